What follows belongs to an exercise in optimizing a design on an open flow for small area; a production flow would make more cautious choices. Where RTL was checked, it was by simulation tests only, not by an equivalence proof against the original. The runs stand in the order in which they began. Some may have run side by side, so a run need not build on the results above it, and the first need not be the original design. Not every run is shown, and edits may drop behaviour that the tests do not exercise. Function not checked in runs 8 and 9: the RTL went through the layout flow alone.

$ cat flow/run.sh
#!/bin/bash
# synth_recipe.tcl (not shown) runs the flow's synth.tcl, then flattens the netlist and writes it again
# the make line also repeats each setting of config.mk as NAME=value (left out here)
make -C /OpenROAD-flow-scripts/flow DESIGN_CONFIG=/design/flow/config.mk WORK_HOME=/design/flow/orfs CLKGATE_MAP_FILE= SYNTH_SCRIPT=/design/flow/synth_recipe.tcl finish
$ cat flow/constraint.sdc
create_clock -name core_clock -period 15.0 [get_ports {clk}]
set_input_delay 3.0000 -clock core_clock [delete_from_list [all_inputs] [get_ports {clk}]]
set_output_delay 3.0000 -clock core_clock [all_outputs]
set_load 0.01 [all_outputs]
$ cat flow/design.v
module i2c_master  
    (input clk,
    input rst,
    output Sda_Out,
    input Sda_In,
    input Processor_Ready,
    input [6:0] Peripheral_Address,
    input [7:0] Command_Data_Frames,
    input Scl_Out,
    input i2c_writes,  
    input [3:0] SHT_Reads,
    input CRC_Error_Out,
    input [2:0] Scl_State_Out,
    output [3:0] Bytes_Received,
    output [7:0] Data_Received,
    output [3:0] Output_Received_Counter,
    output [2:0] Master_State_Out,
    input Scl_Flag_Out
    );
    parameter Master_Processor = 3'b000;
    parameter Master_Start = 3'b001;
    parameter Master_Transmit_Address = 3'b010;
    parameter Master_Receive = 3'b011;
    parameter Master_Write = 3'b100; 
    parameter Master_Ack = 3'b101;
    parameter Master_End = 3'b110;
    parameter Scl_Start = 3'b000;
    parameter Scl_Transmit = 3'b001;
    parameter Scl_Ack = 3'b010;
    parameter Scl_Stop = 3'b011;
    wire [6:0] Master_Address;
    wire [7:0] Master_Frames; 
    wire Sda_Counter_Ready;
    wire Sda_Falling_Edge;
    wire Sda_Rising_Edge;
    reg [18:0] Processor_Counter;
    reg [8:0] Sda_Counter;
    reg [2:0] Master_Writes;
    reg [3:0] Transmit_Counter;
    reg [2:0] Master_State;
    reg Master_Data;
    reg [3:0] Receive_Counter;
    reg [7:0] Received_Data;
    reg Scl_Edge_Checker;
    reg [3:0] Local_Bytes_Received;
    reg [3:0] Total_Receive_Counter;
    reg Write_Flag;
    reg Ack_Error, Ack_Pass;
    reg r_or_w;
    reg Write_State_Flag;
    assign Master_Address = Peripheral_Address;
    assign Master_Frames = Command_Data_Frames;
    assign Sda_Out = Master_Data;
    assign Bytes_Received = Local_Bytes_Received;
    assign Data_Received = Received_Data;
    assign Output_Received_Counter = Total_Receive_Counter;
    assign Master_State_Out = Master_State;
    wire Scl_Falling_Edge, Scl_Rising_Edge;
    assign Sda_Counter_Ready = (Sda_Counter == 480);
    assign Scl_Falling_Edge = (Scl_Edge_Checker && !Scl_Out);
    assign Scl_Rising_Edge = (!Scl_Edge_Checker && Scl_Out);
    always @(posedge clk) begin
        if (rst) begin
            Master_State <= Master_Processor;
            Sda_Counter <= 5'd0;
            Transmit_Counter <= 4'd0;
            Local_Bytes_Received <= 4'd0;
            Total_Receive_Counter <= 4'd0;
            Write_Flag <= 1'b0;
            Ack_Error <= 1'b0;
            Master_Data <= 1'b1;
            Ack_Pass <= 1'b0;
            r_or_w <= 1'b0;
            Receive_Counter <= 4'd0;
            Write_State_Flag <= 1'b0;
            Master_Writes <= 1;
            Processor_Counter <= 0;
            Received_Data <= 8'd0;
            Scl_Edge_Checker <= 1'b0;
        end
        else begin
        case(Master_State)
            Master_Processor: begin  
                Processor_Counter <= Processor_Counter + 1;
                if (Processor_Ready && Processor_Counter > 480) begin  
                    Ack_Error <= 0;
                    Processor_Counter <= 0;
                    Master_State <= Master_Start;
                end
            end
            Master_Start: begin  
                if (Sda_Counter < 480) begin  
                    Sda_Counter <= Sda_Counter + 1;
                end
                Write_State_Flag <= 0;
                if ((Sda_In || Sda_Counter_Ready) && Scl_State_Out == Scl_Start) begin 
                    if (Scl_Out && Sda_Counter_Ready) begin
                        Master_Data <= 0; 
                    end
                    if (Sda_Counter_Ready && Scl_Flag_Out) begin  
                        Sda_Counter <= 0;
                        Master_State <= Master_Transmit_Address; 
                    end
                end
                if (Scl_State_Out !== Scl_Start && Sda_Counter_Ready) begin
                    Sda_Counter <= 0;
                end
            end
            Master_Transmit_Address: begin  
                if (!Scl_Out && Transmit_Counter < 8 && Scl_State_Out == Scl_Transmit) begin  
                    if (Sda_Counter < 480) begin  
                        Sda_Counter <= Sda_Counter + 1;
                        if (Master_Address[6-Transmit_Counter] && Sda_Counter > 240 && Transmit_Counter !== 7) begin  
                            Transmit_Counter <= Transmit_Counter + 1; 
                            Sda_Counter <= 0;
                            Master_Data <= 1;
                        end
                        if (!Master_Address[6-Transmit_Counter] && Sda_Counter > 240 && Transmit_Counter !== 7) begin
                            Transmit_Counter <= Transmit_Counter + 1; 
                            Sda_Counter <= 0;
                            Master_Data <= 0;
                        end
                        if (Transmit_Counter == 7 && Sda_Counter > 240) begin
                            Transmit_Counter <= Transmit_Counter + 1; 
                            Sda_Counter <= 0;
                        end
                    end        
                end
                if (Scl_Out && Transmit_Counter < 8) begin
                    Sda_Counter <= 0;
                end
                if (Transmit_Counter == 8) begin  
                    if (Sda_Counter < 480) begin  
                        Sda_Counter <= Sda_Counter + 1;
                    end
                    Master_Data <= r_or_w ? 1 : 0;
                    if (Sda_Counter_Ready && !Scl_Out) begin
                        Transmit_Counter <= 0; 
                        Sda_Counter <= 0;
                        Master_State <= Master_Ack; 
                    end 	
                end
            end
            Master_Ack: begin  
                if (!Scl_Out && !Write_Flag) begin 
                    if (Sda_Counter < 480) begin  
                        Sda_Counter <= Sda_Counter + 1;
                    end
                    if (Sda_Counter > 240) begin
                        Master_Data <= 1;  
                        Write_Flag <= 1;  
                        Sda_Counter <= 0;
                    end
                end
                if (Write_Flag) begin 
                    if (Scl_Out && !Sda_In) begin  
                        Ack_Pass <= 1;
                    end
                    if (Scl_Out && Sda_In) begin
                        Write_Flag <= 0; 
                        Ack_Error <= 1;
                        Master_State <= Master_End;
                    end
                    if (Ack_Pass && Scl_State_Out == Scl_Ack) begin
                        if (Master_Writes == 0) begin  
                            if (Sda_Counter < 480) begin  
                                Sda_Counter <= Sda_Counter + 1;
                            end
                            if (!Write_State_Flag) begin  
                                Sda_Counter <= 0;
                                Write_Flag <= 0; 
                                Ack_Pass <= 0;
                                Master_State <= Master_Receive; 
                            end
                            if (Write_State_Flag && Sda_Counter > 240) begin
                                Sda_Counter <= 0;
                                Write_Flag <= 0; 
                                Ack_Pass <= 0;
                                Master_Data <= 0;
                                Master_State <= Master_End;
                            end
                        end
                        else begin  
                            Write_Flag <= 0; 
                            Ack_Pass <= 0;
                            Master_State <= Master_Write; 
                        end
                    end
                end
            end
            Master_Write: begin  
                if (!Scl_Out && Transmit_Counter < 8 && Scl_State_Out == Scl_Transmit) begin  
                    if (Sda_Counter < 480) begin 
                        Sda_Counter <= Sda_Counter + 1;
                    end
                        if (Transmit_Counter < 8) begin
                            if (Master_Frames[7 - Transmit_Counter] && Sda_Counter > 240) begin  
                                Transmit_Counter <= Transmit_Counter + 1; 
                                Sda_Counter <= 0;
                                Master_Data <= 1;
                            end
                            else if (!Master_Frames[7 - Transmit_Counter] && Sda_Counter > 240) begin 
                                Transmit_Counter <= Transmit_Counter + 1; 
                                Sda_Counter <= 0;
                                Master_Data <= 0;
                            end
                        end
                        if (Transmit_Counter == 7 && Sda_Counter > 240) begin
                            Transmit_Counter <= Transmit_Counter + 1; 
                            Sda_Counter <= 0;
                        end
                    end
                if (Scl_Out && Transmit_Counter < 8) begin
                    Sda_Counter <= 0;
                end
                if (Transmit_Counter == 8) begin
                    if (Sda_Counter < 480) begin 
                        Sda_Counter <= Sda_Counter + 1;
                    end
                    if (Master_Writes == 1) begin  
                        r_or_w <= 1;
                        Write_State_Flag <= 1;  
                    end
                    if (Sda_Counter_Ready && !Scl_Out) begin
                        Master_Writes <= Master_Writes - 1;  
                        Transmit_Counter <= 0;
                        Master_State <= Master_Ack;
                    end
                end
            end
            Master_Receive: begin                                 
                if (Scl_Out) begin
                    Sda_Counter <= 0;
                end
                Scl_Edge_Checker <= Scl_Out;
                if (Receive_Counter < 8 && Scl_Rising_Edge) begin  
		            Receive_Counter <= Receive_Counter + 1;  
		            Received_Data[7-Receive_Counter] <= Sda_In;  
	            end
                if (Receive_Counter == 8 && !Scl_Out && !Scl_Falling_Edge) begin 
                    if (Sda_Counter < 480) begin  
                        Sda_Counter <= Sda_Counter + 1;
                    end
                    if (Sda_Counter > 240 && SHT_Reads !== Total_Receive_Counter) begin
                        Master_Data <= 0; 
                        Receive_Counter <= Receive_Counter + 1; 
                        Sda_Counter <= 0;
                    end
                    if (Sda_Counter > 240 && SHT_Reads == Total_Receive_Counter) begin  
                        Receive_Counter <= Receive_Counter + 1; 
                        Sda_Counter <= 0;
                    end
                end
                if (Receive_Counter == 9 && !Scl_Out) begin  
                    if (Sda_Counter < 480) begin  
                        Sda_Counter <= Sda_Counter + 1;
                    end
                    if (Sda_Counter > 240) begin
                        Local_Bytes_Received <= Local_Bytes_Received + 1; 
                        Master_Data <= 1;    
                        Receive_Counter <= 0; 
                        Total_Receive_Counter <= Total_Receive_Counter + 1;  
                        Sda_Counter <= 0;
                        if (SHT_Reads == Total_Receive_Counter) begin  
                            Total_Receive_Counter <= 0;
                            Master_Data <= 0; 
                            r_or_w <= 0;
                            Master_Writes <= i2c_writes; 
                            Master_State <= Master_End;                         
                        end
                    end                    
                end
                if (CRC_Error_Out) begin  
                    Receive_Counter <= 0;  
                    Scl_Edge_Checker <= 0;
                    Total_Receive_Counter <= 0;
                    Master_State <= Master_End;
                end
            end
            Master_End: begin
                if (Sda_Counter < 480) begin  
                        Sda_Counter <= Sda_Counter + 1;
                end
                if (Scl_State_Out == Scl_Stop) begin  
                    if (Scl_Out && Sda_Counter_Ready) begin
                        Sda_Counter <= 0;
                        Master_Data <= 1; 
                    end
                end
                if (Scl_State_Out == Scl_Start && Sda_Counter_Ready) begin  
                    Sda_Counter <= 0;
                    Master_State <= Master_Processor; 
                end
                if (Scl_State_Out == Scl_Transmit) begin  
                    Sda_Counter <= 0;
                end
            end
        endcase
        end
    end
endmodule
module i2c_scl 
    (input clk,
    input rst,
    output Scl_Out,
    input Sda_In,
    input [3:0] SHT_Reads,
    input [3:0] Output_Received_Counter,
    input [2:0] Master_State_Out,
    output [2:0] Scl_State_Out,
    output Scl_Flag_Out
    );
    parameter Scl_Start = 3'b000;
    parameter Scl_Transmit = 3'b001;
    parameter Scl_Ack = 3'b010;
    parameter Scl_Stop = 3'b011;
    parameter Master_Processor = 3'b000;
    parameter Master_Start = 3'b001;
    parameter Master_Transmit_Address = 3'b010;
    parameter Master_Receive = 3'b011;
    parameter Master_Write = 3'b100; 
    parameter Master_Ack = 3'b101;
    parameter Master_End = 3'b110;
    reg [2:0] Scl_State;
    reg [8:0] Scl_Counter;
    reg Scl_Out_Local;
    reg [4:0] Scl_Transmit_Counter;
    reg Scl_Flag; 
    wire Scl_Counter_Ready;
    assign Scl_Out = Scl_Out_Local;
    assign Scl_State_Out = Scl_State;
    assign Scl_Counter_Ready = (Scl_Counter == 480);
    assign Scl_Flag_Out = Scl_Flag;
    always @(posedge clk) begin
        if (rst) begin
            Scl_Counter <= 5'd0;
            Scl_Transmit_Counter <= 5'd0;
            Scl_State <= Scl_Start;
            Scl_Out_Local <= 1;
            Scl_Flag <= 0;
        end
        else begin
        case (Scl_State)
            Scl_Start: begin  
                if (Master_State_Out == Master_Start) begin  
                    if (!Sda_In && !Scl_Flag) begin
                        Scl_Counter <= Scl_Counter + 1;
                        if (Scl_Counter_Ready) begin
                            Scl_Out_Local <= 0;
                            Scl_Counter <= 0;
                            Scl_Flag <= 1;
                        end
                    end
                end
                if (Scl_Flag == 1) begin
                    Scl_Counter <= Scl_Counter + 1;
                    if (Scl_Counter_Ready) begin
                        Scl_Counter <= 0;
                        Scl_Flag <= 0;
                        Scl_State <= Scl_Transmit;
                    end
                end                
            end
            Scl_Transmit: begin  
                if (Scl_Transmit_Counter < 18) begin  
                    if (Scl_Counter_Ready) begin
                        if (Scl_Out) begin
                            Scl_Out_Local <= 0;
                            Scl_Counter <= 0;
                            Scl_Transmit_Counter <= Scl_Transmit_Counter + 1;
                        end
                        else begin
                            Scl_Out_Local <= 1;
                            Scl_Counter <= 0;
                            Scl_Transmit_Counter <= Scl_Transmit_Counter + 1;
                        end
                    end
                    else begin
                        Scl_Counter <= Scl_Counter + 1;
                    end
                end
                else begin
                    Scl_Counter <= 0;
                    Scl_Transmit_Counter <= 0; 
                    Scl_State <= Scl_Ack;
                end
            end
            Scl_Ack: begin  
                if (Master_State_Out == Master_End) begin 
                    Scl_State <= Scl_Stop;
                end
                if (Master_State_Out == Master_Start) begin
                    Scl_Counter <= Scl_Counter + 1;
                    if (Scl_Counter_Ready) begin
                        Scl_Out_Local <= 1;
                        Scl_Counter <= 0;
                        Scl_State <= Scl_Start;
                    end
                end
                else if ((Master_State_Out == Master_Receive && SHT_Reads != Output_Received_Counter) || Master_State_Out == Master_Transmit_Address || Master_State_Out == Master_Write) begin  
                    Scl_State <= Scl_Transmit;
                end
            end
            Scl_Stop: begin  
                if (Master_State_Out == Master_End) begin
                    Scl_Counter <= Scl_Counter + 1;
                    if (Scl_Counter > 240) begin
                        Scl_Counter <= 0;
                        Scl_Out_Local <= 1;
                    end
                end
                if (Sda_In && Scl_Out_Local) begin
                    Scl_State <= Scl_Start;
                end
            end
        endcase
        end
    end
endmodule
module i2c_sht40
    (
        input clk,
        input rst,
        input [3:0] Output_Received_Counter,
        input [7:0] Data_Received, 
        output [3:0] SHT_Reads,
        output [15:0] Temperature_Output,
        output [15:0] Humidity_Output,
        output Temp_Ready_Out, RH_Ready_Out,
        output CRC_Error_Out
    );
    parameter SHT_Initial = 3'b000;
    parameter SHT_1 = 3'b001;
    parameter SHT_2 = 3'b010;
    parameter SHT_3 = 3'b011;
    wire Sht_Writes;
    wire [2:0] Sht_Reads;
    wire [1:0] Sht_Checksum;
    wire [5:0] Poly;
    reg [7:0] Temp_CRC; 
    reg [2:0] SHT_State;
    reg CRC_Error;
    reg SHT1_Counter;
    reg SHT2_Counter;
    reg Temp_Ready, RH_Ready;
    reg [15:0] Temperature, Humidity;
    reg [3:0] CRC_Counter;
    reg SHT1_Flag, SHT2_Flag; 
    assign Sht_Writes = 1'b1;  
    assign Sht_Checksum = 2'd3;  
    assign Poly = 6'b110001;  
    assign SHT_Reads = 4'd5;
    assign Temperature_Output = Temperature;
    assign Humidity_Output = Humidity;
    assign Temp_Ready_Out = Temp_Ready;
    assign RH_Ready_Out = RH_Ready;
    assign CRC_Error_Out = CRC_Error;
    always @(posedge clk) begin
        if (rst) begin
            SHT_State <= SHT_Initial;
            CRC_Error <= 1'b0;
            SHT1_Counter <= 1'b0;
            SHT2_Counter <= 1'b0;
            CRC_Counter <= 4'd0;
            SHT1_Flag <= 0;
            SHT2_Flag <= 0;
            RH_Ready <= 0;
            Temp_Ready <= 0;
            Temp_CRC <= 8'd0;
            Temperature <= 16'd0;
            Humidity <= 16'd0;
        end
        else begin
        case (SHT_State)
            SHT_Initial: begin
                CRC_Error <= 0;
                if (Output_Received_Counter == 1) begin 
                    SHT_State <= SHT_1;
                    RH_Ready <= 0;
                end
                if (Output_Received_Counter == 4) begin 
                    Temp_Ready <= 0;
                    SHT_State <= SHT_1;
                end
            end
            SHT_1: begin
                if (Output_Received_Counter == 1 && ~SHT1_Flag) begin
                    Temperature[15:8] <= Data_Received;
                    SHT1_Flag <= 1;
                end
                if (Output_Received_Counter == 4 && ~SHT1_Flag) begin
                    Humidity[15:8] <= Data_Received;
                    SHT1_Flag <= 1;
                end
                if (~SHT1_Counter) begin  
                    Temp_CRC <= (8'b11111111 ^ Data_Received); 
                    SHT1_Counter <= 1;
                end  
                if (CRC_Counter < 8 && SHT1_Counter) begin
                    CRC_Counter <= CRC_Counter + 1;
                    if (Temp_CRC[7] == 1'b0) begin
                        Temp_CRC <= {Temp_CRC[6:0], 1'b0};
                    end
                    else begin
                        Temp_CRC <= {Temp_CRC[6:0], 1'b0} ^ Poly;	
                    end
                end
                if (Output_Received_Counter == 2 || Output_Received_Counter == 5) begin
                    SHT1_Counter <= 0;
                    CRC_Counter <= 0;
                    SHT1_Flag <= 0;
                    SHT_State <= SHT_2; 
                end
            end
            SHT_2: begin
                if (Output_Received_Counter == 2 && ~SHT2_Flag) begin
                    Temperature[7:0] <= Data_Received;
                    SHT2_Flag <= 1;
                end
                if (Output_Received_Counter == 5 && ~SHT2_Flag) begin
                    Humidity[7:0] <= Data_Received;
                    SHT2_Flag <= 1;
                end
                if (~SHT2_Counter) begin  
                    Temp_CRC <= Temp_CRC ^ Data_Received;
                    SHT2_Counter <= 1;
                end
                if (CRC_Counter < 8 && SHT2_Counter) begin
                    CRC_Counter <= CRC_Counter + 1;
                    if (Temp_CRC[7] == 0) begin
                        Temp_CRC <= {Temp_CRC[6:0], 1'b0};
                    end
                    else begin
                        Temp_CRC <= {Temp_CRC[6:0], 1'b0} ^ Poly;	
                    end
                end
                if (Output_Received_Counter == 3 || Output_Received_Counter == 0) begin
                    SHT2_Counter <= 0;
                    CRC_Counter <= 0;
                    SHT2_Flag <= 0;
                    SHT_State <= SHT_3; 
                end              
            end
            SHT_3: begin  
                if (Temp_CRC == Data_Received) begin
                    if (Output_Received_Counter == 3) begin
                        Temp_Ready <= 1;
                        SHT_State <= SHT_Initial;
                    end
                    if (Output_Received_Counter == 0) begin
                        RH_Ready <= 1;
                        SHT_State <= SHT_Initial;
                    end            
                end
                if (Temp_CRC !== Data_Received) begin  
                    CRC_Error <= 1;
                    SHT_State <= SHT_Initial;
                end
            end
        endcase
        end
    end
endmodule
module segdisplay 
    (
        input clk,
        input rst,
        input [15:0] i_temp, i_rh,
        input i_r_temp, i_r_rh,
        output reg an7, an6, an5, an4, an3, an2, an1, an0,  
        output reg ca, cb, cc, cd, ce, cf, cg, dp  
    );
    parameter zero = 7'b0000001;
    parameter one = 7'b1001111;
    parameter two = 7'b0010010;
    parameter three = 7'b0000110;
    parameter four = 7'b1001100;
    parameter five = 7'b0100100;
    parameter six = 7'b0100000;
    parameter seven = 7'b0001111;
    parameter eight = 7'b0000000;
    parameter nine = 7'b0000100;
    parameter f_letter = 7'b0111000;
    parameter h_letter = 7'b1001000;
    parameter blank = 7'b1111111;
    wire [6:0] digit_lut [15:0];
    assign digit_lut[15] = blank;
    assign digit_lut[14] = blank;
    assign digit_lut[13] = blank;
    assign digit_lut[12] = blank;
    assign digit_lut[11] = blank;
    assign digit_lut[10] = blank;
    assign digit_lut[9] = nine;
    assign digit_lut[8] = eight;
    assign digit_lut[7] = seven;
    assign digit_lut[6] = six;
    assign digit_lut[5] = five;
    assign digit_lut[4] = four;
    assign digit_lut[3] = three;
    assign digit_lut[2] = two;
    assign digit_lut[1] = one;
    assign digit_lut[0] = zero;
    wire [3:0] temp_deci;
    wire [6:0] temp_int;
    wire [31:0] temp_temp;
    wire [31:0] temp_rh;
    wire [3:0] rh_deci;
    wire [6:0] rh_int;
    reg [3:0] out_digit;
    reg [3:0] temp_bcd_shifts;
    reg [14:0] double_dabble_temp;  
    reg [3:0] temp_tens;
    reg [3:0] temp_ones;
    reg [3:0] rh_bcd_shifts;
    reg [14:0] double_dabble_rh;  
    reg [3:0] rh_tens;
    reg [3:0] rh_ones;
    reg [20:0] counter;
    reg dd_temp_flag;
    reg dd_rh_flag;
    reg i_r_temp_flag;
    reg i_r_rh_flag;
    reg digit_out_flag;
    assign temp_rh = (i_rh * 1250) >> 16;  
    assign rh_deci = temp_rh % 10;  
    assign rh_int = ((i_rh * 125) >> 16) - 6;  
    assign temp_temp = (i_temp * 3150) >> 16; 
    assign temp_deci = temp_temp % 10;  
    assign temp_int = ((i_temp * 315) >> 16) - 49;  
    always @(posedge clk) begin
        if (rst) begin
            double_dabble_temp <= 15'd0;
            temp_bcd_shifts <= 0;
            temp_tens <= 4'd0;
            temp_ones <= 4'd0;
            dd_temp_flag <= 0;
            i_r_temp_flag <= 0;
        end
        else begin
        if (i_r_temp && ~i_r_temp_flag) begin  
            if (dd_temp_flag == 0) begin
                double_dabble_temp [6:0] <= temp_int;
                double_dabble_temp [14:7] <= 0;
                dd_temp_flag <= 1;
            end
            if (temp_bcd_shifts < 7 && dd_temp_flag == 1) begin
                temp_bcd_shifts <= temp_bcd_shifts + 1;
                double_dabble_temp <= {double_dabble_temp[13:0], 1'b0};
                if (double_dabble_temp[9:6] > 4 && temp_bcd_shifts !== 6) begin  
                    double_dabble_temp[10:7] <= double_dabble_temp[9:6] + 3;
                end               
            end
            if (temp_bcd_shifts == 7) begin 
                temp_bcd_shifts <= 0;
                dd_temp_flag <= 0;
                temp_tens <= double_dabble_temp [14:11];
                temp_ones <= double_dabble_temp [10:7];
                i_r_temp_flag <= 1;
            end
        end
        if (~i_r_temp)
            i_r_temp_flag <= 0;
        end
    end
    always @(posedge clk) begin
        if (rst) begin
            double_dabble_rh <= 15'd0;
            rh_bcd_shifts <= 0;
            rh_tens <= 4'd0;
            rh_ones <= 4'd0;
            dd_rh_flag <= 0;
            i_r_rh_flag <= 0;
        end
        else begin
        if (i_r_rh && ~i_r_rh_flag) begin  
            if (dd_rh_flag == 0) begin
                double_dabble_rh [6:0] <= rh_int;
                double_dabble_rh [14:7] <= 0;
                dd_rh_flag <= 1;
            end
            if (rh_bcd_shifts < 7 && dd_rh_flag == 1) begin 
                rh_bcd_shifts <= rh_bcd_shifts + 1;
                double_dabble_rh <= {double_dabble_rh[13:0], 1'b0};
                if (double_dabble_rh[9:6] > 4 && rh_bcd_shifts !== 6) begin  
                    double_dabble_rh[10:7] <= double_dabble_rh[9:6] + 3;
                end               
            end
            if (rh_bcd_shifts == 7) begin 
                rh_bcd_shifts <= 0;
                dd_rh_flag <= 0;
                rh_tens <= double_dabble_rh [14:11];
                rh_ones <= double_dabble_rh [10:7];
                i_r_rh_flag <= 1;
            end
        end
        if (~i_r_rh)
            i_r_rh_flag <= 0;
        end
    end
    always @(posedge clk) begin
        if (rst) begin
            {an7, an6, an5, an4, an3, an2, an1, an0} <= 8'hFF;
            {ca, cb, cc, cd, ce, cf, cg, dp} <= 8'hFF;
            out_digit <= 1;
            counter <= 0;
            digit_out_flag <= 0;
        end
        else begin
        case (out_digit)  
            1: begin
                if (~digit_out_flag) begin
                    {an7, an6, an5, an4, an3, an2, an1, an0} <= 8'b01111111;
                    {ca, cb, cc, cd, ce, cf, cg} <= digit_lut[temp_tens];
                    dp <= 1;
                    digit_out_flag <= 1;
                end
                counter <= counter + 1;
                if (counter > 2000) begin
                    digit_out_flag <= 0;
                    counter <= 0;
                    out_digit <= 2;
                end
            end
            2: begin
                if (~digit_out_flag) begin
                    {an7, an6, an5, an4, an3, an2, an1, an0} <= 8'b10111111;
                    {ca, cb, cc, cd, ce, cf, cg} <= digit_lut[temp_ones];
                    dp <= 0;
                    digit_out_flag <= 1;
                end
                counter <= counter + 1;
                if (counter > 2000) begin
                    digit_out_flag <= 0;
                    counter <= 0;
                    out_digit <= 3;
                end
            end
            3: begin
                if (~digit_out_flag) begin
                    {an7, an6, an5, an4, an3, an2, an1, an0} <= 8'b11011111;
                    {ca, cb, cc, cd, ce, cf, cg} <= digit_lut[temp_deci];
                    dp <= 1;
                    digit_out_flag <= 1;      
                end 
                counter <= counter + 1;
                if (counter > 2000) begin
                    digit_out_flag <= 0;
                    counter <= 0;
                    out_digit <= 4;
                end         
            end
            4: begin  
                if (~digit_out_flag) begin              
                    {an7, an6, an5, an4, an3, an2, an1, an0} <= 8'b11101111;
                    {ca, cb, cc, cd, ce, cf, cg} <= f_letter;
                    dp <= 1;
                    digit_out_flag <= 1;
                end
                counter <= counter + 1;
                if (counter > 2000) begin
                    digit_out_flag <= 0;
                    counter <= 0;
                    out_digit <= 5;
                end
            end
            5: begin
                if (~digit_out_flag) begin
                    {an7, an6, an5, an4, an3, an2, an1, an0} <= 8'b11110111;
                    {ca, cb, cc, cd, ce, cf, cg} <= digit_lut[rh_tens];
                    dp <= 1;
                    digit_out_flag <= 1;
                end
                counter <= counter + 1;
                if (counter > 2000) begin
                    digit_out_flag <= 0;
                    counter <= 0;
                    out_digit <= 6;
                end
            end
            6: begin
                if (~digit_out_flag) begin
                    {an7, an6, an5, an4, an3, an2, an1, an0} <= 8'b11111011;
                    {ca, cb, cc, cd, ce, cf, cg} <= digit_lut[rh_ones];
                    dp <= 0;
                    digit_out_flag <= 1;
                end
                counter <= counter + 1;
                if (counter > 2000) begin
                    digit_out_flag <= 0;
                    counter <= 0;
                    out_digit <= 7;
                end
            end
            7: begin
                if (~digit_out_flag) begin
                    {an7, an6, an5, an4, an3, an2, an1, an0} <= 8'b11111101;
                    {ca, cb, cc, cd, ce, cf, cg} <= digit_lut[rh_deci];
                    dp <= 1;
                    digit_out_flag <= 1;
                end
                counter <= counter + 1;
                if (counter > 2000) begin
                    digit_out_flag <= 0;
                    counter <= 0;
                    out_digit <= 8;
                end
            end
            8: begin
                if (~digit_out_flag) begin
                    {an7, an6, an5, an4, an3, an2, an1, an0} <= 8'b11111110;
                    {ca, cb, cc, cd, ce, cf, cg} <= h_letter;
                    dp <= 1;
                    digit_out_flag <= 1;
                end
                counter <= counter + 1;
                if (counter > 2000) begin
                    digit_out_flag <= 0;
                    counter <= 0;
                    out_digit <= 1;
                end
            end
        endcase
        end
    end
endmodule
module I2C_Top
    (
        input clk,
        input rst,  
        input processor,
        input Sda_In,  
        output Sda_Out,  
        output Scl_Out,  
        output an7, an6, an5, an4, an3, an2, an1, an0, ca, cb, cc, cd, ce, cf, cg, dp
    );
    wire [6:0] Address;
    wire [7:0] Data_Frames;
    wire writes;
    wire [3:0] shtreads, bytesreceived, outputreceivedcounter;
    wire [2:0] masterstateout;
    wire [7:0] datareceived;
    wire [15:0] tempoutput, rhoutput;
    wire tempreadyout, rhreadyout;
    wire [2:0] sclstateout;
    wire CRC_Error_Out;
    wire Scl_Flag_Out;
    i2c_master master1 (
        .clk (clk),
        .rst (rst),
        .Sda_Out(Sda_Out),
        .Sda_In(Sda_In),
        .Processor_Ready(processor),
        .Command_Data_Frames(Data_Frames),
        .Peripheral_Address(Address),
        .Scl_Out(Scl_Out),
        .i2c_writes(writes),
        .SHT_Reads(shtreads),
        .Bytes_Received(bytesreceived),
        .Data_Received(datareceived),
        .Output_Received_Counter(outputreceivedcounter),
        .Master_State_Out(masterstateout),
        .Scl_State_Out(sclstateout),
        .CRC_Error_Out(CRC_Error_Out),
        .Scl_Flag_Out(Scl_Flag_Out)
        );
    i2c_sht40 peripheral1 (
        .clk (clk),
        .rst (rst),
        .Output_Received_Counter(outputreceivedcounter),
        .Data_Received(datareceived),
        .SHT_Reads(shtreads),
        .Temperature_Output(tempoutput),
        .Humidity_Output(rhoutput),
        .Temp_Ready_Out(tempreadyout),
        .RH_Ready_Out(rhreadyout),
        .CRC_Error_Out(CRC_Error_Out)
        );
    i2c_scl scl1 (
        .clk(clk),
        .rst (rst),
        .Scl_Out(Scl_Out),
        .Sda_In(Sda_In),
        .SHT_Reads(shtreads),
        .Output_Received_Counter(outputreceivedcounter),
        .Master_State_Out(masterstateout),
        .Scl_State_Out(sclstateout),
        .Scl_Flag_Out(Scl_Flag_Out)
    );
    segdisplay segdisplay1 (
        .clk(clk),
        .rst (rst),
        .i_temp(tempoutput),
        .i_rh(rhoutput),
        .i_r_temp(tempreadyout),
        .i_r_rh(rhreadyout),
        .an7(an7),
        .an6(an6),
        .an5(an5),
        .an4(an4),
        .an3(an3),
        .an2(an2),
        .an1(an1),
        .an0(an0),
        .ca(ca),
        .cb(cb),
        .cc(cc),
        .cd(cd),
        .ce(ce),
        .cf(cf),
        .cg(cg),
        .dp(dp)
    );
    assign Address = 7'b1000100;  
    assign Data_Frames = 8'b11100000;  
    assign writes = 1'b1;
endmodule
$ cat flow/config.mk
export PLATFORM = sky130hd
export DESIGN_NAME = I2C_Top
export DESIGN_NICKNAME = I2C_Top
export VERILOG_FILES = /design/flow/design.v
export SDC_FILE = /design/flow/constraint.sdc
export NUM_CORES = 4
export LEC_CHECK = 0
export CAP_MARGIN = 20
export CORE_MARGIN = 2
export CORE_UTILIZATION = 40
export SLEW_MARGIN = 20
==> flow_metrics.tcl, run 1 <==
set metrics [dict create \
    cap_violations 0 \
    cp-start-kind "register" \
    slew_headroom_pct 37.3 \
    crit_start "peripheral1.Humidity[7]" \
    die-area_sq_um 69100 \
    cp_common_cell "ha_1" \
    tightest_slew_ns 0.941 \
    wl_um 68400 \
    cts_buffers 29 \
    nets 3746 \
    grt_remaining_overflow 0 \
    dp_hpwl_um 52400 \
    path_depth 38 \
    cts_resized 0 \
    cts_hold_buffers 0 \
    core-area_sq_um 66100 \
    grt_pass1_wl_um 116000 \
    critPathCaptureType "register" \
    r2r_start "peripheral1.Humidity[7]" \
    avgRoutedWirePerCell_um 16.4 \
    fp.dieH_um 263 \
    vias 24010 \
    fp-row-count 94 \
    synth_ff_type "dfxtp_1" \
    fillers 6723 \
    netlist_area_sq_um 26800 \
    worst_r2r_path_depth 38 \
    synthToLayoutAreaGrowth_pct 6.91 \
    fmax_ghz 0.0865 \
    first_pass_iters 6 \
    worstSetupPathType "register to register" \
    slowest_stage "dfxtp_1" \
    worst_hold_path.num_cells 2 \
    cp-endpoint "segdisplay1.cc" \
    grt_usage_pct 19.5 \
    vias_per_cell 5.74 \
    synthCells 3381 \
    antenna_found_initial 0 \
    clk_latency_ns 0.57 \
    slowest_delay_ns 0.65 \
    final_cells 4182 \
    initial_utilization_pct 40.6 \
    fin_skew_ns 0.0153 \
    ant_nets 0 \
    ys_seq_elements 232 \
    rsz0062_at_grt "no" \
    fin_crit_sh_pct 77.1 \
    io-pin-count 22 \
    worstPathArrival_ns 11.98 \
    grt_start_max_net_pins 69 \
    setup_tns_ns 0 \
    ys_types 120 \
    slew_violations 0 \
    reg2reg_setup_slack_ns 3.44 \
    diodes 0 \
    crit_family "adder cells" \
    r2r-end "segdisplay1.cc" \
    dieWidth_um 263 \
    cts_setup_buffers 0 \
    clk_pin_slew_ns 0.06 \
    placed_cells 4128 \
    critPathBufInv 5 \
    post-route-min-period_ns 11.56 \
    root_buffer "clkbuf_16" \
    synth_edf_count 0 \
    crit_required_ns 15.42 \
    finalSetupViolCount 0 \
    cts_tree "yes" \
    grt_pass1_vias 22861 \
    crit_fanout 15 \
    status "timing/DRC/antenna clean" \
    gp_congestion 0.923 \
    synth_area_per_cell_sq_um 7.93 \
    synth_fp_nets 3832 \
    h-tree-depth 1 \
    port_buffers 21 \
    seq_area_frac_synth_pct 17.3 \
    final-hold-violation-count 0 \
    yosysWarnings 4 \
    fin_util_pct 43.4 \
    async_flop_share_pct 0 \
    cts_sinks 232 \
    clock_path_buffers 3 \
    drt_iter0_drc 1763 \
    drive_gt1_share_pct 5.00 \
    holdCritPathClass "register to register" \
    drc_errors 0 \
]
==> cell usage in the layout, fill, tap and decap left out, drive strengths merged, types with 53 or more instances in the layout <==
cell type  Yosys  layout
nor2         368     368
fa           167     167
a31oi         53      53
dfxtp        232     232
o21ai        162     162
nand2        251     251
a21oi        242     242
nor3         100     100
inv          321     323
xnor2         89      89
mux2i         63      63
nand3        102     102
xor2          56      56
a211oi        68      68
ha           280     280
==> cells by family after synthesis <==
kind of cell             after synthesis  share of synthesized area, %
multiplexers                          71                          2.71
flip-flops                           232                          17.3
XOR/XNOR                             145                          4.76
AND/OR/NAND/NOR                     1105                          20.0
AO/OA/AOI/OAI                        890                          22.4
buffers and inverters                482                          6.93
adder cells (fa/ha/maj)              456                          25.9
==> sequential cells by signal, summed over array words and instances, names as in the netlist, 5 cells and up <==
name	cells
peripheral1.Temperature	16
scl1.Scl_Transmit_Counter	5
scl1.Scl_Counter	9
segdisplay1.double_dabble_temp	15
peripheral1.Humidity	16
master1.Received_Data	8
segdisplay1.counter	21
master1.Sda_Counter	9
segdisplay1.double_dabble_rh	15
master1.Processor_Counter	19
peripheral1.Temp_CRC	8
==> synth_stat cells (all sizes together) (11+ instances only) <==
cell type / instances / share of area, %
a2111oi: 11 / 0.44
a211oi: 68 / 2.0
a21o: 48 / 1.3
a21oi: 242 / 4.6
a221oi: 15 / 0.54
a22oi: 21 / 0.59
a31oi: 53 / 1.3
a41oi: 11 / 0.39
and2: 23 / 0.54
and3: 41 / 0.97
buf: 31 / 0.62
clkbuf: 128 / 1.8
dfxtp: 232 / 17
fa: 167 / 12
ha: 280 / 13
inv: 321 / 4.5
mux2i: 63 / 2.4
nand2: 251 / 3.5
nand2b: 33 / 0.78
nand3: 102 / 1.9
nand4: 42 / 1.0
nor2: 368 / 5.2
nor2b: 27 / 0.64
nor3: 100 / 2.0
nor4: 29 / 0.81
o2111ai: 12 / 0.44
o211ai: 40 / 1.2
o21a: 18 / 0.50
o21ai: 162 / 3.0
o22ai: 31 / 0.75
o31ai: 20 / 0.65
or2: 16 / 0.37
or3: 23 / 0.56
xnor2: 89 / 2.9
xor2: 56 / 1.8
==> how the worst min path moves through the flow <==
stage	startpoint	endpoint	slack, ns
after floorplan	segdisplay1.counter[10]	segdisplay1.counter[10]	0.43
after global placement	segdisplay1.double_dabble_rh[14]	segdisplay1.rh_tens[3]	0.44
after detailed placement	segdisplay1.double_dabble_rh[5]	segdisplay1.double_dabble_rh[5]	0.45
after CTS	segdisplay1.double_dabble_rh[5]	segdisplay1.double_dabble_rh[5]	0.46
after global routing	segdisplay1.double_dabble_rh[5]	segdisplay1.double_dabble_rh[5]	0.48
final	segdisplay1.double_dabble_rh[5]	segdisplay1.double_dabble_rh[5]	0.45
==> metal layers <==
| layer | part of all wire, % | routed length (um) | global-route usage, % |
|---|---|---|---|
| met4 | 2.0 | 1400 | 4.60 |
| met5 | 0 | 0 | 0 |
| met3 | 4.8 | 3290 | 2.10 |
| met1 | 47 | 32100 | 26.7 |
| met2 | 46 | 31700 | 33.0 |
==> final cells by class <==
cell class              count  area [sq um]  area share, %
inverters                 323          1210           4.23
well taps                 864          1080           3.77
clock buffers              41           821           2.86
repair buffers             42           369           1.29
clock inverters            13           205          0.716
multi-input cells        2667         20300           70.9
flip-flops and latches    232          4640           16.2
==> stage by stage <==
step | setup WS, ns | cell area (sq um) | hold WS (ns)
floorplan | 5.07 | 26800 | 0.430
global placement | 3.86 | 27600 | 0.441
detailed placement | 3.57 | 27600 | 0.449
CTS | 3.52 | 28700 | 0.457
global route | 2.41 | 28700 | 0.481
finish | 3.44 | 28700 | 0.455
==> tightest hold or removal path, delay by kind of cell, from the launching register on <==
| kind | cells | cell delay, ns |
|---|---|---|
| flip-flops | 1 | 0.31 |
| AND/OR/NAND/NOR | 1 | 0.05 |
| AO/OA/AOI/OAI | 1 | 0.05 |
Power of run 1 is not shown: the default activity estimate is doubtful for this run.
==> inputs of run 2 (changes only) <==
--- a/flow/design.v
+++ b/flow/design.v
@@ -569,95 +569,29 @@
         input i_r_temp, i_r_rh,
-        output reg an7, an6, an5, an4, an3, an2, an1, an0,  
-        output reg ca, cb, cc, cd, ce, cf, cg, dp  
+        output an7, an6, an5, an4, an3, an2, an1, an0,  
+        output ca, cb, cc, cd, ce, cf, cg, dp  
     );
-    parameter zero = 7'b0000001;
-    parameter one = 7'b1001111;
-    parameter two = 7'b0010010;
-    parameter three = 7'b0000110;
-    parameter four = 7'b1001100;
-    parameter five = 7'b0100100;
-    parameter six = 7'b0100000;
-    parameter seven = 7'b0001111;
-    parameter eight = 7'b0000000;
-    parameter nine = 7'b0000100;
-    parameter f_letter = 7'b0111000;
-    parameter h_letter = 7'b1001000;
-    parameter blank = 7'b1111111;
-    wire [6:0] digit_lut [15:0];
-    assign digit_lut[15] = blank;
-    assign digit_lut[14] = blank;
-    assign digit_lut[13] = blank;
-    assign digit_lut[12] = blank;
-    assign digit_lut[11] = blank;
-    assign digit_lut[10] = blank;
-    assign digit_lut[9] = nine;
-    assign digit_lut[8] = eight;
-    assign digit_lut[7] = seven;
-    assign digit_lut[6] = six;
-    assign digit_lut[5] = five;
-    assign digit_lut[4] = four;
-    assign digit_lut[3] = three;
-    assign digit_lut[2] = two;
-    assign digit_lut[1] = one;
-    assign digit_lut[0] = zero;
-    wire [3:0] temp_deci;
-    wire [6:0] temp_int;
-    wire [31:0] temp_temp;
-    wire [31:0] temp_rh;
-    wire [3:0] rh_deci;
-    wire [6:0] rh_int;
-    reg [3:0] out_digit;
-    reg [3:0] temp_bcd_shifts;
-    reg [14:0] double_dabble_temp;  
-    reg [3:0] temp_tens;
-    reg [3:0] temp_ones;
-    reg [3:0] rh_bcd_shifts;
-    reg [14:0] double_dabble_rh;  
-    reg [3:0] rh_tens;
-    reg [3:0] rh_ones;
-    reg [20:0] counter;
-    reg dd_temp_flag;
-    reg dd_rh_flag;
-    reg i_r_temp_flag;
-    reg i_r_rh_flag;
-    reg digit_out_flag;
-    assign temp_rh = (i_rh * 1250) >> 16;  
-    assign rh_deci = temp_rh % 10;  
-    assign rh_int = ((i_rh * 125) >> 16) - 6;  
-    assign temp_temp = (i_temp * 3150) >> 16; 
-    assign temp_deci = temp_temp % 10;  
-    assign temp_int = ((i_temp * 315) >> 16) - 49;  
+    wire [18:0] t5 = {3'b000, i_temp} + {1'b0, i_temp, 2'b00};
+    wire [24:0] pt = {t5, 6'b0} - {6'b0, t5};
+    wire [18:0] dt = {3'b0, pt[15:0]} + {1'b0, pt[15:0], 2'b00};
+    wire [3:0] temp_deci = dt[18:15];
+    wire [17:0] h3 = {2'b00, i_rh} + {1'b0, i_rh, 1'b0};
+    wire [22:0] ph = {i_rh, 7'b0} - {5'b0, h3};
+    wire [18:0] dh = {3'b0, ph[15:0]} + {1'b0, ph[15:0], 2'b00};
+    wire [3:0] rh_deci = dh[18:15];
+    reg [6:0] ut, uh;
+    reg [3:0] kt, kh;
+    reg ft, fh;
     always @(posedge clk) begin
         if (rst) begin
-            double_dabble_temp <= 15'd0;
-            temp_bcd_shifts <= 0;
-            temp_tens <= 4'd0;
-            temp_ones <= 4'd0;
-            dd_temp_flag <= 0;
-            i_r_temp_flag <= 0;
-        end
-        else begin
-        if (i_r_temp && ~i_r_temp_flag) begin  
-            if (dd_temp_flag == 0) begin
-                double_dabble_temp [6:0] <= temp_int;
-                double_dabble_temp [14:7] <= 0;
-                dd_temp_flag <= 1;
-            end
-            if (temp_bcd_shifts < 7 && dd_temp_flag == 1) begin
-                temp_bcd_shifts <= temp_bcd_shifts + 1;
-                double_dabble_temp <= {double_dabble_temp[13:0], 1'b0};
-                if (double_dabble_temp[9:6] > 4 && temp_bcd_shifts !== 6) begin  
-                    double_dabble_temp[10:7] <= double_dabble_temp[9:6] + 3;
-                end               
-            end
-            if (temp_bcd_shifts == 7) begin 
-                temp_bcd_shifts <= 0;
-                dd_temp_flag <= 0;
-                temp_tens <= double_dabble_temp [14:11];
-                temp_ones <= double_dabble_temp [10:7];
-                i_r_temp_flag <= 1;
+            ut <= 7'd49; kt <= 0; ft <= 0;
+        end else begin
+            if (i_r_temp && ~ft) begin
+                if (kt == 8) begin
+                    kt <= 0;
+                    ut <= pt[22:16];
+                    ft <= 1;
+                end else
+                    kt <= kt + 1;
             end
-        end
-        if (~i_r_temp)
-            i_r_temp_flag <= 0;
+            if (~i_r_temp) ft <= 0;
         end
@@ -666,160 +600,76 @@
         if (rst) begin
-            double_dabble_rh <= 15'd0;
-            rh_bcd_shifts <= 0;
-            rh_tens <= 4'd0;
-            rh_ones <= 4'd0;
-            dd_rh_flag <= 0;
-            i_r_rh_flag <= 0;
-        end
-        else begin
-        if (i_r_rh && ~i_r_rh_flag) begin  
-            if (dd_rh_flag == 0) begin
-                double_dabble_rh [6:0] <= rh_int;
-                double_dabble_rh [14:7] <= 0;
-                dd_rh_flag <= 1;
+            uh <= 7'd6; kh <= 0; fh <= 0;
+        end else begin
+            if (i_r_rh && ~fh) begin
+                if (kh == 8) begin
+                    kh <= 0;
+                    uh <= ph[22:16];
+                    fh <= 1;
+                end else
+                    kh <= kh + 1;
             end
-            if (rh_bcd_shifts < 7 && dd_rh_flag == 1) begin 
-                rh_bcd_shifts <= rh_bcd_shifts + 1;
-                double_dabble_rh <= {double_dabble_rh[13:0], 1'b0};
-                if (double_dabble_rh[9:6] > 4 && rh_bcd_shifts !== 6) begin  
-                    double_dabble_rh[10:7] <= double_dabble_rh[9:6] + 3;
-                end               
-            end
-            if (rh_bcd_shifts == 7) begin 
-                rh_bcd_shifts <= 0;
-                dd_rh_flag <= 0;
-                rh_tens <= double_dabble_rh [14:11];
-                rh_ones <= double_dabble_rh [10:7];
-                i_r_rh_flag <= 1;
-            end
-        end
-        if (~i_r_rh)
-            i_r_rh_flag <= 0;
+            if (~i_r_rh) fh <= 0;
         end
     end
+    reg [10:0] cnt;
+    reg [2:0] sd;
+    reg blank;
+    reg [3:0] code;
+    wire [2:0] nd = sd + 1;
+    wire [6:0] v = nd[2] ? (uh - 7'd6) : (ut - 7'd49);
+    wire [3:0] tens = (v >= 100) ? 4'd15 : v / 10;
+    wire [3:0] ones = v % 10;
+    reg [3:0] ncode;
+    always @(*) begin
+        case (nd[1:0])
+            2'd0: ncode = tens;
+            2'd1: ncode = ones;
+            2'd2: ncode = nd[2] ? rh_deci : temp_deci;
+            default: ncode = nd[2] ? 4'd11 : 4'd10;
+        endcase
+    end
     always @(posedge clk) begin
         if (rst) begin
-            {an7, an6, an5, an4, an3, an2, an1, an0} <= 8'hFF;
-            {ca, cb, cc, cd, ce, cf, cg, dp} <= 8'hFF;
-            out_digit <= 1;
-            counter <= 0;
-            digit_out_flag <= 0;
+            cnt <= 11'd2001;
+            sd <= 3'd7;
+            blank <= 1;
+            code <= 4'd15;
+        end else begin
+            if (cnt == 11'd2001) begin
+                cnt <= 0;
+                sd <= nd;
+                blank <= 0;
+                code <= ncode;
+            end else
+                cnt <= cnt + 1;
         end
-        else begin
-        case (out_digit)  
-            1: begin
-                if (~digit_out_flag) begin
-                    {an7, an6, an5, an4, an3, an2, an1, an0} <= 8'b01111111;
-                    {ca, cb, cc, cd, ce, cf, cg} <= digit_lut[temp_tens];
-                    dp <= 1;
-                    digit_out_flag <= 1;
-                end
-                counter <= counter + 1;
-                if (counter > 2000) begin
-                    digit_out_flag <= 0;
-                    counter <= 0;
-                    out_digit <= 2;
-                end
-            end
-            2: begin
-                if (~digit_out_flag) begin
-                    {an7, an6, an5, an4, an3, an2, an1, an0} <= 8'b10111111;
-                    {ca, cb, cc, cd, ce, cf, cg} <= digit_lut[temp_ones];
-                    dp <= 0;
-                    digit_out_flag <= 1;
-                end
-                counter <= counter + 1;
-                if (counter > 2000) begin
-                    digit_out_flag <= 0;
-                    counter <= 0;
-                    out_digit <= 3;
-                end
-            end
-            3: begin
-                if (~digit_out_flag) begin
-                    {an7, an6, an5, an4, an3, an2, an1, an0} <= 8'b11011111;
-                    {ca, cb, cc, cd, ce, cf, cg} <= digit_lut[temp_deci];
-                    dp <= 1;
-                    digit_out_flag <= 1;      
-                end 
-                counter <= counter + 1;
-                if (counter > 2000) begin
-                    digit_out_flag <= 0;
-                    counter <= 0;
-                    out_digit <= 4;
-                end         
-            end
-            4: begin  
-                if (~digit_out_flag) begin              
-                    {an7, an6, an5, an4, an3, an2, an1, an0} <= 8'b11101111;
-                    {ca, cb, cc, cd, ce, cf, cg} <= f_letter;
-                    dp <= 1;
-                    digit_out_flag <= 1;
-                end
-                counter <= counter + 1;
-                if (counter > 2000) begin
-                    digit_out_flag <= 0;
-                    counter <= 0;
-                    out_digit <= 5;
-                end
-            end
-            5: begin
-                if (~digit_out_flag) begin
-                    {an7, an6, an5, an4, an3, an2, an1, an0} <= 8'b11110111;
-                    {ca, cb, cc, cd, ce, cf, cg} <= digit_lut[rh_tens];
-                    dp <= 1;
-                    digit_out_flag <= 1;
-                end
-                counter <= counter + 1;
-                if (counter > 2000) begin
-                    digit_out_flag <= 0;
-                    counter <= 0;
-                    out_digit <= 6;
-                end
-            end
-            6: begin
-                if (~digit_out_flag) begin
-                    {an7, an6, an5, an4, an3, an2, an1, an0} <= 8'b11111011;
-                    {ca, cb, cc, cd, ce, cf, cg} <= digit_lut[rh_ones];
-                    dp <= 0;
-                    digit_out_flag <= 1;
-                end
-                counter <= counter + 1;
-                if (counter > 2000) begin
-                    digit_out_flag <= 0;
-                    counter <= 0;
-                    out_digit <= 7;
-                end
-            end
-            7: begin
-                if (~digit_out_flag) begin
-                    {an7, an6, an5, an4, an3, an2, an1, an0} <= 8'b11111101;
-                    {ca, cb, cc, cd, ce, cf, cg} <= digit_lut[rh_deci];
-                    dp <= 1;
-                    digit_out_flag <= 1;
-                end
-                counter <= counter + 1;
-                if (counter > 2000) begin
-                    digit_out_flag <= 0;
-                    counter <= 0;
-                    out_digit <= 8;
-                end
-            end
-            8: begin
-                if (~digit_out_flag) begin
-                    {an7, an6, an5, an4, an3, an2, an1, an0} <= 8'b11111110;
-                    {ca, cb, cc, cd, ce, cf, cg} <= h_letter;
-                    dp <= 1;
-                    digit_out_flag <= 1;
-                end
-                counter <= counter + 1;
-                if (counter > 2000) begin
-                    digit_out_flag <= 0;
-                    counter <= 0;
-                    out_digit <= 1;
-                end
-            end
+    end
+    assign an7 = blank | (sd != 3'd0);
+    assign an6 = blank | (sd != 3'd1);
+    assign an5 = blank | (sd != 3'd2);
+    assign an4 = blank | (sd != 3'd3);
+    assign an3 = blank | (sd != 3'd4);
+    assign an2 = blank | (sd != 3'd5);
+    assign an1 = blank | (sd != 3'd6);
+    assign an0 = blank | (sd != 3'd7);
+    assign dp = an6 & an2;
+    reg [6:0] seg;
+    always @(*) begin
+        case (code)
+            4'd0: seg = 7'b0000001;
+            4'd1: seg = 7'b1001111;
+            4'd2: seg = 7'b0010010;
+            4'd3: seg = 7'b0000110;
+            4'd4: seg = 7'b1001100;
+            4'd5: seg = 7'b0100100;
+            4'd6: seg = 7'b0100000;
+            4'd7: seg = 7'b0001111;
+            4'd8: seg = 7'b0000000;
+            4'd9: seg = 7'b0000100;
+            4'd10: seg = 7'b0111000;
+            4'd11: seg = 7'b1001000;
+            default: seg = 7'b1111111;
         endcase
-        end
     end
+    assign {ca, cb, cc, cd, ce, cf, cg} = seg;
 endmodule
==> run 2 against run 1 <==
Against the previous run:
- non-clock buffer count fell by 11
- global-route usage rose by 0.46 points
- worst setup slack gained 4.5 ns
- clock skew fell by 0.0032 ns
- largest cell class unchanged
- fmax up 63%
- via count shrank 44%
- wire length down 45%
- area after synthesis fell by 46%
- final area decreased by 45%
- clock-buffer cell count down 24
- first-iteration DRC count is 45% lower
- critical path type unchanged
==> flow_metrics.tcl, run 2 <==
set metrics [dict create \
    status "timing/DRC/antenna clean" \
    netlist_top_cells_count "nor2_1 (224), dfxtp_1 (182), nand2_1 (155)" \
    synthSimpleGateAreaFrac_pct 23.1 \
    holdCritPathClass "register to register" \
    ant_nets 0 \
    drive_gt1_share_pct 4.20 \
    gp_congestion 0.918 \
    critPathCaptureType "register" \
    cts_sinks 182 \
    synth.most_common_cell "nor2_1" \
    grt_start_max_net_pins 73 \
    cts_setup_buffers 0 \
    reg_top3 "master1.Processor_Counter (19), peripheral1.Humidity (16), peripheral1.Temperature (16)" \
    die-area_sq_um 38000 \
    finalSetupViolCount 0 \
    fmax_ghz 0.141 \
    vias 13530 \
    root_buffer "clkbuf_16" \
    core-area_sq_um 35700 \
    synthCells 1907 \
    netlist_area_sq_um 14600 \
    clock_path_buffers 2 \
    setup_tns_ns 0 \
    fin_skew_ns 0.0121 \
    async_flop_share_pct 0 \
    synth_area_per_cell_sq_um 7.65 \
    synthToLayoutAreaGrowth_pct 7.51 \
    nets 2013 \
    slew_violations 0 \
    crit_required_ns 15.38 \
    ys_types 91 \
    synth.area.top_cells "dfxtp_1 (25%), ha_1 (11%), nor2_1 (5.8%)" \
    diodes 0 \
    antenna_found_initial 0 \
    cts_tree "yes" \
    yosysWarnings 4 \
    fillers 3645 \
    largest_reg_flops 19 \
    slowest_stage "a31oi_1" \
    grt_pass1_vias 12604 \
    clk_latency_ns 0.46 \
    synth_top_family_by_area "simple AND/OR/NAND/NOR gates" \
    avgRoutedWirePerCell_um 16.0 \
    rsz0062_at_grt "no" \
    slowest_delay_ns 0.50 \
    first_pass_iters 5 \
    worstSetupPathType "register to register" \
    worstPathArrival_ns 7.47 \
    synthAdderAreaFrac_pct 12.9 \
    fp-row-count 69 \
    synthMuxAreaShare_pct 4.70 \
    synth_compound_area_share_pct 22.6 \
    seq_area_frac_synth_pct 25.0 \
    initial_utilization_pct 40.8 \
    final-hold-violation-count 0 \
    vias_per_cell 5.78 \
    synth-xor-area-share_pct 6.85 \
    yosysTopAreaCellShare_pct 25.0 \
    cts_hold_buffers 0 \
    most-common-layout-cells "nor2_1 (224), dfxtp_1 (182), nand2_1 (155), a21oi_1 (146), ha_1 (133)" \
    cts_buffers 17 \
    tightest_slew_ns 1.07 \
    cap_violations 0 \
    wl_um 37500 \
    synth_edf_count 0 \
    synth_area_leader_cell "dfxtp_1" \
    h-tree-depth 4 \
    cts_resized 0 \
    dieWidth_um 195 \
    synth_ff_type "dfxtp_1" \
    crit_fanout 6 \
    clk_pin_slew_ns 0.07 \
    io-pin-count 22 \
    dp_hpwl_um 27100 \
    post-route-min-period_ns 7.09 \
    top_register "master1.Processor_Counter" \
    port_buffers 21 \
    slew_headroom_pct 28.4 \
    layout_commonest_cell "nor2_1" \
    grt_usage_pct 20.0 \
    drc_errors 0 \
    ys_seq_elements 182 \
    cp-start-kind "register" \
    drt_iter0_drc 978 \
    synth_fp_nets 2054 \
    fp.dieH_um 195 \
    fin_crit_sh_pct 47.3 \
    grt_remaining_overflow 0 \
    grt_pass1_wl_um 63600 \
]
## run 2: logic make-up after synthesis
group / after synthesis
and+or+nand+nor: 703
AOI/OAI and AO/OA: 509
buffers and inverters: 188
DFF: 182
adders and majority gates: 144
xor gates and xnor gates: 114
muxes: 67
## run 2: cell type report
cell class	instances	area [sq um]	area share, %
tap	461	577	3.68
timing repair buffer	31	283	1.80
clock buffer	17	425	2.71
inverter	97	367	2.34
clock inverter	15	155	0.990
sequential	182	3640	23.2
multi-input combinational	1537	10200	65.2
## run 2: worst paths after layout
check                           cells after the start  slack [ns]                        from            endpoint
worst max-delay path                               30        7.91  peripheral1.Temperature[0]  segdisplay1.seg[1]
worst min-delay path                                1        0.47            master1.Ack_Pass    master1.Ack_Pass
worst max register to register                     30        7.91  peripheral1.Temperature[0]  segdisplay1.seg[1]
worst min register to register                      1        0.47            master1.Ack_Pass    master1.Ack_Pass
## run 2: per-stage QoR
| stage | cells | utilization [%] | worst slack (ns) | instance area [sq um] | hold WS (ns) |
|---|---|---|---|---|---|
| 2_1_floorplan | 1907 | - | 8.79 | 14600 | 0.438 |
| 3_3_place_gp | 2308 | 42.2 | 8.15 | 15100 | 0.449 |
| 3_5_place_dp | 2308 | 42.2 | 7.98 | 15100 | 0.455 |
| 4_1_cts | 2340 | 43.8 | 7.91 | 15700 | 0.474 |
| 5_1_grt | 2340 | 43.9 | 7.45 | 15700 | 0.496 |
| 6_report | 2340 | 43.9 | 7.91 | 15700 | 0.473 |
## run 2: layer usage
layer / vias up / routed length [um] / share of wire [%] / global-route usage (%)
met1: 6364 / 18300 / 49 / 28.0
met2: 331 / 16700 / 45 / 31.5
li1: 6793 / - / - / -
met5: - / 0 / 0 / 0
met4: 0 / 469 / 1.3 / 5.51
met3: 42 / 2010 / 5.4 / 3.42
## run 2: worst max-delay path, delay by kind of cell (launching register included)
kind | cells | cell delay [ns]
adder cells (fa/ha/maj) | 5 | 1.49
XOR/XNOR | 2 | 0.34
buffers and inverters | 2 | 0.24
flip-flops | 1 | 0.38
AND/OR/NAND/NOR | 7 | 1.29
AO/OA/AOI/OAI | 14 | 3.26
Power of run 2 is not shown: the default activity estimate is doubtful for this run.
==> inputs of run 3 (changes only) <==
==> flow/design.v (replaced) <==
module i2c_master  
    (input clk,
    input rst,
    output Sda_Out,
    input Sda_In,
    input Processor_Ready,
    input [6:0] Peripheral_Address,
    input [7:0] Command_Data_Frames,
    input Scl_Out,
    input i2c_writes,  
    input [3:0] SHT_Reads,
    input CRC_Error_Out,
    input [2:0] Scl_State_Out,
    output [3:0] Bytes_Received,
    output [7:0] Data_Received,
    output [3:0] Output_Received_Counter,
    output [2:0] Master_State_Out,
    input Scl_Flag_Out,
    output Bit_Strobe,      
    output Byte_Done        
    );
    localparam [6:0] Address_Bits = 7'b1000100;  
    localparam [7:0] Command_Bits = 8'b11100000;  
    parameter Master_Processor = 3'b000;
    parameter Master_Start = 3'b001;
    parameter Master_Transmit_Address = 3'b010;
    parameter Master_Receive = 3'b011;
    parameter Master_Write = 3'b100; 
    parameter Master_Ack = 3'b101;
    parameter Master_End = 3'b110;
    parameter Scl_Start = 3'b000;
    parameter Scl_Transmit = 3'b001;
    parameter Scl_Ack = 3'b010;
    parameter Scl_Stop = 3'b011;
    reg [18:0] Counter;
    reg [3:0] Bit_Counter;
    reg [2:0] Master_State;
    reg Master_Data;
    reg [7:0] Received_Data;
    reg Scl_Edge_Checker;
    reg [2:0] Total_Receive_Counter;
    reg Write_Flag;
    reg Ack_Pass;
    reg r_or_w;  
    reg Write_State_Flag;
    wire [8:0] Sda_Counter = Counter[8:0];
    wire [3:0] Transmit_Counter = Bit_Counter;
    wire [3:0] Receive_Counter = Bit_Counter;
    wire Sda_Counter_Ready = (Sda_Counter == 480);
    wire Sda_Inc_Ok = (Sda_Counter < 480);
    wire Sda_Half = (Sda_Counter > 240);
    wire [18:0] Sda_Inc = {10'd0, Sda_Counter + 9'd1};
    wire Last_Read = (Total_Receive_Counter == 3'd5);
    assign Sda_Out = Master_Data;
    assign Bytes_Received = 4'd0;
    assign Data_Received = Received_Data;
    assign Output_Received_Counter = {1'b0, Total_Receive_Counter};
    assign Master_State_Out = Master_State;
    wire Scl_Falling_Edge = (Scl_Edge_Checker && !Scl_Out);
    wire Scl_Rising_Edge = (!Scl_Edge_Checker && Scl_Out);
    wire In_Receive = (Master_State == Master_Receive);
    assign Bit_Strobe = In_Receive && Receive_Counter < 8 && Scl_Rising_Edge;
    assign Byte_Done = In_Receive && Receive_Counter == 9 && !Scl_Out && Sda_Half;
    always @(posedge clk) begin
        if (rst) begin
            Master_State <= Master_Processor;
            Counter <= 19'd0;
            Bit_Counter <= 4'd0;
            Total_Receive_Counter <= 3'd0;
            Write_Flag <= 1'b0;
            Master_Data <= 1'b1;
            Ack_Pass <= 1'b0;
            r_or_w <= 1'b0;
            Write_State_Flag <= 1'b0;
            Received_Data <= 8'd0;
            Scl_Edge_Checker <= 1'b0;
        end
        else begin
        case(Master_State)
            Master_Processor: begin
                Counter <= Counter + 1;
                if (Processor_Ready && Counter > 480) begin
                    Counter <= 0;
                    Master_State <= Master_Start;
                end
            end
            Master_Start: begin
                if (Sda_Inc_Ok) Counter <= Sda_Inc;
                Write_State_Flag <= 0;
                if ((Sda_In || Sda_Counter_Ready) && Scl_State_Out == Scl_Start) begin 
                    if (Scl_Out && Sda_Counter_Ready) Master_Data <= 0; 
                    if (Sda_Counter_Ready && Scl_Flag_Out) begin
                        Counter <= 0;
                        Master_State <= Master_Transmit_Address; 
                    end
                end
                if (Scl_State_Out != Scl_Start && Sda_Counter_Ready) Counter <= 0;
            end
            Master_Transmit_Address: begin
                if (!Scl_Out && Transmit_Counter < 8 && Scl_State_Out == Scl_Transmit) begin
                    if (Sda_Inc_Ok) begin
                        Counter <= Sda_Inc;
                        if (Sda_Half) begin
                            Bit_Counter <= Transmit_Counter + 1; 
                            Counter <= 0;
                            if (Transmit_Counter != 7)
                                Master_Data <= Address_Bits[3'd6 - Transmit_Counter[2:0]];
                        end
                    end        
                end
                if (Scl_Out && Transmit_Counter < 8) Counter <= 0;
                if (Transmit_Counter == 8) begin
                    if (Sda_Inc_Ok) Counter <= Sda_Inc;
                    Master_Data <= r_or_w;
                    if (Sda_Counter_Ready && !Scl_Out) begin
                        Bit_Counter <= 0; 
                        Counter <= 0;
                        Master_State <= Master_Ack; 
                    end 	
                end
            end
            Master_Ack: begin
                if (!Scl_Out && !Write_Flag) begin 
                    if (Sda_Inc_Ok) Counter <= Sda_Inc;
                    if (Sda_Half) begin
                        Master_Data <= 1;
                        Write_Flag <= 1;
                        Counter <= 0;
                    end
                end
                if (Write_Flag) begin 
                    if (Scl_Out && !Sda_In) Ack_Pass <= 1;
                    if (Scl_Out && Sda_In) begin
                        Write_Flag <= 0; 
                        Master_State <= Master_End;
                    end
                    if (Ack_Pass && Scl_State_Out == Scl_Ack) begin
                        if (r_or_w) begin
                            if (Sda_Inc_Ok) Counter <= Sda_Inc;
                            if (!Write_State_Flag) begin
                                Counter <= 0;
                                Write_Flag <= 0; 
                                Ack_Pass <= 0;
                                Master_State <= Master_Receive; 
                            end
                            if (Write_State_Flag && Sda_Half) begin
                                Counter <= 0;
                                Write_Flag <= 0; 
                                Ack_Pass <= 0;
                                Master_Data <= 0;
                                Master_State <= Master_End;
                            end
                        end
                        else begin
                            Write_Flag <= 0; 
                            Ack_Pass <= 0;
                            Master_State <= Master_Write; 
                        end
                    end
                end
            end
            Master_Write: begin
                if (!Scl_Out && Transmit_Counter < 8 && Scl_State_Out == Scl_Transmit) begin
                    if (Sda_Inc_Ok) Counter <= Sda_Inc;
                    if (Sda_Half) begin
                        Bit_Counter <= Transmit_Counter + 1; 
                        Counter <= 0;
                        Master_Data <= Command_Bits[3'd7 - Transmit_Counter[2:0]];
                    end
                end
                if (Scl_Out && Transmit_Counter < 8) Counter <= 0;
                if (Transmit_Counter == 8) begin
                    if (Sda_Inc_Ok) Counter <= Sda_Inc;
                    if (!r_or_w) begin
                        r_or_w <= 1;
                        Write_State_Flag <= 1;
                    end
                    if (Sda_Counter_Ready && !Scl_Out) begin
                        Bit_Counter <= 0;
                        Master_State <= Master_Ack;
                    end
                end
            end
            Master_Receive: begin                                 
                if (Scl_Out) Counter <= 0;
                Scl_Edge_Checker <= Scl_Out;
                if (Receive_Counter < 8 && Scl_Rising_Edge) begin
		            Bit_Counter <= Receive_Counter + 1;
		            Received_Data[3'd7 - Receive_Counter[2:0]] <= Sda_In;
	            end
                if (Receive_Counter == 8 && !Scl_Out && !Scl_Falling_Edge) begin 
                    if (Sda_Inc_Ok) Counter <= Sda_Inc;
                    if (Sda_Half) begin
                        if (!Last_Read) Master_Data <= 0; 
                        Bit_Counter <= Receive_Counter + 1; 
                        Counter <= 0;
                    end
                end
                if (Receive_Counter == 9 && !Scl_Out) begin
                    if (Sda_Inc_Ok) Counter <= Sda_Inc;
                    if (Sda_Half) begin
                        Master_Data <= 1;    
                        Bit_Counter <= 0; 
                        Total_Receive_Counter <= Total_Receive_Counter + 1;
                        Counter <= 0;
                        if (Last_Read) begin
                            Total_Receive_Counter <= 0;
                            Master_Data <= 0; 
                            r_or_w <= 0;
                            Master_State <= Master_End;                         
                        end
                    end                    
                end
                if (CRC_Error_Out) begin
                    Bit_Counter <= 0;
                    Scl_Edge_Checker <= 0;
                    Total_Receive_Counter <= 0;
                    Master_State <= Master_End;
                end
            end
            Master_End: begin
                if (Sda_Inc_Ok) Counter <= Sda_Inc;
                if (Scl_State_Out == Scl_Stop) begin
                    if (Scl_Out && Sda_Counter_Ready) begin
                        Counter <= 0;
                        Master_Data <= 1; 
                    end
                end
                if (Scl_State_Out == Scl_Start && Sda_Counter_Ready) begin
                    Counter <= 0;
                    Master_State <= Master_Processor; 
                end
                if (Scl_State_Out == Scl_Transmit) Counter <= 0;
            end
            default: ;
        endcase
        end
    end
endmodule
module i2c_scl 
    (input clk,
    input rst,
    output Scl_Out,
    input Sda_In,
    input [3:0] SHT_Reads,
    input [3:0] Output_Received_Counter,
    input [2:0] Master_State_Out,
    output [2:0] Scl_State_Out,
    output Scl_Flag_Out
    );
    parameter Scl_Start = 3'b000;
    parameter Scl_Transmit = 3'b001;
    parameter Scl_Ack = 3'b010;
    parameter Scl_Stop = 3'b011;
    parameter Master_Processor = 3'b000;
    parameter Master_Start = 3'b001;
    parameter Master_Transmit_Address = 3'b010;
    parameter Master_Receive = 3'b011;
    parameter Master_Write = 3'b100; 
    parameter Master_Ack = 3'b101;
    parameter Master_End = 3'b110;
    reg [2:0] Scl_State;
    reg [8:0] Scl_Counter;
    reg Scl_Out_Local;
    reg [4:0] Scl_Transmit_Counter;
    reg Scl_Flag; 
    wire Scl_Counter_Ready;
    assign Scl_Out = Scl_Out_Local;
    assign Scl_State_Out = Scl_State;
    assign Scl_Counter_Ready = (Scl_Counter == 480);
    assign Scl_Flag_Out = Scl_Flag;
    always @(posedge clk) begin
        if (rst) begin
            Scl_Counter <= 5'd0;
            Scl_Transmit_Counter <= 5'd0;
            Scl_State <= Scl_Start;
            Scl_Out_Local <= 1;
            Scl_Flag <= 0;
        end
        else begin
        case (Scl_State)
            Scl_Start: begin  
                if (Master_State_Out == Master_Start) begin  
                    if (!Sda_In && !Scl_Flag) begin
                        Scl_Counter <= Scl_Counter + 1;
                        if (Scl_Counter_Ready) begin
                            Scl_Out_Local <= 0;
                            Scl_Counter <= 0;
                            Scl_Flag <= 1;
                        end
                    end
                end
                if (Scl_Flag == 1) begin
                    Scl_Counter <= Scl_Counter + 1;
                    if (Scl_Counter_Ready) begin
                        Scl_Counter <= 0;
                        Scl_Flag <= 0;
                        Scl_State <= Scl_Transmit;
                    end
                end                
            end
            Scl_Transmit: begin  
                if (Scl_Transmit_Counter < 18) begin  
                    if (Scl_Counter_Ready) begin
                        if (Scl_Out) begin
                            Scl_Out_Local <= 0;
                            Scl_Counter <= 0;
                            Scl_Transmit_Counter <= Scl_Transmit_Counter + 1;
                        end
                        else begin
                            Scl_Out_Local <= 1;
                            Scl_Counter <= 0;
                            Scl_Transmit_Counter <= Scl_Transmit_Counter + 1;
                        end
                    end
                    else begin
                        Scl_Counter <= Scl_Counter + 1;
                    end
                end
                else begin
                    Scl_Counter <= 0;
                    Scl_Transmit_Counter <= 0; 
                    Scl_State <= Scl_Ack;
                end
            end
            Scl_Ack: begin  
                if (Master_State_Out == Master_End) begin 
                    Scl_State <= Scl_Stop;
                end
                if (Master_State_Out == Master_Start) begin
                    Scl_Counter <= Scl_Counter + 1;
                    if (Scl_Counter_Ready) begin
                        Scl_Out_Local <= 1;
                        Scl_Counter <= 0;
                        Scl_State <= Scl_Start;
                    end
                end
                else if ((Master_State_Out == Master_Receive && SHT_Reads != Output_Received_Counter) || Master_State_Out == Master_Transmit_Address || Master_State_Out == Master_Write) begin  
                    Scl_State <= Scl_Transmit;
                end
            end
            Scl_Stop: begin  
                if (Master_State_Out == Master_End) begin
                    Scl_Counter <= Scl_Counter + 1;
                    if (Scl_Counter > 240) begin
                        Scl_Counter <= 0;
                        Scl_Out_Local <= 1;
                    end
                end
                if (Sda_In && Scl_Out_Local) begin
                    Scl_State <= Scl_Start;
                end
            end
        endcase
        end
    end
endmodule
module i2c_sht40
    (
        input clk,
        input rst,
        input [3:0] Output_Received_Counter,
        input [7:0] Data_Received, 
        input Bit_Strobe,
        input Bit_In,
        input Byte_Done,
        output [3:0] SHT_Reads,
        output [15:0] Temperature_Output,
        output [15:0] Humidity_Output,
        output Temp_Ready_Out, RH_Ready_Out,
        output CRC_Error_Out
    );
    reg Done1, Done2;
    reg [7:0] CRC;
    reg CRC_Error;
    reg Temp_Ready, RH_Ready;
    reg [15:0] Temperature, Humidity;
    wire [2:0] ORC = Output_Received_Counter[2:0];
    assign SHT_Reads = 4'd5;
    assign Temperature_Output = Temperature;
    assign Humidity_Output = Humidity;
    assign Temp_Ready_Out = Temp_Ready;
    assign RH_Ready_Out = RH_Ready;
    assign CRC_Error_Out = CRC_Error;
    wire Check = Done2 && (ORC == 3'd3 || ORC == 3'd0);
    wire CRC_Ok = (CRC == 8'd0);
    always @(posedge clk) begin
        if (rst) begin
            Done1 <= 1'b0;
            Done2 <= 1'b0;
            CRC <= 8'hFF;
            CRC_Error <= 1'b0;
            RH_Ready <= 0;
            Temp_Ready <= 0;
            Temperature <= 16'd0;
            Humidity <= 16'd0;
        end
        else begin
            Done1 <= Byte_Done;
            Done2 <= Done1;
            CRC_Error <= Check && !CRC_Ok;
            if (Done1 && ORC == 3'd1) RH_Ready <= 0;
            if (Done1 && ORC == 3'd4) Temp_Ready <= 0;
            if (Done2 && ORC == 3'd1) Temperature[15:8] <= Data_Received;
            if (Done2 && ORC == 3'd2) Temperature[7:0] <= Data_Received;
            if (Done2 && ORC == 3'd4) Humidity[15:8] <= Data_Received;
            if (Done2 && ORC == 3'd5) Humidity[7:0] <= Data_Received;
            if (Check && CRC_Ok && ORC == 3'd3) Temp_Ready <= 1;
            if (Check && CRC_Ok && ORC == 3'd0) RH_Ready <= 1;
            if (Bit_Strobe)
                CRC <= {CRC[6:0], 1'b0} ^ ((CRC[7] ^ Bit_In) ? 8'h31 : 8'h00);
            if (Check)
                CRC <= 8'hFF;
        end
    end
endmodule
module seg_rca #(parameter W = 8)
    (input [W-1:0] a, input [W-1:0] b, input ci, output [W-1:0] s);
    wire [W:0] c;
    assign c[0] = ci;
    genvar i;
    generate for (i = 0; i < W; i = i + 1) begin : bit_
        assign s[i] = a[i] ^ b[i] ^ c[i];
        assign c[i+1] = (a[i] & b[i]) | (c[i] & (a[i] ^ b[i]));
    end endgenerate
endmodule
module segdisplay 
    (
        input clk,
        input rst,
        input [15:0] i_temp, i_rh,
        input i_r_temp, i_r_rh,
        output an7, an6, an5, an4, an3, an2, an1, an0,  
        output ca, cb, cc, cd, ce, cf, cg, dp  
    );
    wire [18:0] t5;
    seg_rca #(19) a_t5 (.a({3'b0, i_temp}), .b({1'b0, i_temp, 2'b0}), .ci(1'b0), .s(t5));
    wire [22:0] pt;
    seg_rca #(23) a_pt (.a({t5[16:0], 6'b0}), .b(~{4'b0, t5}), .ci(1'b1), .s(pt));
    wire [18:0] dt;
    seg_rca #(19) a_dt (.a({3'b0, pt[15:0]}), .b({1'b0, pt[15:0], 2'b0}), .ci(1'b0), .s(dt));
    wire [3:0] temp_deci = dt[18:15];
    wire [17:0] h3;
    seg_rca #(18) a_h3 (.a({2'b0, i_rh}), .b({1'b0, i_rh, 1'b0}), .ci(1'b0), .s(h3));
    wire [22:0] ph;
    seg_rca #(23) a_ph (.a({i_rh, 7'b0}), .b(~{5'b0, h3}), .ci(1'b1), .s(ph));
    wire [18:0] dh;
    seg_rca #(19) a_dh (.a({3'b0, ph[15:0]}), .b({1'b0, ph[15:0], 2'b0}), .ci(1'b0), .s(dh));
    wire [3:0] rh_deci = dh[18:15];
    reg [10:0] cnt;
    reg [2:0] sd;
    reg blank;
    reg [3:0] code;
    reg [6:0] ut, uh;
    wire load_ok = (cnt < 11'd1993);
    always @(posedge clk) begin
        if (rst) begin
            ut <= 7'd49;
            uh <= 7'd6;
        end else begin
            if (i_r_temp && load_ok) ut <= pt[22:16];
            if (i_r_rh && load_ok) uh <= ph[22:16];
        end
    end
    wire [2:0] nd = sd + 1;
    wire [6:0] v = nd[2] ? (uh - 7'd6) : (ut - 7'd49);
    wire [3:0] tens = (v >= 100) ? 4'd15 : v / 10;
    wire [3:0] ones = v % 10;
    wire [3:0] ncode = (nd[1:0] == 2'd0) ? tens :
                       (nd[1:0] == 2'd1) ? ones :
                       (nd[1:0] == 2'd2) ? (nd[2] ? rh_deci : temp_deci) :
                       (nd[2] ? 4'd11 : 4'd10);
    always @(posedge clk) begin
        if (rst) begin
            cnt <= 11'd2001;
            sd <= 3'd7;
            blank <= 1;
            code <= 4'd15;
        end else begin
            if (cnt == 11'd2001) begin
                cnt <= 0;
                sd <= nd;
                blank <= 0;
                code <= ncode;
            end else
                cnt <= cnt + 1;
        end
    end
    assign an7 = blank | (sd != 3'd0);
    assign an6 = blank | (sd != 3'd1);
    assign an5 = blank | (sd != 3'd2);
    assign an4 = blank | (sd != 3'd3);
    assign an3 = blank | (sd != 3'd4);
    assign an2 = blank | (sd != 3'd5);
    assign an1 = blank | (sd != 3'd6);
    assign an0 = blank | (sd != 3'd7);
    assign dp = an6 & an2;
    wire [6:0] seg =
        (code == 4'd0) ? 7'b0000001 :
        (code == 4'd1) ? 7'b1001111 :
        (code == 4'd2) ? 7'b0010010 :
        (code == 4'd3) ? 7'b0000110 :
        (code == 4'd4) ? 7'b1001100 :
        (code == 4'd5) ? 7'b0100100 :
        (code == 4'd6) ? 7'b0100000 :
        (code == 4'd7) ? 7'b0001111 :
        (code == 4'd8) ? 7'b0000000 :
        (code == 4'd9) ? 7'b0000100 :
        (code == 4'd10) ? 7'b0111000 :
        (code == 4'd11) ? 7'b1001000 : 7'b1111111;
    assign {ca, cb, cc, cd, ce, cf, cg} = seg;
endmodule
module I2C_Top
    (
        input clk,
        input rst,  
        input processor,
        input Sda_In,  
        output Sda_Out,  
        output Scl_Out,  
        output an7, an6, an5, an4, an3, an2, an1, an0, ca, cb, cc, cd, ce, cf, cg, dp
    );
    wire [6:0] Address;
    wire [7:0] Data_Frames;
    wire writes;
    wire [3:0] shtreads, bytesreceived, outputreceivedcounter;
    wire [2:0] masterstateout;
    wire [7:0] datareceived;
    wire [15:0] tempoutput, rhoutput;
    wire tempreadyout, rhreadyout;
    wire [2:0] sclstateout;
    wire CRC_Error_Out;
    wire Scl_Flag_Out;
    wire bitstrobe, bytedone;
    i2c_master master1 (
        .clk (clk),
        .rst (rst),
        .Sda_Out(Sda_Out),
        .Sda_In(Sda_In),
        .Processor_Ready(processor),
        .Command_Data_Frames(Data_Frames),
        .Peripheral_Address(Address),
        .Scl_Out(Scl_Out),
        .i2c_writes(writes),
        .SHT_Reads(shtreads),
        .Bytes_Received(bytesreceived),
        .Data_Received(datareceived),
        .Output_Received_Counter(outputreceivedcounter),
        .Master_State_Out(masterstateout),
        .Scl_State_Out(sclstateout),
        .CRC_Error_Out(CRC_Error_Out),
        .Scl_Flag_Out(Scl_Flag_Out),
        .Bit_Strobe(bitstrobe),
        .Byte_Done(bytedone)
        );
    i2c_sht40 peripheral1 (
        .clk (clk),
        .rst (rst),
        .Output_Received_Counter(outputreceivedcounter),
        .Data_Received(datareceived),
        .Bit_Strobe(bitstrobe),
        .Bit_In(Sda_In),
        .Byte_Done(bytedone),
        .SHT_Reads(shtreads),
        .Temperature_Output(tempoutput),
        .Humidity_Output(rhoutput),
        .Temp_Ready_Out(tempreadyout),
        .RH_Ready_Out(rhreadyout),
        .CRC_Error_Out(CRC_Error_Out)
        );
    i2c_scl scl1 (
        .clk(clk),
        .rst (rst),
        .Scl_Out(Scl_Out),
        .Sda_In(Sda_In),
        .SHT_Reads(shtreads),
        .Output_Received_Counter(outputreceivedcounter),
        .Master_State_Out(masterstateout),
        .Scl_State_Out(sclstateout),
        .Scl_Flag_Out(Scl_Flag_Out)
    );
    segdisplay segdisplay1 (
        .clk(clk),
        .rst (rst),
        .i_temp(tempoutput),
        .i_rh(rhoutput),
        .i_r_temp(tempreadyout),
        .i_r_rh(rhreadyout),
        .an7(an7),
        .an6(an6),
        .an5(an5),
        .an4(an4),
        .an3(an3),
        .an2(an2),
        .an1(an1),
        .an0(an0),
        .ca(ca),
        .cb(cb),
        .cc(cc),
        .cd(cd),
        .ce(ce),
        .cf(cf),
        .cg(cg),
        .dp(dp)
    );
    assign Address = 7'b1000100;  
    assign Data_Frames = 8'b11100000;  
    assign writes = 1'b1;
endmodule
--- a/flow/config.mk
+++ b/flow/config.mk
@@ -7,5 +7,8 @@
 export LEC_CHECK = 0
+export ABC_AREA = 1
 export CAP_MARGIN = 20
 export CORE_MARGIN = 2
-export CORE_UTILIZATION = 40
+export CORE_UTILIZATION = 85
+export CTS_BUF_LIST = sky130_fd_sc_hd__clkbuf_2 sky130_fd_sc_hd__clkbuf_4
+export PLACE_DENSITY = 0.92
 export SLEW_MARGIN = 20
==> run 3 against run 2 <==
Against the previous run:
- the flow now stops in global placement (3_3_place_gp)
- area after synthesis is 24% lower
- synthesized cell count shrank 17%
==> flow_metrics.tcl, run 3 <==
set metrics [dict create \
    synth_edf_count 0 \
    yosysTopAreaCellShare_pct 25.3 \
    io-pin-count 22 \
    seq_area_frac_synth_pct 25.3 \
    dieWidth_um 118 \
    port_buffers 21 \
    fp.dieH_um 118 \
    status "did not finish" \
    synth.area.top_cells "dfxtp_1 (25%), inv_1 (9.9%), fa_1 (9.6%)" \
    synthCells 1580 \
    initial_utilization_pct 87.5 \
    fp-row-count 41 \
    stop_stage "global placement (3_3_place_gp)" \
    async_flop_share_pct 0 \
    firstError "[ERROR GPL-0301] Utilization 100.846 % exceeds 100%." \
    synth_area_leader_cell "dfxtp_1" \
    ys_types 55 \
    synth_ff_type "dfxtp_1" \
    netlist_area_sq_um 11100 \
    netlist_top_cells_count "inv_1 (291), nand2_1 (231), nor2_1 (151)" \
    ys_seq_elements 140 \
    synth_fp_nets 1712 \
    synth_area_per_cell_sq_um 7.01 \
    synth.most_common_cell "inv_1" \
    yosysWarnings 4 \
]
[run 3: cell count changes after synthesis, sizes merged, moves of 42 or more]
cell	previous run	this run
nand2	156	244
dfxtp	182	140
mux2i	61	0
nor2	225	157
fa	10	53
xnor2	65	2
ha	133	75
clkbuf	80	26
inv	97	300
[run 3: logic make-up after synthesis]
kind of cell    count (synthesis)  synth area share (%)
simple gates                  553                  22.3
fa+ha+maj                     128                  18.0
flops                         140                  25.3
xor+xnor                       19                  1.50
compound gates                403                  21.4
buf+inv                       337                  11.5
==> inputs of run 4 (changes only) <==
--- a/flow/design.v
+++ b/flow/design.v
@@ -34,3 +34,4 @@
     parameter Scl_Stop = 3'b011;
-    reg [18:0] Counter;
+    reg [8:0] Counter;
+    reg [9:0] Proc_High;
     reg [3:0] Bit_Counter;
@@ -45,3 +46,3 @@
     reg Write_State_Flag;
-    wire [8:0] Sda_Counter = Counter[8:0];
+    wire [8:0] Sda_Counter = Counter;
     wire [3:0] Transmit_Counter = Bit_Counter;
@@ -51,3 +52,14 @@
     wire Sda_Half = (Sda_Counter > 240);
-    wire [18:0] Sda_Inc = {10'd0, Sda_Counter + 9'd1};
+    wire [8:0] Sda_Inc = Counter + 9'd1;
+    wire Proc_Done = Processor_Ready && (Proc_High != 10'd0 || Counter > 480);
+    always @(posedge clk) begin
+        if (rst)
+            Proc_High <= 10'd0;
+        else if (Master_State == Master_Processor && !Proc_Done) begin
+            if (Counter == 9'd511)
+                Proc_High <= {Proc_High[8:0], Proc_High[9] ^ Proc_High[6] ^ (Proc_High[8:0] == 9'd0)};
+        end
+        else
+            Proc_High <= 10'd0;
+    end
     wire Last_Read = (Total_Receive_Counter == 3'd5);
@@ -63,2 +75,4 @@
     assign Byte_Done = In_Receive && Receive_Counter == 9 && !Scl_Out && Sda_Half;
+    always @(posedge clk)
+        if (Bit_Strobe) Received_Data <= {Received_Data[6:0], Sda_In};
     always @(posedge clk) begin
@@ -66,3 +80,3 @@
             Master_State <= Master_Processor;
-            Counter <= 19'd0;
+            Counter <= 9'd0;
             Bit_Counter <= 4'd0;
@@ -74,3 +88,2 @@
             Write_State_Flag <= 1'b0;
-            Received_Data <= 8'd0;
             Scl_Edge_Checker <= 1'b0;
@@ -80,4 +93,4 @@
             Master_Processor: begin
-                Counter <= Counter + 1;
-                if (Processor_Ready && Counter > 480) begin
+                Counter <= Sda_Inc;
+                if (Proc_Done) begin
                     Counter <= 0;
@@ -188,3 +201,2 @@
 		            Bit_Counter <= Receive_Counter + 1;
-		            Received_Data[3'd7 - Receive_Counter[2:0]] <= Sda_In;
 	            end
@@ -435,16 +447,2 @@
     );
-    wire [18:0] t5;
-    seg_rca #(19) a_t5 (.a({3'b0, i_temp}), .b({1'b0, i_temp, 2'b0}), .ci(1'b0), .s(t5));
-    wire [22:0] pt;
-    seg_rca #(23) a_pt (.a({t5[16:0], 6'b0}), .b(~{4'b0, t5}), .ci(1'b1), .s(pt));
-    wire [18:0] dt;
-    seg_rca #(19) a_dt (.a({3'b0, pt[15:0]}), .b({1'b0, pt[15:0], 2'b0}), .ci(1'b0), .s(dt));
-    wire [3:0] temp_deci = dt[18:15];
-    wire [17:0] h3;
-    seg_rca #(18) a_h3 (.a({2'b0, i_rh}), .b({1'b0, i_rh, 1'b0}), .ci(1'b0), .s(h3));
-    wire [22:0] ph;
-    seg_rca #(23) a_ph (.a({i_rh, 7'b0}), .b(~{5'b0, h3}), .ci(1'b1), .s(ph));
-    wire [18:0] dh;
-    seg_rca #(19) a_dh (.a({3'b0, ph[15:0]}), .b({1'b0, ph[15:0], 2'b0}), .ci(1'b0), .s(dh));
-    wire [3:0] rh_deci = dh[18:15];
     reg [10:0] cnt;
@@ -455,2 +453,12 @@
     wire load_ok = (cnt < 11'd1993);
+    wire [2:0] nd = sd + 1;
+    wire sel_h = load_ok ? i_r_rh : nd[2];
+    wire [15:0] x = sel_h ? i_rh : i_temp;
+    wire [18:0] xm;
+    seg_rca #(19) a_xm (.a({3'b0, x}), .b(sel_h ? {2'b0, x, 1'b0} : {1'b0, x, 2'b0}), .ci(1'b0), .s(xm));
+    wire [22:0] p;
+    seg_rca #(23) a_p (.a(sel_h ? {x, 7'b0} : {xm[16:0], 6'b0}), .b(~{4'b0, xm}), .ci(1'b1), .s(p));
+    wire [18:0] d;
+    seg_rca #(19) a_d (.a({3'b0, p[15:0]}), .b({1'b0, p[15:0], 2'b0}), .ci(1'b0), .s(d));
+    wire [3:0] deci = d[18:15];
     always @(posedge clk) begin
@@ -460,7 +468,6 @@
         end else begin
-            if (i_r_temp && load_ok) ut <= pt[22:16];
-            if (i_r_rh && load_ok) uh <= ph[22:16];
+            if (i_r_temp && load_ok) ut <= p[22:16];
+            if (i_r_rh && load_ok) uh <= p[22:16];
         end
     end
-    wire [2:0] nd = sd + 1;
     wire [6:0] v = nd[2] ? (uh - 7'd6) : (ut - 7'd49);
@@ -470,3 +477,3 @@
                        (nd[1:0] == 2'd1) ? ones :
-                       (nd[1:0] == 2'd2) ? (nd[2] ? rh_deci : temp_deci) :
+                       (nd[1:0] == 2'd2) ? deci :
                        (nd[2] ? 4'd11 : 4'd10);
--- a/flow/config.mk
+++ b/flow/config.mk
@@ -10,5 +10,4 @@
 export CORE_MARGIN = 2
-export CORE_UTILIZATION = 85
-export CTS_BUF_LIST = sky130_fd_sc_hd__clkbuf_2 sky130_fd_sc_hd__clkbuf_4
-export PLACE_DENSITY = 0.92
+export CORE_UTILIZATION = 60
+export CTS_BUF_LIST = sky130_fd_sc_hd__clkbuf_8
 export SLEW_MARGIN = 20
==> run 4 against run 3 <==
Against the previous run:
- the run now finishes clean
- area after synthesis decreased by 8.4%
- synthesized cell count decreased by 4.3%
==> flow_metrics.tcl, run 4 <==
set metrics [dict create \
    status "timing/DRC/antenna clean" \
    port_buffers 21 \
    fmax_ghz 0.0996 \
    grt_usage_pct 29.1 \
    dp_hpwl_um 18600 \
    seq_area_frac_synth_pct 28.4 \
    initial_utilization_pct 61.2 \
    grt_pass1_vias 9093 \
    clock_path_buffers 2 \
    cts_hold_buffers 0 \
    dieWidth_um 134 \
    cp-start-kind "register" \
    reg_top3 "peripheral1.Humidity (16), peripheral1.Temperature (16), segdisplay1.cnt (11)" \
    yosysTopAreaCellShare_pct 26.0 \
    synth_area_leader_cell "dfxtp_1" \
    io-pin-count 22 \
    fp-row-count 47 \
    synth_ff_type "dfxtp_1" \
    critPathCaptureType "register" \
    die-area_sq_um 18000 \
    slowest_delay_ns 0.49 \
    nets 1599 \
    grt_start_max_net_pins 62 \
    yosysWarnings 4 \
    crit_required_ns 15.39 \
    vias_per_cell 5.61 \
    clk_pin_slew_ns 0.08 \
    grt_pass1_wl_um 42800 \
    synth_edf_count 8 \
    slew_headroom_pct 26.1 \
    wl_um 25100 \
    post-route-min-period_ns 10.04 \
    root_buffer "clkbuf_8" \
    async_flop_share_pct 0 \
    antenna_found_initial 0 \
    ant_nets 0 \
    drive_gt1_share_pct 5.42 \
    setup_tns_ns 0 \
    layout_commonest_cell "inv_1" \
    synthToLayoutAreaGrowth_pct 7.36 \
    avgRoutedWirePerCell_um 14.4 \
    ys_types 63 \
    worstSetupPathType "register to register" \
    synth_fp_nets 1593 \
    core-area_sq_um 16600 \
    tightest_slew_ns 1.10 \
    cts_buffers 17 \
    drc_errors 0 \
    synth.most_common_cell "inv_1" \
    slowest_stage "nand2_1" \
    ys_seq_elements 140 \
    fin_skew_ns 0.0164 \
    cts_resized 0 \
    fin_crit_sh_pct 66.9 \
    cap_violations 0 \
    drt_iter0_drc 886 \
    fp.dieH_um 134 \
    worst_hold_path.num_cells 2 \
    cts_tree "yes" \
    h-tree-depth 4 \
    fin_util_pct 65.7 \
    rsz0062_at_grt "no" \
    first_pass_iters 8 \
    holdCritPathClass "register to register" \
    grt_remaining_overflow 0 \
    synth.area.top_cells "dfxtp_1 (26%), inv_1 (10%), nand2_1 (9.0%)" \
    cts_sinks 140 \
    most-common-layout-cells "inv_1 (284), nand2_1 (243), o21ai_0 (167), nor2_1 (146), dfxtp_1 (132)" \
    slew_violations 0 \
    synthCells 1512 \
    final-hold-violation-count 0 \
    netlist_top_cells_count "inv_1 (283), nand2_1 (243), o21ai_0 (167)" \
    vias 9817 \
    finalSetupViolCount 0 \
    synth_area_per_cell_sq_um 6.72 \
    crit_fanout 43 \
    gp_congestion 0.977 \
    netlist_area_sq_um 10200 \
    clk_latency_ns 0.47 \
    worst_r2r_path_depth 37 \
    worstPathArrival_ns 10.43 \
    diodes 0 \
    cts_setup_buffers 0 \
    cp_common_cell "fa_1" \
]
## run 4: final timing paths
check / startpoint / end / slack [ns]
max reg2reg: segdisplay1.sd[0] / segdisplay1.uh[5] / 4.96
min reg2reg: peripheral1.Humidity[12] / peripheral1.Humidity[12] / 0.45
min: peripheral1.Humidity[12] / peripheral1.Humidity[12] / 0.45
max: segdisplay1.sd[0] / segdisplay1.uh[5] / 4.96
## run 4: cell families (layout without fill, tap and decap cells)
| logic type | Yosys count | count (layout) | synth area share, % |
|---|---|---|---|
| buffers and inverters | 335 | 354 | 12.6 |
| AND/OR/NAND/NOR | 540 | 540 | 23.1 |
| flip-flops | 140 | 140 | 28.4 |
| adder cells (fa/ha/maj) | 77 | 77 | 11.6 |
| XOR/XNOR | 17 | 17 | 1.54 |
| AO/OA/AOI/OAI | 403 | 403 | 22.8 |
## run 4: cell type report
| cell class | count | area [sq um] |
|---|---|---|
| sequential | 140 | 2880 |
| clock inverter | 14 | 133 |
| fill | 1555 | 5680 |
| inverter | 293 | 1100 |
| timing repair buffer | 29 | 270 |
| tap | 220 | 275 |
| clock buffer | 18 | 248 |
| multi-input combinational | 1037 | 5990 |
## run 4: critical path: cells and delay by family, from the launching register on
family	cells	cell delay (ns)
AOI/OAI and AO/OA	3	0.29
adders and majority gates	24	7.87
buffers and inverters	7	0.67
DFF	1	0.35
and+or+nand+nor	3	0.77
## run 4: metal layers
layer | vias to the layer above | share of wire, % | track usage (%)
li1 | 4997 | - | -
met1 | 4403 | 43 | 37.0
met2 | 345 | 47 | 50.1
met3 | 72 | 6.6 | 5.29
met4 | 0 | 2.7 | 9.59
met5 | - | 0 | 0
## run 4: stage by stage
step / hold WS [ns] / cell area [sq um] / setup slack (ns) / instances
after detailed placement: 0.439 / 10500 / 5.01 / 1719
after CTS: 0.453 / 10900 / 4.97 / 1751
final: 0.450 / 10900 / 4.96 / 1751
after floorplan: 0.419 / 10200 / 5.91 / 1512
after global routing: 0.472 / 10900 / 4.36 / 1751
after global placement: 0.435 / 10500 / 5.19 / 1719
Power of run 4 is not shown: the default activity estimate is doubtful for this run.
==> inputs of run 5 (changes only) <==
--- a/flow/config.mk
+++ b/flow/config.mk
@@ -10,4 +10,4 @@
 export CORE_MARGIN = 2
-export CORE_UTILIZATION = 60
-export CTS_BUF_LIST = sky130_fd_sc_hd__clkbuf_8
+export CORE_UTILIZATION = 65
+export CTS_BUF_LIST = sky130_fd_sc_hd__clkbuf_4 sky130_fd_sc_hd__clkbuf_8
 export SLEW_MARGIN = 20
==> run 5 against run 4 <==
Against the previous run:
- critical endpoint is now segdisplay1.uh[6]
- final area is 0.18% lower
- area after synthesis stayed put
- clock-buffer cell count is 1 lower
- synthesized cell count stayed put
- via count is 0.50% higher
- register-to-register slack worse by 0.08 ns
- critical path depth stayed put
- core utilization is 5.6 points higher
- global-route usage is 2.0 points higher
==> flow_metrics.tcl, run 5 <==
set metrics [dict create \
    h-tree-depth 4 \
    reg_top3 "peripheral1.Humidity (16), peripheral1.Temperature (16), segdisplay1.cnt (11)" \
    slowest_delay_ns 0.48 \
    grt_remaining_overflow 0 \
    fp.dieH_um 129 \
    holdCritPathClass "register to register" \
    synth_area_per_cell_sq_um 6.72 \
    synthCells 1512 \
    worstSetupPathType "register to register" \
    final-hold-violation-count 0 \
    async_flop_share_pct 0 \
    cap_violations 0 \
    synth.most_common_cell "inv_1" \
    slowest_stage "nand2_1" \
    drive_gt1_share_pct 5.43 \
    slew_violations 0 \
    first_pass_iters 7 \
    worstPathArrival_ns 10.48 \
    wl_um 25300 \
    ys_types 63 \
    cts_buffers 17 \
    crit_required_ns 15.36 \
    post-route-min-period_ns 10.12 \
    vias_per_cell 5.67 \
    crit_start "segdisplay1.sd[0]" \
    final_cells 1740 \
    fin_skew_ns 0.0189 \
    layout_commonest_cell "inv_1" \
    dieWidth_um 129 \
    cts_tree "yes" \
    r2r_start "segdisplay1.sd[0]" \
    fin_util_pct 71.3 \
    min-delay-start "peripheral1.Humidity[12]" \
    antenna_found_initial 0 \
    grt_pass1_wl_um 41600 \
    fillers 1344 \
    cp_common_cell "fa_1" \
    fmax_ghz 0.0988 \
    cts_hold_buffers 0 \
    fin_crit_sh_pct 67.5 \
    grt_pass1_vias 8892 \
    root_buffer "clkbuf_8" \
    synthToLayoutAreaGrowth_pct 7.16 \
    setup_tns_ns 0 \
    drc_errors 0 \
    cts_resized 0 \
    port_buffers 21 \
    critPathCaptureType "register" \
    diodes 0 \
    seq_area_frac_synth_pct 28.4 \
    io-pin-count 22 \
    netlist_area_sq_um 10200 \
    synth_fp_nets 1593 \
    ant_nets 0 \
    cts_sinks 140 \
    initial_utilization_pct 66.6 \
    dp_hpwl_um 18800 \
    rsz0062_at_grt "no" \
    synth_edf_count 8 \
    vias 9866 \
    clk_latency_ns 0.47 \
    grt_usage_pct 31.1 \
    die-area_sq_um 16600 \
    ys_seq_elements 140 \
    yosysTopAreaCellShare_pct 26.0 \
    gp_congestion 0.930 \
    cts_setup_buffers 0 \
    finalSetupViolCount 0 \
    status "timing/DRC/antenna clean" \
    netlist_top_cells_count "inv_1 (283), nand2_1 (243), o21ai_0 (167)" \
    fp-row-count 45 \
    core-area_sq_um 15300 \
    nets 1597 \
    cp-start-kind "register" \
    synth.area.top_cells "dfxtp_1 (26%), inv_1 (10%), nand2_1 (9.0%)" \
    placed_cells 1708 \
    yosysWarnings 4 \
    clk_pin_slew_ns 0.09 \
    synth_area_leader_cell "dfxtp_1" \
    slew_headroom_pct 43.6 \
    crit_fanout 43 \
    synth_ff_type "dfxtp_1" \
    most-common-layout-cells "inv_1 (283), nand2_1 (243), o21ai_0 (167), nor2_1 (146), dfxtp_1 (132)" \
    avgRoutedWirePerCell_um 14.5 \
    tightest_slew_ns 0.843 \
    grt_start_max_net_pins 44 \
    clock_path_buffers 2 \
    drt_iter0_drc 716 \
]
## run 5: final timing paths
kind / endpoint / depth (start not counted) / slack [ns]
setup / recovery: segdisplay1.uh[6] / 37 / 4.88
hold / removal: peripheral1.Humidity[12] / 2 / 0.45
setup reg to reg: segdisplay1.uh[6] / 37 / 4.88
hold reg to reg: peripheral1.Humidity[12] / 2 / 0.45
## run 5: final cells by class
type	instances	area [sq um]	share of cell area [%]
Inverter	293	1100	10.1
Clock inverter	15	148	1.36
Timing Repair Buffer	27	255	2.35
Clock buffer	17	234	2.15
Sequential cell	140	2880	26.5
Multi-Input combinational cell	1037	6000	55.1
Tap cell	211	264	2.43
## run 5: cells by family (layout without fill, tap and decap cells)
| family | count (synthesis) | count (layout) | synth area share [%] |
|---|---|---|---|
| DFF | 140 | 140 | 28.4 |
| buffers and inverters | 335 | 352 | 12.6 |
| adders and majority gates | 77 | 77 | 11.6 |
| AOI/OAI and AO/OA | 403 | 403 | 22.8 |
| and+or+nand+nor | 540 | 540 | 23.1 |
| xor gates and xnor gates | 17 | 17 | 1.54 |
## run 5: metrics by stage
stage	hold WS [ns]	instance area, sq um	setup WS [ns]
after CTS	0.450	10900	4.93
final	0.450	10900	4.88
after global routing	0.474	10900	4.33
after global placement	0.435	10500	5.23
after detailed placement	0.437	10500	4.95
after floorplan	0.419	10200	5.91
## run 5: metal layers
metal / track usage (%) / vias to the layer above / share of wire [%]
li1: - / 4996 / -
met1: 38.5 / 4459 / 42
met2: 52.7 / 346 / 47
met3: 6.11 / 65 / 7.1
met4: 13.5 / 0 / 3.1
met5: 0 / - / 0
## run 5: critical path, delay by kind of cell, from the launching register on
family	cells	cell delay, ns
xor+xnor	1	0.08
compound gates	2	0.26
fa+ha+maj	24	7.89
buf+inv	7	0.68
simple gates	3	0.75
flops	1	0.35
Power of run 5 is not shown: the default activity estimate is doubtful for this run.
==> inputs of run 6 (changes only) <==
==> flow/flow/run.sh (new file) <==
#!/bin/bash
# Own flow: the standard layout (standard.sh) throughout, except that the
# synthesis step reads a copy of ORFS's scripts in which abc_area.script is
# replaced by flow/abc_area.script (a stronger ABC area script). Synthesis
# still maps the flip-flops before ABC runs, so the registers, their names and
# cell types are those of the standard synthesis.
set -euo pipefail
W=$PWD
rm -rf "$W/scripts_mod"
cp -r "$FLOW_HOME/scripts" "$W/scripts_mod"
cp "$W/flow/abc_area.script" "$W/scripts_mod/abc_area.script"
bash standard.sh SCRIPTS_DIR="$W/scripts_mod" synth > "$W/standard_synth.log" 2>&1
bash standard.sh finish > "$W/standard_finish.log" 2>&1
==> flow/flow/abc_area.script (new file) <==
strash
&get -n
&deepsyn -T 60
&put
dch -f
map -a
topo
dnsize -c
==> flow/standard.sh (new file) <==
#!/bin/bash
# synth_recipe.tcl (not shown) runs the flow's synth.tcl, then flattens the netlist and writes it again
# the make line also repeats each setting of config.mk as NAME=value (left out here)
make -C /OpenROAD-flow-scripts/flow DESIGN_CONFIG=/design/flow/config.mk WORK_HOME=/design/flow/orfs CLKGATE_MAP_FILE= SYNTH_SCRIPT=/design/flow/synth_recipe.tcl "${@:-finish}"
removed: flow/run.sh
==> run 6 against run 5 <==
Against the previous run:
- sequential share of layout area grew 5.6 points
- worst setup slack gained 0.16 ns
- clock-buffer cell count grew 2
- fmax grew 1.6%
- register-to-register slack gained 0.16 ns
- wire length shrank 30%
- via count shrank 26%
- cell count shrank 25%
- non-clock buffer count shrank 2
- highest routed layer unchanged
- first-iteration DRC count shrank 38%
- flip-flop and latch count is the same
==> flow_metrics.tcl, run 6 <==
set metrics [dict create \
    post-route-min-period_ns 9.96 \
    synth_area_leader_cell "dfxtp_1" \
    cts_buffers 17 \
    drc_errors 0 \
    ys_seq_elements 140 \
    first_pass_iters 5 \
    diodes 0 \
    status "timing/DRC/antenna clean" \
    core-area_sq_um 12100 \
    cap_violations 0 \
    gp_congestion 0.946 \
    avgRoutedWirePerCell_um 13.6 \
    root_buffer "clkbuf_8" \
    synth_area_per_cell_sq_um 7.52 \
    cts_hold_buffers 0 \
    cts_resized 0 \
    cp-start-kind "register" \
    cts_setup_buffers 0 \
    slowest_stage "fa_1" \
    grt_pass1_vias 6828 \
    antenna_found_initial 0 \
    io-pin-count 22 \
    die-area_sq_um 13400 \
    ant_nets 0 \
    synth_edf_count 8 \
    clock_path_buffers 2 \
    grt_remaining_overflow 0 \
    wl_um 17700 \
    seq_area_frac_synth_pct 35.6 \
    yosysTopAreaCellShare_pct 32.6 \
    slew_headroom_pct 39.0 \
    cts_sinks 140 \
    synth_compound_area_share_pct 20.8 \
    synth.most_common_cell "clkinv_1" \
    setup_tns_ns 0 \
    initial_utilization_pct 67.1 \
    clk_pin_slew_ns 0.09 \
    slowest_delay_ns 0.45 \
    h-tree-depth 4 \
    most-common-layout-cells "clkinv_1 (235), nor2_1 (139), dfxtp_1 (132), nand2_1 (104), a21oi_1 (84)" \
    layout_commonest_cell "clkinv_1" \
    synthAdderAreaFrac_pct 14.5 \
    slew_violations 0 \
    dieWidth_um 116 \
    grt_usage_pct 28.3 \
    netlist_top_cells_count "clkinv_1 (235), nor2_1 (139), dfxtp_1 (132)" \
    vias 7319 \
    crit_required_ns 15.33 \
    synth.area.top_cells "dfxtp_1 (33%), clkinv_1 (11%), ha_1 (7.6%)" \
    port_buffers 21 \
    synthCells 1076 \
    synth_fp_nets 1157 \
    async_flop_share_pct 0 \
    tightest_slew_ns 0.906 \
    drive_gt1_share_pct 3.35 \
    dp_hpwl_um 13500 \
    rsz0062_at_grt "no" \
    synth_ff_type "dfxtp_1" \
    synthMuxAreaShare_pct 0.124 \
    fp.dieH_um 116 \
    yosysWarnings 4 \
    layout.area.seq_sq_um 2880 \
    critPathCaptureType "register" \
    nets 1201 \
    clk_latency_ns 0.45 \
    fin_crit_sh_pct 66.4 \
    holdCritPathClass "register to register" \
    cts_tree "yes" \
    multi_input_area_sq_um 4330 \
    reg_top3 "peripheral1.Humidity (16), peripheral1.Temperature (16), segdisplay1.cnt (11)" \
    ys_types 41 \
    synth_top_family_by_area "compound AO/OA/AOI/OAI gates" \
    drt_iter0_drc 442 \
    crit_fanout 36 \
    worstPathArrival_ns 10.29 \
    worstSetupPathType "register to register" \
    grt_start_max_net_pins 37 \
    cp_common_cell "fa_1" \
    synthSimpleGateAreaFrac_pct 17.5 \
    fmax_ghz 0.100 \
    netlist_area_sq_um 8100 \
    synth-xor-area-share_pct 0.541 \
    vias_per_cell 5.63 \
    final-hold-violation-count 0 \
    fin_skew_ns 0.0135 \
    synthToLayoutAreaGrowth_pct 10.9 \
    finalSetupViolCount 0 \
    grt_pass1_wl_um 30400 \
    fillers 975 \
    fp-row-count 40 \
]
-- run 6: cell types whose count changed after synthesis, moves of 8 or more --
cell / change
a21oi_1: -46
clkbuf_1: -37
clkinv_1: +234
inv_1: -283
nand2_1: -139
nand2_2: -11
nand3_1: -21
o211ai_1: -13
o21a_1: +8
o21ai_0: -107
o22ai_1: +36
xor2_1: -11
-- run 6: critical path: cells and delay by family (launching register included) --
family	cells	cell delay [ns]
adder cells (fa/ha/maj)	22	7.05
buffers and inverters	10	1.18
AND/OR/NAND/NOR	5	0.80
flip-flops	1	0.32
AO/OA/AOI/OAI	3	0.27
XOR/XNOR	1	0.21
-- run 6: logic make-up after synthesis --
family,Yosys count
mux,1
fa+ha+maj,77
buf+inv,235
compound gates,279
flops,140
xor+xnor,5
simple gates,339
-- run 6: routing by layer --
metal,up-vias,routed length (um),part of all wire [%],GRT usage [%]
met5,-,0,0,0
li1,3762,-,-,-
met3,48,905,5.1,6.49
met1,3313,8120,46,36.7
met2,196,8170,46,45.8
met4,0,516,2.9,12.2
-- run 6: stage by stage --
stage	setup WS [ns]	instances	utilization (%)	hold WS [ns]	cell area, sq um
finish	5.04	1301	74.4	0.442	8980
global route	4.41	1301	74.4	0.472	8980
CTS	5.07	1301	74.4	0.449	8980
detailed placement	5.14	1269	70.9	0.446	8550
global placement	5.37	1269	70.9	0.425	8550
floorplan	4.69	1076	-	0.412	8100
-- run 6: worst paths after layout --
kind,startpoint,endpoint,slack (ns),depth (start not counted)
setup / recovery,segdisplay1.cnt[7],segdisplay1.ut[6],5.04,41
setup reg to reg,segdisplay1.cnt[7],segdisplay1.ut[6],5.04,41
hold / removal,peripheral1.Done1,peripheral1.Done2,0.44,2
hold reg to reg,peripheral1.Done1,peripheral1.Done2,0.44,2
-- run 6: final cells by class --
cell class,count,area share [%]
multi-input cells,701,48.2
flip-flops and latches,140,32.1
inverters,235,9.82
clock buffers,19,2.84
repair buffers,25,2.68
well taps,168,2.34
clock inverters,13,1.98
Power of run 6 is not shown: the default activity estimate is doubtful for this run.
==> inputs of run 7 (changes only) <==
--- a/flow/config.mk
+++ b/flow/config.mk
@@ -12,2 +12,4 @@
 export CTS_BUF_LIST = sky130_fd_sc_hd__clkbuf_4 sky130_fd_sc_hd__clkbuf_8
+export CTS_CLUSTER_DIAMETER = 100
+export CTS_CLUSTER_SIZE = 40
 export SLEW_MARGIN = 20
==> run 7 against run 6 <==
Against the previous run:
- sequential share of layout area unchanged
- global-route usage unchanged
- worst setup slack unchanged
- cell count unchanged
==> flow_metrics.tcl, run 7 <==
set metrics [dict create \
    cp_common_cell "fa_1" \
    drive_gt1_share_pct 3.35 \
    core-area_sq_um 12100 \
    cts_hold_buffers 0 \
    nets 1201 \
    yosysWarnings 4 \
    synth_area_per_cell_sq_um 7.52 \
    synth.most_common_cell "clkinv_1" \
    path_depth 41 \
    cap_violations 0 \
    cts_setup_buffers 0 \
    clock_path_buffers 2 \
    worstPathArrival_ns 10.29 \
    clk_latency_ns 0.45 \
    final-hold-violation-count 0 \
    synth_fp_nets 1157 \
    fin_skew_ns 0.0135 \
    first_pass_iters 5 \
    status "timing/DRC/antenna clean" \
    worst_r2r_path_depth 41 \
    vias_per_cell 5.63 \
    synthToLayoutAreaGrowth_pct 10.9 \
    min-delay-start "peripheral1.Done1" \
    seq_area_frac_synth_pct 35.6 \
    critPathBufInv 10 \
    grt_start_max_net_pins 37 \
    worstSetupPathType "register to register" \
    grt_usage_pct 28.3 \
    critPathCaptureType "register" \
    fp-row-count 40 \
    h-tree-depth 4 \
    cts_sinks 140 \
    synthCells 1076 \
    reg2reg_setup_slack_ns 5.04 \
    fmax_ghz 0.100 \
    netlist_area_sq_um 8100 \
    vias 7319 \
    fp.dieH_um 116 \
    pre_cts_ws_ns 5.14 \
    grt_remaining_overflow 0 \
    r2r_start "segdisplay1.cnt[7]" \
    slowest_stage "fa_1" \
    finalSetupViolCount 0 \
    fin_ws_ns 5.04 \
    synth.area.top_cells "dfxtp_1 (33%), clkinv_1 (11%), ha_1 (7.6%)" \
    gp_congestion 0.946 \
    reg_top3 "peripheral1.Humidity (16), peripheral1.Temperature (16), segdisplay1.cnt (11)" \
    slew_headroom_pct 39.0 \
    slew_violations 0 \
    synth_edf_count 8 \
    rsz0062_at_grt "no" \
    initial_utilization_pct 67.1 \
    ys_types 41 \
    setup_tns_ns 0 \
    cp-start-kind "register" \
    post-route-min-period_ns 9.96 \
    grt_pass1_wl_um 30400 \
    cts_buffers 17 \
    cts_tree "yes" \
    diodes 0 \
    port_buffers 21 \
    layout_commonest_cell "clkinv_1" \
    wl_um 17700 \
    most-common-layout-cells "clkinv_1 (235), nor2_1 (139), dfxtp_1 (132), nand2_1 (104), a21oi_1 (84)" \
    antenna_found_initial 0 \
    hold_ws_ns 0.442 \
    grt_pass1_vias 6828 \
    fin_crit_sh_pct 66.4 \
    drt_iter0_drc 442 \
    clk_pin_slew_ns 0.09 \
    die-area_sq_um 13400 \
    dieWidth_um 116 \
    slowest_delay_ns 0.45 \
    holdCritPathClass "register to register" \
    synth_ff_type "dfxtp_1" \
    crit_required_ns 15.33 \
    r2r-end "segdisplay1.ut[6]" \
    drc_errors 0 \
    ys_seq_elements 140 \
    crit_family "adder cells" \
    synth_area_leader_cell "dfxtp_1" \
    root_buffer "clkbuf_8" \
    crit_start "segdisplay1.cnt[7]" \
    ant_nets 0 \
    netlist_top_cells_count "clkinv_1 (235), nor2_1 (139), dfxtp_1 (132)" \
    crit_fanout 36 \
    async_flop_share_pct 0 \
    cp-endpoint "segdisplay1.ut[6]" \
    cts_resized 0 \
    io-pin-count 22 \
    yosysTopAreaCellShare_pct 32.6 \
    tightest_slew_ns 0.906 \
    dp_hpwl_um 13500 \
    avgRoutedWirePerCell_um 13.6 \
]
## run 7: cell counts in the layout (fill, tap and decap cells not counted)
No cell type changed its count.
## run 7: logic make-up after synthesis
| logic type | count (synthesis) | synth area share, % |
|---|---|---|
| compound gates | 279 | 20.8 |
| xor+xnor | 5 | 0.541 |
| fa+ha+maj | 77 | 14.5 |
| buf+inv | 235 | 10.9 |
| flops | 140 | 35.6 |
| mux | 1 | 0.124 |
| simple gates | 339 | 17.5 |
## run 7: worst min-delay path by stage
stage / to / depth (start not counted) / slack (ns)
after floorplan: peripheral1.Done2 / 2 / 0.41
after global placement: peripheral1.Done2 / 2 / 0.43
after detailed placement: master1.Received_Data[1] / 0 / 0.45
after CTS: peripheral1.Done2 / 2 / 0.45
after global routing: peripheral1.Done2 / 2 / 0.47
final: peripheral1.Done2 / 2 / 0.44
## run 7: layout make-up
| class | count | area [sq um] |
|---|---|---|
| tap | 168 | 210 |
| timing repair buffer | 25 | 240 |
| fill | 975 | 3080 |
| multi-input combinational | 701 | 4330 |
| clock buffer | 19 | 255 |
| sequential | 140 | 2880 |
| clock inverter | 13 | 178 |
| inverter | 235 | 882 |
## run 7: stage by stage
step	std cells	instance area, sq um	utilization [%]
2_1_floorplan	1076	8100	-
3_3_place_gp	1269	8550	70.9
3_5_place_dp	1269	8550	70.9
4_1_cts	1301	8980	74.4
5_1_grt	1301	8980	74.4
6_report	1301	8980	74.4
## run 7: routing by layer
metal  global-route usage [%]  part of all wire (%)
met2                     45.8                    46
met5                        0                     0
met4                     12.2                   2.9
met1                     36.7                    46
met3                     6.49                   5.1
## run 7: worst min-delay path, stage by stage (launching register included)
cell and delay [ns]:
dfxtp_1 0.33, clkinv_1 0.05, nor2_1 0.03
Power of run 7 is not shown: the default activity estimate is doubtful for this run.
==> inputs of run 8 (changes only) <==
--- a/flow/design.v
+++ b/flow/design.v
@@ -449,4 +449,5 @@
     reg [2:0] sd;
-    reg blank;
     reg [3:0] code;
+    wire blank = (cnt == 11'd2047);
+    wire next_digit = (cnt == 11'd2001) || blank;
     reg [6:0] ut, uh;
@@ -481,11 +482,9 @@
         if (rst) begin
-            cnt <= 11'd2001;
+            cnt <= 11'd2047;
             sd <= 3'd7;
-            blank <= 1;
             code <= 4'd15;
         end else begin
-            if (cnt == 11'd2001) begin
+            if (next_digit) begin
                 cnt <= 0;
                 sd <= nd;
-                blank <= 0;
                 code <= ncode;
==> flow/flow/run.sh (replaced) <==
#!/bin/bash
# Own flow: the standard layout (standard.sh) with two changes:
#  - synthesis reads a copy of ORFS's scripts in which abc_area.script is
#    replaced by flow/abc_area.script (a stronger ABC area script); the
#    flip-flops are mapped before ABC runs, so the registers, their names and
#    cell types are those of the standard synthesis;
#  - the port buffers that global placement inserts on every input and output
#    are sky130_fd_sc_hd__buf_1 cells.
set -euo pipefail
W=$PWD
rm -rf "$W/scripts_mod"
cp -r "$FLOW_HOME/scripts" "$W/scripts_mod"
cp "$W/flow/abc_area.script" "$W/scripts_mod/abc_area.script"
bash standard.sh SCRIPTS_DIR="$W/scripts_mod" synth > "$W/standard_synth.log" 2>&1
bash standard.sh BUFFER_PORTS_ARGS="-buffer_cell sky130_fd_sc_hd__buf_1" finish > "$W/standard_finish.log" 2>&1
--- a/flow/config.mk
+++ b/flow/config.mk
@@ -12,4 +12,2 @@
 export CTS_BUF_LIST = sky130_fd_sc_hd__clkbuf_4 sky130_fd_sc_hd__clkbuf_8
-export CTS_CLUSTER_DIAMETER = 100
-export CTS_CLUSTER_SIZE = 40
 export SLEW_MARGIN = 20
==> run 8 against run 7 <==
Against the previous run:
- wire length decreased by 3.8%
- critical endpoint unchanged
- flip-flop and latch count decreased by 1
- worst setup slack got worse by 0.033 ns
- area after synthesis decreased by 0.85%
- clock-buffer cell count increased by 2
- core utilization decreased by 2.1 points
- highest routed layer unchanged
==> flow_metrics.tcl, run 8 <==
set metrics [dict create \
    cts_hold_buffers 0 \
    dp_hpwl_um 13200 \
    worst_r2r_path_depth 37 \
    drive_gt1_share_pct 3.49 \
    crit_fanout 36 \
    vias_per_cell 5.65 \
    cts_resized 0 \
    async_flop_share_pct 0 \
    final-hold-violation-count 0 \
    final_cells 1264 \
    pre_cts_ws_ns 5.03 \
    tightest_slew_ns 0.769 \
    synth_ff_type "dfxtp_1" \
    synth_area_per_cell_sq_um 7.57 \
    fmax_ghz 0.100 \
    synth_area_leader_cell "dfxtp_1" \
    setup_tns_ns 0 \
    rsz0062_at_grt "no" \
    netlist_area_sq_um 8030 \
    grt_start_max_net_pins 37 \
    slew_headroom_pct 48.4 \
    initial_utilization_pct 66.8 \
    clk_latency_ns 0.44 \
    h-tree-depth 4 \
    grtUsageMet1_pct 34.8 \
    avgRoutedWirePerCell_um 13.5 \
    fin_skew_ns 0.00910 \
    busiest_layer "met2" \
    synth.area.top_cells "dfxtp_1 (33%), clkinv_1 (11%), ha_1 (7.6%)" \
    grt_usage_pct 27.3 \
    antenna_found_initial 0 \
    slowest_delay_ns 0.47 \
    drc_errors 0 \
    dieWidth_um 115 \
    fin_ws_ns 5.00 \
    fp.dieH_um 115 \
    layout_commonest_cell "clkinv_1" \
    layout.area.seq_sq_um 2860 \
    critPathCaptureType "register" \
    synth_fp_nets 1141 \
    seq_area_frac_synth_pct 35.7 \
    cts_buffers 17 \
    yosysWarnings 4 \
    use_met3_pct 5.59 \
    reg_top3 "peripheral1.Humidity (16), peripheral1.Temperature (16), segdisplay1.cnt (11)" \
    wl_um 17000 \
    io-pin-count 22 \
    grtUsageMet2_pct 46.3 \
    crit_required_ns 15.32 \
    finalSetupViolCount 0 \
    grt_pass1_vias 6574 \
    cts_setup_buffers 0 \
    slew_violations 0 \
    slowest_stage "ha_1" \
    ant_nets 0 \
    worst_hold_path.num_cells 2 \
    nets 1185 \
    root_buffer "clkbuf_8" \
    multi_input_area_sq_um 4320 \
    worstPathArrival_ns 10.31 \
    post-route-min-period_ns 10.0 \
    core-area_sq_um 12000 \
    cts_tree "yes" \
    holdCritPathClass "register to register" \
    synthToLayoutAreaGrowth_pct 8.31 \
    drt_iter0_drc 446 \
    first_pass_iters 5 \
    port_buffers 21 \
    synth.most_common_cell "clkinv_1" \
    status "timing/DRC/antenna clean" \
    clock_path_buffers 2 \
    die-area_sq_um 13300 \
    ys_types 39 \
    fillers 1004 \
    diodes 0 \
    fin_crit_sh_pct 66.6 \
    synthCells 1060 \
    yosysTopAreaCellShare_pct 32.7 \
    cp-start-kind "register" \
    ys_seq_elements 139 \
    grt_pass1_wl_um 29200 \
    gp_congestion 0.954 \
    synth_edf_count 8 \
    placed_cells 1232 \
    netlist_top_cells_count "clkinv_1 (227), nor2_1 (135), dfxtp_1 (131)" \
    grt_remaining_overflow 0 \
    cp_common_cell "fa_1" \
    cap_violations 0 \
    most-common-layout-cells "clkinv_1 (227), nor2_1 (135), dfxtp_1 (131), nand2_1 (92), a21oi_1 (83)" \
    clk_pin_slew_ns 0.07 \
    fp-row-count 40 \
    worstSetupPathType "register to register" \
    cts_sinks 139 \
    vias 7144 \
]
run 8: cell types whose count changed in the layout (fill, tap and decap cells not counted), sizes merged, moves of 4 or more:
| cell | previous run | this run |
|---|---|---|
| clkinv | 237 | 233 |
| nand3 | 45 | 54 |
| nor3 | 30 | 25 |
| inv | 7 | 2 |
| nand2 | 104 | 92 |
| buf | 4 | 25 |
| clkdlybuf4s50 | 21 | 0 |
| nor2 | 139 | 135 |
| o21ai | 60 | 65 |
| nor3b | 0 | 4 |
run 8: critical path: cells and delay by family (launching register included):
family,cells,cell delay (ns)
and+or+nand+nor,2,0.16
buffers and inverters,9,1.33
DFF,1,0.41
xor gates and xnor gates,1,0.22
AOI/OAI and AO/OA,2,0.17
adders and majority gates,23,7.56
run 8: cell families after synthesis:
family	share of synthesized area [%]
AOI/OAI and AO/OA	21.0
and+or+nand+nor	17.4
buffers and inverters	10.6
xor gates and xnor gates	0.655
adders and majority gates	14.6
DFF	35.7
run 8: layout make-up:
class | instances | area share [%]
multi-input combinational | 694 | 49.6
sequential | 139 | 32.9
inverter | 227 | 9.80
clock buffer | 21 | 3.18
tap | 147 | 2.12
timing repair buffer | 25 | 1.25
clock inverter | 11 | 1.08
run 8: through the flow:
step / utilization, % / cell area [sq um] / hold slack, ns
floorplan: - / 8030 / 0.411
global placement: 69.3 / 8320 / 0.422
detailed placement: 69.3 / 8320 / 0.429
CTS: 72.4 / 8690 / 0.439
global route: 72.4 / 8690 / 0.446
finish: 72.4 / 8690 / 0.436
run 8: final timing paths:
path,startpoint,endpoint,slack [ns]
worst max register to register,segdisplay1.sd[2],segdisplay1.ut[6],5.00
worst min-delay path,peripheral1.Done1,peripheral1.Done2,0.44
worst max-delay path,segdisplay1.sd[2],segdisplay1.ut[6],5.00
worst min register to register,peripheral1.Done1,peripheral1.Done2,0.44
run 8: routing by layer:
| metal | up-vias | part of all wire [%] |
|---|---|---|
| met5 | - | 0 |
| met1 | 3228 | 46 |
| met4 | 0 | 2.2 |
| met2 | 170 | 47 |
| li1 | 3711 | - |
| met3 | 35 | 4.1 |
Power of run 8 is not shown: the default activity estimate is doubtful for this run.
==> inputs of run 9 (changes only) <==
--- a/flow/flow/run.sh
+++ b/flow/flow/run.sh
@@ -14,2 +14,2 @@
 bash standard.sh SCRIPTS_DIR="$W/scripts_mod" synth > "$W/standard_synth.log" 2>&1
-bash standard.sh BUFFER_PORTS_ARGS="-buffer_cell sky130_fd_sc_hd__buf_1" finish > "$W/standard_finish.log" 2>&1
+bash standard.sh BUFFER_PORTS_ARGS="-buffer_cell sky130_fd_sc_hd__buf_1" CTS_ARGS="-sink_clustering_enable -repair_clock_nets -sink_buffer_max_cap_derate 0.3 -buf_list {sky130_fd_sc_hd__clkbuf_4 sky130_fd_sc_hd__clkbuf_8}" finish > "$W/standard_finish.log" 2>&1
==> run 9 against run 8 <==
Against the previous run:
- critical path depth did not move
- non-clock buffer count did not move
- critical endpoint unchanged
- die area did not move
- still clean on timing, DRC and antenna
- critical path type unchanged
- worst setup slack got worse by 0.016 ns
- highest routed layer unchanged
- register-to-register slack got worse by 0.02 ns
==> flow_metrics.tcl, run 9 <==
set metrics [dict create \
    status "timing/DRC/antenna clean" \
    ys_types 39 \
    synthMuxAreaShare_pct 0 \
    synth_fp_nets 1141 \
    async_flop_share_pct 0 \
    layout.area.seq_sq_um 2860 \
    synth_edf_count 8 \
    synthToLayoutAreaGrowth_pct 8.23 \
    routed.top_layer "met4" \
    synth_compound_area_share_pct 21.0 \
    wl_met2_um 8050 \
    worst_hold_path.num_cells 2 \
    multi_input_area_sq_um 4320 \
    ys_seq_elements 139 \
    setup_tns_ns 0 \
    initial_utilization_pct 66.8 \
    fin_util_pct 72.3 \
    cp-start-kind "register" \
    clk_latency_ns 0.58 \
    vias 7140 \
    tightest_slew_ns 0.764 \
    yosysTopAreaCellShare_pct 32.7 \
    die-area_sq_um 13300 \
    drt_iter0_drc 459 \
    cp_common_cell "fa_1" \
    grt_start_max_net_pins 37 \
    synth_top_family_by_area "compound AO/OA/AOI/OAI gates" \
    dp_hpwl_um 13200 \
    final-hold-violation-count 0 \
    fin_skew_ns 0.00716 \
    yosysWarnings 4 \
    cp-endpoint "segdisplay1.ut[6]" \
    slowest_stage "ha_1" \
    rsz0062_at_grt "no" \
    crit_required_ns 15.45 \
    avgRoutedWirePerCell_um 13.5 \
    port_buffers 21 \
    fillers 1005 \
    cts_hold_buffers 0 \
    worstPathArrival_ns 10.47 \
    slowest_delay_ns 0.47 \
    worstSetupPathType "register to register" \
    fin_crit_sh_pct 66.7 \
    finalSetupViolCount 0 \
    slew_violations 0 \
    synth_area_per_cell_sq_um 7.57 \
    crit_start "segdisplay1.sd[2]" \
    worst_r2r_path_depth 37 \
    grt_pass1_wl_um 29200 \
    vias_per_cell 5.65 \
    clock_path_buffers 2 \
    cts_setup_buffers 0 \
    reg_top3 "peripheral1.Humidity (16), peripheral1.Temperature (16), segdisplay1.cnt (11)" \
    ant_nets 0 \
    root_buffer "clkbuf_4" \
    synth_ff_type "dfxtp_1" \
    synth-xor-area-share_pct 0.655 \
    layout_commonest_cell "clkinv_1" \
    r2r-end "segdisplay1.ut[6]" \
    synth.area.top_cells "dfxtp_1 (33%), clkinv_1 (11%), ha_1 (7.6%)" \
    seq_area_frac_synth_pct 35.7 \
    core-area_sq_um 12000 \
    fp.dieH_um 115 \
    grt_remaining_overflow 0 \
    diodes 0 \
    netlist_top_cells_count "clkinv_1 (227), nor2_1 (135), dfxtp_1 (131)" \
    synthCells 1060 \
    antenna_found_initial 0 \
    cts_sinks 139 \
    gp_congestion 0.954 \
    synthSimpleGateAreaFrac_pct 17.4 \
    drc_errors 0 \
    post-route-min-period_ns 10.01 \
    reg2reg_setup_slack_ns 4.99 \
    m1WireLength_um 7860 \
    synthAdderAreaFrac_pct 14.6 \
    critPathCaptureType "register" \
    holdCritPathClass "register to register" \
    fmax_ghz 0.0999 \
    h-tree-depth 4 \
    most-common-layout-cells "clkinv_1 (227), nor2_1 (135), dfxtp_1 (131), nand2_1 (92), a21oi_1 (83)" \
    cts_buffers 17 \
    crit_fanout 36 \
    cts_tree "yes" \
    grt_usage_pct 27.4 \
    dieWidth_um 115 \
    dr_wl_met3_um 749 \
    fp-row-count 40 \
    synth.most_common_cell "clkinv_1" \
    drive_gt1_share_pct 3.49 \
    synth_area_leader_cell "dfxtp_1" \
    clk_pin_slew_ns 0.08 \
    nets 1185 \
    slew_headroom_pct 48.7 \
    io-pin-count 22 \
    wl_um 17000 \
    netlist_area_sq_um 8030 \
    grt_pass1_vias 6573 \
    first_pass_iters 7 \
    cap_violations 0 \
    cts_resized 0 \
    r2r_start "segdisplay1.sd[2]" \
]
## run 9: worst max-delay path, delay by kind of cell (launching register included)
kind / cells / cell delay (ns)
adders and majority gates: 23 / 7.56
AOI/OAI and AO/OA: 2 / 0.17
DFF: 1 / 0.41
and+or+nand+nor: 2 / 0.16
buffers and inverters: 9 / 1.35
xor gates and xnor gates: 1 / 0.22
## run 9: through the flow
| step | worst slack [ns] | instances | hold WS, ns | area, sq um |
|---|---|---|---|---|
| detailed placement | 5.03 | 1232 | 0.429 | 8320 |
| CTS | 5.03 | 1264 | 0.439 | 8690 |
| global route | 4.43 | 1264 | 0.446 | 8690 |
| floorplan | 4.78 | 1060 | 0.411 | 8030 |
| global placement | 5.34 | 1232 | 0.422 | 8320 |
| finish | 4.99 | 1264 | 0.437 | 8690 |
## run 9: kinds of logic (layout without fill, tap and decap cells)
kind of cell / Yosys count / in the layout
adders and majority gates: 77 / 77
buffers and inverters: 227 / 284
and+or+nand+nor: 329 / 329
xor gates and xnor gates: 6 / 6
AOI/OAI and AO/OA: 282 / 282
DFF: 139 / 139
## run 9: worst min-delay path by stage
stage / from / end / slack, ns
4_1_cts: peripheral1.Done1 / peripheral1.Done2 / 0.44
6_report: peripheral1.Done1 / peripheral1.Done2 / 0.44
2_1_floorplan: peripheral1.Done1 / peripheral1.Done2 / 0.41
3_3_place_gp: peripheral1.Done1 / peripheral1.Done2 / 0.42
3_5_place_dp: peripheral1.Done1 / peripheral1.Done2 / 0.43
5_1_grt: peripheral1.Done1 / peripheral1.Done2 / 0.45
## run 9: layout make-up
type                            count  share of cell area [%]
Clock inverter                     11                    1.08
Clock buffer                       21                    3.11
Sequential cell                   139                    33.0
Tap cell                          147                    2.12
Multi-Input combinational cell    694                    49.7
Timing Repair Buffer               25                    1.25
Inverter                          227                    9.81
## run 9: metal layers
metal / vias to the layer above / global-route usage, %
met5: - / 0
met4: 0 / 9.64
met3: 34 / 5.75
met2: 180 / 46.3
met1: 3215 / 34.8
li1: 3711 / -
Power of run 9 is not shown: the default activity estimate is doubtful for this run.
==> inputs of run 10 (changes only) <==
--- a/flow/design.v
+++ b/flow/design.v
@@ -49,4 +49,7 @@
     wire [3:0] Receive_Counter = Bit_Counter;
-    wire Sda_Counter_Ready = (Sda_Counter == 480);
-    wire Sda_Inc_Ok = (Sda_Counter < 480);
+    wire Sda_Counter_Ready = &Sda_Counter[8:5];       
+    wire Sda_Inc_Ok = !Sda_Counter_Ready;             
+    wire K_Lt8 = !Bit_Counter[3];                     
+    wire K_Eq8 = Bit_Counter[3] && !Bit_Counter[0];   
+    wire K_Eq9 = Bit_Counter[3] && Bit_Counter[0];    
     wire Sda_Half = (Sda_Counter > 240);
@@ -64,3 +67,3 @@
     end
-    wire Last_Read = (Total_Receive_Counter == 3'd5);
+    wire Last_Read = Total_Receive_Counter[2] && Total_Receive_Counter[0];  
     assign Sda_Out = Master_Data;
@@ -73,4 +76,4 @@
     wire In_Receive = (Master_State == Master_Receive);
-    assign Bit_Strobe = In_Receive && Receive_Counter < 8 && Scl_Rising_Edge;
-    assign Byte_Done = In_Receive && Receive_Counter == 9 && !Scl_Out && Sda_Half;
+    assign Bit_Strobe = In_Receive && K_Lt8 && Scl_Rising_Edge;
+    assign Byte_Done = In_Receive && K_Eq9 && !Scl_Out && Sda_Half;
     always @(posedge clk)
@@ -112,3 +115,3 @@
             Master_Transmit_Address: begin
-                if (!Scl_Out && Transmit_Counter < 8 && Scl_State_Out == Scl_Transmit) begin
+                if (!Scl_Out && K_Lt8 && Scl_State_Out == Scl_Transmit) begin
                     if (Sda_Inc_Ok) begin
@@ -118,3 +121,3 @@
                             Counter <= 0;
-                            if (Transmit_Counter != 7)
+                            if (Transmit_Counter[2:0] != 3'd7)
                                 Master_Data <= Address_Bits[3'd6 - Transmit_Counter[2:0]];
@@ -123,4 +126,4 @@
                 end
-                if (Scl_Out && Transmit_Counter < 8) Counter <= 0;
-                if (Transmit_Counter == 8) begin
+                if (Scl_Out && K_Lt8) Counter <= 0;
+                if (K_Eq8) begin
                     if (Sda_Inc_Ok) Counter <= Sda_Inc;
@@ -175,3 +178,3 @@
             Master_Write: begin
-                if (!Scl_Out && Transmit_Counter < 8 && Scl_State_Out == Scl_Transmit) begin
+                if (!Scl_Out && K_Lt8 && Scl_State_Out == Scl_Transmit) begin
                     if (Sda_Inc_Ok) Counter <= Sda_Inc;
@@ -183,4 +186,4 @@
                 end
-                if (Scl_Out && Transmit_Counter < 8) Counter <= 0;
-                if (Transmit_Counter == 8) begin
+                if (Scl_Out && K_Lt8) Counter <= 0;
+                if (K_Eq8) begin
                     if (Sda_Inc_Ok) Counter <= Sda_Inc;
@@ -199,6 +202,6 @@
                 Scl_Edge_Checker <= Scl_Out;
-                if (Receive_Counter < 8 && Scl_Rising_Edge) begin
+                if (K_Lt8 && Scl_Rising_Edge) begin
 		            Bit_Counter <= Receive_Counter + 1;
 	            end
-                if (Receive_Counter == 8 && !Scl_Out && !Scl_Falling_Edge) begin 
+                if (K_Eq8 && !Scl_Out && !Scl_Falling_Edge) begin 
                     if (Sda_Inc_Ok) Counter <= Sda_Inc;
@@ -210,3 +213,3 @@
                 end
-                if (Receive_Counter == 9 && !Scl_Out) begin
+                if (K_Eq9 && !Scl_Out) begin
                     if (Sda_Inc_Ok) Counter <= Sda_Inc;
@@ -281,3 +284,3 @@
     assign Scl_State_Out = Scl_State;
-    assign Scl_Counter_Ready = (Scl_Counter == 480);
+    assign Scl_Counter_Ready = &Scl_Counter[8:5];  
     assign Scl_Flag_Out = Scl_Flag;
@@ -314,3 +317,3 @@
             Scl_Transmit: begin  
-                if (Scl_Transmit_Counter < 18) begin  
+                if (!(Scl_Transmit_Counter[4] && Scl_Transmit_Counter[1])) begin  
                     if (Scl_Counter_Ready) begin
@@ -349,3 +352,3 @@
                 end
-                else if ((Master_State_Out == Master_Receive && SHT_Reads != Output_Received_Counter) || Master_State_Out == Master_Transmit_Address || Master_State_Out == Master_Write) begin  
+                else if ((Master_State_Out == Master_Receive && !(Output_Received_Counter[2] && Output_Received_Counter[0])  ) || Master_State_Out == Master_Transmit_Address || Master_State_Out == Master_Write) begin  
                     Scl_State <= Scl_Transmit;
@@ -396,3 +399,9 @@
     assign CRC_Error_Out = CRC_Error;
-    wire Check = Done2 && (ORC == 3'd3 || ORC == 3'd0);
+    wire O0 = !ORC[2] && !ORC[1] && !ORC[0];
+    wire O1 = !ORC[2] && !ORC[1] && ORC[0];
+    wire O2 = ORC[1] && !ORC[0];
+    wire O3 = ORC[1] && ORC[0];
+    wire O4 = ORC[2] && !ORC[0];
+    wire O5 = ORC[2] && ORC[0];
+    wire Check = Done2 && (O3 || O0);
     wire CRC_Ok = (CRC == 8'd0);
@@ -413,10 +422,10 @@
             CRC_Error <= Check && !CRC_Ok;
-            if (Done1 && ORC == 3'd1) RH_Ready <= 0;
-            if (Done1 && ORC == 3'd4) Temp_Ready <= 0;
-            if (Done2 && ORC == 3'd1) Temperature[15:8] <= Data_Received;
-            if (Done2 && ORC == 3'd2) Temperature[7:0] <= Data_Received;
-            if (Done2 && ORC == 3'd4) Humidity[15:8] <= Data_Received;
-            if (Done2 && ORC == 3'd5) Humidity[7:0] <= Data_Received;
-            if (Check && CRC_Ok && ORC == 3'd3) Temp_Ready <= 1;
-            if (Check && CRC_Ok && ORC == 3'd0) RH_Ready <= 1;
+            if (Done1 && O1) RH_Ready <= 0;
+            if (Done1 && O4) Temp_Ready <= 0;
+            if (Done2 && O1) Temperature[15:8] <= Data_Received;
+            if (Done2 && O2) Temperature[7:0] <= Data_Received;
+            if (Done2 && O4) Humidity[15:8] <= Data_Received;
+            if (Done2 && O5) Humidity[7:0] <= Data_Received;
+            if (Check && CRC_Ok && O3) Temp_Ready <= 1;
+            if (Check && CRC_Ok && O0) RH_Ready <= 1;
             if (Bit_Strobe)
@@ -451,5 +460,5 @@
     wire blank = (cnt == 11'd2047);
-    wire next_digit = (cnt == 11'd2001) || blank;
+    wire next_digit = &cnt[10:6] && cnt[4] && cnt[0];  
     reg [6:0] ut, uh;
-    wire load_ok = (cnt < 11'd1993);
+    wire load_ok = !(&cnt[10:6] && (cnt[5] || cnt[4] || (cnt[3] && |cnt[2:0])));  
     wire [2:0] nd = sd + 1;
--- a/flow/flow/run.sh
+++ b/flow/flow/run.sh
@@ -14,2 +14,2 @@
 bash standard.sh SCRIPTS_DIR="$W/scripts_mod" synth > "$W/standard_synth.log" 2>&1
-bash standard.sh BUFFER_PORTS_ARGS="-buffer_cell sky130_fd_sc_hd__buf_1" CTS_ARGS="-sink_clustering_enable -repair_clock_nets -sink_buffer_max_cap_derate 0.3 -buf_list {sky130_fd_sc_hd__clkbuf_4 sky130_fd_sc_hd__clkbuf_8}" finish > "$W/standard_finish.log" 2>&1
+bash standard.sh BUFFER_PORTS_ARGS="-buffer_cell sky130_fd_sc_hd__buf_1" finish > "$W/standard_finish.log" 2>&1
==> run 10 against run 9 <==
Against the previous run:
- still clean
- core utilization increased by 0.53 points
- critical path depth is the same
- cell count is 0.16% higher
- non-clock buffer count shrank 1
- largest cell class unchanged
==> flow_metrics.tcl, run 10 <==
set metrics [dict create \
    reg2reg_setup_slack_ns 5.19 \
    worstPathArrival_ns 10.15 \
    synth_area_per_cell_sq_um 7.53 \
    drive_gt1_share_pct 3.22 \
    fillers 1015 \
    die-area_sq_um 13200 \
    clock_path_buffers 2 \
    grt_remaining_overflow 0 \
    dp_hpwl_um 13400 \
    diodes 0 \
    cp_common_cell "fa_1" \
    fin_util_pct 72.9 \
    async_flop_share_pct 0 \
    holdCritPathClass "register to register" \
    slew_headroom_pct 45.1 \
    grt_pass1_vias 6733 \
    root_buffer "clkbuf_8" \
    cp-start-kind "register" \
    final-hold-violation-count 0 \
    antenna_found_initial 0 \
    worst_r2r_path_depth 37 \
    ys_seq_elements 139 \
    netlist_area_sq_um 8010 \
    cts_hold_buffers 0 \
    yosysTopAreaCellShare_pct 32.8 \
    synth.most_common_cell "clkinv_1" \
    clk_latency_ns 0.46 \
    io-pin-count 22 \
    slowest_stage "ha_1" \
    crit_required_ns 15.34 \
    h-tree-depth 4 \
    slew_violations 0 \
    nets 1187 \
    synthMuxAreaShare_pct 0 \
    synth_edf_count 8 \
    synthCells 1063 \
    seq_area_frac_synth_pct 35.8 \
    tightest_slew_ns 0.819 \
    ys_types 34 \
    min-delay-start "segdisplay1.cnt[0]" \
    synth_ff_type "dfxtp_1" \
    layout_commonest_cell "clkinv_1" \
    worst_hold_path.num_cells 1 \
    cts_tree "yes" \
    first_pass_iters 5 \
    gp_congestion 1.01 \
    cts_sinks 139 \
    reg_top3 "peripheral1.Humidity (16), peripheral1.Temperature (16), segdisplay1.cnt (11)" \
    synthAdderAreaFrac_pct 14.7 \
    status "timing/DRC/antenna clean" \
    wl_um 17300 \
    synth_top_family_by_area "compound AO/OA/AOI/OAI gates" \
    port_buffers 21 \
    synthSimpleGateAreaFrac_pct 17.0 \
    finalSetupViolCount 0 \
    cts_resized 0 \
    fp-row-count 40 \
    rsz0062_at_grt "no" \
    dieWidth_um 115 \
    yosysWarnings 4 \
    crit_family "adder cells" \
    drc_errors 0 \
    holdPathEnd "segdisplay1.cnt[0]" \
    avgRoutedWirePerCell_um 13.7 \
    synthToLayoutAreaGrowth_pct 9.30 \
    synth-xor-area-share_pct 0.875 \
    cts_buffers 17 \
    drt_iter0_drc 399 \
    critPathBufInv 9 \
    crit_fanout 34 \
    layout.area.seq_sq_um 2860 \
    multi_input_area_sq_um 4300 \
    r2r_start "segdisplay1.sd[2]" \
    synth_fp_nets 1144 \
    cap_violations 0 \
    ant_nets 0 \
    setup_tns_ns 0 \
    synth_compound_area_share_pct 21.2 \
    initial_utilization_pct 66.7 \
    fmax_ghz 0.102 \
    vias_per_cell 5.75 \
    r2r-end "segdisplay1.uh[6]" \
    core-area_sq_um 12000 \
    final_cells 1266 \
    post-route-min-period_ns 9.81 \
    cts_setup_buffers 0 \
    critPathCaptureType "register" \
    synth.area.top_cells "dfxtp_1 (33%), clkinv_1 (11%), ha_1 (7.7%)" \
    most-common-layout-cells "clkinv_1 (226), dfxtp_1 (131), nor2_1 (120), nand2_1 (120), o21ai_0 (84)" \
    fin_skew_ns 0.0115 \
    grt_usage_pct 27.8 \
    grt_start_max_net_pins 35 \
    grt_pass1_wl_um 29600 \
    slowest_delay_ns 0.57 \
    worstSetupPathType "register to register" \
    netlist_top_cells_count "clkinv_1 (225), dfxtp_1 (131), nand2_1 (120), nor2_1 (120), o21ai_0 (85)" \
    vias 7279 \
    placed_cells 1234 \
    synth_area_leader_cell "dfxtp_1" \
    fp.dieH_um 115 \
    fin_crit_sh_pct 65.4 \
    clk_pin_slew_ns 0.07 \
]
run 10: worst reg2reg max path: cells and delay by family, from the launching register on:
| family | cells | cell delay [ns] |
|---|---|---|
| buf+inv | 9 | 1.10 |
| fa+ha+maj | 23 | 7.56 |
| flops | 1 | 0.41 |
| xor+xnor | 1 | 0.17 |
| simple gates | 1 | 0.11 |
| compound gates | 3 | 0.33 |
run 10: cell type report:
| class | count | area share [%] |
|---|---|---|
| clock buffer | 18 | 2.76 |
| timing repair buffer | 24 | 1.16 |
| multi-input combinational | 699 | 49.1 |
| sequential | 139 | 32.7 |
| tap | 147 | 2.10 |
| inverter | 225 | 9.65 |
| clock inverter | 14 | 2.49 |
run 10: kinds of logic (layout without fill, tap and decap cells):
kind of cell,after synthesis,after routing
simple gates,326,326
flops,139,139
buf+inv,225,281
xor+xnor,8,8
compound gates,288,288
fa+ha+maj,77,77
run 10: worst max-delay path by stage:
stage	endpoint	depth (start not counted)	slack, ns	from
floorplan	segdisplay1.uh[6]	35	4.74	segdisplay1.sd[0]
global placement	segdisplay1.ut[6]	37	5.41	segdisplay1.sd[0]
detailed placement	segdisplay1.uh[6]	37	5.22	segdisplay1.sd[0]
CTS	segdisplay1.uh[6]	37	5.21	segdisplay1.sd[0]
global route	segdisplay1.uh[6]	37	4.67	segdisplay1.sd[2]
finish	segdisplay1.uh[6]	37	5.19	segdisplay1.sd[2]
run 10: per-stage QoR:
| stage | area, sq um | worst slack, ns | hold WS (ns) |
|---|---|---|---|
| floorplan | 8010 | 4.74 | 0.400 |
| global placement | 8290 | 5.41 | 0.414 |
| detailed placement | 8290 | 5.22 | 0.417 |
| CTS | 8750 | 5.21 | 0.436 |
| global route | 8750 | 4.67 | 0.467 |
| finish | 8750 | 5.19 | 0.434 |
run 10: metal layers:
metal / up-vias / share of wire (%) / GRT usage (%)
met1: 3344 / 44 / 34.6
met3: 38 / 5.3 / 7.01
met2: 180 / 48 / 47.3
met5: - / 0 / 0
li1: 3717 / - / -
met4: 0 / 2.5 / 9.64
Power of run 10 is not shown: the default activity estimate is doubtful for this run.
==> inputs of run 11 (changes only) <==
==> flow/flow/abc_area.script (replaced) <==
strash
&get -n
&deepsyn -T 60
&nf -p -F 8 -A 4 -a -R 1000
&put
topo
dnsize -c
--- a/flow/config.mk
+++ b/flow/config.mk
@@ -10,3 +10,3 @@
 export CORE_MARGIN = 2
-export CORE_UTILIZATION = 65
+export CORE_UTILIZATION = 75
 export CTS_BUF_LIST = sky130_fd_sc_hd__clkbuf_4 sky130_fd_sc_hd__clkbuf_8
==> run 11 against run 10 <==
Against the previous run:
- global-route usage grew 5.4 points
- register-to-register slack lost 0.57 ns
- core utilization grew 11 points
- via count shrank 2.9%
- still clean on timing, DRC and antenna
- non-clock buffer count is the same
- die area shrank 14%
- clock skew shrank 0.0017 ns
- flip-flop and latch count is the same
- final area shrank 1.3%
- clock-buffer cell count grew 2
==> flow_metrics.tcl, run 11 <==
set metrics [dict create \
    status "timing/DRC/antenna clean" \
    cts_hold_buffers 0 \
    core-area_sq_um 10300 \
    grt_pass1_vias 6687 \
    rsz0062_at_grt "no" \
    cts_setup_buffers 0 \
    synthCells 907 \
    drive_gt1_share_pct 3.95 \
    vias_per_cell 6.43 \
    diodes 0 \
    crit_family "adder cells" \
    post_dp_cell_area_sq_um 8170 \
    ant_nets 0 \
    first_pass_iters 8 \
    hold_ws_ns 0.449 \
    post-route-min-period_ns 10.38 \
    worstSetupPathType "register to register" \
    crit_required_ns 15.34 \
    fin_skew_ns 0.00975 \
    grt_start_max_net_pins 61 \
    synth_ff_type "dfxtp_1" \
    grt_pass1_wl_um 30600 \
    synth.area.top_cells "dfxtp_1 (33%), ha_1 (7.8%), fa_1 (7.1%)" \
    critPathCaptureType "register" \
    cts_sinks 139 \
    synth_fp_nets 988 \
    fin_crit_sh_pct 69.2 \
    initial_utilization_pct 76.8 \
    synthToLayoutAreaGrowth_pct 9.51 \
    slowest_delay_ns 0.63 \
    cts_resized 0 \
    use_met3_pct 6.74 \
    avgRoutedWirePerCell_um 16.7 \
    nets 1031 \
    pre_cts_ws_ns 4.81 \
    synth_area_per_cell_sq_um 8.70 \
    synth_area_leader_cell "dfxtp_1" \
    cts_tree "yes" \
    critPathBufInv 6 \
    fp-row-count 37 \
    grtUsageMet2_pct 57.5 \
    crit_fanout 38 \
    cp_common_cell "fa_1" \
    netlist_top_cells_count "dfxtp_1 (131), nand2_1 (120), nor2_1 (86)" \
    dp_hpwl_um 13000 \
    async_flop_share_pct 0 \
    yosysTopAreaCellShare_pct 33.2 \
    reg_top3 "peripheral1.Humidity (16), peripheral1.Temperature (16), segdisplay1.cnt (11)" \
    seq_area_frac_synth_pct 36.3 \
    layout_commonest_cell "dfxtp_1" \
    ys_seq_elements 139 \
    fp.dieH_um 107 \
    h-tree-depth 4 \
    root_buffer "clkbuf_8" \
    stdcell_area_sq_um 8640 \
    vias 7066 \
    synth.most_common_cell "dfxtp_1" \
    tightest_slew_ns 1.08 \
    grt_usage_pct 33.3 \
    netlist_area_sq_um 7890 \
    finalSetupViolCount 0 \
    grt_remaining_overflow 0 \
    cts_buffers 17 \
    slew_headroom_pct 27.4 \
    holdCritPathClass "register to register" \
    port_buffers 21 \
    setup_tns_ns 0 \
    slowest_stage "ha_1" \
    worstPathArrival_ns 10.72 \
    cap_violations 0 \
    clk_pin_slew_ns 0.08 \
    busiest_layer "met2" \
    clock_path_buffers 2 \
    gp_congestion 0.920 \
    clk_latency_ns 0.44 \
    final-hold-violation-count 0 \
    drc_errors 0 \
    grtUsageMet1_pct 41.1 \
    fin_ws_ns 4.62 \
    most-common-layout-cells "dfxtp_1 (131), nand2_1 (120), nor2_1 (85), a21oi_1 (67), clkinv_1 (58)" \
    dieWidth_um 107 \
    cp-start-kind "register" \
    drt_iter0_drc 614 \
    wl_um 18300 \
    yosysWarnings 4 \
    io-pin-count 22 \
    die-area_sq_um 11400 \
    antenna_found_initial 0 \
    synth_edf_count 8 \
    ys_types 56 \
    slew_violations 0 \
    fmax_ghz 0.0963 \
]
run 11: kinds of logic (layout without fill, tap and decap cells):
| logic type | count (synthesis) | in the layout | synth area share (%) |
|---|---|---|---|
| compound gates | 253 | 253 | 22.1 |
| xor+xnor | 12 | 12 | 1.33 |
| fa+ha+maj | 77 | 77 | 14.9 |
| buf+inv | 58 | 114 | 2.76 |
| flops | 139 | 139 | 36.3 |
| mux | 5 | 5 | 0.682 |
| simple gates | 363 | 363 | 21.9 |
run 11: stage by stage:
step | utilization [%] | std cells
after floorplan | - | 907
after global placement | 79.4 | 1067
after detailed placement | 79.4 | 1067
after CTS | 84.0 | 1099
after global routing | 84.1 | 1099
final | 84.1 | 1099
run 11: layout make-up:
type,count,area [sq um]
clock inverter,12,208
inverter,58,218
clock buffer,20,263
fill,639,1640
tap,136,170
multi-input combinational,710,4820
sequential,139,2860
timing repair buffer,24,103
run 11: metal layers:
layer,part of all wire [%],vias up
met4,2.0,0
met1,42,3371
met2,50,265
met5,0,-
li1,-,3380
met3,5.8,50
run 11: path summary, 6_finish.rpt:
check                                         start             endpoint  slack (ns)  depth (start not counted)
worst max-delay path              segdisplay1.sd[0]    segdisplay1.uh[6]        4.62                         36
worst min-delay path            scl1.Scl_Counter[7]  scl1.Scl_Counter[7]        0.45                          1
worst min register to register  scl1.Scl_Counter[7]  scl1.Scl_Counter[7]        0.45                          1
worst max register to register    segdisplay1.sd[0]    segdisplay1.uh[6]        4.62                         36
Power of run 11 is not shown: the default activity estimate is doubtful for this run.
==> inputs of run 12 (changes only) <==
--- a/flow/flow/run.sh
+++ b/flow/flow/run.sh
@@ -6,2 +6,4 @@
 #    cell types are those of the standard synthesis;
+#  - clock tree synthesis builds its tree from clkbuf_8 cells and
+#    clusters the sinks under clkbuf_4 cells;
 #  - the port buffers that global placement inserts on every input and output
@@ -14,2 +16,2 @@
 bash standard.sh SCRIPTS_DIR="$W/scripts_mod" synth > "$W/standard_synth.log" 2>&1
-bash standard.sh BUFFER_PORTS_ARGS="-buffer_cell sky130_fd_sc_hd__buf_1" finish > "$W/standard_finish.log" 2>&1
+bash standard.sh BUFFER_PORTS_ARGS="-buffer_cell sky130_fd_sc_hd__buf_1" CTS_ARGS="-sink_clustering_enable -repair_clock_nets -root_buf sky130_fd_sc_hd__clkbuf_8 -tree_buf sky130_fd_sc_hd__clkbuf_8 -sink_clustering_buffer sky130_fd_sc_hd__clkbuf_4 -buf_list {sky130_fd_sc_hd__clkbuf_4 sky130_fd_sc_hd__clkbuf_8}" finish > "$W/standard_finish.log" 2>&1
--- a/flow/config.mk
+++ b/flow/config.mk
@@ -10,3 +10,3 @@
 export CORE_MARGIN = 2
-export CORE_UTILIZATION = 75
+export CORE_UTILIZATION = 65
 export CTS_BUF_LIST = sky130_fd_sc_hd__clkbuf_4 sky130_fd_sc_hd__clkbuf_8
==> run 12 against run 11 <==
Against the previous run:
- still clean
- first-iteration DRC count fell by 28%
- fmax barely moved
- final area barely moved
- core utilization fell by 11 points
- worst setup slack got worse by 0.0049 ns
==> flow_metrics.tcl, run 12 <==
set metrics [dict create \
    synth.area.top_cells "dfxtp_1 (33%), ha_1 (7.8%), fa_1 (7.1%)" \
    diodes 0 \
    synth_ff_type "dfxtp_1" \
    synthSimpleGateAreaFrac_pct 21.9 \
    ys_types 56 \
    slowest_stage "ha_1" \
    crit_start "segdisplay1.sd[0]" \
    core-area_sq_um 11900 \
    gp_congestion 0.901 \
    worstSetupPathType "register to register" \
    avgRoutedWirePerCell_um 15.7 \
    ant_nets 0 \
    async_flop_share_pct 0 \
    synthCells 907 \
    clk_pin_slew_ns 0.07 \
    drive_gt1_share_pct 4.05 \
    synthAdderAreaFrac_pct 14.9 \
    vias_per_cell 6.14 \
    worstPathArrival_ns 10.71 \
    cp-start-kind "register" \
    port_buffers 21 \
    synth.most_common_cell "dfxtp_1" \
    slew_violations 0 \
    critPathCaptureType "register" \
    synthToLayoutAreaGrowth_pct 9.59 \
    clock_path_buffers 2 \
    drt_iter0_drc 442 \
    r2r_start "segdisplay1.sd[0]" \
    rsz0062_at_grt "no" \
    crit_required_ns 15.33 \
    grt_start_max_net_pins 61 \
    synth_edf_count 8 \
    netlist_top_cells_count "dfxtp_1 (131), nand2_1 (120), nor2_1 (86)" \
    finalSetupViolCount 0 \
    clk_latency_ns 0.44 \
    cts_sinks 139 \
    antenna_found_initial 0 \
    fp-row-count 40 \
    holdCritPathClass "register to register" \
    synth_top_family_by_area "compound AO/OA/AOI/OAI gates" \
    dp_hpwl_um 12800 \
    synth_fp_nets 988 \
    cap_violations 0 \
    cts_resized 0 \
    grt_usage_pct 27.7 \
    cts_tree "yes" \
    synthMuxAreaShare_pct 0.682 \
    slew_headroom_pct 29.6 \
    ys_seq_elements 139 \
    root_buffer "clkbuf_8" \
    most-common-layout-cells "dfxtp_1 (131), nand2_1 (120), nor2_1 (85), a21oi_1 (67), clkinv_1 (58)" \
    die-area_sq_um 13000 \
    synth-xor-area-share_pct 1.33 \
    setup_tns_ns 0 \
    grt_remaining_overflow 0 \
    wl_um 17400 \
    final-hold-violation-count 0 \
    fp.dieH_um 114 \
    vias 6811 \
    fin_skew_ns 0.0104 \
    drc_errors 0 \
    crit_fanout 38 \
    post-route-min-period_ns 10.39 \
    cp_common_cell "fa_1" \
    initial_utilization_pct 66.2 \
    dieWidth_um 114 \
    h-tree-depth 4 \
    synth_area_per_cell_sq_um 8.70 \
    cts_hold_buffers 0 \
    seq_area_frac_synth_pct 36.3 \
    grt_pass1_vias 6540 \
    layout_commonest_cell "dfxtp_1" \
    tightest_slew_ns 1.05 \
    status "timing/DRC/antenna clean" \
    fmax_ghz 0.0963 \
    reg_top3 "peripheral1.Humidity (16), peripheral1.Temperature (16), segdisplay1.cnt (11)" \
    critPathBufInv 6 \
    crit_family "adder cells" \
    netlist_area_sq_um 7890 \
    yosysTopAreaCellShare_pct 33.2 \
    cts_buffers 17 \
    slowest_delay_ns 0.60 \
    first_pass_iters 8 \
    yosysWarnings 4 \
    synth_area_leader_cell "dfxtp_1" \
    nets 1031 \
    fin_crit_sh_pct 69.2 \
    synth_compound_area_share_pct 22.1 \
    grt_pass1_wl_um 29500 \
    cts_setup_buffers 0 \
    io-pin-count 22 \
    min-delay-start "scl1.Scl_Counter[7]" \
]
==> run 12: cell counts after synthesis <==
No cell type changed its count.
==> run 12: final timing paths <==
kind                         endpoint  slack [ns]  depth (start not counted)
hold / removal    scl1.Scl_Counter[7]        0.46                          1
setup / recovery    segdisplay1.ut[6]        4.61                         36
setup reg to reg    segdisplay1.ut[6]        4.61                         36
hold reg to reg   scl1.Scl_Counter[7]        0.46                          1
==> run 12: cell type report <==
type / count / area, sq um
Clock buffer: 20 / 263
Clock inverter: 12 / 195
Fill cell: 926 / 3260
Inverter: 58 / 218
Multi-Input combinational cell: 710 / 4820
Sequential cell: 139 / 2860
Tap cell: 147 / 184
Timing Repair Buffer: 24 / 103
==> run 12: kinds of logic (layout without fill, tap and decap cells) <==
group                      after synthesis  count (layout)
DFF                                    139             139
AOI/OAI and AO/OA                      253             253
buffers and inverters                   58             114
adders and majority gates               77              77
muxes                                    5               5
xor gates and xnor gates                12              12
and+or+nand+nor                        363             363
==> run 12: layer usage <==
metal  routed length (um)  up-vias  track usage (%)
li1                     -     3374                -
met1                 7730     3222             35.2
met2                 8540      176             47.3
met3                  732       39             5.19
met4                  410        0             10.3
met5                    0        -                0
==> run 12: through the flow <==
stage | instances | instance area, sq um | setup WS [ns] | utilization [%] | hold slack, ns
2_1_floorplan | 907 | 7890 | 4.33 | - | 0.419
3_3_place_gp | 1078 | 8180 | 5.06 | 68.7 | 0.434
4_1_cts | 1110 | 8640 | 4.69 | 72.5 | 0.461
3_5_place_dp | 1078 | 8180 | 4.70 | 68.7 | 0.443
5_1_grt | 1110 | 8650 | 4.12 | 72.6 | 0.480
6_report | 1110 | 8650 | 4.61 | 72.6 | 0.460
Power of run 12 is not shown: the default activity estimate is doubtful for this run.
==> inputs of run 13 (changes only) <==
==> flow/flow/run.sh (replaced) <==
#!/bin/bash
# Own flow: the standard layout (standard.sh) with two changes:
#  - synthesis reads a copy of ORFS's scripts in which abc_area.script is
#    replaced by flow/abc_area.script (a stronger ABC area script); the
#    flip-flops are mapped before ABC runs, so the registers, their names and
#    cell types are those of the standard synthesis;
#  - the port buffers that global placement inserts on every input and output
#    are sky130_fd_sc_hd__buf_1 cells.
set -euo pipefail
W=$PWD
rm -rf "$W/scripts_mod"
cp -r "$FLOW_HOME/scripts" "$W/scripts_mod"
cp "$W/flow/abc_area.script" "$W/scripts_mod/abc_area.script"
bash standard.sh SCRIPTS_DIR="$W/scripts_mod" synth > "$W/standard_synth.log" 2>&1
bash standard.sh BUFFER_PORTS_ARGS="-buffer_cell sky130_fd_sc_hd__buf_1" finish > "$W/standard_finish.log" 2>&1
--- a/flow/config.mk
+++ b/flow/config.mk
@@ -8,6 +8,6 @@
 export ABC_AREA = 1
-export CAP_MARGIN = 20
+export CAP_MARGIN = 5
 export CORE_MARGIN = 2
-export CORE_UTILIZATION = 65
+export CORE_UTILIZATION = 75
 export CTS_BUF_LIST = sky130_fd_sc_hd__clkbuf_4 sky130_fd_sc_hd__clkbuf_8
-export SLEW_MARGIN = 20
+export SLEW_MARGIN = 5
==> run 13 against run 12 <==
Against the previous run:
- still clean on timing, DRC and antenna
- register-to-register slack better by 0.02 ns
- fmax up 0.20%
- via count grew 3.2%
- synthesized cell count stayed put
- clock-buffer cell count stayed put
- clock skew down 0.0011 ns
- wire length rose by 5.5%
- critical path depth unchanged
==> flow_metrics.tcl, run 13 <==
set metrics [dict create \
    cts_setup_buffers 0 \
    finalSetupViolCount 0 \
    netlist_top_cells_count "dfxtp_1 (131), nand2_1 (120), nor2_1 (86)" \
    vias 7028 \
    die-area_sq_um 11400 \
    core-area_sq_um 10300 \
    port_buffers 21 \
    crit_required_ns 15.35 \
    synthToLayoutAreaGrowth_pct 9.45 \
    worstPathArrival_ns 10.72 \
    dp_hpwl_um 13000 \
    yosysTopAreaCellShare_pct 33.2 \
    cts_resized 0 \
    fp.dieH_um 107 \
    fmax_ghz 0.0965 \
    setup_tns_ns 0 \
    tightest_slew_ns 1.19 \
    critPathCaptureType "register" \
    ys_seq_elements 139 \
    cp-endpoint "segdisplay1.uh[6]" \
    slew_violations 0 \
    r2r_start "segdisplay1.sd[0]" \
    worstSetupPathType "register to register" \
    cts_buffers 17 \
    min-delay-start "scl1.Scl_Counter[7]" \
    final-hold-violation-count 0 \
    seq_area_frac_synth_pct 36.3 \
    rsz0062_at_grt "no" \
    async_flop_share_pct 0 \
    reg_top3 "peripheral1.Humidity (16), peripheral1.Temperature (16), segdisplay1.cnt (11)" \
    diodes 0 \
    grt_start_max_net_pins 61 \
    status "timing/DRC/antenna clean" \
    cap_violations 0 \
    clock_path_buffers 2 \
    synthCells 907 \
    grt_usage_pct 33.3 \
    h-tree-depth 4 \
    synth-xor-area-share_pct 1.33 \
    crit_start "segdisplay1.sd[0]" \
    grt_remaining_overflow 0 \
    dieWidth_um 107 \
    cts_sinks 139 \
    clk_pin_slew_ns 0.08 \
    synth.area.top_cells "dfxtp_1 (33%), ha_1 (7.8%), fa_1 (7.1%)" \
    reg2reg_setup_slack_ns 4.64 \
    r2r-end "segdisplay1.uh[6]" \
    netlist_area_sq_um 7890 \
    gp_congestion 0.920 \
    ant_nets 0 \
    fin_skew_ns 0.00935 \
    synth_compound_area_share_pct 22.1 \
    yosysWarnings 4 \
    wl_um 18400 \
    crit_fanout 38 \
    drc_errors 0 \
    synth.most_common_cell "dfxtp_1" \
    synthAdderAreaFrac_pct 14.9 \
    layout_commonest_cell "dfxtp_1" \
    slowest_delay_ns 0.62 \
    grt_pass1_vias 6687 \
    slowest_stage "ha_1" \
    ys_types 56 \
    cp_common_cell "fa_1" \
    worst_r2r_path_depth 36 \
    fp-row-count 37 \
    post-route-min-period_ns 10.36 \
    initial_utilization_pct 76.8 \
    fin_crit_sh_pct 69.1 \
    fin_util_pct 84.0 \
    synthSimpleGateAreaFrac_pct 21.9 \
    grt_pass1_wl_um 30600 \
    antenna_found_initial 0 \
    io-pin-count 22 \
    most-common-layout-cells "dfxtp_1 (131), nand2_1 (120), nor2_1 (85), a21oi_1 (67), clkinv_1 (58)" \
    cp-start-kind "register" \
    synth_ff_type "dfxtp_1" \
    drive_gt1_share_pct 3.84 \
    slew_headroom_pct 20.7 \
    avgRoutedWirePerCell_um 16.7 \
    drt_iter0_drc 625 \
    synth_top_family_by_area "compound AO/OA/AOI/OAI gates" \
    synth_fp_nets 988 \
    first_pass_iters 6 \
    synth_edf_count 8 \
    cts_hold_buffers 0 \
    holdCritPathClass "register to register" \
    vias_per_cell 6.39 \
    synthMuxAreaShare_pct 0.682 \
    root_buffer "clkbuf_8" \
    clk_latency_ns 0.45 \
    cts_tree "yes" \
    synth_area_leader_cell "dfxtp_1" \
    synth_area_per_cell_sq_um 8.70 \
    nets 1031 \
]
## run 13: cell counts after synthesis
Identical to the previous run, type by type.
## run 13: worst min-delay path by stage
stage	cells past startpoint	end	slack [ns]
global placement	1	scl1.Scl_Counter[7]	0.43
global route	1	scl1.Scl_Counter[7]	0.48
finish	1	scl1.Scl_Counter[7]	0.45
CTS	1	scl1.Scl_Counter[7]	0.45
detailed placement	1	scl1.Scl_Counter[7]	0.44
floorplan	1	scl1.Scl_Counter[7]	0.42
## run 13: routing by layer
metal	part of all wire (%)	up-vias	wire [um]	global-route usage [%]
li1	-	3373	-	-
met1	41	3337	7620	41.1
met2	50	273	9280	57.5
met3	5.9	45	1090	6.74
met4	2.1	0	388	12.2
met5	0	-	0	0
## run 13: metrics by stage
step	instance area [sq um]	setup slack [ns]	instances	hold slack, ns
6_report	8640	4.64	1099	0.449
4_1_cts	8640	4.75	1099	0.451
3_3_place_gp	8170	5.09	1067	0.432
5_1_grt	8640	4.15	1099	0.480
2_1_floorplan	7890	4.33	907	0.419
3_5_place_dp	8170	4.81	1067	0.440
## run 13: final cells by class
class / count / area [sq um]
clock inverter: 12 / 208
inverter: 58 / 218
tap: 136 / 170
sequential: 139 / 2860
clock buffer: 20 / 263
fill: 642 / 1640
timing repair buffer: 24 / 103
multi-input combinational: 710 / 4810
## run 13: cell families after synthesis
| family | count (synthesis) |
|---|---|
| xor+xnor | 12 |
| mux | 5 |
| flops | 139 |
| compound gates | 253 |
| simple gates | 363 |
| buf+inv | 58 |
| fa+ha+maj | 77 |
## run 13: worst max-delay path: cells and delay by family, from the launching register on
kind,cells,cell delay (ns)
AO/OA/AOI/OAI,1,0.20
XOR/XNOR,1,0.09
adder cells (fa/ha/maj),24,8.04
buffers and inverters,6,1.03
flip-flops,1,0.36
AND/OR/NAND/NOR,4,0.55
Power of run 13 is not shown: the default activity estimate is doubtful for this run.
==> inputs of run 14 (changes only) <==
--- a/flow/flow/run.sh
+++ b/flow/flow/run.sh
@@ -1,3 +1,3 @@
 #!/bin/bash
-# Own flow: the standard layout (standard.sh) with two changes:
+# Own flow: the standard layout (standard.sh) with these changes:
 #  - synthesis reads a copy of ORFS's scripts in which abc_area.script is
@@ -6,2 +6,3 @@
 #    cell types are those of the standard synthesis;
+#  - clock tree synthesis adds no dummy load cells (-dont_use_dummy_load);
 #  - the port buffers that global placement inserts on every input and output
@@ -14,2 +15,2 @@
 bash standard.sh SCRIPTS_DIR="$W/scripts_mod" synth > "$W/standard_synth.log" 2>&1
-bash standard.sh BUFFER_PORTS_ARGS="-buffer_cell sky130_fd_sc_hd__buf_1" finish > "$W/standard_finish.log" 2>&1
+bash standard.sh BUFFER_PORTS_ARGS="-buffer_cell sky130_fd_sc_hd__buf_1" CTS_ARGS="-repair_clock_nets -dont_use_dummy_load -buf_list {sky130_fd_sc_hd__clkbuf_4 sky130_fd_sc_hd__clkbuf_8}" finish > "$W/standard_finish.log" 2>&1
--- a/flow/config.mk
+++ b/flow/config.mk
@@ -8,3 +8,3 @@
 export ABC_AREA = 1
-export CAP_MARGIN = 5
+export CAP_MARGIN = 20
 export CORE_MARGIN = 2
@@ -12,2 +12,2 @@
 export CTS_BUF_LIST = sky130_fd_sc_hd__clkbuf_4 sky130_fd_sc_hd__clkbuf_8
-export SLEW_MARGIN = 5
+export SLEW_MARGIN = 20
==> run 14 against run 13 <==
Against the previous run:
- worst setup slack better by 0.094 ns
- non-clock buffer count stayed put
- first-iteration DRC count is 6.4% lower
- die area stayed put
- global-route usage is 1.4 points lower
- hold slack better by 0.0060 ns
- critical path type unchanged
==> flow_metrics.tcl, run 14 <==
set metrics [dict create \
    status "timing/DRC/antenna clean" \
    slew_violations 0 \
    final-hold-violation-count 0 \
    vias 6873 \
    cp_common_cell "fa_1" \
    synth_edf_count 8 \
    rsz0062_at_grt "no" \
    synthToLayoutAreaGrowth_pct 6.64 \
    synth_fp_nets 988 \
    reg_top3 "peripheral1.Humidity (16), peripheral1.Temperature (16), segdisplay1.cnt (11)" \
    fmax_ghz 0.0974 \
    grt_usage_pct 31.8 \
    synth_ff_type "dfxtp_1" \
    port_buffers 21 \
    synth_area_per_cell_sq_um 8.70 \
    cts_buffers 17 \
    dieWidth_um 107 \
    slew_headroom_pct 48.6 \
    cts_sinks 139 \
    antenna_found_initial 0 \
    avgRoutedWirePerCell_um 16.2 \
    drc_errors 0 \
    crit_required_ns 15.32 \
    setup_tns_ns 0 \
    netlist_area_sq_um 7890 \
    ys_seq_elements 139 \
    worstPathArrival_ns 10.59 \
    ys_types 56 \
    layout_commonest_cell "dfxtp_1" \
    worstSetupPathType "register to register" \
    seq_area_frac_synth_pct 36.3 \
    netlist_top_cells_count "dfxtp_1 (131), nand2_1 (120), nor2_1 (86)" \
    synth.most_common_cell "dfxtp_1" \
    io-pin-count 22 \
    grt_remaining_overflow 0 \
    yosysTopAreaCellShare_pct 33.2 \
    fin_skew_ns 0.0308 \
    grtUsageMet2_pct 54.8 \
    drt_iter0_drc 585 \
    cts_resized 0 \
    root_buffer "clkbuf_8" \
    initial_utilization_pct 76.8 \
    synthCells 907 \
    crit_fanout 38 \
    clock_path_buffers 2 \
    post-route-min-period_ns 10.27 \
    async_flop_share_pct 0 \
    finalSetupViolCount 0 \
    busiest_layer "met2" \
    critPathCaptureType "register" \
    use_met3_pct 6.13 \
    fp.dieH_um 107 \
    first_pass_iters 5 \
    grt_start_max_net_pins 61 \
    vias_per_cell 6.34 \
    tightest_slew_ns 0.763 \
    drive_gt1_share_pct 2.64 \
    cts_tree "yes" \
    clk_pin_slew_ns 0.08 \
    diodes 0 \
    cp-start-kind "register" \
    grt_pass1_vias 6518 \
    slowest_stage "ha_1" \
    h-tree-depth 4 \
    cts_setup_buffers 0 \
    nets 1031 \
    fp-row-count 37 \
    slowest_delay_ns 0.59 \
    synth.area.top_cells "dfxtp_1 (33%), ha_1 (7.8%), fa_1 (7.1%)" \
    clk_latency_ns 0.43 \
    wl_um 17500 \
    gp_congestion 0.920 \
    cts_hold_buffers 0 \
    dp_hpwl_um 13000 \
    grt_pass1_wl_um 29500 \
    ant_nets 0 \
    die-area_sq_um 11400 \
    grtUsageMet1_pct 40.1 \
    holdCritPathClass "register to register" \
    cap_violations 0 \
    yosysWarnings 4 \
    most-common-layout-cells "dfxtp_1 (131), nand2_1 (120), nor2_1 (85), a21oi_1 (67), clkinv_1 (58)" \
    core-area_sq_um 10300 \
    fin_crit_sh_pct 68.5 \
    synth_area_leader_cell "dfxtp_1" \
]
## run 14: critical path, delay by kind of cell, from the launching register on
kind	cells	cell delay (ns)
flip-flops	1	0.35
XOR/XNOR	1	0.09
AO/OA/AOI/OAI	1	0.19
buffers and inverters	6	1.03
AND/OR/NAND/NOR	4	0.54
adder cells (fa/ha/maj)	24	7.96
## run 14: final timing paths
check,slack [ns],cells past startpoint,end,from
max,4.73,36,segdisplay1.ut[6],segdisplay1.sd[0]
min reg2reg,0.45,1,scl1.Scl_Counter[7],scl1.Scl_Counter[7]
max reg2reg,4.73,36,segdisplay1.ut[6],segdisplay1.sd[0]
min,0.45,1,scl1.Scl_Counter[7],scl1.Scl_Counter[7]
## run 14: per-layer routing
metal | routed length [um] | share of wire (%)
met4 | 281 | 1.6
met1 | 7570 | 43
met5 | 0 | 0
met3 | 948 | 5.4
met2 | 8740 | 50
## run 14: area by class of cell
type | count | area [sq um]
multi-input combinational | 710 | 4830
fill | 713 | 1860
clock buffer | 17 | 234
inverter | 58 | 218
sequential | 139 | 2860
tap | 136 | 170
timing repair buffer | 24 | 103
## run 14: kinds of logic after synthesis
kind of cell               after synthesis  share of synthesized area [%]
AOI/OAI and AO/OA                      253                           22.1
adders and majority gates               77                           14.9
muxes                                    5                          0.682
DFF                                    139                           36.3
buffers and inverters                   58                           2.76
and+or+nand+nor                        363                           21.9
xor gates and xnor gates                12                           1.33
## run 14: metrics by stage
| stage | setup WS (ns) | hold WS (ns) | instances | util [%] | cell area, sq um |
|---|---|---|---|---|---|
| after floorplan | 4.33 | 0.419 | 907 | - | 7890 |
| after global placement | 5.09 | 0.432 | 1067 | 79.4 | 8170 |
| after detailed placement | 4.81 | 0.440 | 1067 | 79.4 | 8170 |
| after CTS | 4.81 | 0.452 | 1084 | 81.7 | 8400 |
| after global routing | 4.17 | 0.480 | 1084 | 81.9 | 8410 |
| final | 4.73 | 0.455 | 1084 | 81.9 | 8410 |
Power of run 14 is not shown: the default activity estimate is doubtful for this run.
==> inputs of run 15 (changes only) <==
--- a/flow/flow/run.sh
+++ b/flow/flow/run.sh
@@ -15,2 +15,2 @@
 bash standard.sh SCRIPTS_DIR="$W/scripts_mod" synth > "$W/standard_synth.log" 2>&1
-bash standard.sh BUFFER_PORTS_ARGS="-buffer_cell sky130_fd_sc_hd__buf_1" CTS_ARGS="-repair_clock_nets -dont_use_dummy_load -buf_list {sky130_fd_sc_hd__clkbuf_4 sky130_fd_sc_hd__clkbuf_8}" finish > "$W/standard_finish.log" 2>&1
+bash standard.sh BUFFER_PORTS_ARGS="-buffer_cell sky130_fd_sc_hd__buf_1" CTS_ARGS="-sink_clustering_enable -repair_clock_nets -dont_use_dummy_load -buf_list {sky130_fd_sc_hd__clkbuf_4 sky130_fd_sc_hd__clkbuf_8}" finish > "$W/standard_finish.log" 2>&1
==> run 15 against run 14 <==
Against the previous run:
- non-clock buffer count is the same
- critical path depth stayed put
- clock skew is the same
- cell count stayed put
- die area unchanged
- fmax is the same
==> flow_metrics.tcl, run 15 <==
set metrics [dict create \
    grt_remaining_overflow 0 \
    fp-row-count 37 \
    fmax_ghz 0.0974 \
    clock_path_buffers 2 \
    vias_per_cell 6.34 \
    worstPathArrival_ns 10.59 \
    vias 6873 \
    setup_tns_ns 0 \
    slew_headroom_pct 48.6 \
    fillers 713 \
    drt_iter0_drc 585 \
    worstSetupPathType "register to register" \
    status "timing/DRC/antenna clean" \
    cp-start-kind "register" \
    drc_errors 0 \
    holdCritPathClass "register to register" \
    cts_buffers 17 \
    h-tree-depth 4 \
    ys_seq_elements 139 \
    path_depth 36 \
    synth.most_common_cell "dfxtp_1" \
    cts_setup_buffers 0 \
    first_pass_iters 5 \
    synth_fp_nets 988 \
    layout_commonest_cell "dfxtp_1" \
    rsz0062_at_grt "no" \
    crit_required_ns 15.32 \
    post-route-min-period_ns 10.27 \
    netlist_area_sq_um 7890 \
    seq_area_frac_synth_pct 36.3 \
    fin_skew_ns 0.0308 \
    clk_latency_ns 0.43 \
    synth_area_leader_cell "dfxtp_1" \
    cp_common_cell "fa_1" \
    slew_violations 0 \
    slowest_stage "ha_1" \
    synth_ff_type "dfxtp_1" \
    r2r_start "segdisplay1.sd[0]" \
    synth_edf_count 8 \
    worst_hold_path.num_cells 1 \
    avgRoutedWirePerCell_um 16.2 \
    critPathBufInv 6 \
    synthToLayoutAreaGrowth_pct 6.64 \
    root_buffer "clkbuf_8" \
    port_buffers 21 \
    die-area_sq_um 11400 \
    crit_fanout 38 \
    cts_tree "yes" \
    antenna_found_initial 0 \
    fp.dieH_um 107 \
    synthCells 907 \
    wl_um 17500 \
    cap_violations 0 \
    cts_resized 0 \
    yosysTopAreaCellShare_pct 33.2 \
    worst_r2r_path_depth 36 \
    min-delay-start "scl1.Scl_Counter[7]" \
    crit_start "segdisplay1.sd[0]" \
    drive_gt1_share_pct 2.64 \
    grt_usage_pct 31.8 \
    synth_area_per_cell_sq_um 8.70 \
    finalSetupViolCount 0 \
    clk_pin_slew_ns 0.08 \
    reg_top3 "peripheral1.Humidity (16), peripheral1.Temperature (16), segdisplay1.cnt (11)" \
    netlist_top_cells_count "dfxtp_1 (131), nand2_1 (120), nor2_1 (86)" \
    diodes 0 \
    crit_family "adder cells" \
    slowest_delay_ns 0.59 \
    io-pin-count 22 \
    reg2reg_setup_slack_ns 4.73 \
    yosysWarnings 4 \
    grt_pass1_wl_um 29500 \
    synth.area.top_cells "dfxtp_1 (33%), ha_1 (7.8%), fa_1 (7.1%)" \
    ys_types 56 \
    final-hold-violation-count 0 \
    hold_ws_ns 0.455 \
    nets 1031 \
    dp_hpwl_um 13000 \
    tightest_slew_ns 0.763 \
    cts_hold_buffers 0 \
    async_flop_share_pct 0 \
    gp_congestion 0.920 \
    cts_sinks 139 \
    fin_util_pct 81.9 \
    core-area_sq_um 10300 \
    most-common-layout-cells "dfxtp_1 (131), nand2_1 (120), nor2_1 (85), a21oi_1 (67), clkinv_1 (58)" \
    critPathCaptureType "register" \
    dieWidth_um 107 \
    grt_start_max_net_pins 61 \
    grt_pass1_vias 6518 \
    fin_crit_sh_pct 68.5 \
    initial_utilization_pct 76.8 \
    ant_nets 0 \
]
run 15: routing by layer:
layer	routed length, um	vias up	share of wire (%)	global-route usage (%)
met5	0	-	0	0
met4	281	0	1.6	10.7
met3	948	27	5.4	6.13
met2	8740	251	50	54.8
met1	7570	3245	43	40.1
li1	-	3350	-	-
run 15: final timing paths:
| kind | end |
|---|---|
| setup reg to reg | segdisplay1.ut[6] |
| hold / removal | scl1.Scl_Counter[7] |
| setup / recovery | segdisplay1.ut[6] |
| hold reg to reg | scl1.Scl_Counter[7] |
run 15: area by class of cell:
type | instances | area, sq um | area share [%]
Multi-Input combinational cell | 710 | 4830 | 57.4
Sequential cell | 139 | 2860 | 34.0
Clock buffer | 17 | 234 | 2.78
Inverter | 58 | 218 | 2.59
Tap cell | 136 | 170 | 2.02
Timing Repair Buffer | 24 | 103 | 1.22
run 15: worst reg2reg max path: cells and delay by family (launching register included):
| kind | cells | cell delay (ns) |
|---|---|---|
| simple gates | 4 | 0.54 |
| flops | 1 | 0.35 |
| buf+inv | 6 | 1.03 |
| xor+xnor | 1 | 0.09 |
| compound gates | 1 | 0.19 |
| fa+ha+maj | 24 | 7.97 |
run 15: logic make-up after synthesis:
kind of cell               share of synthesized area (%)
AOI/OAI and AO/OA                                   22.1
DFF                                                 36.3
adders and majority gates                           14.9
and+or+nand+nor                                     21.9
muxes                                              0.682
xor gates and xnor gates                            1.33
buffers and inverters                               2.76
run 15: stage by stage:
stage / cell area [sq um] / setup slack [ns] / std cells
final: 8410 / 4.73 / 1084
after global routing: 8410 / 4.17 / 1084
after CTS: 8400 / 4.81 / 1084
after detailed placement: 8170 / 4.81 / 1067
after global placement: 8170 / 5.09 / 1067
after floorplan: 7890 / 4.33 / 907
Power of run 15 is not shown: the default activity estimate is doubtful for this run.
==> inputs of run 16 (changes only) <==
--- a/flow/design.v
+++ b/flow/design.v
@@ -483,3 +483,3 @@
     wire [6:0] v = nd[2] ? (uh - 7'd6) : (ut - 7'd49);
-    wire [3:0] tens = (v >= 100) ? 4'd15 : v / 10;
+    wire [3:0] tens = v / 10;
     wire [3:0] ones = v % 10;
@@ -488,3 +488,3 @@
                        (nd[1:0] == 2'd2) ? deci :
-                       (nd[2] ? 4'd11 : 4'd10);
+                       (nd[2] ? 4'd14 : 4'd13);
     always @(posedge clk) begin
@@ -523,4 +523,4 @@
         (code == 4'd9) ? 7'b0000100 :
-        (code == 4'd10) ? 7'b0111000 :
-        (code == 4'd11) ? 7'b1001000 : 7'b1111111;
+        (code == 4'd13) ? 7'b0111000 :
+        (code == 4'd14) ? 7'b1001000 : 7'b1111111;
     assign {ca, cb, cc, cd, ce, cf, cg} = seg;
--- a/flow/flow/run.sh
+++ b/flow/flow/run.sh
@@ -15,2 +15,2 @@
 bash standard.sh SCRIPTS_DIR="$W/scripts_mod" synth > "$W/standard_synth.log" 2>&1
-bash standard.sh BUFFER_PORTS_ARGS="-buffer_cell sky130_fd_sc_hd__buf_1" CTS_ARGS="-sink_clustering_enable -repair_clock_nets -dont_use_dummy_load -buf_list {sky130_fd_sc_hd__clkbuf_4 sky130_fd_sc_hd__clkbuf_8}" finish > "$W/standard_finish.log" 2>&1
+bash standard.sh BUFFER_PORTS_ARGS="-buffer_cell sky130_fd_sc_hd__buf_1" CTS_ARGS="-sink_clustering_enable -repair_clock_nets -dont_use_dummy_load -root_buf sky130_fd_sc_hd__clkbuf_8 -buf_list {sky130_fd_sc_hd__clkbuf_4}" finish > "$W/standard_finish.log" 2>&1
==> run 16 against run 15 <==
Against the previous run:
- still clean on timing, DRC and antenna
- synthesized cell count increased by 1.9%
- via count is 2.7% higher
- die area increased by 1.1%
- area after synthesis is 1.2% higher
- fmax increased by 2.5%
- register-to-register slack improved by 0.25 ns
==> flow_metrics.tcl, run 16 <==
set metrics [dict create \
    yosysWarnings 4 \
    antenna_found_initial 0 \
    post-route-min-period_ns 10.02 \
    clk_pin_slew_ns 0.11 \
    drc_errors 0 \
    netlist_top_cells_count "dfxtp_1 (131), a21oi_1 (90), nor2_1 (88)" \
    synth_area_per_cell_sq_um 8.64 \
    gp_congestion 0.927 \
    die-area_sq_um 11500 \
    setup_tns_ns 0 \
    crit_fanout 59 \
    placed_cells 1085 \
    stdcell_area_sq_um 8400 \
    post_dp_cell_area_sq_um 8260 \
    cts_setup_buffers 0 \
    fin_crit_sh_pct 66.8 \
    synth_ff_type "dfxtp_1" \
    holdCritPathClass "register to register" \
    synthToLayoutAreaGrowth_pct 5.17 \
    critPathBufInv 5 \
    initial_utilization_pct 77.3 \
    yosysTopAreaCellShare_pct 32.8 \
    wl_um 18000 \
    grt_remaining_overflow 0 \
    h-tree-depth 4 \
    vias 7056 \
    synth_area_leader_cell "dfxtp_1" \
    cp-start-kind "register" \
    clock_path_buffers 2 \
    slew_headroom_pct 30.6 \
    cts_sinks 139 \
    cts_buffers 17 \
    clk_latency_ns 0.42 \
    async_flop_share_pct 0 \
    cts_hold_buffers 0 \
    cts_resized 0 \
    grt_start_max_net_pins 60 \
    synthCells 924 \
    synth_fp_nets 1010 \
    finalSetupViolCount 0 \
    synth_edf_count 8 \
    tightest_slew_ns 1.04 \
    most-common-layout-cells "dfxtp_1 (131), a21oi_1 (90), nor2_1 (88), nand2_1 (87), clkinv_1 (81)" \
    crit_family "adder cells" \
    diodes 0 \
    grt_pass1_vias 6692 \
    worstPathArrival_ns 10.32 \
    ys_types 53 \
    core-area_sq_um 10300 \
    nets 1054 \
    critPathCaptureType "register" \
    vias_per_cell 6.40 \
    synth.area.top_cells "dfxtp_1 (33%), ha_1 (8.5%), fa_1 (7.0%)" \
    rsz0062_at_grt "no" \
    drive_gt1_share_pct 2.17 \
    dieWidth_um 107 \
    reg_top3 "peripheral1.Humidity (16), peripheral1.Temperature (16), segdisplay1.cnt (11)" \
    port_buffers 21 \
    final-hold-violation-count 0 \
    ant_nets 0 \
    drt_iter0_drc 642 \
    slowest_delay_ns 0.60 \
    root_buffer "clkbuf_8" \
    first_pass_iters 5 \
    fmax_ghz 0.0998 \
    io-pin-count 22 \
    hold_ws_ns 0.478 \
    dp_hpwl_um 13600 \
    fin_skew_ns 0.0298 \
    cap_violations 0 \
    netlist_area_sq_um 7980 \
    crit_required_ns 15.30 \
    slowest_stage "ha_1" \
    slew_violations 0 \
    fp.dieH_um 107 \
    ys_seq_elements 139 \
    final_cells 1102 \
    fp-row-count 37 \
    grt_pass1_wl_um 29800 \
    avgRoutedWirePerCell_um 16.3 \
    cp_common_cell "fa_1" \
    status "timing/DRC/antenna clean" \
    layout_commonest_cell "dfxtp_1" \
    seq_area_frac_synth_pct 35.9 \
    synth.most_common_cell "dfxtp_1" \
    cts_tree "yes" \
    grt_usage_pct 32.3 \
    worstSetupPathType "register to register" \
]
run 16: cell types whose count changed after synthesis, moves of 8 or more:
cell / previous run / this run
a21oi_1: 67 / 90
clkinv_1: 58 / 81
nand2_1: 120 / 87
a31oi_1: 11 / 19
o21ai_0: 36 / 44
run 16: per-stage QoR:
stage	utilization (%)	worst slack, ns
after floorplan	-	5.10
after global placement	80.0	5.36
after detailed placement	80.0	5.05
after CTS	81.3	5.01
after global routing	81.3	4.50
final	81.3	4.98
run 16: layout make-up:
type / instances / area [sq um]
multi-input combinational: 704 / 4820
sequential: 139 / 2860
fill: 665 / 1930
inverter: 81 / 304
tap: 136 / 170
clock buffer: 17 / 134
timing repair buffer: 25 / 109
run 16: routing by layer:
layer	track usage (%)	part of all wire, %
met1	38.4	42
met2	55.8	49
met3	6.50	5.3
met4	15.3	3.6
met5	0	0
run 16: cells by family (layout without fill, tap and decap cells):
logic type	count (synthesis)	after routing	synth area share [%]
AND/OR/NAND/NOR	317	317	19.1
AO/OA/AOI/OAI	287	287	23.7
flip-flops	139	139	35.9
adder cells (fa/ha/maj)	82	82	15.5
buffers and inverters	81	123	3.81
XOR/XNOR	10	10	1.10
multiplexers	8	8	1.00
run 16: path summary, 6_finish.rpt:
path	slack [ns]	startpoint	depth (start not counted)	endpoint
worst max-delay path	4.98	segdisplay1.sd[0]	34	segdisplay1.ut[6]
worst min-delay path	0.48	segdisplay1.cnt[0]	1	segdisplay1.cnt[0]
worst max register to register	4.98	segdisplay1.sd[0]	34	segdisplay1.ut[6]
worst min register to register	0.48	segdisplay1.cnt[0]	1	segdisplay1.cnt[0]
Power of run 16 is not shown: the default activity estimate is doubtful for this run.
==> inputs of run 17 (changes only) <==
--- a/flow/config.mk
+++ b/flow/config.mk
@@ -10,3 +10,3 @@
 export CORE_MARGIN = 2
-export CORE_UTILIZATION = 75
+export CORE_UTILIZATION = 80
 export CTS_BUF_LIST = sky130_fd_sc_hd__clkbuf_4 sky130_fd_sc_hd__clkbuf_8
==> run 17 against run 16 <==
Against the previous run:
- still clean on timing, DRC and antenna
- fmax down 0.64%
- sequential share of layout area about the same
- global-route usage up 3.6 points
- via count up 2.6%
- cell count down 0.27%
- synthesized cell count unchanged
- worst setup slack worse by 0.064 ns
- hold slack about the same
- flip-flop and latch count unchanged
- register-to-register slack worse by 0.06 ns
==> flow_metrics.tcl, run 17 <==
set metrics [dict create \
    rsz0062_at_grt "no" \
    cp-start-kind "register" \
    slew_violations 0 \
    fp.dieH_um 104 \
    vias_per_cell 6.59 \
    clk_latency_ns 0.44 \
    diodes 0 \
    crit_fanout 59 \
    synthCells 924 \
    fin_ws_ns 4.92 \
    synth.most_common_cell "dfxtp_1" \
    status "timing/DRC/antenna clean" \
    cts_setup_buffers 0 \
    most-common-layout-cells "dfxtp_1 (131), a21oi_1 (90), nor2_1 (88), nand2_1 (87), clkinv_1 (81)" \
    critPathCaptureType "register" \
    synth.area.top_cells "dfxtp_1 (33%), ha_1 (8.5%), fa_1 (7.0%)" \
    ant_nets 0 \
    synth_area_leader_cell "dfxtp_1" \
    cts_hold_buffers 0 \
    grt_remaining_overflow 0 \
    crit_required_ns 15.29 \
    netlist_area_sq_um 7980 \
    grt_pass1_vias 6996 \
    holdCritPathClass "register to register" \
    synth_edf_count 8 \
    synth_area_per_cell_sq_um 8.64 \
    grt_pass1_wl_um 32100 \
    ys_types 53 \
    grt_usage_pct 35.9 \
    pre_cts_ws_ns 5.04 \
    slew_headroom_pct 26.8 \
    synth_fp_nets 1010 \
    netlist_top_cells_count "dfxtp_1 (131), a21oi_1 (90), nor2_1 (88)" \
    setup_tns_ns 0 \
    clock_path_buffers 2 \
    fillers 558 \
    cts_resized 0 \
    stdcell_area_sq_um 8390 \
    io-pin-count 22 \
    slowest_stage "ha_1" \
    wl_um 18800 \
    fin_crit_sh_pct 67.2 \
    slowest_delay_ns 0.61 \
    cts_tree "yes" \
    tightest_slew_ns 1.10 \
    yosysTopAreaCellShare_pct 32.8 \
    finalSetupViolCount 0 \
    fmax_ghz 0.0992 \
    dp_hpwl_um 14100 \
    reg_top3 "peripheral1.Humidity (16), peripheral1.Temperature (16), segdisplay1.cnt (11)" \
    post_dp_cell_area_sq_um 8260 \
    die-area_sq_um 10800 \
    drt_iter0_drc 692 \
    ys_seq_elements 139 \
    worst_r2r_path_depth 34 \
    port_buffers 21 \
    cap_violations 0 \
    dieWidth_um 104 \
    h-tree-depth 4 \
    seq_area_frac_synth_pct 35.9 \
    drc_errors 0 \
    cp_common_cell "fa_1" \
    async_flop_share_pct 0 \
    nets 1054 \
    worst_hold_path.num_cells 1 \
    worstSetupPathType "register to register" \
    post-route-min-period_ns 10.08 \
    fin_util_pct 86.3 \
    cts_buffers 17 \
    core-area_sq_um 9730 \
    synth_ff_type "dfxtp_1" \
    first_pass_iters 7 \
    layout_commonest_cell "dfxtp_1" \
    initial_utilization_pct 82.1 \
    avgRoutedWirePerCell_um 17.1 \
    clk_pin_slew_ns 0.10 \
    drive_gt1_share_pct 2.17 \
    cts_sinks 139 \
    root_buffer "clkbuf_8" \
    gp_congestion 0.919 \
    worstPathArrival_ns 10.38 \
    vias 7241 \
    final-hold-violation-count 0 \
    fin_skew_ns 0.0410 \
    yosysWarnings 4 \
    grt_start_max_net_pins 60 \
    synthToLayoutAreaGrowth_pct 5.12 \
    fp-row-count 36 \
    antenna_found_initial 0 \
]
## run 17: stage by stage
step / cells / hold WS [ns]
2_1_floorplan: 924 / 0.415
3_3_place_gp: 1082 / 0.426
3_5_place_dp: 1082 / 0.451
4_1_cts: 1099 / 0.474
5_1_grt: 1099 / 0.500
6_report: 1099 / 0.479
## run 17: layout make-up
class	count	area, sq um	share of cell area [%]
multi-input cells	704	4820	57.4
flip-flops and latches	139	2860	34.1
inverters	81	304	3.62
well taps	133	166	1.98
clock buffers	17	134	1.60
repair buffers	25	109	1.30
## run 17: final timing paths
path	start	endpoint	slack [ns]
max reg2reg	segdisplay1.sd[0]	segdisplay1.ut[6]	4.92
max	segdisplay1.sd[0]	segdisplay1.ut[6]	4.92
min reg2reg	segdisplay1.cnt[0]	segdisplay1.cnt[0]	0.48
min	segdisplay1.cnt[0]	segdisplay1.cnt[0]	0.48
## run 17: cells by family after synthesis
kind of cell               Yosys count  synth area share [%]
muxes                                8                  1.00
and+or+nand+nor                    317                  19.1
AOI/OAI and AO/OA                  287                  23.7
DFF                                139                  35.9
buffers and inverters               81                  3.81
xor gates and xnor gates            10                  1.10
adders and majority gates           82                  15.5
## run 17: metal layers
layer	part of all wire, %	up-vias	global-route usage (%)
li1	-	3431	-
met1	40	3354	43.6
met2	50	382	62.8
met3	7.0	74	6.14
met4	3.1	0	15.7
met5	0	-	0
## run 17: critical path: cells and delay by family, from the launching register on
family / cells / cell delay (ns)
XOR/XNOR: 1 / 0.10
flip-flops: 1 / 0.37
AND/OR/NAND/NOR: 2 / 0.28
AO/OA/AOI/OAI: 2 / 0.42
buffers and inverters: 5 / 0.69
adder cells (fa/ha/maj): 24 / 8.09
Power of run 17 is not shown: the default activity estimate is doubtful for this run.
==> inputs of run 18 (changes only) <==
--- a/flow/design.v
+++ b/flow/design.v
@@ -483,3 +483,3 @@
     wire [6:0] v = nd[2] ? (uh - 7'd6) : (ut - 7'd49);
-    wire [3:0] tens = v / 10;
+    wire [3:0] tens = (v >= 100) ? 4'd15 : v / 10;
     wire [3:0] ones = v % 10;
@@ -488,3 +488,3 @@
                        (nd[1:0] == 2'd2) ? deci :
-                       (nd[2] ? 4'd14 : 4'd13);
+                       (nd[2] ? 4'd11 : 4'd10);
     always @(posedge clk) begin
@@ -523,4 +523,4 @@
         (code == 4'd9) ? 7'b0000100 :
-        (code == 4'd13) ? 7'b0111000 :
-        (code == 4'd14) ? 7'b1001000 : 7'b1111111;
+        (code == 4'd10) ? 7'b0111000 :
+        (code == 4'd11) ? 7'b1001000 : 7'b1111111;
     assign {ca, cb, cc, cd, ce, cf, cg} = seg;
--- a/flow/config.mk
+++ b/flow/config.mk
@@ -10,3 +10,3 @@
 export CORE_MARGIN = 2
-export CORE_UTILIZATION = 80
+export CORE_UTILIZATION = 75
 export CTS_BUF_LIST = sky130_fd_sc_hd__clkbuf_4 sky130_fd_sc_hd__clkbuf_8
==> run 18 against run 17 <==
Against the previous run:
- still clean on timing, DRC and antenna
- worst setup slack got worse by 0.20 ns
- sequential share of layout area rose by 0.36 points
- fmax fell by 1.9%
- core utilization fell by 5.5 points
- die area rose by 5.2%
- via count fell by 4.5%
- clock-buffer cell count did not move
- final area fell by 1.1%
- critical endpoint unchanged
==> flow_metrics.tcl, run 18 <==
set metrics [dict create \
    most-common-layout-cells "dfxtp_1 (131), nand2_1 (120), nor2_1 (85), a21oi_1 (67), clkinv_1 (58)" \
    cp_common_cell "fa_1" \
    io-pin-count 22 \
    synth.area.top_cells "dfxtp_1 (33%), ha_1 (7.8%), fa_1 (7.1%)" \
    synth_top_family_by_area "compound AO/OA/AOI/OAI gates" \
    synth-xor-area-share_pct 1.33 \
    synthAdderAreaFrac_pct 14.9 \
    crit_fanout 38 \
    cts_setup_buffers 0 \
    grt_pass1_wl_um 29100 \
    cp-start-kind "register" \
    grt_usage_pct 31.4 \
    initial_utilization_pct 76.8 \
    drc_errors 0 \
    vias 6915 \
    synthCells 907 \
    grt_pass1_vias 6487 \
    holdCritPathClass "register to register" \
    setup_tns_ns 0 \
    synth_edf_count 8 \
    cts_hold_buffers 0 \
    synthToLayoutAreaGrowth_pct 5.25 \
    synth_ff_type "dfxtp_1" \
    grt_start_max_net_pins 61 \
    first_pass_iters 5 \
    clock_path_buffers 2 \
    seq_area_frac_synth_pct 36.3 \
    cts_tree "yes" \
    synth_compound_area_share_pct 22.1 \
    avgRoutedWirePerCell_um 15.9 \
    drt_iter0_drc 509 \
    clk_pin_slew_ns 0.12 \
    slowest_stage "ha_1" \
    post-route-min-period_ns 10.28 \
    clk_latency_ns 0.42 \
    reg_top3 "peripheral1.Humidity (16), peripheral1.Temperature (16), segdisplay1.cnt (11)" \
    root_buffer "clkbuf_8" \
    fp-row-count 37 \
    cts_sinks 139 \
    vias_per_cell 6.38 \
    ys_types 56 \
    port_buffers 21 \
    yosysTopAreaCellShare_pct 33.2 \
    wl_um 17200 \
    layout_commonest_cell "dfxtp_1" \
    fin_crit_sh_pct 68.5 \
    synthMuxAreaShare_pct 0.682 \
    critPathCaptureType "register" \
    core-area_sq_um 10300 \
    die-area_sq_um 11400 \
    antenna_found_initial 0 \
    synth_area_per_cell_sq_um 8.70 \
    finalSetupViolCount 0 \
    slew_violations 0 \
    cts_resized 0 \
    dp_hpwl_um 13000 \
    h-tree-depth 4 \
    synth_area_leader_cell "dfxtp_1" \
    worstSetupPathType "register to register" \
    dieWidth_um 107 \
    yosysWarnings 4 \
    ys_seq_elements 139 \
    worstPathArrival_ns 10.59 \
    grt_remaining_overflow 0 \
    fin_skew_ns 0.0453 \
    cap_violations 0 \
    cts_buffers 17 \
    ant_nets 0 \
    fp.dieH_um 107 \
    netlist_area_sq_um 7890 \
    netlist_top_cells_count "dfxtp_1 (131), nand2_1 (120), nor2_1 (86)" \
    synthSimpleGateAreaFrac_pct 21.9 \
    status "timing/DRC/antenna clean" \
    synth.most_common_cell "dfxtp_1" \
    fmax_ghz 0.0973 \
    drive_gt1_share_pct 2.43 \
    nets 1031 \
    final-hold-violation-count 0 \
    diodes 0 \
    gp_congestion 0.920 \
    tightest_slew_ns 1.12 \
    synth_fp_nets 988 \
    crit_required_ns 15.31 \
    async_flop_share_pct 0 \
    slew_headroom_pct 25.3 \
    rsz0062_at_grt "no" \
    slowest_delay_ns 0.58 \
]
run 18: changes by cell type after synthesis, sizes merged, moves of 5 or more:
cell / delta
o21ai: -8
mux2i: -6
a31oi: -8
a21oi: -23
nand2: +33
a41oi: -5
nor3: +6
ha: -5
clkinv: -23
nand2b: +5
run 18: layout make-up:
type                    count  area, sq um
clock buffers              17          134
fillers                   733         1970
inverters                  58          218
multi-input cells         710         4820
flip-flops and latches    139         2860
well taps                 136          170
repair buffers             24          103
run 18: worst max-delay path: cells and delay by family, from the launching register on:
family | cells | cell delay, ns
buffers and inverters | 6 | 1.03
xor gates and xnor gates | 1 | 0.09
adders and majority gates | 24 | 7.98
AOI/OAI and AO/OA | 1 | 0.19
and+or+nand+nor | 4 | 0.54
DFF | 1 | 0.36
run 18: final timing paths:
path              cells after the start  slack, ns                   to                 from
setup / recovery                     36       4.72    segdisplay1.ut[6]    segdisplay1.sd[0]
hold / removal                        1       0.46  scl1.Scl_Counter[7]  scl1.Scl_Counter[7]
setup reg to reg                     36       4.72    segdisplay1.ut[6]    segdisplay1.sd[0]
hold reg to reg                       1       0.46  scl1.Scl_Counter[7]  scl1.Scl_Counter[7]
run 18: cell families after synthesis:
family | Yosys count
xor gates and xnor gates | 12
AOI/OAI and AO/OA | 253
buffers and inverters | 58
muxes | 5
and+or+nand+nor | 363
adders and majority gates | 77
DFF | 139
run 18: metrics by stage:
step	setup WS (ns)	util [%]	cell area, sq um	hold slack [ns]	std cells
finish	4.72	80.8	8300	0.456	1084
global route	4.18	80.8	8300	0.479	1084
CTS	4.81	80.8	8300	0.457	1084
detailed placement	4.81	79.4	8170	0.440	1067
global placement	5.09	79.4	8170	0.432	1067
floorplan	4.33	-	7890	0.419	907
run 18: layer usage:
metal  vias to the layer above  wire length (um)  global-route usage, %  part of all wire [%]
met5                         -                 0                      0                     0
met3                        41               891                   5.95                   5.2
met4                         0               361                   12.0                   2.1
li1                       3356                 -                      -                     -
met2                       249              8540                   54.0                    50
met1                      3269              7430                   39.3                    43
Power of run 18 is not shown: the default activity estimate is doubtful for this run.
==> inputs of run 19 (changes only) <==
--- a/flow/flow/run.sh
+++ b/flow/flow/run.sh
@@ -6,3 +6,4 @@
 #    cell types are those of the standard synthesis;
-#  - clock tree synthesis adds no dummy load cells (-dont_use_dummy_load);
+#  - clock tree synthesis adds no dummy load cells (-dont_use_dummy_load)
+#    and builds the tree from a clkbuf_8 root and clkbuf_4 buffers;
 #  - the port buffers that global placement inserts on every input and output
==> flow/flow/abc_area.script (replaced) <==
strash
&get -n
&deepsyn -T 120
&nf -p -F 8 -A 4 -a -R 1000
&put
topo
dnsize -c
==> run 19 against run 18 <==
Against the previous run:
- worst setup slack lost 0.10 ns
- critical path depth shrank 2
- critical endpoint is now segdisplay1.code[2]
- still clean on timing, DRC and antenna
- clock skew decreased by 0.0058 ns
- synthesized cell count down 1.5%
- hold slack better by 0.013 ns
- non-clock buffer count grew 1
- core utilization about the same
==> flow_metrics.tcl, run 19 <==
set metrics [dict create \
    post-route-min-period_ns 10.38 \
    synth_fp_nets 974 \
    synthCells 893 \
    reg2reg_setup_slack_ns 4.62 \
    worst_r2r_path_depth 34 \
    tightest_slew_ns 1.09 \
    port_buffers 21 \
    gp_congestion 0.960 \
    fp.dieH_um 106 \
    async_flop_share_pct 0 \
    layout_commonest_cell "dfxtp_1" \
    worstPathArrival_ns 10.68 \
    cp-start-kind "register" \
    vias_per_cell 6.32 \
    synth_area_leader_cell "dfxtp_1" \
    grt_remaining_overflow 0 \
    root_buffer "clkbuf_8" \
    drive_gt1_share_pct 2.46 \
    cts_hold_buffers 0 \
    cp-endpoint "segdisplay1.code[2]" \
    synth_edf_count 8 \
    ant_nets 0 \
    grt_start_max_net_pins 56 \
    synth.area.top_cells "dfxtp_1 (33%), ha_1 (7.8%), fa_1 (7.1%)" \
    grt_usage_pct 31.9 \
    slowest_delay_ns 0.61 \
    clk_latency_ns 0.42 \
    synth_ff_type "dfxtp_1" \
    slew_violations 0 \
    vias 6773 \
    cp_common_cell "fa_1" \
    r2r_start "segdisplay1.sd[0]" \
    crit_required_ns 15.30 \
    cts_tree "yes" \
    slowest_stage "ha_1" \
    io-pin-count 22 \
    netlist_area_sq_um 7850 \
    nets 1018 \
    cts_buffers 17 \
    clock_path_buffers 2 \
    seq_area_frac_synth_pct 36.5 \
    finalSetupViolCount 0 \
    diodes 0 \
    core-area_sq_um 10200 \
    slew_headroom_pct 27.4 \
    yosysTopAreaCellShare_pct 33.4 \
    die-area_sq_um 11300 \
    synth_area_per_cell_sq_um 8.79 \
    crit_fanout 38 \
    antenna_found_initial 0 \
    reg_top3 "peripheral1.Humidity (16), peripheral1.Temperature (16), segdisplay1.cnt (11)" \
    ys_seq_elements 139 \
    critPathCaptureType "register" \
    final-hold-violation-count 0 \
    holdCritPathClass "register to register" \
    avgRoutedWirePerCell_um 16.2 \
    r2r-end "segdisplay1.code[2]" \
    drc_errors 0 \
    cap_violations 0 \
    layout.area.seq_sq_um 2860 \
    status "timing/DRC/antenna clean" \
    dieWidth_um 106 \
    h-tree-depth 4 \
    setup_tns_ns 0 \
    grt_pass1_wl_um 29100 \
    first_pass_iters 19 \
    synth.most_common_cell "dfxtp_1" \
    fillers 699 \
    yosysWarnings 4 \
    fp-row-count 37 \
    cts_setup_buffers 0 \
    grt_pass1_vias 6455 \
    drt_iter0_drc 550 \
    crit_start "segdisplay1.sd[0]" \
    cts_sinks 139 \
    netlist_top_cells_count "dfxtp_1 (131), nand2_1 (119), nor2_1 (85)" \
    worstSetupPathType "register to register" \
    multi_input_area_sq_um 4790 \
    clk_pin_slew_ns 0.08 \
    fin_crit_sh_pct 69.2 \
    rsz0062_at_grt "no" \
    synthToLayoutAreaGrowth_pct 5.31 \
    fmax_ghz 0.0963 \
    ys_types 58 \
    most-common-layout-cells "dfxtp_1 (131), nand2_1 (119), nor2_1 (84), a21oi_1 (57), clkinv_1 (54)" \
    cts_resized 0 \
    dp_hpwl_um 13000 \
    wl_um 17300 \
    fin_skew_ns 0.0396 \
    initial_utilization_pct 76.7 \
]
## run 19: cell count changes in the layout (fill, tap and decap cells not counted), moves of 4 or more
cell | previous run | this run
clkinv_1 | 58 | 54
nand2b_1 | 20 | 24
nor3_1 | 28 | 21
a31oi_1 | 11 | 15
nand4_1 | 8 | 4
a21oi_1 | 67 | 57
## run 19: logic make-up (layout without fill, tap and decap cells)
family                     after synthesis  count (layout)  share of synthesized area, %
xor gates and xnor gates                11              11                          1.23
buffers and inverters                   54              96                          2.58
AOI/OAI and AO/OA                      251             251                          22.2
adders and majority gates               77              77                          15.0
DFF                                    139             139                          36.5
and+or+nand+nor                        352             352                          21.4
muxes                                    9               9                          1.21
## run 19: worst min path at each step
stage / start / slack, ns / depth (start not counted) / end
after floorplan: scl1.Scl_Transmit_Counter[3] / 0.43 / 1 / scl1.Scl_Transmit_Counter[3]
after global placement: segdisplay1.cnt[0] / 0.44 / 1 / segdisplay1.cnt[0]
after detailed placement: peripheral1.Temperature[5] / 0.46 / 1 / peripheral1.Temperature[5]
after CTS: peripheral1.Temperature[15] / 0.47 / 1 / peripheral1.Temperature[15]
after global routing: segdisplay1.uh[1] / 0.50 / 2 / segdisplay1.uh[1]
final: peripheral1.Temperature[15] / 0.47 / 1 / peripheral1.Temperature[15]
## run 19: worst max-delay path, delay by kind of cell, from the launching register on
kind,cells,cell delay (ns)
adder cells (fa/ha/maj),21,7.82
buffers and inverters,4,0.88
AND/OR/NAND/NOR,6,0.66
AO/OA/AOI/OAI,3,0.54
flip-flops,1,0.36
## run 19: cell type report
type                    instances  area share, %
repair buffers                 25           1.33
well taps                     136           2.06
inverters                      54           2.45
multi-input cells             700           57.9
clock buffers                  17           1.62
flip-flops and latches        139           34.6
## run 19: layer usage
layer / track usage (%) / vias up / wire length [um] / part of all wire [%]
li1: - / 3313 / - / -
met1: 40.0 / 3210 / 7520 / 43
met2: 54.6 / 209 / 8590 / 50
met3: 6.50 / 41 / 837 / 4.8
met4: 11.8 / 0 / 355 / 2.1
met5: 0 / - / 0 / 0
## run 19: through the flow
step | utilization, % | hold WS, ns | cell area, sq um | instances | setup WS, ns
after detailed placement | 79.5 | 0.457 | 8130 | 1054 | 4.73
after floorplan | - | 0.427 | 7850 | 893 | 4.30
final | 80.8 | 0.469 | 8270 | 1071 | 4.62
after CTS | 80.8 | 0.474 | 8270 | 1071 | 4.69
after global routing | 80.8 | 0.504 | 8270 | 1071 | 3.98
after global placement | 79.5 | 0.441 | 8130 | 1054 | 5.06
Power of run 19 is not shown: the default activity estimate is doubtful for this run.

[static timing again, ports no longer ideal]
The flow's constraints put no driver on any port. The routed layouts listed below were extracted and timed again, unchanged, in two steps. Step 1, drivers: a clkbuf_16 drives clk and a buf_2 each remaining input, both assumed. Step 2 also shifts input and output timing later by t, the mid clock arrival at the registers, as if the neighbouring blocks saw the same clock. a / b / c = no drivers / after step 1 / after step 2; a / b = the first two.
run | shift t [ns] | setup WS [ns] | worst register clock-pin slew, ns | cell pins on the clock port's net
run 1 | 0.616 | 3.442 / 3.442 / 3.442 | 0.06 / 0.06 | 1
run 2 | 0.506 | 7.912 / 7.912 / 7.912 | 0.08 / 0.08 | 1
run 4 | 0.506 | 4.958 / 4.958 / 4.958 | 0.09 / 0.09 | 1
run 5 | 0.502 | 4.882 / 4.882 / 4.882 | 0.10 / 0.10 | 1
run 6 | 0.484 | 5.038 / 5.038 / 5.038 | 0.09 / 0.09 | 1
run 7 | 0.484 | 5.038 / 5.038 / 5.038 | 0.09 / 0.09 | 1
run 8 | 0.472 | 5.005 / 5.005 / 5.005 | 0.08 / 0.08 | 1
run 9 | 0.608 | 4.989 / 4.989 / 4.989 | 0.08 / 0.08 | 1
run 10 | 0.493 | 5.188 / 5.188 / 5.188 | 0.08 / 0.08 | 1
run 11 | 0.478 | 4.619 / 4.619 / 4.619 | 0.08 / 0.08 | 1
run 12 | 0.470 | 4.615 / 4.615 / 4.615 | 0.08 / 0.08 | 1
run 13 | 0.486 | 4.636 / 4.636 / 4.636 | 0.08 / 0.08 | 1
run 14 | 0.452 | 4.730 / 4.730 / 4.730 | 0.08 / 0.08 | 1
run 15 | 0.452 | 4.730 / 4.730 / 4.730 | 0.08 / 0.08 | 1
run 16 | 0.442 | 4.982 / 4.982 / 4.982 | 0.11 / 0.11 | 1
run 17 | 0.454 | 4.917 / 4.917 / 4.917 | 0.12 / 0.12 | 1
run 18 | 0.438 | 4.718 / 4.718 / 4.718 | 0.12 / 0.12 | 1
run 19 | 0.440 | 4.618 / 4.618 / 4.618 | 0.11 / 0.11 | 1
After both steps setup and hold are still met in every run listed.
